This design comes from an exercise in tuning for small area on the open sky130 flow, not from production work. Where RTL was checked, it was by simulation tests only, not by an equivalence proof against the original. Order is by start time. A run may have started before the one above it ended, and the first run may already hold edits. Some runs may be left out. An edit can pass the tests and still lose a function that they never use. Function not checked in runs 3 to 6: the RTL went through the layout flow alone. In runs 11 to 21 the design's own scripts or RTL, not TritonCTS, make the clock network. The flow treats the clock pin as an ideal source. Dropping or thinning the clock tree relies on that and would not hold on a real chip.

**design.v**
```verilog
`timescale 1ns/1ps
module uart_tx #(
    parameter integer CLOCK_FREQ = 100_000_000,  
    parameter integer BAUD       = 57600        
)(
    input  logic        clk,         
    input  logic        rstn,        
    input  logic        send,        
    input  logic [7:0]  bit_value,   
    output logic        tx,          
    output logic        busy,        
    output logic        ready        
);
    localparam integer CYCLES_PER_BIT = CLOCK_FREQ / BAUD;  
    typedef enum logic [1:0] {
        IDLE  = 2'b00,
        START = 2'b01,
        DATA  = 2'b10,
        STOP  = 2'b11
    } state_t;
    state_t state, next_state;
    localparam WIDTH = $clog2(CYCLES_PER_BIT);
    logic [WIDTH:0] cycle_cnt;
    int index, index_next;  
    always_comb begin
        index_next = index;
        busy       = (state != IDLE);
        ready      = (state == IDLE);
        case (state)
            IDLE: begin
                tx = 1'b1;  
            end
            START: begin
                tx = 1'b0;  
            end
            DATA: begin
                tx        = (index < 8) ? bit_value[index[2:0]] : 1'b1;  
                index_next = (index==8)?0:index + 1;
            end
            STOP: begin
                busy = 1'b0;
                tx   = 1'b1;  
            end
            default: begin
                tx = 1'b1;
            end
        endcase
    end
    always_ff @(posedge clk or posedge rstn) begin
        if (rstn) begin
            cycle_cnt  <= 0;
            next_state <= IDLE;
            index      <= 0;
            state      <= IDLE;
        end
        else begin
            case (state)
                IDLE: begin
                    cycle_cnt <= 0;
                    if (send) begin
                        next_state <= START;
                        index      <= 0;
                    end
                end
                START: begin
                    if (cycle_cnt < (WIDTH+1)'(CYCLES_PER_BIT - 1)) begin
                        cycle_cnt <= cycle_cnt + 1;
                    end
                    else begin
                        cycle_cnt  <= 0;
                        next_state <= DATA;
                    end
                end
                DATA: begin
                    if (cycle_cnt < (WIDTH+1)'(CYCLES_PER_BIT - 1)) begin
                        cycle_cnt <= cycle_cnt + 1;
                    end
                    else if (index == 8) begin
                        cycle_cnt  <= 0;
                        next_state <= STOP;
                        index      <= 0;
                    end
                    else begin
                        cycle_cnt <= 0;
                        index     <= index_next;
                    end
                end
                STOP: begin
                    if (cycle_cnt < (WIDTH+1)'(CYCLES_PER_BIT - 1)) begin
                        cycle_cnt <= cycle_cnt + 1;
                    end
                    else begin
                        cycle_cnt  <= 0;
                        next_state <= IDLE;
                    end
                end
                default: begin
                    cycle_cnt  <= 0;
                    next_state <= IDLE;
                end
            endcase
            state <= next_state;
        end
    end
endmodule
module uart_rx #(
    parameter CLOCK_FREQ = 100_000_000,  
    parameter BAUD       = 57600  
)(
    input  logic clk,
    input  logic rstn,
    input  logic rx,
    output logic [7:0] r_data,
    output logic       r_valid
);
    localparam int CYCLES_PER_BIT = CLOCK_FREQ / BAUD;
    localparam int CTR_WIDTH = $clog2(CYCLES_PER_BIT);
    typedef enum logic [1:0] {
        IDLE = 2'b00,
        START= 2'b01,
        DATA = 2'b10,
        STOP = 2'b11
    } state_t;
    state_t state;
    logic [CTR_WIDTH-1:0] count_cycles;
    logic [2:0]           bit_index;   
    logic [7:0]           rx_shift;
    logic hold_valid;
    always_ff @(posedge clk or posedge rstn) begin
        if (rstn) begin
            state        <= IDLE;
            count_cycles <= 0;
            bit_index    <= 0;
            rx_shift     <= 0;
            r_data       <= 0;
            r_valid      <= 0;
            hold_valid   <= 0;
        end else begin
            r_valid<=0;
            case (state)
                IDLE: begin
                    if (rx == 0) begin   
                        state        <= START;
                        count_cycles <= 0;
                    end
                end
                START: begin
                    if (count_cycles == CTR_WIDTH'(CYCLES_PER_BIT/2)) begin
                        if (rx == 0) begin
                            state        <= DATA;
                            count_cycles <= 0;
                            bit_index    <= 0;
                        end else begin
                            state <= IDLE;  
                        end
                    end else
                        count_cycles <= count_cycles + 1;
                end
                DATA: begin
                    if (count_cycles == CTR_WIDTH'(CYCLES_PER_BIT-1)) begin
                        count_cycles <= 0;
                        rx_shift[bit_index] <= rx;  
                        if (bit_index == 7) begin
                            state <= STOP;
                        end else
                            bit_index <= bit_index + 1;
                    end else
                        count_cycles <= count_cycles + 1;
                end
                STOP: begin
                    if (count_cycles == CTR_WIDTH'(CYCLES_PER_BIT-1)) begin
                        state        <= IDLE;
                        count_cycles <= 0;
                        r_data       <= rx_shift;
                        r_valid      <= 1; 
                    end else
                        count_cycles <= count_cycles + 1;
                end
            endcase
        end
    end
endmodule
`timescale 1ns/1ps
module send_message #(
    parameter logic[2:0] message_count=3
) (
    output logic[7:0] message,
    input logic  clk,
    input logic rstn,
    input logic ready
);
always_ff @( posedge clk ) begin
    if (ready) begin
         message<="E";
    end
end
endmodule
module rxlogic_handle(
    input  logic[7:0] r_data,
    input  logic clk,
    input logic rstp,
    input logic r_valid,
    output logic[7:0]  digit0,
    output logic[7:0]  digit1,
    output logic[7:0]  digit2,
    output logic[7:0]  digit3,
    output logic[7:0]  digit4,
    output logic[7:0]  digit5,
    output logic[7:0]  digit6,
    output logic[7:0]  digit7
);
logic[2:0] index;
always_ff @( posedge clk or posedge rstp ) begin : LogicHandler
    if(rstp) begin
      digit0<="0";
      digit1<="0";
      digit2<="0";
      digit3<="0";
      digit4<="0";
      digit5<="0";
      digit6<="0";
      digit7<="0";
      index<='1;
    end
    else begin
    if (r_valid) begin
        case (index)
            3'b111: begin
                digit7 <= r_data;
                index  <= index - 1;
            end
            3'b110: begin
                digit6 <= r_data;
                index  <= index - 1;
            end
            3'b101: begin
                digit5 <= r_data;
                index  <= index - 1;
            end
            3'b100: begin
                digit4 <= r_data;
                index  <= index - 1;
            end
            3'b011: begin
                digit3 <= r_data;
                index  <= index - 1;
            end
            3'b010: begin
                digit2 <= r_data;
                index  <= index - 1;
            end
            3'b001: begin
                digit1 <= r_data;
                index  <= index - 1;
            end
            3'b000: begin
                digit0 <= r_data;
                index  <= '1;
            end
            default:digit7<=r_data;
        endcase
    end
end
end
endmodule
module NDigitDisplay #(
    parameter N_DIGITS=8
)(
    input  logic        clk,
    input  logic        rstn, 
    input logic         rx,
    input logic         send,
    output logic        tx, 
    output logic [7:0]  an,
    output logic [6:0]  seg
);
    logic [7:0]  digit0;
    logic [7:0]  digit1;
    logic [7:0]  digit2;
    logic [7:0]  digit3;
    logic [7:0]  digit4;
    logic [7:0]  digit5;
    logic [7:0]  digit6;
    logic [7:0]  digit7;
    logic [7:0] message;
    logic ready;
    logic r_valid;
    logic [7:0] r_data;
    uart_tx UART_TX(
        .clk(clk),
        .tx(tx),
        .rstn(rstn),
        .send(send),
        .bit_value(message),
        .busy(),
        .ready(ready)
    );
    uart_rx UART_RX(
        .clk(clk),
        .rstn(rstn),
        .rx(rx),
        .r_data(r_data),
        .r_valid(r_valid)
    );
    send_message Message(
        .clk(clk),
        .rstn(rstn),
        .message(message),
        .ready(ready)
    );
    rxlogic_handle RxLogic(
        .clk(clk),
        .rstp(rstn),
        .r_data(r_data),
        .digit0(digit0),
        .digit1(digit1),
        .digit2(digit2),
        .digit3(digit3),
        .digit4(digit4),
        .digit5(digit5),
        .digit6(digit6),
        .digit7(digit7),
        .r_valid(r_valid)
    );
  function bit[6:0] CharToSSD(input logic [7:0] ascii);
    begin
      case(ascii)
        "0": CharToSSD = 7'b1000000;
        "1": CharToSSD = 7'b1111001;
        "2": CharToSSD = 7'b0100100;
        "3": CharToSSD = 7'b0110000;
        "4": CharToSSD = 7'b0011001;
        "5": CharToSSD = 7'b0010010;
        "6": CharToSSD = 7'b0000010;
        "7": CharToSSD = 7'b1111000;
        "8": CharToSSD = 7'b0000000;
        "9": CharToSSD = 7'b0010000;
        "A": CharToSSD = 7'b0001000;
        "B": CharToSSD = 7'b0000011;
        "C": CharToSSD = 7'b1000110;
        "D": CharToSSD = 7'b0100001;
        "E": CharToSSD = 7'b0000110;
        "F": CharToSSD = 7'b0001110;
        "G": CharToSSD = 7'b1000010;
        "H": CharToSSD = 7'b0001001;
        "I": CharToSSD = 7'b1111001;
        "J": CharToSSD = 7'b1110001;
        "K": CharToSSD = 7'b0001010;  
        "L": CharToSSD = 7'b1000111;
        "M": CharToSSD = 7'b0101011;  
        "N": CharToSSD = 7'b0101011;  
        "O": CharToSSD = 7'b1000000;
        "P": CharToSSD = 7'b0001100;
        "Q": CharToSSD = 7'b0011000;
        "R": CharToSSD = 7'b0001101;
        "S": CharToSSD = 7'b0010010;
        "T": CharToSSD = 7'b0000111;
        "U": CharToSSD = 7'b1000001;
        "V": CharToSSD = 7'b1110001;
        "W": CharToSSD = 7'b0101010;  
        "X": CharToSSD = 7'b0001001;
        "Y": CharToSSD = 7'b0010001;
        "Z": CharToSSD = 7'b0100100;
        default: CharToSSD = 7'b1111111;  
      endcase
    end
  endfunction
    localparam int refresh_cnt = 1000;
    localparam int ON_TIME = 100_000_000 / (refresh_cnt * N_DIGITS);
    localparam int CW = $clog2((ON_TIME > 1) ? ON_TIME : 2)+1;
    logic [CW-1:0] cnt;
    int index;
    always_ff @(posedge clk or posedge rstn) begin : ClockBlock
        if (rstn) begin
            cnt   <= '0;
            index <= 0;
            an    <= 8'b11111110;    
            seg   <= 7'b1111111;     
        end
        else begin : MainLogicBlock
            if (cnt == CW'(ON_TIME - 1)) begin
                cnt <= '0;
                if (index < 8) an[index[2:0]] <= 1'b1;   
                if (index != 7) an[(index==8) ? 3'd0 : index[2:0] + 3'd1] <= 1'b0;   
                index          <= (index==8)?0:index+1;
            end
            else begin
                cnt <= cnt + 1;           
            end
            case (index)
                0: seg <= CharToSSD(digit0);
                1: seg <= CharToSSD(digit1);
                2: seg <= CharToSSD(digit2);
                3: seg <= CharToSSD(digit3);
                4: seg <= CharToSSD(digit4);
                5: seg <= CharToSSD(digit5);
                6: seg <= CharToSSD(digit6);
                7: seg <= CharToSSD(digit7);
                default: seg <= CharToSSD(digit0);
            endcase
        end : MainLogicBlock
    end : ClockBlock
endmodule
```
**run.sh**
```bash
#!/bin/bash
# synth_recipe.tcl (not shown) runs the flow's synth.tcl, then flattens the netlist and writes it again
# the make line also repeats each setting of config.mk as NAME=value (left out here)
make -C /OpenROAD-flow-scripts/flow DESIGN_CONFIG=/design/flow/config.mk WORK_HOME=/design/flow/orfs CLKGATE_MAP_FILE= SYNTH_SCRIPT=/design/flow/synth_recipe.tcl finish
```
**config.mk**
```make
export PLATFORM = sky130hd
export DESIGN_NAME = NDigitDisplay
export DESIGN_NICKNAME = NDigitDisplay
export VERILOG_FILES = /design/flow/design.v
export SDC_FILE = /design/flow/constraint.sdc
export NUM_CORES = 4
export LEC_CHECK = 0
export CAP_MARGIN = 20
export CORE_MARGIN = 2
export CORE_UTILIZATION = 40
export SLEW_MARGIN = 20
```
**constraint.sdc**
```tcl
create_clock -name core_clock -period 10.0 [get_ports {clk}]
set_input_delay 2.0000 -clock core_clock [delete_from_list [all_inputs] [get_ports {clk}]]
set_output_delay 2.0000 -clock core_clock [all_outputs]
set_load 0.01 [all_outputs]
```
==> results.ini, run 1 <==
[status]
status=complete, no violations

[global_route]
antenna_found_initial=0
grt_max_degree=141
grt_pass1_wl_um=60000
grt_overflow_total=0
grt_pass1_vias=11500
grt_usage_pct=18.6

[synth]
synthArstFlopShare_pct=100
syn_nets=1744
ys_ff_latch=210
synthesis.area_mm2=0.0149
syn_avg_cell_area_um2=9.07
ys.warnings.count=5
synth_edf_count=0
synth_cells=1645
synth_seq_area_share_pct=35.5
yosysUniqueCellTypes=77
synth-main-ff-cell=dfrtp_1

[timing]
worst_pin_slew_ns=1.16
hold_violations=0
hold_ws_ns=0.382
min_period_over_period_pct=46.0
fin_crit_ns=4.60
finalSetupViolCount=0
fin_tns_setup_ns=0
slew_headroom_pct=20.7
rsz0062_at_grt=no
slew_violations=0
fmax_mhz=217
clock_skew_ns=0.0159

[worst_setup_path]
cp.required_ns=8.00
crit_buf_inv=1
worstPathArrival_ns=2.60
max_stage_delay_ns=0.48
startpoint_type=register
crit_family=simple AND/OR/NAND/NOR gates
path_class=reg -> out
slowest_stage=clkdlybuf4s50_1
cp_max_fo=7
path_cells=nor4_1 > nand4_1 > nor3_1 > nor2_1 > o31ai_1 > a21oi_1 > clkdlybuf4s50_1
cp-end-kind=output port

[place]
place_area_mm2=0.0154
portBuffers=19
gp_congestion=0.878
hpwl_um=25400

[detailed_routing]
drt-met1-wl_um=16900
vias=12200
dr.pass1.iters=6
route.met2.wl_um=16500
routed_via_density=5.82
wl_met3_um=1500
wl_per_cell_um=17.3
drc=0
ant_nets=0
wirelength_um=36100
drt_iter0_drc=943
top_layer=met4

[cts]
cts_sinks=210
cts_tree=done
cts.hold.buffers_added=0
cts_root_buf=clkbuf_16
clkTransAtPathRegs_ns=0.06
clk_latency_ns=0.52
cts_resized=0
cts_buffers=25
clockBufferDepth=3
post_cts_buffers=0
htree_levels=1

[finish]
layout-drive-gt1-share_pct=12.0
nNetsFinal=1704
syn2layout_area_growth_pct=8.79
stdcell_area_mm2=0.0162
diodes=0

[floorplan]
core_mm2=0.0367
num_rows=70
die_width_um=197
ios=20
dieArea_mm2=0.0389
start_util_pct=40.7
die_y_um=197

[job]
drv_cap=0

[min_path]
hp-class=reg -> reg

==> final cells by class <==
type / count / area, um^2
tap: 468 / 586
timing repair buffer: 26 / 243
clock buffer: 37 / 721
multi-input combinational: 1263 / 8990
fill: 3510 / 20500
clock inverter: 8 / 104
sequential: 210 / 5300
inverter: 79 / 304
==> per-stage QoR <==
step / utilization, % / setup slack [ns] / cells
floorplan: - / 2.32 / 1645
global placement: 42.0 / 5.78 / 2046
detailed placement: 42.0 / 5.76 / 2046
CTS: 44.3 / 5.34 / 2091
global route: 44.3 / 5.11 / 2091
finish: 44.3 / 5.40 / 2091
==> Yosys cell counts, drive strengths merged, types with 18 or more instances <==
cell type	number	area (um^2)
o22ai	23	144
xnor2	63	552
o221ai	18	158
nand4	28	181
nor4	28	190
a31oi	24	150
nor2b	37	231
nand2b	32	200
xor2	25	219
mux2i	19	190
ha	95	1190
dfrtp	177	4430
dfstp	33	867
clkbuf	77	289
and3	26	164
nand2	117	439
o211ai	22	165
o21ai	80	400
nand3	55	275
mux2	85	957
a211oi	20	150
inv	79	297
a21oi	92	460
nor3	27	140
nor2	142	533
==> layer usage <==
layer  vias to the layer above  global-route usage (%)
met4                         0                    6.15
met5                         -                       0
li1                       5920                       -
met1                      5905                    26.0
met2                       288                    29.7
met3                        67                    2.37
==> path summary, 6_finish.rpt <==
path,from,to,slack (ns),depth (start not counted)
worst min register to register,UART_TX.next_state[0],UART_TX.state[0],0.38,0
min in group asynchronous,rstn,UART_TX.next_state[1],2.11,2
worst min-delay path,UART_TX.next_state[0],UART_TX.state[0],0.38,0
max in group asynchronous,rstn,RxLogic.digit7[0],6.40,3
worst max register to register,index[12],seg[6],6.42,6
worst max-delay path,UART_TX.index[4],tx,5.40,7
==> state kept, by name (all words and copies together), names as in the netlist, named ones only <==
signal,flops
RxLogic.digit0,8
RxLogic.digit1,8
RxLogic.digit2,8
RxLogic.digit3,8
RxLogic.digit4,8
RxLogic.digit5,8
RxLogic.digit6,8
RxLogic.digit7,8
RxLogic.index,3
UART_RX.bit_index,3
UART_RX.count_cycles,11
UART_RX.r_data,8
UART_RX.r_valid,1
UART_RX.rx_shift,8
UART_RX.state,1
UART_TX.cycle_cnt,12
UART_TX.index,32
UART_TX.next_state,2
UART_TX.state,2
an,8
cnt,15
index,32
seg,7
==> worst reg2reg max path, stage by stage (launching register included) <==
cell	delay, ns
dfrtp_1	0.44
or4_1	0.68
nor3_2	0.66
nand3_1	0.50
a221oi_1	0.66
a2111oi_0	0.30
a31oi_1	0.27
==> placed cells by master (no fill, tap or decap), types with 26 or more instances in the layout <==
cell / synthesis / layout
dfstp_2: 33 / 33
nand4_1: 27 / 27
nor2b_1: 37 / 37
nor3_1: 26 / 26
dfrtp_1: 177 / 177
o21ai_0: 80 / 80
a21oi_1: 92 / 92
nand2b_1: 32 / 32
nand3_1: 55 / 55
ha_1: 95 / 95
mux2_2: 85 / 85
nand2_1: 117 / 117
nor4_1: 27 / 27
xnor2_1: 63 / 63
nor2_1: 142 / 142
inv_1: 79 / 78
==> cells by family (layout without fill, tap and decap cells) <==
kind of cell / after synthesis / after routing / synth area share, %
muxes: 117 / 117 / 9.65
xor gates and xnor gates: 88 / 88 / 5.16
buffers and inverters: 172 / 150 / 4.35
other: 1 / 1 / 0.0251
DFF: 210 / 210 / 35.5
adders and majority gates: 95 / 95 / 7.96
and+or+nand+nor: 566 / 566 / 19.7
AOI/OAI and AO/OA: 396 / 396 / 17.6
Power of run 1 is not shown: the default activity estimate is doubtful for this run.
==> inputs of run 2 (changes only) <==
==> design.v (replaced) <==
module uart_tx (
    input  logic clk,
    input  logic rst,
    input  logic send,
    output logic tx
);
    localparam int PER = 1736;
    localparam logic [7:0] MSG = "E";
    logic [3:0]  st;
    logic [10:0] t;
    wire term = (t == 11'(PER - 1));
    wire run  = (st >= 4'd2);
    always_ff @(posedge clk or posedge rst) begin
        if (rst) begin
            st <= 4'd0;
            t  <= 11'd0;
        end else begin
            if (!run)      t <= 11'd0;
            else if (term) t <= 11'd0;
            else           t <= t + 11'd1;
            case (st)
                4'd0:  if (send) st <= 4'd1;
                4'd1:  st <= 4'd2;
                4'd3:  st <= 4'd4;
                4'd14: st <= 4'd0;
                default: if (term) st <= st + 4'd1;
            endcase
        end
    end
    always_comb begin
        if (st == 4'd2 || st == 4'd3)       tx = 1'b0;
        else if (st >= 4'd4 && st <= 4'd11) tx = MSG[st - 4'd4];
        else                                tx = 1'b1;
    end
endmodule
module uart_rx (
    input  logic       clk,
    input  logic       rst,
    input  logic       rx,
    output logic [7:0] data,
    output logic       valid
);
    localparam int PER = 1736;
    logic [3:0]  st;
    logic [10:0] t;
    wire idle = (st == 4'd0);
    wire term = (t == 11'(PER - 1));
    always_ff @(posedge clk or posedge rst) begin
        if (rst) begin
            st    <= 4'd0;
            t     <= 11'd0;
            valid <= 1'b0;
        end else begin
            valid <= (st == 4'd10) && term;
            if (idle)
                t <= 11'(PER - 1 - 868);
            else
                t <= term ? 11'd0 : t + 11'd1;
            if (idle) begin
                if (!rx) st <= 4'd1;
            end else if (term) begin
                if (st == 4'd1)       st <= rx ? 4'd0 : 4'd2;
                else if (st == 4'd10) st <= 4'd0;
                else                  st <= st + 4'd1;
            end
        end
    end
    always_ff @(posedge clk)
        if (term && st >= 4'd2 && st <= 4'd9) data <= {rx, data[7:1]};
endmodule
module rxlogic_handle (
    input  logic        clk,
    input  logic        rst,
    input  logic [7:0]  data,
    input  logic        valid,
    input  logic [3:0]  sel,
    output logic [4:0]  code
);
    function automatic logic [4:0] enc(input logic [7:0] c);
        case (c)
            8'h30: enc = 5'd0;
            8'h31: enc = 5'd2;
            8'h32: enc = 5'd3;
            8'h33: enc = 5'd4;
            8'h34: enc = 5'd5;
            8'h35: enc = 5'd6;
            8'h36: enc = 5'd7;
            8'h37: enc = 5'd8;
            8'h38: enc = 5'd9;
            8'h39: enc = 5'd10;
            8'h41: enc = 5'd11;
            8'h42: enc = 5'd12;
            8'h43: enc = 5'd13;
            8'h44: enc = 5'd14;
            8'h45: enc = 5'd15;
            8'h46: enc = 5'd16;
            8'h47: enc = 5'd17;
            8'h48: enc = 5'd18;
            8'h49: enc = 5'd2;
            8'h4a: enc = 5'd19;
            8'h4b: enc = 5'd20;
            8'h4c: enc = 5'd21;
            8'h4d: enc = 5'd22;
            8'h4e: enc = 5'd22;
            8'h4f: enc = 5'd0;
            8'h50: enc = 5'd23;
            8'h51: enc = 5'd24;
            8'h52: enc = 5'd25;
            8'h53: enc = 5'd6;
            8'h54: enc = 5'd26;
            8'h55: enc = 5'd27;
            8'h56: enc = 5'd19;
            8'h57: enc = 5'd28;
            8'h58: enc = 5'd18;
            8'h59: enc = 5'd29;
            8'h5a: enc = 5'd3;            default: enc = 5'd1;
        endcase
    endfunction
    logic [4:0] d [8];
    logic [2:0] ptr;
    wire  [4:0] wcode = enc(data);
    always_ff @(posedge clk or posedge rst) begin
        if (rst) begin
            ptr <= 3'd7;
            for (int i = 0; i < 8; i++) d[i] <= 5'd0;
        end else if (valid) begin
            ptr    <= ptr - 3'd1;
            d[ptr] <= wcode;
        end
    end
    assign code = d[sel[2:0] & {3{~sel[3]}}];
endmodule
module NDigitDisplay #(
    parameter N_DIGITS=8
)(
    input  logic        clk,
    input  logic        rstn,
    input  logic        rx,
    input  logic        send,
    output logic        tx,
    output logic [7:0]  an,
    output logic [6:0]  seg
);
    function automatic logic [6:0] dec(input logic [4:0] c);
        case (c)
            5'd0: dec = 7'b1000000;
            5'd1: dec = 7'b1111111;
            5'd2: dec = 7'b1111001;
            5'd3: dec = 7'b0100100;
            5'd4: dec = 7'b0110000;
            5'd5: dec = 7'b0011001;
            5'd6: dec = 7'b0010010;
            5'd7: dec = 7'b0000010;
            5'd8: dec = 7'b1111000;
            5'd9: dec = 7'b0000000;
            5'd10: dec = 7'b0010000;
            5'd11: dec = 7'b0001000;
            5'd12: dec = 7'b0000011;
            5'd13: dec = 7'b1000110;
            5'd14: dec = 7'b0100001;
            5'd15: dec = 7'b0000110;
            5'd16: dec = 7'b0001110;
            5'd17: dec = 7'b1000010;
            5'd18: dec = 7'b0001001;
            5'd19: dec = 7'b1110001;
            5'd20: dec = 7'b0001010;
            5'd21: dec = 7'b1000111;
            5'd22: dec = 7'b0101011;
            5'd23: dec = 7'b0001100;
            5'd24: dec = 7'b0011000;
            5'd25: dec = 7'b0001101;
            5'd26: dec = 7'b0000111;
            5'd27: dec = 7'b1000001;
            5'd28: dec = 7'b0101010;
            5'd29: dec = 7'b0010001;            default: dec = 7'bxxxxxxx;
        endcase
    endfunction
    logic [7:0] r_data;
    logic       r_valid;
    logic [4:0] code;
    uart_tx UART_TX (.clk(clk), .rst(rstn), .send(send), .tx(tx));
    uart_rx UART_RX (.clk(clk), .rst(rstn), .rx(rx), .data(r_data), .valid(r_valid));
    logic [13:0] cnt;
    logic [3:0]  index;
    rxlogic_handle RxLogic (.clk(clk), .rst(rstn), .data(r_data), .valid(r_valid),
                            .sel(index), .code(code));
    always_ff @(posedge clk or posedge rstn) begin
        if (rstn) begin
            cnt   <= '0;
            index <= '0;
            seg   <= 7'b1111111;
        end else begin
            if (cnt == 14'd12499) begin
                cnt   <= '0;
                index <= (index == 4'd8) ? 4'd0 : index + 4'd1;
            end else
                cnt <= cnt + 14'd1;
            seg <= dec(code);
        end
    end
    always_comb
        for (int k = 0; k < 8; k++) an[k] = (index != 4'(k));
endmodule
==> results.ini, run 2 <==
[cts]
cts.hold.buffers_added=0  ; unchanged
cts_buffers=9  ; was 25
cts_tree=done  ; unchanged
clkTransAtPathRegs_ns=0.07  ; was 0.06 ns
cts_resized=0  ; unchanged
cts_root_buf=clkbuf_16  ; unchanged
clockBufferDepth=2  ; was 3
post_cts_buffers=0  ; unchanged
htree_levels=3  ; was 1
cts_sinks=112  ; was 210
clk_latency_ns=0.35  ; was 0.52 ns

[detailed_routing]
routed_via_density=5.50  ; was 5.82
route.met2.wl_um=6080  ; was 16500 um
drc=0  ; unchanged
wl_per_cell_um=14.7  ; was 17.3 um
drt-met1-wl_um=6390  ; was 16900 um
ant_nets=0  ; unchanged
vias=4947  ; was 12200
wl_met3_um=462  ; was 1500 um
drt_iter0_drc=487  ; was 943
wirelength_um=13200  ; was 36100 um
top_layer=met4  ; unchanged
dr.pass1.iters=5  ; was 6

[synth]
synth_adder_area_share_pct=6.74  ; was 7.96%
synth_cells=676  ; was 1645
yosysUniqueCellTypes=67  ; was 77
yosysMostFrequentCell=nand2_1  ; was dfrtp_1
synth_top_family_by_area=simple AND/OR/NAND/NOR gates  ; unchanged
synth_mux_area_share_pct=3.80  ; was 9.65%
yosysTopAreaCell=dfrtp_1  ; unchanged
synth-compound-area-share_pct=18.1  ; was 17.6%
yosys.area_share.simple_pct=18.9  ; was 19.7%
yosys-top-cells-count=nand2_1, dfrtp_1, o21ai_0, nor2_1, ha_1  ; was dfrtp_1, nor2_1, nand2_1, ha_1, a21oi_1
ys_ff_latch=112  ; was 210
synthXorXnorAreaFrac_pct=4.58  ; was 5.16%
ys.warnings.count=5  ; unchanged
synthTopCellsByArea=dfrtp_1, ha_1, nand2_1, o21ai_0, dfstp_2  ; was dfrtp_1, ha_1, mux2_2, dfstp_2, xnor2_1
synthArstFlopShare_pct=88.4  ; was 100%
syn_avg_cell_area_um2=9.34  ; was 9.07 um^2
synth_edf_count=8  ; was 0
synth-main-ff-cell=dfrtp_1  ; unchanged
yosysTopAreaCellShare_pct=35.3  ; was 29.7%
syn_nets=714  ; was 1744
synthesis.area_mm2=0.00632  ; was 0.0149 mm^2
synth_seq_area_share_pct=44.8  ; was 35.5%

[timing]
slew_violations=0  ; unchanged
rsz0062_at_grt=no  ; unchanged
fmax_mhz=232  ; was 217 MHz
worst_pin_slew_ns=0.989  ; was 1.16 ns
min_period_over_period_pct=43.2  ; was 46.0%
finalSetupViolCount=0  ; unchanged
fin_crit_ns=4.32  ; was 4.60 ns
slew_headroom_pct=34.1  ; was 20.7%
fin_tns_setup_ns=0  ; unchanged
clock_skew_ns=0.00933  ; was 0.0159 ns
hold_violations=0  ; unchanged

[finish]
top_regs=RxLogic.d x40, cnt x14  ; was UART_TX.index x32, index x32, cnt x15
top_register=RxLogic.d
layout-drive-gt1-share_pct=6.39  ; was 12.0%
diodes=0  ; unchanged
final_common_cell=nand2_1  ; was dfrtp_1
syn2layout_area_growth_pct=11.3  ; was 8.79%
largest_reg_flops=40
fill_cells=1444  ; was 3510
nNetsFinal=722  ; was 1704
utilization_pct=45.9  ; was 44.3%
final_cell_mix=nand2_1, dfrtp_1, o21ai_0  ; was dfrtp_1, nor2_1, nand2_1

[worst_setup_path]
cp-end-kind=output port  ; unchanged
max_stage_delay_ns=0.99  ; was 0.48 ns
cp.required_ns=8.00  ; about the same
reg2regPathDepth=7  ; was 6
path_class=reg -> out  ; unchanged
slowest_stage=dfrtp_1  ; was clkdlybuf4s50_1
worstPathArrival_ns=2.32  ; was 2.60 ns
path_cells=inv_1 > nor2_1 > nand2_1 > clkdlybuf4s50_1  ; was nor4_1 > nand4_1 > nor3_1 > nor2_1 > o31ai_1 > a21oi_1 > clkdlybuf4s50_1
reg2reg_slack_ns=6.50  ; was 6.42 ns
cp_max_fo=26  ; was 7
startpoint_type=register  ; unchanged

[job]
drv_cap=0  ; unchanged

[global_route]
grt_pass1_wl_um=22900  ; was 60000 um
grt_usage_pct=16.8  ; was 18.6%
grt_max_degree=59  ; was 141
antenna_found_initial=0  ; unchanged
grt_overflow_total=0  ; unchanged
grt_pass1_vias=4688  ; was 11500

[place]
gp_congestion=0.843  ; was 0.878
hpwl_um=9110  ; was 25400 um
portBuffers=19  ; unchanged

[floorplan]
core_mm2=0.0153  ; was 0.0367 mm^2
num_rows=45  ; was 70
start_util_pct=41.2  ; was 40.7%
ios=20  ; unchanged
dieArea_mm2=0.0168  ; was 0.0389 mm^2
die_width_um=130  ; was 197 um
die_y_um=130  ; was 197 um

[status]
status=complete, no violations  ; unchanged

[min_path]
whs_path_depth=1  ; was 0
hp-class=reg -> reg  ; unchanged

## run 2: metrics by stage
step / std cells / instance area, um^2 / setup slack (ns) / hold WS (ns)
5_1_grt: 900 / 7030 / 5.49 / 0.476
3_5_place_dp: 884 / 6690 / 6.04 / 0.458
3_3_place_gp: 884 / 6690 / 6.13 / 0.451
2_1_floorplan: 676 / 6320 / 5.43 / 0.424
4_1_cts: 900 / 7030 / 5.67 / 0.472
6_report: 900 / 7030 / 5.68 / 0.463
## run 2: logic make-up after synthesis
kind of cell             Yosys count
XOR/XNOR                          33
adder cells (fa/ha/maj)           34
buffers and inverters             50
AO/OA/AOI/OAI                    172
flip-flops                       112
AND/OR/NAND/NOR                  252
multiplexers                      23
## run 2: worst max-delay path, delay by kind of cell (launching register included)
kind	cells	cell delay [ns]
buf+inv	2	0.67
flops	1	0.99
simple gates	2	0.31
## run 2: worst paths after layout
| kind | to | start |
|---|---|---|
| min in group asynchronous | cnt[0] | rstn |
| max in group asynchronous | UART_RX.st[0] | rstn |
| setup reg to reg | seg[1] | index[2] |
| hold reg to reg | UART_TX.t[0] | UART_TX.t[0] |
| setup / recovery | an[6] | index[2] |
| hold / removal | UART_TX.t[0] | UART_TX.t[0] |
## run 2: per-layer routing
| metal | GRT usage (%) | vias up |
|---|---|---|
| met5 | 0 | - |
| met4 | 6.39 | 0 |
| met3 | 2.81 | 26 |
| met2 | 25.9 | 102 |
| met1 | 23.7 | 2381 |
| li1 | - | 2438 |
## run 2: area by class of cell
| type | count | area (um^2) | share of cell area [%] |
|---|---|---|---|
| Clock buffer | 11 | 264 | 3.75 |
| Clock inverter | 5 | 72.6 | 1.03 |
| Inverter | 26 | 100 | 1.42 |
| Multi-Input combinational cell | 514 | 3300 | 46.9 |
| Sequential cell | 112 | 2830 | 40.2 |
| Tap cell | 211 | 264 | 3.75 |
| Timing Repair Buffer | 21 | 205 | 2.92 |
Power of run 2 is not shown: the default activity estimate is doubtful for this run.
==> inputs of run 3 (changes only) <==
==> design.v (replaced) <==
module uart_tx (
    input  logic clk,
    input  logic rst,
    input  logic send,
    output logic tx
);
    localparam logic [10:0] T_INIT = 11'd1007;
    localparam logic [7:0] MSG = "E";
    logic [3:0]  st;
    logic [10:0] t;
    wire term = (t[9:0] == 10'd503);
    wire fb   = ~(t[10] ^ t[1]) ^ term;
    wire run  = (st != 4'd0) && (st != 4'd1);
    always_ff @(posedge clk or posedge rst) begin
        if (rst) begin
            st <= 4'd0;
            t  <= T_INIT;
        end else begin
            t <= run ? {t[9:0], fb} : T_INIT;
            case (st)
                4'd0:  if (send) st <= 4'd1;
                4'd1:  st <= 4'd2;
                4'd2:  if (term) st <= 4'd3;
                4'd3:  st <= 4'd4;
                4'd4:  if (term) st <= 4'd5;
                4'd5:  if (term) st <= 4'd6;
                4'd6:  if (term) st <= 4'd7;
                4'd7:  if (term) st <= 4'd8;
                4'd8:  if (term) st <= 4'd9;
                4'd9:  if (term) st <= 4'd10;
                4'd10: if (term) st <= 4'd11;
                4'd11: if (term) st <= 4'd12;
                4'd12: if (term) st <= 4'd13;
                4'd13: if (term) st <= 4'd14;
                default: st <= 4'd0;
            endcase
        end
    end
    always_comb begin
        case (st)
            4'd2, 4'd3:                  tx = 1'b0;        
            4'd4:                        tx = MSG[0];
            4'd5:                        tx = MSG[1];
            4'd6:                        tx = MSG[2];
            4'd7:                        tx = MSG[3];
            4'd8:                        tx = MSG[4];
            4'd9:                        tx = MSG[5];
            4'd10:                       tx = MSG[6];
            4'd11:                       tx = MSG[7];
            default:                     tx = 1'b1;
        endcase
    end
endmodule
module uart_rx (
    input  logic       clk,
    input  logic       rst,
    input  logic       rx,
    output logic [7:0] data,
    output logic       valid
);
    localparam logic [10:0] T_INIT = 11'd1515;
    localparam logic [3:0] S_IDLE = 4'd0, S_DONE = 4'd11, S_START = 4'd1, S_STOP = 4'd10;
    logic [3:0]  st;
    logic [10:0] t;
    wire idle = (st == S_IDLE) || (st == S_DONE);
    wire term = (t[9:0] == 10'd503);
    wire fb   = ~(t[10] ^ t[1]) ^ term;
    assign valid = (st == S_DONE);
    logic [3:0] st_succ;
    always_comb
        case (st)
            4'd2: st_succ = 4'd3;
            4'd3: st_succ = 4'd4;
            4'd4: st_succ = 4'd5;
            4'd5: st_succ = 4'd6;
            4'd6: st_succ = 4'd7;
            4'd7: st_succ = 4'd8;
            4'd8: st_succ = 4'd9;
            default: st_succ = 4'd10;
        endcase
    wire in_data = (st != S_IDLE) && (st != S_DONE) && (st != S_START) && (st != S_STOP);
    always_ff @(posedge clk or posedge rst) begin
        if (rst) begin
            st <= S_IDLE;
            t  <= T_INIT;
        end else begin
            t <= idle ? T_INIT : {t[9:0], fb};
            if (idle) st <= rx ? S_IDLE : S_START;
            else if (term) begin
                if (st == S_START)     st <= rx ? S_IDLE : 4'd2;
                else if (st == S_STOP) st <= S_DONE;
                else                   st <= st_succ;
            end
        end
    end
    always_ff @(posedge clk)
        if (term && in_data) data <= {rx, data[7:1]};
endmodule
module rxlogic_handle (
    input  logic        clk,
    input  logic        rst,
    input  logic [7:0]  data,
    input  logic        valid,
    input  logic [8:0]  sel,    
    output logic [4:0]  code
);
    function automatic logic [4:0] enc(input logic [7:0] c);
        enc[0] = ~((c == 8'h30) | (c == 8'h31) | (c == 8'h33) | (c == 8'h35) | (c == 8'h37) | (c == 8'h39) | (c == 8'h42) | (c == 8'h44) | (c == 8'h46) | (c == 8'h48) | (c == 8'h49) | (c == 8'h4b) | (c == 8'h4d) | (c == 8'h4e) | (c == 8'h4f) | (c == 8'h51) | (c == 8'h53) | (c == 8'h54) | (c == 8'h57) | (c == 8'h58));
        enc[1] = (c == 8'h31) | (c == 8'h32) | (c == 8'h35) | (c == 8'h36) | (c == 8'h39) | (c == 8'h41) | (c == 8'h44) | (c == 8'h45) | (c == 8'h48) | (c == 8'h49) | (c == 8'h4a) | (c == 8'h4d) | (c == 8'h4e) | (c == 8'h50) | (c == 8'h53) | (c == 8'h54) | (c == 8'h55) | (c == 8'h56) | (c == 8'h58) | (c == 8'h5a);
        enc[2] = (c == 8'h33) | (c == 8'h34) | (c == 8'h35) | (c == 8'h36) | (c == 8'h42) | (c == 8'h43) | (c == 8'h44) | (c == 8'h45) | (c == 8'h4b) | (c == 8'h4c) | (c == 8'h4d) | (c == 8'h4e) | (c == 8'h50) | (c == 8'h53) | (c == 8'h57) | (c == 8'h59);
        enc[3] = (c == 8'h37) | (c == 8'h38) | (c == 8'h39) | (c == 8'h41) | (c == 8'h42) | (c == 8'h43) | (c == 8'h44) | (c == 8'h45) | (c == 8'h51) | (c == 8'h52) | (c == 8'h54) | (c == 8'h55) | (c == 8'h57) | (c == 8'h59);
        enc[4] = (c == 8'h46) | (c == 8'h47) | (c == 8'h48) | (c == 8'h4a) | (c == 8'h4b) | (c == 8'h4c) | (c == 8'h4d) | (c == 8'h4e) | (c == 8'h50) | (c == 8'h51) | (c == 8'h52) | (c == 8'h54) | (c == 8'h55) | (c == 8'h56) | (c == 8'h57) | (c == 8'h58) | (c == 8'h59);
    endfunction
    logic [39:0] d;
    logic [2:0]  ptr;
    wire  [4:0]  wcode = enc(data);
    always_ff @(posedge clk or posedge rst) begin
        if (rst) begin
            ptr <= 3'd7;
            d   <= '0;
        end else if (valid) begin
            ptr <= {ptr[2] ^ ~(ptr[1] | ptr[0]), ptr[1] ^ ~ptr[0], ~ptr[0]};
            for (int k = 0; k < 8; k++)
                if (ptr == 3'(k)) d[5*k +: 5] <= wcode;
        end
    end
    always_comb begin
        code = '0;
        for (int k = 0; k < 8; k++)
            code = code | (d[5*k +: 5] & {5{sel[k]}});
        code = code | (d[4:0] & {5{sel[8]}});
    end
endmodule
module NDigitDisplay #(
    parameter N_DIGITS=8
)(
    input  logic        clk,
    input  logic        rstn,
    input  logic        rx,
    input  logic        send,
    output logic        tx,
    output logic [7:0]  an,
    output logic [6:0]  seg
);
    function automatic logic [6:0] dec(input logic [4:0] c);
        dec[0] = (c == 5'd1) | (c == 5'd2) | (c == 5'd5) | (c == 5'd12) | (c == 5'd14) | (c == 5'd18) | (c == 5'd19) | (c == 5'd21) | (c == 5'd22) | (c == 5'd25) | (c == 5'd26) | (c == 5'd27) | (c == 5'd29);
        dec[1] = (c == 5'd1) | (c == 5'd6) | (c == 5'd7) | (c == 5'd12) | (c == 5'd13) | (c == 5'd15) | (c == 5'd16) | (c == 5'd17) | (c == 5'd20) | (c == 5'd21) | (c == 5'd22) | (c == 5'd26) | (c == 5'd28);
        dec[2] = (c == 5'd1) | (c == 5'd3) | (c == 5'd13) | (c == 5'd15) | (c == 5'd16) | (c == 5'd21) | (c == 5'd23) | (c == 5'd25) | (c == 5'd26);
        dec[3] = (c == 5'd1) | (c == 5'd2) | (c == 5'd5) | (c == 5'd8) | (c == 5'd11) | (c == 5'd16) | (c == 5'd18) | (c == 5'd20) | (c == 5'd22) | (c == 5'd23) | (c == 5'd24) | (c == 5'd25) | (c == 5'd28);
        dec[4] = (c == 5'd1) | (c == 5'd2) | (c == 5'd4) | (c == 5'd5) | (c == 5'd6) | (c == 5'd8) | (c == 5'd10) | (c == 5'd19) | (c == 5'd24) | (c == 5'd29);
        dec[5] = (c == 5'd1) | (c == 5'd2) | (c == 5'd3) | (c == 5'd4) | (c == 5'd8) | (c == 5'd14) | (c == 5'd19) | (c == 5'd22) | (c == 5'd28);
        dec[6] = (c == 5'd0) | (c == 5'd1) | (c == 5'd2) | (c == 5'd8) | (c == 5'd13) | (c == 5'd17) | (c == 5'd19) | (c == 5'd21) | (c == 5'd27);
    endfunction
    logic [7:0] r_data;
    logic       r_valid;
    logic [4:0] code;
    uart_tx UART_TX (.clk(clk), .rst(rstn), .send(send), .tx(tx));
    uart_rx UART_RX (.clk(clk), .rst(rstn), .rx(rx), .data(r_data), .valid(r_valid));
    localparam logic [13:0] C_INIT = 14'd13977;
    logic [13:0] cnt;
    logic [3:0]  index;
    logic [8:0]  onehot;
    wire cterm = ({cnt[13], cnt[9:0]} == {1'b0, 10'd844});
    wire cfb   = ~(cnt[13] ^ cnt[11] ^ cnt[4] ^ cnt[1]) ^ cterm;
    rxlogic_handle RxLogic (.clk(clk), .rst(rstn), .data(r_data), .valid(r_valid),
                            .sel(onehot), .code(code));
    always_ff @(posedge clk or posedge rstn) begin
        if (rstn) begin
            cnt   <= C_INIT;
            index <= '0;
            seg   <= 7'b1111111;
        end else begin
            cnt <= {cnt[12:0], cfb};
            if (cterm)
                case (index)
                    4'd0: index <= 4'd1;
                    4'd1: index <= 4'd2;
                    4'd2: index <= 4'd3;
                    4'd3: index <= 4'd4;
                    4'd4: index <= 4'd5;
                    4'd5: index <= 4'd6;
                    4'd6: index <= 4'd7;
                    4'd7: index <= 4'd8;
                    default: index <= 4'd0;
                endcase
            seg <= dec(code);
        end
    end
    always_comb
        for (int k = 0; k < 9; k++) onehot[k] = (index == 4'(k));
    assign an = ~onehot[7:0];
endmodule
==> flow/run.sh (new file) <==
#!/bin/bash
# Layout flow: the standard synthesis with an area-oriented ABC script
# and no adder extraction, then the standard ORFS steps with a lighter clock
# tree and minimum-size port buffers. Each step's output goes to its own log.
set -euo pipefail
F=$PWD/flow
export MY_ABC_SCRIPT=$F/abc_area.script
export FLOW_SYNTH_TCL=$PWD/synth_recipe.tcl
bash standard.sh SYNTH_SCRIPT=$F/mysynth.tcl ADDER_MAP_FILE= synth > synth.log 2>&1
bash standard.sh \
  "CTS_ARGS=-sink_clustering_enable -repair_clock_nets -dont_use_dummy_load -buf_list sky130_fd_sc_hd__clkbuf_16 -sink_clustering_size 30" \
  "BUFFER_PORTS_ARGS=-buffer_cell sky130_fd_sc_hd__buf_1" \
  finish > layout.log 2>&1
==> flow/abc_area.script (new file) <==
strash
&get -n
&st
&syn2
&dch
&nf -R 1000
&st
&syn2
&dch
&nf -R 1000
&put
topo
==> flow/mysynth.tcl (new file) <==
# The standard synthesis (synth_recipe.tcl), with the ABC step given an
# area-oriented script instead of ORFS's speed script.
proc abc {args} {
  set i [lsearch -exact $args -script]
  if {$i >= 0} { lset args [expr {$i+1}] $::env(MY_ABC_SCRIPT) }
  yosys abc {*}$args
}
source $::env(FLOW_SYNTH_TCL)
==> standard.sh (new file) <==
#!/bin/bash
# synth_recipe.tcl (not shown) runs the flow's synth.tcl, then flattens the netlist and writes it again
# the make line also repeats each setting of config.mk as NAME=value (left out here)
make -C /OpenROAD-flow-scripts/flow DESIGN_CONFIG=/design/flow/config.mk WORK_HOME=/design/flow/orfs CLKGATE_MAP_FILE= SYNTH_SCRIPT=/design/flow/synth_recipe.tcl "${@:-finish}"
removed: run.sh
==> results.ini, run 3 <==
[synth]
yosysTopAreaCell=dfrtp_1  ; unchanged
synthTopCellsByArea=dfrtp_1, dfstp_2, edfxtp_1, nand2_1, mux2_1  ; was dfrtp_1, ha_1, nand2_1, o21ai_0, dfstp_2
ys.warnings.count=4  ; was 5
synth_cells=486  ; was 676
yosysUniqueCellTypes=46  ; was 67
yosys-top-cells-count=dfrtp_1, nand2_1, nor2_1, o21ai_0, dfstp_2  ; was nand2_1, dfrtp_1, o21ai_0, nor2_1, ha_1
synthArstFlopShare_pct=92.5  ; was 88.4%
synth_seq_area_share_pct=55.5  ; was 44.8%
synthesis.area_mm2=0.00493  ; was 0.00632 mm^2
synth-main-ff-cell=dfrtp_1  ; unchanged
syn_avg_cell_area_um2=10.2  ; was 9.34 um^2
syn_nets=490  ; was 714
yosysMostFrequentCell=dfrtp_1  ; was nand2_1
ys_ff_latch=106  ; was 112
synth_edf_count=8  ; unchanged
yosysTopAreaCellShare_pct=32.0  ; was 35.3%

[worst_setup_path]
startpoint_type=register  ; unchanged
cp-end-kind=output port  ; unchanged
cp.required_ns=8.00  ; about the same
worstPathArrival_ns=1.82  ; was 2.32 ns
cp_max_fo=16  ; was 26
path_class=reg -> out  ; unchanged

[timing]
slew_headroom_pct=34.2  ; was 34.1%
worst_pin_slew_ns=0.979  ; was 0.989 ns
fin_tns_setup_ns=0  ; unchanged
hold_violations=0  ; unchanged
rsz0062_at_grt=no  ; unchanged
min_period_over_period_pct=38.2  ; was 43.2%
clock_skew_ns=0.0179  ; was 0.00933 ns
finalSetupViolCount=0  ; unchanged
fmax_mhz=262  ; was 232 MHz
slew_violations=0  ; unchanged
fin_crit_ns=3.82  ; was 4.32 ns

[finish]
final_cell_mix=dfrtp_1, nand2_1, nor2_1  ; was nand2_1, dfrtp_1, o21ai_0
diodes=0  ; unchanged
syn2layout_area_growth_pct=10.8  ; was 11.3%
layout-drive-gt1-share_pct=10.2  ; was 6.39%
top_regs=RxLogic.d x40, cnt x14  ; unchanged
top_register=RxLogic.d  ; unchanged
final_common_cell=dfrtp_1  ; was nand2_1
nNetsFinal=526  ; was 722
largest_reg_flops=40  ; unchanged

[status]
status=complete, no violations  ; unchanged

[cts]
clockBufferDepth=2  ; unchanged
cts_root_buf=clkbuf_16  ; unchanged
cts.hold.buffers_added=0  ; unchanged
clk_latency_ns=0.35  ; about the same
clkTransAtPathRegs_ns=0.07  ; about the same
cts_buffers=9  ; unchanged
post_cts_buffers=0  ; unchanged
cts_tree=done  ; unchanged
cts_sinks=106  ; was 112
htree_levels=3  ; unchanged
cts_resized=0  ; unchanged

[floorplan]
dieArea_mm2=0.0132  ; was 0.0168 mm^2
core_mm2=0.0120  ; was 0.0153 mm^2
num_rows=40  ; was 45
die_y_um=115  ; was 130 um
ios=20  ; unchanged
start_util_pct=41.1  ; was 41.2%
die_width_um=115  ; was 130 um

[min_path]
hp-class=reg -> reg  ; unchanged

[place]
hpwl_um=7740  ; was 9110 um
portBuffers=19  ; unchanged
gp_congestion=0.888  ; was 0.843

[detailed_routing]
wirelength_um=11100  ; was 13200 um
routed_via_density=5.74  ; was 5.50
vias=3829  ; was 4947
wl_per_cell_um=16.6  ; was 14.7 um
drc=0  ; unchanged
ant_nets=0  ; unchanged
drt_iter0_drc=446  ; was 487
dr.pass1.iters=5  ; unchanged

[global_route]
grt_pass1_wl_um=18400  ; was 22900 um
grt_usage_pct=17.7  ; was 16.8%
grt_overflow_total=0  ; unchanged
grt_max_degree=55  ; was 59
antenna_found_initial=0  ; unchanged
grt_pass1_vias=3722  ; was 4688

[job]
drv_cap=0  ; unchanged

[run 3: critical path, stage by stage, from the launching register on]
cell	delay (ns)
dfrtp_1	0.65
nand2_1	0.17
nor2_1	0.35
clkinv_1	0.15
buf_1	0.15
[run 3: through the flow]
step	setup slack [ns]	utilization (%)	hold WS (ns)	cells	instance area [um^2]
2_1_floorplan	6.38	-	0.345	486	4930
3_3_place_gp	6.56	43.5	0.348	657	5230
3_5_place_dp	6.54	43.6	0.352	657	5240
4_1_cts	6.15	45.5	0.359	666	5460
5_1_grt	5.98	45.5	0.365	667	5470
6_report	6.18	45.5	0.358	667	5470
[run 3: logic make-up after synthesis]
| kind of cell | share of synthesized area [%] |
|---|---|
| buf+inv | 1.07 |
| flops | 55.5 |
| compound gates | 16.4 |
| xor+xnor | 1.95 |
| mux | 4.29 |
| simple gates | 20.8 |
[run 3: routing by layer]
layer | track usage (%) | wire, um | vias up
met1 | 23.8 | 5290 | 1863
met5 | 0 | 0 | -
li1 | - | - | 1861
met3 | 3.27 | 350 | 17
met4 | 9.32 | 240 | 0
met2 | 27.3 | 5180 | 88
[run 3: layout make-up]
type | instances | area [um^2]
Sequential cell | 106 | 2740
Clock buffer | 9 | 225
Fill cell | 1185 | 6540
Inverter | 14 | 55.1
Multi-Input combinational cell | 366 | 2150
Timing Repair Buffer | 25 | 114
Tap cell | 147 | 184
[run 3: path summary, 6_finish.rpt]
kind | endpoint | cells past startpoint | start | slack, ns
max | an[3] | 4 | index[0] | 6.18
min | cnt[13] | 0 | cnt[12] | 0.36
max reg2reg | RxLogic.d[17] | 8 | UART_RX.data[3] | 6.89
min reg2reg | cnt[13] | 0 | cnt[12] | 0.36
max in group asynchronous | RxLogic.d[25] | 3 | rstn | 7.26
min in group asynchronous | UART_TX.st[0] | 2 | rstn | 1.69
Power of run 3 is not shown: the default activity estimate is doubtful for this run.
==> inputs of run 4 (changes only) <==
--- a/flow/run.sh
+++ b/flow/run.sh
@@ -10,3 +10,3 @@
 bash standard.sh \
-  "CTS_ARGS=-sink_clustering_enable -repair_clock_nets -dont_use_dummy_load -buf_list sky130_fd_sc_hd__clkbuf_16 -sink_clustering_size 30" \
+  "CTS_ARGS=-sink_clustering_enable -repair_clock_nets -dont_use_dummy_load -buf_list sky130_fd_sc_hd__clkbuf_8" \
   "BUFFER_PORTS_ARGS=-buffer_cell sky130_fd_sc_hd__buf_1" \
==> results.ini, run 4 <==
[status]
status=complete, no violations  ; unchanged

[cts]
clkTransAtPathRegs_ns=0.10  ; was 0.07 ns
clk_latency_ns=0.38  ; was 0.35 ns
cts_resized=0  ; unchanged
cts_tree=done  ; unchanged
cts_buffers=9  ; unchanged
cts.hold.buffers_added=0  ; unchanged
cts_sinks=106  ; unchanged
post_cts_buffers=0  ; unchanged
htree_levels=3  ; unchanged
cts_root_buf=clkbuf_8  ; was clkbuf_16
clockBufferDepth=2  ; unchanged

[timing]
worst_pin_slew_ns=0.996  ; was 0.979 ns
slew_violations=0  ; unchanged
finalSetupViolCount=0  ; unchanged
hold_violations=0  ; unchanged
slew_headroom_pct=33.1  ; was 34.2%
clock_skew_ns=0.0283  ; was 0.0179 ns
min_period_over_period_pct=38.6  ; was 38.2%
rsz0062_at_grt=no  ; unchanged
fin_crit_ns=3.86  ; was 3.82 ns
fmax_mhz=259  ; was 262 MHz
setup_slack_ns=6.14  ; was 6.18 ns
fin_tns_setup_ns=0  ; unchanged

[detailed_routing]
wl_per_cell_um=16.5  ; was 16.6 um
drc=0  ; unchanged
dr.pass1.iters=5  ; unchanged
vias=3836  ; was 3829
wirelength_um=11000  ; was 11100 um
ant_nets=0  ; unchanged
drt_iter0_drc=405  ; was 446
routed_via_density=5.75  ; was 5.74

[floorplan]
ios=20  ; unchanged
die_width_um=115  ; unchanged
die_y_um=115  ; unchanged
core_mm2=0.0120  ; unchanged
start_util_pct=41.1  ; unchanged
num_rows=40  ; unchanged
dieArea_mm2=0.0132  ; unchanged

[synth]
yosysTopAreaCell=dfrtp_1  ; unchanged
synth_cells=486  ; unchanged
synth-main-ff-cell=dfrtp_1  ; unchanged
synthTopCellsByArea=dfrtp_1, dfstp_2, edfxtp_1, nand2_1, mux2_1  ; unchanged
yosys-top-cells-count=dfrtp_1, nand2_1, nor2_1, o21ai_0, dfstp_2  ; unchanged
syn_avg_cell_area_um2=10.2  ; unchanged
synth_seq_area_share_pct=55.5  ; unchanged
ys_ff_latch=106  ; unchanged
yosysTopAreaCellShare_pct=32.0  ; unchanged
synthesis.area_mm2=0.00493  ; unchanged
ys.warnings.count=4  ; unchanged
synthArstFlopShare_pct=92.5  ; unchanged
syn_nets=490  ; unchanged
synth_edf_count=8  ; unchanged
yosysMostFrequentCell=dfrtp_1  ; unchanged
yosysUniqueCellTypes=46  ; unchanged

[finish]
syn2layout_area_growth_pct=8.78  ; was 10.8%
top_register=RxLogic.d  ; unchanged
nNetsFinal=526  ; unchanged
largest_reg_flops=40  ; unchanged
stdcell_area_mm2=0.00537  ; was 0.00547 mm^2
final_common_cell=dfrtp_1  ; unchanged
diodes=0  ; unchanged
layout-drive-gt1-share_pct=10.2  ; unchanged
top_regs=RxLogic.d x40, cnt x14  ; unchanged
final_cell_mix=dfrtp_1, nand2_1, nor2_1  ; unchanged

[min_path]
whs_path_depth=0  ; unchanged
hp-start=cnt[12]  ; unchanged
hp-class=reg -> reg  ; unchanged
holdPathEnd=cnt[13]  ; unchanged

[worst_setup_path]
cp_max_fo=16  ; unchanged
startpoint_type=register  ; unchanged
rr_endpoint=RxLogic.d[17]  ; unchanged
worstPathArrival_ns=1.86  ; was 1.82 ns
reg2regPathDepth=8  ; unchanged
cp-end-kind=output port  ; unchanged
r2r_start=UART_RX.data[3]  ; unchanged
path_class=reg -> out  ; unchanged
cp.required_ns=8.00  ; about the same
reg2reg_slack_ns=6.90  ; was 6.89 ns

[global_route]
antenna_found_initial=0  ; unchanged
grt_pass1_wl_um=18100  ; was 18400 um
grt_pass1_vias=3661  ; was 3722
grt_usage_pct=17.4  ; was 17.7%
grt_max_degree=55  ; unchanged
grt_overflow_total=0  ; unchanged

[place]
portBuffers=19  ; unchanged
hpwl_um=7740  ; unchanged
place_area_mm2=0.00524  ; unchanged
gp_congestion=0.888  ; unchanged
dp_slack_ns=6.54  ; unchanged

[job]
drv_cap=0  ; unchanged

## run 4: layer usage
layer | global-route usage, % | wire, um | up-vias | part of all wire, %
li1 | - | - | 1862 | -
met1 | 23.7 | 5300 | 1856 | 48
met2 | 26.7 | 5030 | 96 | 46
met3 | 3.27 | 346 | 22 | 3.2
met4 | 9.08 | 294 | 0 | 2.7
met5 | 0 | 0 | - | 0
## run 4: cells by family (layout without fill, tap and decap cells)
| kind of cell | count (synthesis) | in the layout | share of synthesized area (%) |
|---|---|---|---|
| xor gates and xnor gates | 11 | 11 | 1.95 |
| buffers and inverters | 14 | 48 | 1.07 |
| DFF | 106 | 106 | 55.5 |
| and+or+nand+nor | 208 | 208 | 20.8 |
| AOI/OAI and AO/OA | 128 | 128 | 16.4 |
| muxes | 19 | 19 | 4.29 |
## run 4: worst max path at each step
| stage | cells past startpoint | end | startpoint | slack [ns] |
|---|---|---|---|---|
| global route | 4 | an[3] | index[0] | 5.94 |
| finish | 4 | an[3] | index[0] | 6.14 |
| CTS | 4 | an[6] | index[0] | 6.12 |
| floorplan | 1 | RxLogic.d[0] | rstn | 6.38 |
| global placement | 4 | an[6] | index[0] | 6.56 |
| detailed placement | 4 | an[6] | index[0] | 6.54 |
## run 4: final cells by class
cell class	instances	area [um^2]
clock buffer	9	124
inverter	14	55.1
timing repair buffer	25	114
tap	147	184
fill	1193	6650
multi-input combinational	366	2150
sequential	106	2740
## run 4: through the flow
step	hold slack, ns	cells	util [%]
after floorplan	0.345	486	-
after global placement	0.348	657	43.5
after detailed placement	0.352	657	43.6
after CTS	0.364	666	44.6
after global routing	0.370	667	44.7
final	0.362	667	44.7
## run 4: worst max-delay path, stage by stage (launching register included)
cell and delay [ns]:
dfrtp_1 0.66, nand2_1 0.17, nor2_1 0.36, clkinv_1 0.15, buf_1 0.15
Power of run 4 is not shown: the default activity estimate is doubtful for this run.
==> inputs of run 5 (changes only) <==
--- a/flow/run.sh
+++ b/flow/run.sh
@@ -10,3 +10,3 @@
 bash standard.sh \
-  "CTS_ARGS=-sink_clustering_enable -repair_clock_nets -dont_use_dummy_load -buf_list sky130_fd_sc_hd__clkbuf_8" \
+  "CTS_ARGS=-sink_clustering_enable -repair_clock_nets -dont_use_dummy_load -buf_list sky130_fd_sc_hd__clkbuf_16 -sink_clustering_size 60 -sink_clustering_max_diameter 150" \
   "BUFFER_PORTS_ARGS=-buffer_cell sky130_fd_sc_hd__buf_1" \
==> results.ini, run 5 <==
[detailed_routing]
ant_nets=0  ; unchanged
routed_via_density=5.74  ; was 5.75
dr.pass1.iters=5  ; unchanged
drc=0  ; unchanged
drt_iter0_drc=446  ; was 405
wl_per_cell_um=16.6  ; was 16.5 um
vias=3829  ; was 3836
wirelength_um=11100  ; was 11000 um

[worst_setup_path]
cp_max_fo=16  ; unchanged
reg2regPathDepth=8  ; unchanged
cp-end-kind=output port  ; unchanged
path_class=reg -> out  ; unchanged
worstPathArrival_ns=1.82  ; was 1.86 ns
cp.required_ns=8.00  ; about the same
startpoint_type=register  ; unchanged

[finish]
post_layout_nonfiller_instances=667  ; unchanged
diodes=0  ; unchanged
layout-drive-gt1-share_pct=10.2  ; unchanged
final_common_cell=dfrtp_1  ; unchanged
nNetsFinal=526  ; unchanged
top_register=RxLogic.d  ; unchanged
final_cell_mix=dfrtp_1, nand2_1, nor2_1  ; unchanged
syn2layout_area_growth_pct=10.8  ; was 8.78%
largest_reg_flops=40  ; unchanged
top_regs=RxLogic.d x40, cnt x14  ; unchanged
fill_cells=1185  ; was 1193

[timing]
setup_slack_ns=6.18  ; was 6.14 ns
hold_violations=0  ; unchanged
slew_headroom_pct=34.2  ; was 33.1%
clock_skew_ns=0.0179  ; was 0.0283 ns
min_period_over_period_pct=38.2  ; was 38.6%
fin_crit_ns=3.82  ; was 3.86 ns
worst_pin_slew_ns=0.979  ; was 0.996 ns
fin_tns_setup_ns=0  ; unchanged
hold_ws_ns=0.358  ; was 0.362 ns
rsz0062_at_grt=no  ; unchanged
finalSetupViolCount=0  ; unchanged
fmax_mhz=262  ; was 259 MHz
slew_violations=0  ; unchanged

[cts]
cts.hold.buffers_added=0  ; unchanged
clkTransAtPathRegs_ns=0.07  ; was 0.10 ns
htree_levels=3  ; unchanged
cts_buffers=9  ; unchanged
cts_root_buf=clkbuf_16  ; was clkbuf_8
cts_resized=0  ; unchanged
cts_tree=done  ; unchanged
clockBufferDepth=2  ; unchanged
post_cts_buffers=0  ; unchanged
clk_latency_ns=0.35  ; was 0.38 ns
cts_sinks=106  ; unchanged

[synth]
yosysTopAreaCell=dfrtp_1  ; unchanged
synthesis.area_mm2=0.00493  ; unchanged
ys_ff_latch=106  ; unchanged
synthArstFlopShare_pct=92.5  ; unchanged
yosysTopAreaCellShare_pct=32.0  ; unchanged
yosys-top-cells-count=dfrtp_1, nand2_1, nor2_1, o21ai_0, dfstp_2  ; unchanged
ys.warnings.count=4  ; unchanged
synth_cells=486  ; unchanged
syn_avg_cell_area_um2=10.2  ; unchanged
synth_edf_count=8  ; unchanged
synth-main-ff-cell=dfrtp_1  ; unchanged
syn_nets=490  ; unchanged
synthTopCellsByArea=dfrtp_1, dfstp_2, edfxtp_1, nand2_1, mux2_1  ; unchanged
yosysMostFrequentCell=dfrtp_1  ; unchanged
synth_seq_area_share_pct=55.5  ; unchanged
yosysUniqueCellTypes=46  ; unchanged

[min_path]
whs_path_depth=0  ; unchanged
hp-class=reg -> reg  ; unchanged

[floorplan]
num_rows=40  ; unchanged
dieArea_mm2=0.0132  ; unchanged
die_width_um=115  ; unchanged
start_util_pct=41.1  ; unchanged
die_y_um=115  ; unchanged
ios=20  ; unchanged
core_mm2=0.0120  ; unchanged

[place]
dp_slack_ns=6.54  ; unchanged
portBuffers=19  ; unchanged
gp_congestion=0.888  ; unchanged
dp_cells=657  ; unchanged
hpwl_um=7740  ; unchanged

[global_route]
antenna_found_initial=0  ; unchanged
grt_pass1_wl_um=18400  ; was 18100 um
grt_pass1_vias=3722  ; was 3661
grt_max_degree=55  ; unchanged
grt_usage_pct=17.7  ; was 17.4%
grt_overflow_total=0  ; unchanged

[status]
status=complete, no violations  ; unchanged

[job]
drv_cap=0  ; unchanged

-- run 5: cell counts after synthesis --
No cell type changed its count.
-- run 5: area by class of cell --
cell class	count	area [um^2]	share of cell area, %
Sequential cell	106	2740	50.0
Multi-Input combinational cell	366	2150	39.4
Clock buffer	9	225	4.12
Tap cell	147	184	3.36
Timing Repair Buffer	25	114	2.08
Inverter	14	55.1	1.01
-- run 5: logic make-up (layout without fill, tap and decap cells) --
kind of cell / Yosys count / count (layout) / share of synthesized area, %
AOI/OAI and AO/OA: 128 / 128 / 16.4
xor gates and xnor gates: 11 / 11 / 1.95
DFF: 106 / 106 / 55.5
muxes: 19 / 19 / 4.29
buffers and inverters: 14 / 48 / 1.07
and+or+nand+nor: 208 / 208 / 20.8
-- run 5: path summary, 6_finish.rpt --
path                                  from       endpoint  slack [ns]
setup reg to reg           UART_RX.data[3]  RxLogic.d[17]        6.89
min in group asynchronous             rstn  UART_TX.st[0]        1.69
setup / recovery                  index[0]          an[3]        6.18
max in group asynchronous             rstn  RxLogic.d[25]        7.26
hold reg to reg                    cnt[12]        cnt[13]        0.36
hold / removal                     cnt[12]        cnt[13]        0.36
-- run 5: per-layer routing --
layer	part of all wire (%)	vias up	GRT usage, %
li1	-	1861	-
met1	48	1863	23.8
met2	47	88	27.3
met3	3.2	17	3.27
met4	2.2	0	9.32
met5	0	-	0
-- run 5: critical path: stages (launching register included) --
cell and delay (ns):
dfrtp_1 0.65, nand2_1 0.17, nor2_1 0.35, clkinv_1 0.15
buf_1 0.15
-- run 5: metrics by stage --
stage | instance area [um^2] | util, %
after global placement | 5230 | 43.5
after detailed placement | 5240 | 43.6
final | 5470 | 45.5
after floorplan | 4930 | -
after global routing | 5470 | 45.5
after CTS | 5460 | 45.5
Power of run 5 is not shown: the default activity estimate is doubtful for this run.
==> inputs of run 6 (changes only) <==
--- a/flow/run.sh
+++ b/flow/run.sh
@@ -10,3 +10,3 @@
 bash standard.sh \
-  "CTS_ARGS=-sink_clustering_enable -repair_clock_nets -dont_use_dummy_load -buf_list sky130_fd_sc_hd__clkbuf_16 -sink_clustering_size 60 -sink_clustering_max_diameter 150" \
+  "CTS_ARGS=-sink_clustering_enable -repair_clock_nets -dont_use_dummy_load -buf_list sky130_fd_sc_hd__clkbuf_8 -sink_clustering_size 40 -sink_clustering_max_diameter 100" \
   "BUFFER_PORTS_ARGS=-buffer_cell sky130_fd_sc_hd__buf_1" \
==> results.ini, run 6 <==
[timing]
finalSetupViolCount=0  ; unchanged
fin_crit_ns=3.86  ; was 3.82 ns
slew_violations=0  ; unchanged
fin_tns_setup_ns=0  ; unchanged
hold_violations=0  ; unchanged
worst_pin_slew_ns=0.996  ; was 0.979 ns
clock_skew_ns=0.0283  ; was 0.0179 ns
min_period_over_period_pct=38.6  ; was 38.2%
rsz0062_at_grt=no  ; unchanged
slew_headroom_pct=33.1  ; was 34.2%
fmax_mhz=259  ; was 262 MHz

[cts]
cts_buffers=9  ; unchanged
cts_root_buf=clkbuf_8  ; was clkbuf_16
post_cts_buffers=0  ; unchanged
clkTransAtPathRegs_ns=0.10  ; was 0.07 ns
clockBufferDepth=2  ; unchanged
htree_levels=3  ; unchanged
cts_resized=0  ; unchanged
cts_tree=done  ; unchanged
cts.hold.buffers_added=0  ; unchanged
clk_latency_ns=0.38  ; was 0.35 ns
cts_sinks=106  ; unchanged

[finish]
diodes=0  ; unchanged
final_common_cell=dfrtp_1  ; unchanged
top_regs=RxLogic.d x40, cnt x14  ; unchanged
final_cell_mix=dfrtp_1, nand2_1, nor2_1  ; unchanged
layout-drive-gt1-share_pct=10.2  ; unchanged
syn2layout_area_growth_pct=8.78  ; was 10.8%
stdcell_area_mm2=0.00537  ; was 0.00547 mm^2
top_register=RxLogic.d  ; unchanged
nNetsFinal=526  ; unchanged
largest_reg_flops=40  ; unchanged

[synth]
synthesis.area_mm2=0.00493  ; unchanged
ys_ff_latch=106  ; unchanged
synth_edf_count=8  ; unchanged
yosys-top-cells-count=dfrtp_1, nand2_1, nor2_1, o21ai_0, dfstp_2  ; unchanged
yosysMostFrequentCell=dfrtp_1  ; unchanged
synth-main-ff-cell=dfrtp_1  ; unchanged
yosysTopAreaCellShare_pct=32.0  ; unchanged
syn_avg_cell_area_um2=10.2  ; unchanged
synthTopCellsByArea=dfrtp_1, dfstp_2, edfxtp_1, nand2_1, mux2_1  ; unchanged
syn_nets=490  ; unchanged
yosysTopAreaCell=dfrtp_1  ; unchanged
yosysUniqueCellTypes=46  ; unchanged
synthArstFlopShare_pct=92.5  ; unchanged
synth_seq_area_share_pct=55.5  ; unchanged
synth_cells=486  ; unchanged
ys.warnings.count=4  ; unchanged

[place]
portBuffers=19  ; unchanged
gp_congestion=0.888  ; unchanged
hpwl_um=7740  ; unchanged
place_area_mm2=0.00524  ; unchanged

[global_route]
antenna_found_initial=0  ; unchanged
grt_pass1_wl_um=18100  ; was 18400 um
grt_usage_pct=17.4  ; was 17.7%
grt_max_degree=55  ; unchanged
grt_overflow_total=0  ; unchanged
grt_pass1_vias=3661  ; was 3722

[detailed_routing]
drt_iter0_drc=405  ; was 446
routed_via_density=5.75  ; was 5.74
vias=3836  ; was 3829
wirelength_um=11000  ; was 11100 um
dr.pass1.iters=5  ; unchanged
wl_per_cell_um=16.5  ; was 16.6 um
drc=0  ; unchanged
ant_nets=0  ; unchanged

[job]
drv_cap=0  ; unchanged

[floorplan]
start_util_pct=41.1  ; unchanged
core_mm2=0.0120  ; unchanged
num_rows=40  ; unchanged
dieArea_mm2=0.0132  ; unchanged
die_y_um=115  ; unchanged
die_width_um=115  ; unchanged
ios=20  ; unchanged

[worst_setup_path]
cp-end-kind=output port  ; unchanged
startpoint_type=register  ; unchanged
path_class=reg -> out  ; unchanged
cp.required_ns=8.00  ; about the same
cp_max_fo=16  ; unchanged
worstPathArrival_ns=1.86  ; was 1.82 ns

[status]
status=complete, no violations  ; unchanged

[min_path]
hp-class=reg -> reg  ; unchanged

==> run 6: cell counts after synthesis <==
Identical to the previous run, type by type.
==> run 6: per-stage QoR <==
stage          setup slack [ns]  util [%]  hold WS, ns  std cells
2_1_floorplan              6.38         -        0.345        486
3_3_place_gp               6.56      43.5        0.348        657
3_5_place_dp               6.54      43.6        0.352        657
4_1_cts                    6.12      44.6        0.364        666
5_1_grt                    5.94      44.7        0.370        667
6_report                   6.14      44.7        0.362        667
==> run 6: logic make-up (layout without fill, tap and decap cells) <==
family          after synthesis  count (layout)  synth area share [%]
simple gates                208             208                  20.8
compound gates              128             128                  16.4
flops                       106             106                  55.5
buf+inv                      14              48                  1.07
xor+xnor                     11              11                  1.95
mux                          19              19                  4.29
==> run 6: worst max-delay path, cell delays in order (launching register included) <==
cell and delay, ns:
dfrtp_1 0.66, nand2_1 0.17, nor2_1 0.36, clkinv_1 0.15, buf_1 0.15
==> run 6: metal layers <==
| metal | GRT usage (%) | share of wire (%) |
|---|---|---|
| met3 | 3.27 | 3.2 |
| met2 | 26.7 | 46 |
| met5 | 0 | 0 |
| met1 | 23.7 | 48 |
| met4 | 9.08 | 2.7 |
==> run 6: worst paths after layout <==
check,cells past startpoint,endpoint,from,slack (ns)
min in group asynchronous,2,UART_TX.st[0],rstn,1.65
hold reg to reg,0,cnt[13],cnt[12],0.36
hold / removal,0,cnt[13],cnt[12],0.36
setup reg to reg,8,RxLogic.d[17],UART_RX.data[3],6.90
setup / recovery,4,an[3],index[0],6.14
max in group asynchronous,3,RxLogic.d[27],rstn,7.28
==> run 6: area by class of cell <==
type,instances,area [um^2]
clock buffers,9,124
repair buffers,25,114
inverters,14,55.1
flip-flops and latches,106,2740
multi-input cells,366,2150
well taps,147,184
fillers,1193,6650
Power of run 6 is not shown: the default activity estimate is doubtful for this run.
==> inputs of run 7 (changes only) <==
--- a/design.v
+++ b/design.v
@@ -103,31 +103,44 @@
     input  logic        valid,
-    input  logic [8:0]  sel,    
-    output logic [4:0]  code
+    input  logic        adv,     
+    output logic [4:0]  code     
 );
     function automatic logic [4:0] enc(input logic [7:0] c);
-        enc[0] = ~((c == 8'h30) | (c == 8'h31) | (c == 8'h33) | (c == 8'h35) | (c == 8'h37) | (c == 8'h39) | (c == 8'h42) | (c == 8'h44) | (c == 8'h46) | (c == 8'h48) | (c == 8'h49) | (c == 8'h4b) | (c == 8'h4d) | (c == 8'h4e) | (c == 8'h4f) | (c == 8'h51) | (c == 8'h53) | (c == 8'h54) | (c == 8'h57) | (c == 8'h58));
-        enc[1] = (c == 8'h31) | (c == 8'h32) | (c == 8'h35) | (c == 8'h36) | (c == 8'h39) | (c == 8'h41) | (c == 8'h44) | (c == 8'h45) | (c == 8'h48) | (c == 8'h49) | (c == 8'h4a) | (c == 8'h4d) | (c == 8'h4e) | (c == 8'h50) | (c == 8'h53) | (c == 8'h54) | (c == 8'h55) | (c == 8'h56) | (c == 8'h58) | (c == 8'h5a);
-        enc[2] = (c == 8'h33) | (c == 8'h34) | (c == 8'h35) | (c == 8'h36) | (c == 8'h42) | (c == 8'h43) | (c == 8'h44) | (c == 8'h45) | (c == 8'h4b) | (c == 8'h4c) | (c == 8'h4d) | (c == 8'h4e) | (c == 8'h50) | (c == 8'h53) | (c == 8'h57) | (c == 8'h59);
-        enc[3] = (c == 8'h37) | (c == 8'h38) | (c == 8'h39) | (c == 8'h41) | (c == 8'h42) | (c == 8'h43) | (c == 8'h44) | (c == 8'h45) | (c == 8'h51) | (c == 8'h52) | (c == 8'h54) | (c == 8'h55) | (c == 8'h57) | (c == 8'h59);
-        enc[4] = (c == 8'h46) | (c == 8'h47) | (c == 8'h48) | (c == 8'h4a) | (c == 8'h4b) | (c == 8'h4c) | (c == 8'h4d) | (c == 8'h4e) | (c == 8'h50) | (c == 8'h51) | (c == 8'h52) | (c == 8'h54) | (c == 8'h55) | (c == 8'h56) | (c == 8'h57) | (c == 8'h58) | (c == 8'h59);
-    endfunction
-    logic [39:0] d;
-    logic [2:0]  ptr;
+        logic is_letter, is_digit;
+        logic [4:0] lcode, dcode;
+        is_letter = (c[7:5] == 3'b010) && (c[4:0] != 5'd0) && (c[4:0] <= 5'd26);
+        is_digit  = (c[7:4] == 4'b0011) && (c[3:0] <= 4'd9);
+        lcode = ((c[4:0] == 5'd24) ? 5'd8 : c[4:0]) ^ 5'd15;
+        dcode[0] = (c[3:0] == 4'd2) | (c[3:0] == 4'd4) | (c[3:0] == 4'd7) | (c[3:0] == 4'd9);
+        dcode[1] = (c[3:0] == 4'd1) | (c[3:0] == 4'd4) | (c[3:0] == 4'd6) | (c[3:0] == 4'd7) | (c[3:0] == 4'd9);
+        dcode[2] = (c[3:0] == 4'd1) | (c[3:0] == 4'd2) | (c[3:0] == 4'd3) | (c[3:0] == 4'd4) | (c[3:0] == 4'd5) | (c[3:0] == 4'd7);
+        dcode[3] = (c[3:0] == 4'd5) | (c[3:0] == 4'd7);
+        dcode[4] = (c[3:0] == 4'd2) | (c[3:0] == 4'd3) | (c[3:0] == 4'd4) | (c[3:0] == 4'd5) | (c[3:0] == 4'd6) | (c[3:0] == 4'd8) | (c[3:0] == 4'd9);
+        enc = is_letter ? lcode : is_digit ? dcode : 5'd17;
+    endfunction
+    logic [39:0] d;        
+    logic [2:0]  rs;       
+    logic [2:0]  wpos;     
+    logic        pend;     
     wire  [4:0]  wcode = enc(data);
+    wire         wnow  = (valid | pend) && (wpos == 3'd7);
+    function automatic logic [2:0] inc1(input logic [2:0] x);
+        inc1 = {x[2] ^ (x[1] & x[0]), x[1] ^ x[0], ~x[0]};
+    endfunction
+    function automatic logic [2:0] inc2(input logic [2:0] x);
+        inc2 = {x[2] ^ x[1], ~x[1], x[0]};
+    endfunction
     always_ff @(posedge clk or posedge rst) begin
         if (rst) begin
-            ptr <= 3'd7;
-            d   <= '0;
-        end else if (valid) begin
-            ptr <= {ptr[2] ^ ~(ptr[1] | ptr[0]), ptr[1] ^ ~ptr[0], ~ptr[0]};
-            for (int k = 0; k < 8; k++)
-                if (ptr == 3'(k)) d[5*k +: 5] <= wcode;
-        end
-    end
-    always_comb begin
-        code = '0;
-        for (int k = 0; k < 8; k++)
-            code = code | (d[5*k +: 5] & {5{sel[k]}});
-        code = code | (d[4:0] & {5{sel[8]}});
-    end
+            d    <= '0;
+            rs   <= 3'd0;
+            wpos <= 3'd7;
+            pend <= 1'b0;
+        end else begin
+            d    <= {d[34:0], wnow ? wcode : d[39:35]};
+            pend <= (valid | pend) && !wnow;
+            wpos <= wnow ? wpos : inc1(wpos);
+            rs   <= adv ? inc2(rs) : inc1(rs);
+        end
+    end
+    assign code = (pend && rs == wpos) ? wcode : d[5*rs +: 5];
 endmodule
@@ -145,9 +158,9 @@
     function automatic logic [6:0] dec(input logic [4:0] c);
-        dec[0] = (c == 5'd1) | (c == 5'd2) | (c == 5'd5) | (c == 5'd12) | (c == 5'd14) | (c == 5'd18) | (c == 5'd19) | (c == 5'd21) | (c == 5'd22) | (c == 5'd25) | (c == 5'd26) | (c == 5'd27) | (c == 5'd29);
-        dec[1] = (c == 5'd1) | (c == 5'd6) | (c == 5'd7) | (c == 5'd12) | (c == 5'd13) | (c == 5'd15) | (c == 5'd16) | (c == 5'd17) | (c == 5'd20) | (c == 5'd21) | (c == 5'd22) | (c == 5'd26) | (c == 5'd28);
-        dec[2] = (c == 5'd1) | (c == 5'd3) | (c == 5'd13) | (c == 5'd15) | (c == 5'd16) | (c == 5'd21) | (c == 5'd23) | (c == 5'd25) | (c == 5'd26);
-        dec[3] = (c == 5'd1) | (c == 5'd2) | (c == 5'd5) | (c == 5'd8) | (c == 5'd11) | (c == 5'd16) | (c == 5'd18) | (c == 5'd20) | (c == 5'd22) | (c == 5'd23) | (c == 5'd24) | (c == 5'd25) | (c == 5'd28);
-        dec[4] = (c == 5'd1) | (c == 5'd2) | (c == 5'd4) | (c == 5'd5) | (c == 5'd6) | (c == 5'd8) | (c == 5'd10) | (c == 5'd19) | (c == 5'd24) | (c == 5'd29);
-        dec[5] = (c == 5'd1) | (c == 5'd2) | (c == 5'd3) | (c == 5'd4) | (c == 5'd8) | (c == 5'd14) | (c == 5'd19) | (c == 5'd22) | (c == 5'd28);
-        dec[6] = (c == 5'd0) | (c == 5'd1) | (c == 5'd2) | (c == 5'd8) | (c == 5'd13) | (c == 5'd17) | (c == 5'd19) | (c == 5'd21) | (c == 5'd27);
+        dec[0] = (c == 5'd13) | (c == 5'd11) | (c == 5'd7) | (c == 5'd6) | (c == 5'd5) | (c == 5'd3) | (c == 5'd2) | (c == 5'd1) | (c == 5'd29) | (c == 5'd27) | (c == 5'd26) | (c == 5'd25) | (c == 5'd23) | (c == 5'd22) | (c == 5'd17);
+        dec[1] = (c == 5'd13) | (c == 5'd12) | (c == 5'd10) | (c == 5'd9) | (c == 5'd8) | (c == 5'd4) | (c == 5'd3) | (c == 5'd2) | (c == 5'd1) | (c == 5'd28) | (c == 5'd27) | (c == 5'd24) | (c == 5'd18) | (c == 5'd17);
+        dec[2] = (c == 5'd12) | (c == 5'd10) | (c == 5'd9) | (c == 5'd3) | (c == 5'd31) | (c == 5'd29) | (c == 5'd27) | (c == 5'd21) | (c == 5'd17);
+        dec[3] = (c == 5'd15) | (c == 5'd14) | (c == 5'd9) | (c == 5'd7) | (c == 5'd6) | (c == 5'd4) | (c == 5'd2) | (c == 5'd1) | (c == 5'd31) | (c == 5'd30) | (c == 5'd29) | (c == 5'd24) | (c == 5'd23) | (c == 5'd17);
+        dec[4] = (c == 5'd15) | (c == 5'd6) | (c == 5'd5) | (c == 5'd30) | (c == 5'd28) | (c == 5'd25) | (c == 5'd23) | (c == 5'd22) | (c == 5'd20) | (c == 5'd19) | (c == 5'd17);
+        dec[5] = (c == 5'd15) | (c == 5'd11) | (c == 5'd6) | (c == 5'd5) | (c == 5'd2) | (c == 5'd1) | (c == 5'd25) | (c == 5'd24) | (c == 5'd21) | (c == 5'd20) | (c == 5'd17);
+        dec[6] = (c == 5'd15) | (c == 5'd12) | (c == 5'd8) | (c == 5'd6) | (c == 5'd5) | (c == 5'd3) | (c == 5'd0) | (c == 5'd26) | (c == 5'd25) | (c == 5'd17);
     endfunction
@@ -156,2 +169,4 @@
     logic [4:0] code;
+    logic [4:0] scode;    
+    localparam logic [4:0] BLANK = 5'd17;   
     uart_tx UART_TX (.clk(clk), .rst(rstn), .send(send), .tx(tx));
@@ -165,3 +180,3 @@
     rxlogic_handle RxLogic (.clk(clk), .rst(rstn), .data(r_data), .valid(r_valid),
-                            .sel(onehot), .code(code));
+                            .adv(cterm && index != 4'd8), .code(code));
     always_ff @(posedge clk or posedge rstn) begin
@@ -170,3 +185,3 @@
             index <= '0;
-            seg   <= 7'b1111111;
+            scode <= BLANK;
         end else begin
@@ -185,3 +200,3 @@
                 endcase
-            seg <= dec(code);
+            scode <= code;
         end
@@ -190,3 +205,4 @@
         for (int k = 0; k < 9; k++) onehot[k] = (index == 4'(k));
-    assign an = ~onehot[7:0];
-endmodule
+    assign an  = ~onehot[7:0];
+    assign seg = dec(scode);
+endmodule
--- a/flow/run.sh
+++ b/flow/run.sh
@@ -10,3 +10,3 @@
 bash standard.sh \
-  "CTS_ARGS=-sink_clustering_enable -repair_clock_nets -dont_use_dummy_load -buf_list sky130_fd_sc_hd__clkbuf_8 -sink_clustering_size 40 -sink_clustering_max_diameter 100" \
+  "CTS_ARGS=-sink_clustering_enable -repair_clock_nets -dont_use_dummy_load -buf_list sky130_fd_sc_hd__clkbuf_8" \
   "BUFFER_PORTS_ARGS=-buffer_cell sky130_fd_sc_hd__buf_1" \
==> results.ini, run 7 <==
[synth]
synth-main-ff-cell=dfrtp_1  ; unchanged
yosysTopAreaCellShare_pct=39.5  ; was 32.0%
synthesis.area_mm2=0.00444  ; was 0.00493 mm^2
synth_cells=369  ; was 486
yosysTopAreaCell=dfrtp_1  ; unchanged
yosysUniqueCellTypes=44  ; was 46
yosys-top-cells-count=dfrtp_1, a21oi_1, dfstp_2, nand2_1, o21ai_0  ; was dfrtp_1, nand2_1, nor2_1, o21ai_0, dfstp_2
ys_ff_latch=108  ; was 106
synthArstFlopShare_pct=92.6  ; was 92.5%
synth_edf_count=8  ; unchanged
yosysMostFrequentCell=dfrtp_1  ; unchanged
synth_seq_area_share_pct=62.7  ; was 55.5%
syn_avg_cell_area_um2=12.0  ; was 10.2 um^2
synthTopCellsByArea=dfrtp_1, dfstp_2, edfxtp_1, a21oi_1, mux2_1  ; was dfrtp_1, dfstp_2, edfxtp_1, nand2_1, mux2_1
syn_nets=373  ; was 490
ys.warnings.count=4  ; unchanged

[cts]
clkTransAtPathRegs_ns=0.10  ; about the same
cts_resized=0  ; unchanged
cts.hold.buffers_added=0  ; unchanged
post_cts_buffers=0  ; unchanged
cts_buffers=9  ; unchanged
cts_tree=done  ; unchanged
cts_root_buf=clkbuf_8  ; unchanged
htree_levels=3  ; unchanged
cts_sinks=108  ; was 106
clockBufferDepth=2  ; unchanged
clk_latency_ns=0.37  ; was 0.38 ns

[floorplan]
ios=20  ; unchanged
start_util_pct=40.9  ; was 41.1%
dieArea_mm2=0.0119  ; was 0.0132 mm^2
num_rows=38  ; was 40
core_mm2=0.0108  ; was 0.0120 mm^2
die_y_um=109  ; was 115 um
die_width_um=109  ; was 115 um

[finish]
diodes=0  ; unchanged
register_area_mm2=0.00278  ; was 0.00274 mm^2
syn2layout_area_growth_pct=8.55  ; was 8.78%
top_register=RxLogic.d  ; unchanged
final_cell_mix=dfrtp_1, a21oi_1, dfstp_2  ; was dfrtp_1, nand2_1, nor2_1
largest_reg_flops=40  ; unchanged
layout-drive-gt1-share_pct=11.6  ; was 10.2%
nNetsFinal=404  ; was 526
fill_cells=1004  ; was 1193
stdcell_area_mm2=0.00481  ; was 0.00537 mm^2
multiInputGateArea_mm2=0.00161  ; was 0.00215 mm^2
top_regs=RxLogic.d x40, cnt x14  ; unchanged
final_common_cell=dfrtp_1  ; unchanged

[global_route]
grt_max_degree=74  ; was 55
grt_pass1_wl_um=12700  ; was 18100 um
antenna_found_initial=0  ; unchanged
grt_overflow_total=0  ; unchanged
grt_usage_pct=13.7  ; was 17.4%
grt_pass1_vias=2655  ; was 3661

[place]
portBuffers=19  ; unchanged
hpwl_um=4820  ; was 7740 um
place_area_mm2=0.00469  ; was 0.00524 mm^2
gp_congestion=0.805  ; was 0.888

[detailed_routing]
drc=0  ; unchanged
ant_nets=0  ; unchanged
wl_per_cell_um=13.8  ; was 16.5 um
drt_iter0_drc=200  ; was 405
vias=2785  ; was 3836
wirelength_um=7420  ; was 11000 um
routed_via_density=5.18  ; was 5.75
dr.pass1.iters=4  ; was 5

[worst_setup_path]
path_class=reg -> out  ; unchanged
startpoint_type=register  ; unchanged
worstPathArrival_ns=2.21  ; was 1.86 ns
reg2regPathDepth=5  ; was 8
rr_endpoint=UART_RX.st[3]  ; was RxLogic.d[17]
critPathLaunch=scode[0]  ; was index[0]
cp.required_ns=8.00  ; about the same
cp-end-kind=output port  ; unchanged
reg2reg_slack_ns=7.59  ; was 6.90 ns
cp_max_fo=10  ; was 16
cp-endpoint=seg[2]  ; was an[3]
r2r_start=UART_RX.st[1]  ; was UART_RX.data[3]

[timing]
clock_skew_ns=0.0230  ; was 0.0283 ns
fmax_mhz=238  ; was 259 MHz
rsz0062_at_grt=no  ; unchanged
fin_crit_ns=4.21  ; was 3.86 ns
finalSetupViolCount=0  ; unchanged
slew_violations=0  ; unchanged
hold_violations=0  ; unchanged
slew_headroom_pct=37.1  ; was 33.1%
worst_pin_slew_ns=0.943  ; was 0.996 ns
fin_tns_setup_ns=0  ; unchanged
min_period_over_period_pct=42.1  ; was 38.6%

[status]
status=complete, no violations  ; unchanged

[job]
drv_cap=0  ; unchanged

[min_path]
hp-class=reg -> reg  ; unchanged

-- run 7: cell types whose count changed after synthesis, sizes merged, moves of 9 or more --
cell and change:
nor2 -27, nand3 +9, a22oi -9, nand2 -26, nor3 -11, o21ai -15, or3 -9
-- run 7: per-stage QoR --
step / util [%] / instances / hold WS [ns] / worst slack, ns
final: 44.4 / 538 / 0.343 / 5.79
after floorplan: - / 369 / 0.345 / 6.34
after detailed placement: 43.3 / 529 / 0.350 / 6.18
after global routing: 44.4 / 538 / 0.340 / 5.62
after global placement: 43.3 / 529 / 0.349 / 6.23
after CTS: 44.4 / 538 / 0.341 / 5.80
-- run 7: layer usage --
layer | vias to the layer above | wire, um | track usage [%]
met5 | - | 0 | 0
met4 | 0 | 149 | 7.05
met3 | 12 | 187 | 2.13
met2 | 38 | 3350 | 20.2
met1 | 1339 | 3740 | 19.6
li1 | 1396 | - | -
-- run 7: final cells by class --
class,instances,share of cell area (%)
timing repair buffer,20,1.64
multi-input combinational,250,33.5
sequential,108,57.7
inverter,11,0.884
tap,140,3.64
clock buffer,9,2.57
-- run 7: worst max-delay path: stages (launching register included) --
cell	delay (ns)
dfstp_2	0.62
clkinv_1	0.18
nor2_1	0.25
nand2b_1	0.23
a22oi_1	0.11
nor2_1	0.12
a31oi_1	0.05
o22ai_1	0.14
buf_1	0.17
-- run 7: cell families after synthesis --
| family | after synthesis | share of synthesized area (%) |
|---|---|---|
| AO/OA/AOI/OAI | 87 | 11.8 |
| XOR/XNOR | 17 | 3.36 |
| buffers and inverters | 11 | 0.931 |
| flip-flops | 108 | 62.7 |
| multiplexers | 22 | 6.69 |
| AND/OR/NAND/NOR | 124 | 14.5 |
-- run 7: how the worst min path moves through the flow --
stage	to	slack [ns]	start	cells after the start
floorplan	cnt[13]	0.35	cnt[12]	0
global placement	cnt[13]	0.35	cnt[12]	0
detailed placement	cnt[13]	0.35	cnt[12]	0
CTS	cnt[13]	0.34	cnt[12]	0
global route	cnt[13]	0.34	cnt[12]	0
finish	cnt[13]	0.34	cnt[12]	0
Power of run 7 is not shown: the default activity estimate is doubtful for this run.
==> inputs of run 8 (changes only) <==
==> run.sh (new file) <==
#!/bin/bash
# synth_recipe.tcl (not shown) runs the flow's synth.tcl, then flattens the netlist and writes it again
# the make line also repeats each setting of config.mk as NAME=value (left out here)
make -C /OpenROAD-flow-scripts/flow DESIGN_CONFIG=/design/flow/config.mk WORK_HOME=/design/flow/orfs CLKGATE_MAP_FILE= SYNTH_SCRIPT=/design/flow/synth_recipe.tcl finish
removed: flow/run.sh
removed: flow/abc_area.script
removed: flow/mysynth.tcl
removed: standard.sh
==> results.ini, run 8 <==
[global_route]
grt_pass1_vias=2832  ; was 2655
grt_pass1_wl_um=13600  ; was 12700 um
grt_max_degree=82  ; was 74
grt_overflow_total=0  ; unchanged
grt_usage_pct=13.2  ; was 13.7%
antenna_found_initial=0  ; unchanged

[cts]
post_cts_buffers=0  ; unchanged
cts_tree=done  ; unchanged
cts_root_buf=clkbuf_16  ; was clkbuf_8
cts_buffers=9  ; unchanged
clkTransAtPathRegs_ns=0.07  ; was 0.10 ns
cts_sinks=108  ; unchanged
cts_resized=0  ; unchanged
clk_latency_ns=0.34  ; was 0.37 ns
cts.hold.buffers_added=0  ; unchanged
htree_levels=3  ; unchanged
clockBufferDepth=2  ; unchanged

[floorplan]
core_mm2=0.0115  ; was 0.0108 mm^2
num_rows=39  ; was 38
dieArea_mm2=0.0127  ; was 0.0119 mm^2
die_y_um=113  ; was 109 um
die_width_um=113  ; was 109 um
start_util_pct=41.1  ; was 40.9%
ios=20  ; unchanged

[place]
portBuffers=19  ; unchanged
hpwl_um=5110  ; was 4820 um
gp_congestion=0.777  ; was 0.805
dp_cells=532  ; was 529

[detailed_routing]
routed_via_density=5.42  ; was 5.18
vias=2968  ; was 2785
dr.pass1.iters=4  ; unchanged
drt-met1-wl_um=3900  ; was 3740 um
wl_per_cell_um=14.3  ; was 13.8 um
top_layer=met4  ; unchanged
drt_iter0_drc=240  ; was 200
wirelength_um=7830  ; was 7420 um
drc=0  ; unchanged
route.met2.wl_um=3650  ; was 3350 um
wl_met3_um=176  ; was 187 um
ant_nets=0  ; unchanged

[synth]
ys.warnings.count=4  ; unchanged
synthTopCellsByArea=dfrtp_1, dfstp_2, edfxtp_1, mux4_2, nand2_1  ; was dfrtp_1, dfstp_2, edfxtp_1, a21oi_1, mux2_1
synth-main-ff-cell=dfrtp_1  ; unchanged
syn_avg_cell_area_um2=12.1  ; was 12.0 um^2
yosysUniqueCellTypes=62  ; was 44
yosysMostFrequentCell=dfrtp_1  ; unchanged
synth_edf_count=8  ; unchanged
yosysTopAreaCellShare_pct=37.1  ; was 39.5%
synthesis.area_mm2=0.00472  ; was 0.00444 mm^2
yosys-top-cells-count=dfrtp_1, nand2_1, dfstp_2, o21ai_0, clkbuf_1  ; was dfrtp_1, a21oi_1, dfstp_2, nand2_1, o21ai_0
synth_seq_area_share_pct=59.0  ; was 62.7%
yosysTopAreaCell=dfrtp_1  ; unchanged
ys_ff_latch=108  ; unchanged
syn_nets=402  ; was 373
synthArstFlopShare_pct=92.6  ; unchanged
synth_cells=390  ; was 369

[timing]
min_period_over_period_pct=43.3  ; was 42.1%
fmax_mhz=231  ; was 238 MHz
clock_skew_ns=0.00605  ; was 0.0230 ns
worst_pin_slew_ns=0.950  ; was 0.943 ns
fin_tns_setup_ns=0  ; unchanged
fin_crit_ns=4.33  ; was 4.21 ns
slew_headroom_pct=36.6  ; was 37.1%
slew_violations=0  ; unchanged
hold_violations=0  ; unchanged
finalSetupViolCount=0  ; unchanged
rsz0062_at_grt=no  ; unchanged

[worst_setup_path]
path_class=reg -> out  ; unchanged
cp-end-kind=output port  ; unchanged
cp.required_ns=8.00  ; about the same
cp_max_fo=20  ; was 10
startpoint_type=register  ; unchanged
worstPathArrival_ns=2.33  ; was 2.21 ns

[finish]
utilization_pct=46.2  ; was 44.4%
top_register=RxLogic.d  ; unchanged
layout-drive-gt1-share_pct=20.0  ; was 11.6%
syn2layout_area_growth_pct=12.4  ; was 8.55%
nNetsFinal=412  ; was 404
largest_reg_flops=40  ; unchanged
diodes=0  ; unchanged
top_regs=RxLogic.d x40, cnt x14  ; unchanged
final_cell_mix=dfrtp_1, nand2_1, dfstp_2  ; was dfrtp_1, a21oi_1, dfstp_2
final_common_cell=dfrtp_1  ; unchanged
post_layout_nonfiller_instances=548  ; was 538

[job]
drv_cap=0  ; unchanged

[min_path]
hp-class=reg -> reg  ; unchanged

[status]
status=complete, no violations  ; unchanged

[run 8: kinds of logic (layout without fill, tap and decap cells)]
family / after synthesis / after routing / synth area share, %
simple gates: 124 / 124 / 14.4
buf+inv: 32 / 47 / 2.76
fa+ha+maj: 8 / 8 / 2.12
compound gates: 76 / 76 / 10.6
xor+xnor: 20 / 20 / 3.71
mux: 22 / 22 / 7.51
flops: 108 / 108 / 59.0
[run 8: cell type report]
type / count / area (um^2)
clock buffers: 10 / 239
clock inverters: 6 / 52.6
fillers: 1033 / 6170
inverters: 10 / 38.8
multi-input cells: 250 / 1810
flip-flops and latches: 108 / 2780
well taps: 143 / 179
repair buffers: 21 / 205
[run 8: critical path: stages, from the launching register on]
cell and delay, ns:
dfrtp_1 0.72, or2_2 0.22, o21ai_0 0.07, a22o_1 0.20, a211o_1 0.29, clkdlybuf4s50_1 0.47
[run 8: routing by layer]
metal  track usage [%]  up-vias
met5                 0        -
met4              5.37        0
met3              3.08        8
met2              20.3       30
met1              18.1     1517
li1                  -     1413
[run 8: final timing paths]
kind                               from               to  slack (ns)  depth (start not counted)
hold reg to reg                 cnt[12]          cnt[13]        0.36                          0
hold / removal                  cnt[12]          cnt[13]        0.36                          0
max in group asynchronous          rstn    RxLogic.d[11]        6.83                          3
setup reg to reg           UART_RX.t[1]  UART_RX.data[1]        7.75                          3
min in group asynchronous          rstn    UART_TX.st[1]        1.92                          2
setup / recovery               scode[1]           seg[3]        5.67                          5
[run 8: metrics by stage]
stage | setup slack [ns] | hold slack, ns | area, um^2
floorplan | 5.43 | 0.345 | 4720
global placement | 6.11 | 0.348 | 5010
detailed placement | 6.06 | 0.347 | 5010
CTS | 5.65 | 0.361 | 5300
global route | 5.42 | 0.369 | 5300
finish | 5.67 | 0.360 | 5300
Power of run 8 is not shown: the default activity estimate is doubtful for this run.
==> inputs of run 9 (changes only) <==
==> flow/run.sh (new file) <==
#!/bin/bash
# Layout flow: the standard synthesis with an area-oriented ABC script
# and no adder extraction, then the standard ORFS steps with a lighter clock
# tree and minimum-size port buffers. Each step's output goes to its own log.
set -euo pipefail
F=$PWD/flow
export MY_ABC_SCRIPT=$F/abc_area.script
export FLOW_SYNTH_TCL=$PWD/synth_recipe.tcl
bash standard.sh SYNTH_SCRIPT=$F/mysynth.tcl ADDER_MAP_FILE= synth > synth.log 2>&1
bash standard.sh \
  "CTS_ARGS=-sink_clustering_enable -repair_clock_nets -dont_use_dummy_load -buf_list sky130_fd_sc_hd__clkbuf_8" \
  "BUFFER_PORTS_ARGS=-buffer_cell sky130_fd_sc_hd__buf_1" \
  finish > layout.log 2>&1
==> flow/abc_area.script (new file) <==
strash
&get -n
&st
&dc2
&syn4
&dc2
&dch
&nf -R 2000 -a
&put
topo
==> flow/mysynth.tcl (new file) <==
# The standard synthesis (synth_recipe.tcl), with the ABC step given an
# area-oriented script instead of ORFS's speed script.
proc abc {args} {
  set i [lsearch -exact $args -script]
  if {$i >= 0} { lset args [expr {$i+1}] $::env(MY_ABC_SCRIPT) }
  yosys abc {*}$args
}
source $::env(FLOW_SYNTH_TCL)
==> standard.sh (new file) <==
#!/bin/bash
# synth_recipe.tcl (not shown) runs the flow's synth.tcl, then flattens the netlist and writes it again
# the make line also repeats each setting of config.mk as NAME=value (left out here)
make -C /OpenROAD-flow-scripts/flow DESIGN_CONFIG=/design/flow/config.mk WORK_HOME=/design/flow/orfs CLKGATE_MAP_FILE= SYNTH_SCRIPT=/design/flow/synth_recipe.tcl "${@:-finish}"
--- a/config.mk
+++ b/config.mk
@@ -9,3 +9,3 @@
 export CORE_MARGIN = 2
-export CORE_UTILIZATION = 40
+export CORE_UTILIZATION = 65
 export SLEW_MARGIN = 20
removed: run.sh
==> results.ini, run 9 <==
[worst_setup_path]
critPathLaunch=scode[4]  ; was scode[1]
slowest_stage=dfstp_2  ; was dfrtp_1
worstPathArrival_ns=1.92  ; was 2.33 ns
crit_buf_inv=1  ; unchanged
worst_path_most_repeated_cell=o21ai_0
path_cells=nand2b_1 > nor3_1 > a31oi_1 > o21ai_0 > a21oi_1 > o21ai_0 > buf_1  ; was or2_2 > o21ai_0 > a22o_1 > a211o_1 > clkdlybuf4s50_1
cp.required_ns=8.00  ; about the same
path_class=reg -> out  ; unchanged
startpoint_type=register  ; unchanged
max_stage_delay_ns=0.62  ; was 0.72 ns
cp-end-kind=output port  ; unchanged
crit_family=flip-flops  ; unchanged
r2r_start=UART_RX.t[1]  ; unchanged
cp_max_fo=11  ; was 20

[synth]
yosys.area_share.simple_pct=17.8  ; was 14.4%
syn_nets=374  ; was 402
synth_edf_count=8  ; unchanged
ys.warnings.count=4  ; unchanged
yosysMostFrequentCell=dfrtp_1  ; unchanged
synth_top_family_by_area=simple AND/OR/NAND/NOR gates  ; unchanged
synthXorXnorAreaFrac_pct=2.85  ; was 3.71%
synthesis.area_mm2=0.00430  ; was 0.00472 mm^2
synth_cells=370  ; was 390
synth_seq_area_share_pct=64.7  ; was 59.0%
synthTopCellsByArea=dfrtp_1, dfstp_2, edfxtp_1, nand2_1, o21ai_0  ; was dfrtp_1, dfstp_2, edfxtp_1, mux4_2, nand2_1
synth_mux_area_share_pct=1.72  ; was 7.51%
yosys-top-cells-count=dfrtp_1, nand2_1, dfstp_2, o21ai_0, nor2_1  ; was dfrtp_1, nand2_1, dfstp_2, o21ai_0, clkbuf_1
synth_adder_area_share_pct=0  ; was 2.12%
yosysTopAreaCell=dfrtp_1  ; unchanged
syn_avg_cell_area_um2=11.6  ; was 12.1 um^2
synth-main-ff-cell=dfrtp_1  ; unchanged
synthArstFlopShare_pct=92.6  ; unchanged
ys_ff_latch=108  ; unchanged
yosysTopAreaCellShare_pct=40.8  ; was 37.1%
synth-compound-area-share_pct=12.4  ; was 10.6%
yosysUniqueCellTypes=44  ; was 62

[finish]
top_regs=RxLogic.d x40, cnt x14  ; unchanged
final_cell_mix=dfrtp_1, nand2_1, dfstp_2  ; unchanged
final_common_cell=dfrtp_1  ; unchanged
layout-drive-gt1-share_pct=11.2  ; was 20.0%
stdcell_area_mm2=0.00462  ; was 0.00530 mm^2
fill_cells=449  ; was 1033
largest_reg_flops=40  ; unchanged
top_register=RxLogic.d  ; unchanged
syn2layout_area_growth_pct=7.60  ; was 12.4%
diodes=0  ; unchanged
utilization_pct=72.4  ; was 46.2%
nNetsFinal=407  ; was 412

[timing]
slew_headroom_pct=45.8  ; was 36.6%
slew_violations=0  ; unchanged
fmax_mhz=255  ; was 231 MHz
worst_pin_slew_ns=0.807  ; was 0.950 ns
setup_slack_ns=6.08  ; was 5.67 ns
fin_crit_ns=3.92  ; was 4.33 ns
clock_skew_ns=0.0326  ; was 0.00605 ns
rsz0062_at_grt=no  ; unchanged
finalSetupViolCount=0  ; unchanged
fin_tns_setup_ns=0  ; unchanged
hold_violations=0  ; unchanged
min_period_over_period_pct=39.2  ; was 43.3%

[detailed_routing]
dr.pass1.iters=5  ; was 4
wirelength_um=7520  ; was 7830 um
ant_nets=0  ; unchanged
wl_per_cell_um=15.7  ; was 14.3 um
drt_iter0_drc=238  ; was 240
drc=0  ; unchanged
routed_via_density=6.06  ; was 5.42
vias=2898  ; was 2968

[cts]
htree_levels=3  ; unchanged
post_cts_buffers=0  ; unchanged
cts_root_buf=clkbuf_8  ; was clkbuf_16
clkTransAtPathRegs_ns=0.10  ; was 0.07 ns
cts.hold.buffers_added=0  ; unchanged
cts_buffers=9  ; unchanged
clockBufferDepth=2  ; unchanged
cts_tree=done  ; unchanged
cts_sinks=108  ; unchanged
cts_resized=0  ; unchanged
clk_latency_ns=0.37  ; was 0.34 ns

[global_route]
antenna_found_initial=0  ; unchanged
grt_pass1_vias=2737  ; was 2832
grt_max_degree=62  ; was 82
grt_pass1_wl_um=13200  ; was 13600 um
grt_overflow_total=0  ; unchanged
grt_usage_pct=23.1  ; was 13.2%

[place]
hpwl_um=5000  ; was 5110 um
portBuffers=19  ; unchanged
gp_congestion=0.890  ; was 0.777
place_area_mm2=0.00449  ; was 0.00501 mm^2
dp_slack_ns=6.24  ; was 6.06 ns

[min_path]
hp-start=cnt[9]  ; was cnt[12]
hp-class=reg -> reg  ; unchanged

[status]
status=complete, no violations  ; unchanged

[floorplan]
num_rows=29  ; was 39
die_width_um=85.3  ; was 113 um
dieArea_mm2=0.00728  ; was 0.0127 mm^2
ios=20  ; unchanged
start_util_pct=67.3  ; was 41.1%
core_mm2=0.00639  ; was 0.0115 mm^2
die_y_um=85.3  ; was 113 um

[job]
drv_cap=0  ; unchanged

run 9: cell types whose count changed in the layout (fill, tap and decap cells not counted), sizes merged, moves of 10 or more:
cell | previous run | this run
inv | 13 | 1
buf | 2 | 22
mux4 | 10 | 0
clkdlybuf4s50 | 19 | 0
o22ai | 1 | 16
nor3 | 2 | 14
run 9: path summary, 6_finish.rpt:
check                      slack (ns)  cells after the start         endpoint
min in group asynchronous        1.64                      2           cnt[6]
min reg2reg                      0.35                      0          cnt[10]
max in group asynchronous        7.25                      3    RxLogic.d[12]
min                              0.35                      0          cnt[10]
max reg2reg                      7.58                      3  UART_RX.data[6]
max                              6.08                      7           seg[3]
run 9: per-stage QoR:
stage               std cells  hold WS, ns
finish                    478        0.348
global placement          469        0.347
CTS                       478        0.345
detailed placement        469        0.349
floorplan                 370        0.345
global route              478        0.347
run 9: layout make-up:
type | instances | area [um^2] | share of cell area [%]
multi-input cells | 255 | 1500 | 32.5
inverters | 7 | 28.8 | 0.622
flip-flops and latches | 108 | 2780 | 60.1
clock buffers | 9 | 124 | 2.68
well taps | 77 | 96.3 | 2.08
repair buffers | 22 | 93.8 | 2.03
run 9: worst reg2reg max path, cell delays in order (launching register included):
cell	delay, ns
dfstp_2	0.57
nand4b_1	0.13
nor3_1	0.69
nor3b_2	0.65
run 9: routing by layer:
layer,vias to the layer above,wire [um],global-route usage (%)
met1,1421,3490,33.2
li1,1401,-,-
met3,10,264,6.42
met5,-,0,0
met4,0,86,6.35
met2,66,3680,35.3
run 9: cell families (layout without fill, tap and decap cells):
family,count (synthesis),count (layout)
AND/OR/NAND/NOR,149,149
flip-flops,108,108
AO/OA/AOI/OAI,85,85
XOR/XNOR,14,14
multiplexers,7,7
buffers and inverters,7,38
Power of run 9 is not shown: the default activity estimate is doubtful for this run.
==> inputs of run 10 (changes only) <==
--- a/config.mk
+++ b/config.mk
@@ -9,3 +9,3 @@
 export CORE_MARGIN = 2
-export CORE_UTILIZATION = 65
+export CORE_UTILIZATION = 40
 export SLEW_MARGIN = 20
==> results.ini, run 10 <==
[detailed_routing]
drc=0  ; unchanged
ant_nets=0  ; unchanged
vias=2904  ; was 2898
dr.pass1.iters=4  ; was 5
routed_via_density=5.42  ; was 6.06
drt_iter0_drc=187  ; was 238
wl_per_cell_um=14.6  ; was 15.7 um
wirelength_um=7810  ; was 7520 um

[floorplan]
die_width_um=108  ; was 85.3 um
ios=20  ; unchanged
die_y_um=108  ; was 85.3 um
dieArea_mm2=0.0116  ; was 0.00728 mm^2
core_mm2=0.0104  ; was 0.00639 mm^2
start_util_pct=41.4  ; was 67.3%
num_rows=37  ; was 29

[cts]
cts.hold.buffers_added=0  ; unchanged
cts_sinks=108  ; unchanged
cts_tree=done  ; unchanged
clockBufferDepth=2  ; unchanged
clk_latency_ns=0.37  ; about the same
post_cts_buffers=0  ; unchanged
cts_resized=0  ; unchanged
cts_root_buf=clkbuf_8  ; unchanged
htree_levels=3  ; unchanged
cts_buffers=9  ; unchanged
clkTransAtPathRegs_ns=0.08  ; was 0.10 ns

[timing]
fin_crit_ns=3.98  ; was 3.92 ns
fmax_mhz=251  ; was 255 MHz
worst_pin_slew_ns=0.900  ; was 0.807 ns
fin_tns_setup_ns=0  ; unchanged
finalSetupViolCount=0  ; unchanged
rsz0062_at_grt=no  ; unchanged
min_period_over_period_pct=39.8  ; was 39.2%
clock_skew_ns=0.0283  ; was 0.0326 ns
slew_headroom_pct=39.6  ; was 45.8%
hold_violations=0  ; unchanged
slew_violations=0  ; unchanged

[global_route]
grt_usage_pct=14.9  ; was 23.1%
grt_overflow_total=0  ; unchanged
antenna_found_initial=0  ; unchanged
grt_pass1_vias=2845  ; was 2737
grt_pass1_wl_um=13600  ; was 13200 um
grt_max_degree=60  ; was 62

[worst_setup_path]
crit_buf_inv=2  ; was 1
critPathLaunch=scode[3]  ; was scode[4]
crit_family=flip-flops  ; unchanged
r2r_start=UART_RX.t[1]  ; unchanged
path_class=reg -> out  ; unchanged
rr_endpoint=UART_RX.data[2]  ; was UART_RX.data[6]
startpoint_type=register  ; unchanged
worstPathArrival_ns=1.98  ; was 1.92 ns
cp-end-kind=output port  ; unchanged
cp.required_ns=8.00  ; about the same
reg2reg_slack_ns=7.51  ; was 7.58 ns
path_cells=clkinv_1 > a2111oi_0 > a41oi_1 > nand3_1 > buf_1  ; was nand2b_1 > nor3_1 > a31oi_1 > o21ai_0 > a21oi_1 > o21ai_0 > buf_1
cp_max_fo=14  ; was 11
slowest_stage=dfrtp_1  ; was dfstp_2
max_stage_delay_ns=0.60  ; was 0.62 ns
reg2regPathDepth=3  ; unchanged

[synth]
synthesis.area_mm2=0.00430  ; unchanged
yosys.area_share.simple_pct=17.8  ; unchanged
yosysMostFrequentCell=dfrtp_1  ; unchanged
synthArstFlopShare_pct=92.6  ; unchanged
synthXorXnorAreaFrac_pct=2.85  ; unchanged
synth-compound-area-share_pct=12.4  ; unchanged
synth_edf_count=8  ; unchanged
synth_mux_area_share_pct=1.72  ; unchanged
yosysTopAreaCell=dfrtp_1  ; unchanged
ys.warnings.count=4  ; unchanged
synth-main-ff-cell=dfrtp_1  ; unchanged
syn_avg_cell_area_um2=11.6  ; unchanged
syn_nets=374  ; unchanged
synth_adder_area_share_pct=0  ; unchanged
yosysUniqueCellTypes=44  ; unchanged
ys_ff_latch=108  ; unchanged
synthTopCellsByArea=dfrtp_1, dfstp_2, edfxtp_1, nand2_1, o21ai_0  ; unchanged
yosys-top-cells-count=dfrtp_1, nand2_1, dfstp_2, o21ai_0, nor2_1  ; unchanged
synth_seq_area_share_pct=64.7  ; unchanged
synth_top_family_by_area=simple AND/OR/NAND/NOR gates  ; unchanged
yosysTopAreaCellShare_pct=40.8  ; unchanged
synth_cells=370  ; unchanged

[finish]
layout-drive-gt1-share_pct=11.0  ; was 11.2%
nNetsFinal=406  ; was 407
final_cell_mix=dfrtp_1, nand2_1, dfstp_2  ; unchanged
syn2layout_area_growth_pct=9.14  ; was 7.60%
diodes=0  ; unchanged
top_register=RxLogic.d  ; unchanged
final_common_cell=dfrtp_1  ; unchanged
top_regs=RxLogic.d x40, cnt x14  ; unchanged
largest_reg_flops=40  ; unchanged
fill_cells=979  ; was 449

[min_path]
hp-class=reg -> reg  ; unchanged
whs_path_depth=0  ; unchanged
hp-start=cnt[12]  ; was cnt[9]
holdPathEnd=cnt[13]  ; was cnt[10]

[job]
drv_cap=0  ; unchanged

[place]
hpwl_um=5240  ; was 5000 um
gp_congestion=0.826  ; was 0.890
portBuffers=19  ; unchanged

[status]
status=complete, no violations  ; unchanged

[run 10: how the worst max path moves through the flow]
stage | cells past startpoint | to | slack, ns
floorplan | 1 | RxLogic.d[0] | 6.34
global placement | 4 | tx | 6.29
detailed placement | 4 | tx | 6.22
CTS | 4 | tx | 5.77
global route | 5 | seg[6] | 5.87
finish | 5 | seg[6] | 6.02
[run 10: cells by family after synthesis]
kind of cell	after synthesis
muxes	7
buffers and inverters	7
DFF	108
and+or+nand+nor	149
AOI/OAI and AO/OA	85
xor gates and xnor gates	14
[run 10: metal layers]
layer	track usage (%)	part of all wire, %
met1	20.8	48
met2	22.2	47
met3	4.18	3.2
met4	5.31	1.6
met5	0	0
[run 10: through the flow]
stage	instance area (um^2)	util (%)	setup WS, ns	hold slack (ns)	std cells
finish	4690	45.2	6.02	0.361	536
global route	4690	45.2	5.87	0.364	536
CTS	4680	45.1	5.77	0.363	536
detailed placement	4560	43.9	6.22	0.348	527
global placement	4560	43.9	6.29	0.347	527
floorplan	4300	-	6.34	0.345	370
[run 10: worst reg2reg max path, cell delays in order (launching register included)]
cell	delay (ns)
dfstp_2	0.56
nand4b_1	0.13
nor3_1	0.76
nor3b_2	0.67
[run 10: final cells by class]
type	count	area, um^2	share of cell area (%)
inverters	7	28.8	0.613
well taps	136	170	3.63
clock buffers	9	124	2.64
flip-flops and latches	108	2780	59.3
repair buffers	21	86.3	1.84
multi-input cells	255	1500	32.0
Power of run 10 is not shown: the default activity estimate is doubtful for this run.
==> inputs of run 11 (changes only) <==
--- a/flow/run.sh
+++ b/flow/run.sh
@@ -9,4 +9,4 @@
 bash standard.sh SYNTH_SCRIPT=$F/mysynth.tcl ADDER_MAP_FILE= synth > synth.log 2>&1
+export PRE_CTS_TCL=$F/mycts.tcl
 bash standard.sh \
-  "CTS_ARGS=-sink_clustering_enable -repair_clock_nets -dont_use_dummy_load -buf_list sky130_fd_sc_hd__clkbuf_8" \
   "BUFFER_PORTS_ARGS=-buffer_cell sky130_fd_sc_hd__buf_1" \
==> flow/mycts.tcl (new file) <==
# PRE_CTS hook: replaces TritonCTS with a small hand-built clock tree. The
# clock port drives one root inverter, which drives MY_CTS_NBUF leaf
# inverters, each driving the flip-flops of one cluster (k-means on the
# flip-flop positions) from the cluster's centre. Every flip-flop sees the
# same two inversions; the rest of ORFS's CTS step (placement legalisation,
# timing repair) runs as usual.
set ::env(MY_CTS_NBUF) 6
set ::env(MY_CTS_BUF) sky130_fd_sc_hd__inv_8
set ::env(MY_CTS_ROOT) sky130_fd_sc_hd__inv_6
# Clock tree built by hand in place of TritonCTS: the clock port drives
# NBUF buffers (CLKBUF), each driving the flip-flops of one cluster
# (k-means on the flip-flop positions), placed at its cluster's centre.
proc my_clock_tree {args} {
  set nbuf $::env(MY_CTS_NBUF)
  set cell $::env(MY_CTS_BUF)
  set block [ord::get_db_block]
  set master [[ord::get_db] findMaster $cell]
  set clknet [$block findNet clk]
  set sinks {}
  foreach it [$clknet getITerms] {
    set inst [$it getInst]
    set loc [$inst getLocation]
    lappend sinks [list $it [lindex $loc 0] [lindex $loc 1]]
  }
  # k-means, seeded along x
  set sorted [lsort -real -index 1 $sinks]
  set n [llength $sorted]
  set cent {}
  for {set k 0} {$k < $nbuf} {incr k} {
    set s [lindex $sorted [expr {int(($k + 0.5) * $n / $nbuf)}]]
    lappend cent [list [lindex $s 1] [lindex $s 2]]
  }
  for {set iter 0} {$iter < 50} {incr iter} {
    set groups {}
    for {set k 0} {$k < $nbuf} {incr k} { lappend groups {} }
    foreach s $sinks {
      set best 0; set bd 1e30
      for {set k 0} {$k < $nbuf} {incr k} {
        set c [lindex $cent $k]
        set d [expr {abs([lindex $s 1]-[lindex $c 0]) + abs([lindex $s 2]-[lindex $c 1])}]
        if {$d < $bd} { set bd $d; set best $k }
      }
      lset groups $best [concat [lindex $groups $best] [list $s]]
    }
    set cent {}
    foreach g $groups {
      set sx 0; set sy 0
      foreach s $g { set sx [expr {$sx + [lindex $s 1]}]; set sy [expr {$sy + [lindex $s 2]}] }
      set m [expr {max(1, [llength $g])}]
      lappend cent [list [expr {int($sx / $m)}] [expr {int($sy / $m)}]]
    }
  }
  for {set k 0} {$k < $nbuf} {incr k} {
    set g [lindex $groups $k]
    if {[llength $g] == 0} { continue }
    set inst [odb::dbInst_create $block $master "clkbuf_leaf_$k"]
    set net [odb::dbNet_create $block "clknet_leaf_$k"]
    $net setSigType CLOCK
    foreach s $g {
      set it [lindex $s 0]
      $it disconnect
      $it connect $net
    }
    [$inst findITerm A] connect $clknet
    [outterm $inst] connect $net
    set c [lindex $cent $k]
    $inst setLocation [lindex $c 0] [lindex $c 1]
    $inst setPlacementStatus PLACED
    puts "clock buffer $k: [llength $g] sinks at $c"
  }
  $clknet setSigType CLOCK
  if {[info exists ::env(MY_CTS_ROOT)]} {
    set rm [[ord::get_db] findMaster $::env(MY_CTS_ROOT)]
    set root [odb::dbInst_create $block $rm "clkbuf_root"]
    set rnet [odb::dbNet_create $block "clknet_root"]
    $rnet setSigType CLOCK
    set sx 0; set sy 0; set n 0
    foreach it [$clknet getITerms] {
      set l [[$it getInst] getLocation]
      set sx [expr {$sx + [lindex $l 0]}]; set sy [expr {$sy + [lindex $l 1]}]; incr n
      $it disconnect
      $it connect $rnet
    }
    [$root findITerm A] connect $clknet
    [outterm $root] connect $rnet
    $root setLocation [expr {int($sx/$n)}] [expr {int($sy/$n)}]
    $root setPlacementStatus PLACED
  }
}
proc outterm {inst} {
  set t [$inst findITerm X]
  if {$t == "NULL" || $t == ""} { set t [$inst findITerm Y] }
  return $t
}
proc clock_tree_synthesis {args} {
  my_clock_tree
  set_propagated_clock [all_clocks]
}
==> results.ini, run 11 <==
[status]
status=complete, no violations  ; unchanged

[synth]
yosys-top-cells-count=dfrtp_1, nand2_1, dfstp_2, o21ai_0, nor2_1  ; unchanged
syn_avg_cell_area_um2=11.6  ; unchanged
yosysTopAreaCell=dfrtp_1  ; unchanged
yosysMostFrequentCell=dfrtp_1  ; unchanged
synth-main-ff-cell=dfrtp_1  ; unchanged
yosysUniqueCellTypes=44  ; unchanged
ys_ff_latch=108  ; unchanged
synthArstFlopShare_pct=92.6  ; unchanged
syn_nets=374  ; unchanged
synth_edf_count=8  ; unchanged
synthesis.area_mm2=0.00430  ; unchanged
yosysTopAreaCellShare_pct=40.8  ; unchanged
ys.warnings.count=4  ; unchanged
synth_cells=370  ; unchanged
synth_seq_area_share_pct=64.7  ; unchanged
synthTopCellsByArea=dfrtp_1, dfstp_2, edfxtp_1, nand2_1, o21ai_0  ; unchanged

[cts]
clk_latency_ns=0.22  ; was 0.37 ns
cts_resized=0  ; unchanged
clkTransAtPathRegs_ns=0.10  ; was 0.08 ns
cts.hold.buffers_added=0  ; unchanged
post_cts_buffers=0  ; unchanged

[global_route]
antenna_found_initial=0  ; unchanged
grt_max_degree=60  ; unchanged
grt_pass1_vias=2827  ; was 2845
grt_usage_pct=13.7  ; was 14.9%
grt_overflow_total=0  ; unchanged
grt_pass1_wl_um=13500  ; was 13600 um

[floorplan]
die_width_um=108  ; unchanged
die_y_um=108  ; unchanged
start_util_pct=41.4  ; unchanged
ios=20  ; unchanged
num_rows=37  ; unchanged
dieArea_mm2=0.0116  ; unchanged
core_mm2=0.0104  ; unchanged

[timing]
rsz0062_at_grt=no  ; unchanged
finalSetupViolCount=0  ; unchanged
slew_violations=0  ; unchanged
worst_pin_slew_ns=0.892  ; was 0.900 ns
slew_headroom_pct=40.1  ; was 39.6%
fmax_mhz=261  ; was 251 MHz
hold_violations=0  ; unchanged
fin_crit_ns=3.84  ; was 3.98 ns
min_period_over_period_pct=38.4  ; was 39.8%
clock_skew_ns=0.0268  ; was 0.0283 ns
setup_slack_ns=6.16  ; was 6.02 ns
fin_tns_setup_ns=0  ; unchanged
hold_ws_ns=0.361  ; about the same

[min_path]
hp-start=cnt[12]  ; unchanged
whs_path_depth=0  ; unchanged
holdPathEnd=cnt[13]  ; unchanged
hp-class=reg -> reg  ; unchanged

[finish]
layout-drive-gt1-share_pct=10.6  ; was 11.0%
final_cell_mix=dfrtp_1, nand2_1, dfstp_2  ; unchanged
top_regs=RxLogic.d x40, cnt x14  ; unchanged
final_common_cell=dfrtp_1  ; unchanged
syn2layout_area_growth_pct=8.03  ; was 9.14%
largest_reg_flops=40  ; unchanged
diodes=0  ; unchanged
top_register=RxLogic.d  ; unchanged
nNetsFinal=404  ; was 406

[worst_setup_path]
r2r_start=UART_RX.t[1]  ; unchanged
slowest_stage=dfrtp_1  ; unchanged
reg2reg_slack_ns=7.49  ; was 7.51 ns
worstPathArrival_ns=1.84  ; was 1.98 ns
startpoint_type=register  ; unchanged
cp-end-kind=output port  ; unchanged
path_cells=clkinv_1 > a2111oi_0 > a41oi_1 > nand3_1 > buf_1  ; unchanged
max_stage_delay_ns=0.61  ; was 0.60 ns
crit_family=flip-flops  ; unchanged
rr_endpoint=UART_RX.data[0]  ; was UART_RX.data[2]
critPathLaunch=scode[3]  ; unchanged
reg2regPathDepth=3  ; unchanged
cp.required_ns=8.00  ; about the same
path_class=reg -> out  ; unchanged
crit_buf_inv=2  ; unchanged
cp_max_fo=14  ; unchanged
worst-path-stages=5  ; unchanged

[detailed_routing]
ant_nets=0  ; unchanged
wirelength_um=7700  ; was 7810 um
routed_via_density=5.44  ; was 5.42
drc=0  ; unchanged
drt_iter0_drc=192  ; was 187
wl_per_cell_um=14.4  ; was 14.6 um
dr.pass1.iters=4  ; unchanged
vias=2907  ; was 2904

[place]
portBuffers=19  ; unchanged
hpwl_um=5240  ; unchanged
dp_slack_ns=6.22  ; unchanged
gp_congestion=0.826  ; unchanged

[job]
drv_cap=0  ; unchanged

==> run 11: cell types whose count changed in the layout (fill, tap and decap cells not counted) <==
| cell | change |
|---|---|
| inv_8 | +6 |
| inv_6 | +1 |
| clkbuf_8 | -9 |
==> run 11: metrics by stage <==
stage / util, % / cells / instance area, um^2
floorplan: - / 370 / 4300
global placement: 43.9 / 527 / 4560
detailed placement: 43.9 / 527 / 4560
CTS: 44.7 / 534 / 4630
global route: 44.8 / 534 / 4640
finish: 44.8 / 534 / 4640
==> run 11: final cells by class <==
class	count	area, um^2
fillers	987	5730
flip-flops and latches	108	2780
repair buffers	21	86.3
inverters	14	105
well taps	136	170
multi-input cells	255	1500
==> run 11: cells by family after synthesis <==
group	synth area share [%]
buffers and inverters	0.611
AND/OR/NAND/NOR	17.8
AO/OA/AOI/OAI	12.4
flip-flops	64.7
multiplexers	1.72
XOR/XNOR	2.85
==> run 11: per-layer routing <==
metal	track usage [%]	wire (um)	share of wire, %	vias to the layer above
li1	-	-	-	1409
met1	20.6	3800	49	1450
met2	21.7	3560	46	32
met3	1.21	179	2.3	16
met4	2.93	162	2.1	0
met5	0	0	0	-
==> run 11: worst reg2reg max path: stages, from the launching register on <==
cell and delay (ns):
dfstp_2 0.57, nand4b_1 0.13, nor3_1 0.76, nor3b_2 0.67
==> run 11: worst max path at each step <==
| stage | slack [ns] | to |
|---|---|---|
| 2_1_floorplan | 6.34 | RxLogic.d[0] |
| 3_3_place_gp | 6.29 | tx |
| 3_5_place_dp | 6.22 | tx |
| 4_1_cts | 5.97 | tx |
| 5_1_grt | 6.02 | seg[6] |
| 6_report | 6.16 | seg[6] |
Power of run 11 is not shown: the default activity estimate is doubtful for this run.
==> inputs of run 12 (changes only) <==
--- a/design.v
+++ b/design.v
@@ -6,9 +6,8 @@
 );
-    localparam logic [10:0] T_INIT = 11'd1007;
     localparam logic [7:0] MSG = "E";
     logic [3:0]  st;
-    logic [10:0] t;
-    wire term = (t[9:0] == 10'd503);
-    wire fb   = ~(t[10] ^ t[1]) ^ term;
-    wire run  = (st != 4'd0) && (st != 4'd1);
+    logic [10:0] u;
+    wire term = (u[9:0] == 10'd520);           
+    wire kick = (st == 4'd1);
+    wire stop = term && (st == 4'd13);
     always_ff @(posedge clk or posedge rst) begin
@@ -16,5 +15,5 @@
             st <= 4'd0;
-            t  <= T_INIT;
-        end else begin
-            t <= run ? {t[9:0], fb} : T_INIT;
+            u  <= '0;
+        end else begin
+            u <= {u[9] ^ kick ^ stop, u[8:4], u[3] ^ kick ^ stop, u[2:0], u[10] ^ u[1] ^ term};
             case (st)
@@ -60,9 +59,9 @@
 );
-    localparam logic [10:0] T_INIT = 11'd1515;
     localparam logic [3:0] S_IDLE = 4'd0, S_DONE = 4'd11, S_START = 4'd1, S_STOP = 4'd10;
     logic [3:0]  st;
-    logic [10:0] t;
+    logic [10:0] u;
     wire idle = (st == S_IDLE) || (st == S_DONE);
-    wire term = (t[9:0] == 10'd503);
-    wire fb   = ~(t[10] ^ t[1]) ^ term;
+    wire term = (u[9:0] == 10'd520);
+    wire kick = idle && !rx;
+    wire stop = term && (st == S_STOP || (st == S_START && rx));
     assign valid = (st == S_DONE);
@@ -84,5 +83,5 @@
             st <= S_IDLE;
-            t  <= T_INIT;
-        end else begin
-            t <= idle ? T_INIT : {t[9:0], fb};
+            u  <= '0;
+        end else begin
+            u <= {u[9] ^ stop, u[8] ^ kick, u[7:4], u[3] ^ kick ^ stop, u[2], u[1] ^ kick, u[0], u[10] ^ u[1] ^ term};
             if (idle) st <= rx ? S_IDLE : S_START;
==> results.ini, run 12 <==
[worst_setup_path]
slowest_stage=dfstp_2  ; was dfrtp_1
reg2regPathDepth=4  ; was 3
reg2reg_slack_ns=7.77  ; was 7.49 ns
startpoint_type=register  ; unchanged
cp-endpoint=seg[6]  ; unchanged
worstPathArrival_ns=1.81  ; was 1.84 ns
path_class=reg -> out  ; unchanged
cp.required_ns=8.00  ; about the same
critPathLaunch=scode[0]  ; was scode[3]
worst-path-stages=5  ; unchanged
rr_endpoint=RxLogic.d[3]  ; was UART_RX.data[0]
worst_path_most_repeated_cell=nor2b_1
cp_max_fo=16  ; was 14
cp-end-kind=output port  ; unchanged
path_cells=nor2b_1 > nor2b_1 > nand3b_1 > nand4_1 > buf_1  ; was clkinv_1 > a2111oi_0 > a41oi_1 > nand3_1 > buf_1
max_stage_delay_ns=0.68  ; was 0.61 ns
crit_buf_inv=1  ; was 2
crit_family=simple AND/OR/NAND/NOR gates  ; was flip-flops
r2r_start=UART_RX.data[1]  ; was UART_RX.t[1]

[cts]
cts.hold.buffers_added=0  ; unchanged
post_cts_buffers=0  ; unchanged
cts_resized=0  ; unchanged
clkTransAtPathRegs_ns=0.10  ; about the same
clk_latency_ns=0.21  ; was 0.22 ns

[synth]
ys.warnings.count=4  ; unchanged
synth-main-ff-cell=dfrtp_1  ; unchanged
synthTopCellsByArea=dfrtp_1, dfstp_2, edfxtp_1, nand2_1, nor2_1  ; was dfrtp_1, dfstp_2, edfxtp_1, nand2_1, o21ai_0
syn_nets=374  ; unchanged
yosysTopAreaCell=dfrtp_1  ; unchanged
yosysMostFrequentCell=dfrtp_1  ; unchanged
yosysTopAreaCellShare_pct=50.7  ; was 40.8%
synth_cells=370  ; unchanged
synthesis.area_mm2=0.00429  ; was 0.00430 mm^2
synth_seq_area_share_pct=64.3  ; was 64.7%
ys_ff_latch=108  ; unchanged
yosys-top-cells-count=dfrtp_1, nand2_1, nor2_1, a21oi_1, o21ai_0  ; was dfrtp_1, nand2_1, dfstp_2, o21ai_0, nor2_1
yosysUniqueCellTypes=45  ; was 44
synthArstFlopShare_pct=92.6  ; unchanged
synth_edf_count=8  ; unchanged
syn_avg_cell_area_um2=11.6  ; about the same

[finish]
largest_reg_flops=40  ; unchanged
layout-drive-gt1-share_pct=6.03  ; was 10.6%
nNetsFinal=404  ; unchanged
stdcell_area_mm2=0.00464  ; about the same
top_register=RxLogic.d  ; unchanged
syn2layout_area_growth_pct=8.02  ; was 8.03%
diodes=0  ; unchanged
top_regs=RxLogic.d x40, cnt x14  ; unchanged
final_common_cell=dfrtp_1  ; unchanged
final_cell_mix=dfrtp_1, nand2_1, nor2_1  ; was dfrtp_1, nand2_1, dfstp_2
post_layout_nonfiller_instances=534  ; unchanged

[global_route]
grt_usage_pct=13.8  ; was 13.7%
grt_pass1_vias=2792  ; was 2827
grt_max_degree=89  ; was 60
antenna_found_initial=0  ; unchanged
grt_overflow_total=0  ; unchanged
grt_pass1_wl_um=13400  ; was 13500 um

[detailed_routing]
routed_via_density=5.51  ; was 5.44
wl_per_cell_um=14.4  ; about the same
vias=2941  ; was 2907
dr.pass1.iters=5  ; was 4
wirelength_um=7670  ; was 7700 um
ant_nets=0  ; unchanged
drc=0  ; unchanged
drt_iter0_drc=212  ; was 192

[timing]
fmax_mhz=262  ; was 261 MHz
setup_slack_ns=6.19  ; was 6.16 ns
clock_skew_ns=0.0197  ; was 0.0268 ns
worst_pin_slew_ns=0.752  ; was 0.892 ns
hold_violations=0  ; unchanged
fin_crit_ns=3.81  ; was 3.84 ns
rsz0062_at_grt=no  ; unchanged
finalSetupViolCount=0  ; unchanged
slew_violations=0  ; unchanged
slew_headroom_pct=49.9  ; was 40.1%
min_period_over_period_pct=38.1  ; was 38.4%
fin_tns_setup_ns=0  ; unchanged

[place]
gp_congestion=0.804  ; was 0.826
place_area_mm2=0.00455  ; was 0.00456 mm^2
dp_slack_ns=6.44  ; was 6.22 ns
dp_cells=527  ; unchanged
hpwl_um=5150  ; was 5240 um
portBuffers=19  ; unchanged

[floorplan]
dieArea_mm2=0.0116  ; about the same
die_y_um=108  ; about the same
die_width_um=108  ; about the same
ios=20  ; unchanged
num_rows=37  ; unchanged
core_mm2=0.0104  ; unchanged
start_util_pct=41.4  ; about the same

[min_path]
hp-class=reg -> reg  ; unchanged

[job]
drv_cap=0  ; unchanged

[status]
status=complete, no violations  ; unchanged

## run 12: changes by cell type in the layout (fill, tap and decap cells not counted), moves of 3 or more
cell and change:
a21oi_1 +10, and2_0 -5, or2_0 -8, nand4b_1 -3, nand2b_1 -7, nor2_1 +7
dfstp_2 -17, nor4b_1 +6, xor2_1 +3, nand2_1 -6, o21ai_0 -4, dfrtp_1 +17
## run 12: metrics by stage
step                      hold slack, ns  util (%)
after global placement             0.347      43.9
after detailed placement           0.349      43.9
after floorplan                    0.345         -
after CTS                          0.359      44.6
after global routing               0.353      44.7
final                              0.353      44.7
## run 12: worst min path at each step
stage	start	to	slack, ns	cells after the start
floorplan	cnt[12]	cnt[13]	0.35	0
global placement	cnt[12]	cnt[13]	0.35	0
detailed placement	cnt[12]	cnt[13]	0.35	0
CTS	RxLogic.d[7]	RxLogic.d[12]	0.36	0
global route	cnt[12]	cnt[13]	0.35	0
finish	RxLogic.d[7]	RxLogic.d[12]	0.35	0
## run 12: logic make-up (layout without fill, tap and decap cells)
kind of cell	after synthesis	in the layout	share of synthesized area (%)
muxes	7	7	1.72
buffers and inverters	9	37	0.787
AOI/OAI and AO/OA	93	93	13.7
xor gates and xnor gates	18	18	3.67
and+or+nand+nor	135	135	15.8
DFF	108	108	64.3
## run 12: per-layer routing
| metal | global-route usage [%] | vias up | wire (um) |
|---|---|---|---|
| met4 | 2.93 | 0 | 151 |
| li1 | - | 1414 | - |
| met1 | 20.2 | 1457 | 3640 |
| met3 | 1.21 | 11 | 276 |
| met2 | 22.5 | 59 | 3600 |
| met5 | 0 | - | 0 |
## run 12: cell type report
| cell class | instances | area (um^2) |
|---|---|---|
| Multi-Input combinational cell | 253 | 1500 |
| Tap cell | 136 | 170 |
| Sequential cell | 108 | 2760 |
| Timing Repair Buffer | 21 | 90.1 |
| Fill cell | 977 | 5730 |
| Inverter | 16 | 113 |
Power of run 12 is not shown: the default activity estimate is doubtful for this run.
==> inputs of run 13 (changes only) <==
==> flow/abc_area.script (replaced) <==
strash
&get -n
&st
&dc2
&syn3
&dch
&nf -R 2000 -a
&put
topo
==> results.ini, run 13 <==
[status]
status=complete, no violations  ; unchanged

[timing]
fin_tns_setup_ns=0  ; unchanged
clock_skew_ns=0.0292  ; was 0.0197 ns
slew_violations=0  ; unchanged
rsz0062_at_grt=no  ; unchanged
slew_headroom_pct=30.6  ; was 49.9%
fmax_mhz=254  ; was 262 MHz
worst_pin_slew_ns=1.03  ; was 0.752 ns
fin_crit_ns=3.93  ; was 3.81 ns
min_period_over_period_pct=39.3  ; was 38.1%
finalSetupViolCount=0  ; unchanged
hold_violations=0  ; unchanged
setup_slack_ns=6.07  ; was 6.19 ns

[floorplan]
dieArea_mm2=0.0117  ; was 0.0116 mm^2
die_y_um=108  ; about the same
num_rows=38  ; was 37
ios=20  ; unchanged
start_util_pct=40.6  ; was 41.4%
core_mm2=0.0107  ; was 0.0104 mm^2
die_width_um=108  ; about the same

[worst_setup_path]
reg2reg_slack_ns=7.66  ; was 7.77 ns
path_cells=nor2b_1 > o21ai_0 > a221o_1 > o31ai_1 > buf_1  ; was nor2b_1 > nor2b_1 > nand3b_1 > nand4_1 > buf_1
rr_endpoint=UART_RX.data[2]  ; was RxLogic.d[3]
slowest_stage=dfstp_2  ; unchanged
critPathLaunch=scode[0]  ; unchanged
path_class=reg -> out  ; unchanged
r2r_start=UART_RX.u[7]  ; was UART_RX.data[1]
crit_family=flip-flops  ; was simple AND/OR/NAND/NOR gates
cp.required_ns=8.00  ; about the same
crit_buf_inv=1  ; unchanged
cp-endpoint=seg[6]  ; unchanged
cp_max_fo=15  ; was 16
worstPathArrival_ns=1.93  ; was 1.81 ns
worst-path-stages=5  ; unchanged
reg2regPathDepth=3  ; was 4
cp-end-kind=output port  ; unchanged
max_stage_delay_ns=0.69  ; was 0.68 ns
startpoint_type=register  ; unchanged

[min_path]
whs_path_depth=0  ; unchanged
hp-class=reg -> reg  ; unchanged

[synth]
yosysTopAreaCell=dfrtp_1  ; unchanged
yosysMostFrequentCell=dfrtp_1  ; unchanged
synth_cells=383  ; was 370
ys.warnings.count=4  ; unchanged
synth_seq_area_share_pct=63.5  ; was 64.3%
yosysTopAreaCellShare_pct=50.1  ; was 50.7%
synthArstFlopShare_pct=92.6  ; unchanged
syn_avg_cell_area_um2=11.3  ; was 11.6 um^2
ys_ff_latch=108  ; unchanged
synthTopCellsByArea=dfrtp_1, dfstp_2, edfxtp_1, o21ai_0, nand2_1  ; was dfrtp_1, dfstp_2, edfxtp_1, nand2_1, nor2_1
synth_edf_count=8  ; unchanged
synth-main-ff-cell=dfrtp_1  ; unchanged
syn_nets=387  ; was 374
yosys-top-cells-count=dfrtp_1, nand2_1, o21ai_0, a21oi_1, nor2_1  ; was dfrtp_1, nand2_1, nor2_1, a21oi_1, o21ai_0
synthesis.area_mm2=0.00434  ; was 0.00429 mm^2
yosysUniqueCellTypes=40  ; was 45

[place]
dp_slack_ns=6.33  ; was 6.44 ns
hpwl_um=5050  ; was 5150 um
gp_congestion=0.756  ; was 0.804
portBuffers=19  ; unchanged
place_area_mm2=0.00460  ; was 0.00455 mm^2

[global_route]
grt_max_degree=89  ; unchanged
grt_pass1_vias=2761  ; was 2792
grt_pass1_wl_um=13000  ; was 13400 um
antenna_found_initial=0  ; unchanged
grt_overflow_total=0  ; unchanged
grt_usage_pct=13.1  ; was 13.8%

[cts]
clk_latency_ns=0.22  ; was 0.21 ns
clkTransAtPathRegs_ns=0.11  ; was 0.10 ns
cts_resized=0  ; unchanged
post_cts_buffers=0  ; unchanged
cts.hold.buffers_added=0  ; unchanged

[detailed_routing]
wirelength_um=7510  ; was 7670 um
wl_met3_um=175  ; was 276 um
wl_per_cell_um=13.7  ; was 14.4 um
vias=2898  ; was 2941
route.met2.wl_um=3600  ; about the same
drt-met1-wl_um=3600  ; was 3640 um
dr.pass1.iters=4  ; was 5
top_layer=met4  ; unchanged
routed_via_density=5.27  ; was 5.51
drc=0  ; unchanged
ant_nets=0  ; unchanged
drt_iter0_drc=228  ; was 212

[finish]
largest_reg_flops=40  ; unchanged
final_cell_mix=dfrtp_1, nand2_1, o21ai_0  ; was dfrtp_1, nand2_1, nor2_1
syn2layout_area_growth_pct=7.75  ; was 8.02%
layout-drive-gt1-share_pct=5.37  ; was 6.03%
final_common_cell=dfrtp_1  ; unchanged
diodes=0  ; unchanged
nNetsFinal=416  ; was 404
multiInputGateArea_mm2=0.00154  ; was 0.00150 mm^2
top_regs=RxLogic.d x40, cnt x14  ; unchanged
fill_cells=1027  ; was 977
register_area_mm2=0.00276  ; unchanged
top_register=RxLogic.d  ; unchanged
utilization_pct=43.7  ; was 44.7%
stdcell_area_mm2=0.00468  ; was 0.00464 mm^2

[job]
drv_cap=0  ; unchanged

run 13: cell count changes in the layout (fill, tap and decap cells not counted), moves of 4 or more:
cell,previous run,this run
nor2_1,32,28
mux2i_1,4,10
nand2_1,33,43
o22ai_1,17,2
o21ai_0,22,35
a221oi_1,1,6
a21oi_1,22,32
run 13: logic make-up after synthesis:
logic type | count (synthesis) | share of synthesized area (%)
simple gates | 134 | 15.3
compound gates | 96 | 12.9
buf+inv | 11 | 0.951
xor+xnor | 22 | 4.44
mux | 12 | 2.82
flops | 108 | 63.5
run 13: how the worst min path moves through the flow:
stage	slack (ns)	endpoint	start
global placement	0.35	cnt[13]	cnt[12]
finish	0.36	cnt[10]	cnt[9]
detailed placement	0.35	cnt[13]	cnt[12]
floorplan	0.35	cnt[13]	cnt[12]
global route	0.37	cnt[13]	cnt[12]
CTS	0.36	cnt[10]	cnt[9]
run 13: metal layers:
| metal | vias to the layer above | GRT usage, % |
|---|---|---|
| met5 | - | 0 |
| met4 | 0 | 2.01 |
| met3 | 7 | 0.964 |
| met2 | 27 | 21.9 |
| met1 | 1433 | 19.3 |
| li1 | 1431 | - |
run 13: area by class of cell:
cell class / count / share of cell area [%]
Multi-Input combinational cell: 264 / 32.9
Inverter: 18 / 2.57
Tap cell: 140 / 3.74
Timing Repair Buffer: 20 / 1.77
Sequential cell: 108 / 59.0
run 13: per-stage QoR:
stage	std cells	hold WS, ns
after detailed placement	543	0.349
after global routing	550	0.373
final	550	0.360
after global placement	543	0.347
after CTS	550	0.363
after floorplan	383	0.345
Power of run 13 is not shown: the default activity estimate is doubtful for this run.
==> inputs of run 14 (changes only) <==
==> flow/abc_area.script (replaced) <==
strash
&get -n
&st
&dc2
&syn4
&dch
&nf -R 2000 -a
&put
topo
==> results.ini, run 14 <==
[status]
status=complete, no violations  ; unchanged

[timing]
worst_pin_slew_ns=1.07  ; was 1.03 ns
slew_headroom_pct=28.2  ; was 30.6%
fin_tns_setup_ns=0  ; unchanged
min_period_over_period_pct=38.4  ; was 39.3%
slew_violations=0  ; unchanged
fmax_mhz=260  ; was 254 MHz
fin_crit_ns=3.84  ; was 3.93 ns
clock_skew_ns=0.0255  ; was 0.0292 ns
hold_violations=0  ; unchanged
finalSetupViolCount=0  ; unchanged
rsz0062_at_grt=no  ; unchanged

[finish]
nNetsFinal=410  ; was 416
fill_cells=987  ; was 1027
top_register=RxLogic.d  ; unchanged
syn2layout_area_growth_pct=7.73  ; was 7.75%
layout-drive-gt1-share_pct=5.69  ; was 5.37%
register_area_mm2=0.00276  ; unchanged
diodes=0  ; unchanged
final_cell_mix=dfrtp_1, nand2_1, nor2_1  ; was dfrtp_1, nand2_1, o21ai_0
final_common_cell=dfrtp_1  ; unchanged
multiInputGateArea_mm2=0.00152  ; was 0.00154 mm^2
top_regs=RxLogic.d x40, cnt x14  ; unchanged
utilization_pct=44.7  ; was 43.7%
largest_reg_flops=40  ; unchanged
stdcell_area_mm2=0.00464  ; was 0.00468 mm^2

[cts]
cts.hold.buffers_added=0  ; unchanged
clkTransAtPathRegs_ns=0.10  ; was 0.11 ns
post_cts_buffers=0  ; unchanged
clk_latency_ns=0.20  ; was 0.22 ns
cts_resized=0  ; unchanged

[global_route]
antenna_found_initial=0  ; unchanged
grt_max_degree=67  ; was 89
grt_usage_pct=13.7  ; was 13.1%
grt_pass1_wl_um=13400  ; was 13000 um
grt_pass1_vias=2797  ; was 2761
grt_overflow_total=0  ; unchanged

[worst_setup_path]
r2r_start=UART_RX.u[8]  ; was UART_RX.u[7]
reg2reg_slack_ns=7.85  ; was 7.66 ns
cp-end-kind=output port  ; unchanged
reg2regPathDepth=7  ; was 3
worstPathArrival_ns=1.84  ; was 1.93 ns
rr_endpoint=UART_RX.u[4]  ; was UART_RX.data[2]
startpoint_type=register  ; unchanged
cp.required_ns=8.00  ; about the same
path_class=reg -> out  ; unchanged
cp_max_fo=16  ; was 15

[synth]
ys_ff_latch=108  ; unchanged
yosys-top-cells-count=dfrtp_1, nand2_1, nor2_1, o21ai_0, nand3_1  ; was dfrtp_1, nand2_1, o21ai_0, a21oi_1, nor2_1
yosysUniqueCellTypes=42  ; was 40
yosysTopAreaCellShare_pct=50.6  ; was 50.1%
synthTopCellsByArea=dfrtp_1, dfstp_2, edfxtp_1, nand2_1, o21ai_0  ; was dfrtp_1, dfstp_2, edfxtp_1, o21ai_0, nand2_1
synthesis.area_mm2=0.00431  ; was 0.00434 mm^2
synth_seq_area_share_pct=64.1  ; was 63.5%
syn_avg_cell_area_um2=11.4  ; was 11.3 um^2
yosysTopAreaCell=dfrtp_1  ; unchanged
yosysMostFrequentCell=dfrtp_1  ; unchanged
synthArstFlopShare_pct=92.6  ; unchanged
synth-main-ff-cell=dfrtp_1  ; unchanged
ys.warnings.count=4  ; unchanged
synth_edf_count=8  ; unchanged
syn_nets=381  ; was 387
synth_cells=377  ; was 383

[detailed_routing]
vias=2945  ; was 2898
ant_nets=0  ; unchanged
wirelength_um=7650  ; was 7510 um
dr.pass1.iters=4  ; unchanged
drt_iter0_drc=171  ; was 228
routed_via_density=5.45  ; was 5.27
wl_per_cell_um=14.2  ; was 13.7 um
drc=0  ; unchanged

[floorplan]
die_y_um=108  ; about the same
die_width_um=108  ; about the same
ios=20  ; unchanged
start_util_pct=41.5  ; was 40.6%
num_rows=37  ; was 38
core_mm2=0.0104  ; was 0.0107 mm^2
dieArea_mm2=0.0116  ; was 0.0117 mm^2

[place]
hpwl_um=5230  ; was 5050 um
place_area_mm2=0.00456  ; was 0.00460 mm^2
gp_congestion=0.852  ; was 0.756
portBuffers=19  ; unchanged

[min_path]
hp-start=RxLogic.d[8]  ; was cnt[9]
whs_path_depth=0  ; unchanged
hp-class=reg -> reg  ; unchanged
holdPathEnd=RxLogic.d[13]  ; was cnt[10]

[job]
drv_cap=0  ; unchanged

-- run 14: worst max-delay path by stage --
| stage | start | to | depth (start not counted) |
|---|---|---|---|
| floorplan | rstn | RxLogic.d[0] | 1 |
| global placement | scode[3] | seg[6] | 5 |
| detailed placement | scode[3] | seg[6] | 5 |
| CTS | scode[3] | seg[6] | 5 |
| global route | scode[3] | seg[6] | 5 |
| finish | scode[3] | seg[6] | 5 |
-- run 14: routing by layer --
metal	global-route usage, %	wire length (um)
met2	21.6	3490
met4	2.29	123
met1	21.2	3760
met5	0	0
met3	1.09	273
-- run 14: layout make-up --
class                      instances  share of cell area [%]
inverter                          16                    2.43
multi-input combinational        260                    32.7
sequential                       108                    59.5
tap                              136                    3.67
timing repair buffer              20                    1.70
-- run 14: cells by family (layout without fill, tap and decap cells) --
logic type / Yosys count / in the layout / share of synthesized area (%)
simple gates: 156 / 156 / 18.9
flops: 108 / 108 / 64.1
compound gates: 80 / 80 / 11.1
xor+xnor: 17 / 17 / 3.46
buf+inv: 9 / 36 / 0.785
mux: 7 / 7 / 1.71
-- run 14: worst max-delay path: stages, from the launching register on --
cell and delay [ns]:
dfrtp_1 0.65, clkinv_1 0.19, a2111oi_0 0.43, a41oi_1 0.09, nand3_1 0.12, buf_1 0.15
-- run 14: through the flow --
step	worst slack, ns	hold WS [ns]	cells
after floorplan	6.32	0.345	377
after global placement	6.51	0.346	533
after detailed placement	6.41	0.349	533
after CTS	6.15	0.363	540
after global routing	5.99	0.365	540
final	6.16	0.359	540
Power of run 14 is not shown: the default activity estimate is doubtful for this run.
==> inputs of run 15 (changes only) <==
--- a/design.v
+++ b/design.v
@@ -122,2 +122,3 @@
     logic        pend;     
+    logic        fl;       
     wire  [4:0]  wcode = enc(data);
@@ -132,3 +133,3 @@
         if (rst) begin
-            d    <= '0;
+            fl   <= 1'b1;
             rs   <= 3'd0;
@@ -137,3 +138,3 @@
         end else begin
-            d    <= {d[34:0], wnow ? wcode : d[39:35]};
+            if (wpos == 3'd6) fl <= 1'b0;
             pend <= (valid | pend) && !wnow;
@@ -143,3 +144,5 @@
     end
-    assign code = (pend && rs == wpos) ? wcode : d[5*rs +: 5];
+    always_ff @(posedge clk)
+        d <= {d[34:0], wnow ? wcode : (d[39:35] & {5{~fl}})};
+    assign code = (pend && rs == wpos) ? wcode : (d[5*rs +: 5] & {5{~fl}});
 endmodule
==> flow/abc_area.script (replaced) <==
strash
&get -n
&st
&dc2
&syn4
&dc2
&dch
&nf -R 2000 -a
&put
topo
==> results.ini, run 15 <==
[status]
status=complete, no violations  ; unchanged

[place]
hpwl_um=5140  ; was 5230 um
portBuffers=19  ; unchanged
gp_congestion=0.914  ; was 0.852

[timing]
clock_skew_ns=0.0238  ; was 0.0255 ns
hold_violations=0  ; unchanged
slew_headroom_pct=51.2  ; was 28.2%
finalSetupViolCount=0  ; unchanged
fmax_mhz=252  ; was 260 MHz
slew_violations=0  ; unchanged
min_period_over_period_pct=39.7  ; was 38.4%
fin_tns_setup_ns=0  ; unchanged
fin_crit_ns=3.97  ; was 3.84 ns
worst_pin_slew_ns=0.732  ; was 1.07 ns
rsz0062_at_grt=no  ; unchanged

[synth]
synth_cells=368  ; was 377
yosysTopAreaCellShare_pct=28.6  ; was 50.6%
synth_edf_count=8  ; unchanged
yosysMostFrequentCell=dfrtp_1  ; unchanged
syn_nets=372  ; was 381
synthArstFlopShare_pct=56.0  ; was 92.6%
ys_ff_latch=109  ; was 108
syn_avg_cell_area_um2=11.2  ; was 11.4 um^2
synthTopCellsByArea=dfrtp_1, dfxtp_1, dfstp_2, edfxtp_1, nand2_1  ; was dfrtp_1, dfstp_2, edfxtp_1, nand2_1, o21ai_0
ys.warnings.count=4  ; unchanged
synthesis.area_mm2=0.00412  ; was 0.00431 mm^2
synth_seq_area_share_pct=62.8  ; was 64.1%
yosysTopAreaCell=dfrtp_1  ; unchanged
yosysUniqueCellTypes=47  ; was 42
synth-main-ff-cell=dfrtp_1  ; unchanged
yosys-top-cells-count=dfrtp_1, dfxtp_1, nand2_1, nor2_1, o21ai_0  ; was dfrtp_1, nand2_1, nor2_1, o21ai_0, nand3_1

[min_path]
hp-class=reg -> reg  ; unchanged

[finish]
largest_reg_flops=40  ; unchanged
layout-drive-gt1-share_pct=6.06  ; was 5.69%
top_regs=RxLogic.d x40, cnt x14  ; unchanged
diodes=0  ; unchanged
syn2layout_area_growth_pct=8.08  ; was 7.73%
multiInputGateArea_mm2=0.00150  ; was 0.00152 mm^2
fill_cells=973  ; was 987
top_register=RxLogic.d  ; unchanged
nNetsFinal=402  ; was 410
register_area_mm2=0.00258  ; was 0.00276 mm^2
final_cell_mix=dfrtp_1, dfxtp_1, nand2_1  ; was dfrtp_1, nand2_1, nor2_1
final_common_cell=dfrtp_1  ; unchanged

[worst_setup_path]
path_cells=nor2b_1 > nor2_1 > a32oi_1 > o311ai_0 > a21o_1 > buf_1  ; was clkinv_1 > a2111oi_0 > a41oi_1 > nand3_1 > buf_1
cp-end-kind=output port  ; unchanged
startpoint_type=register  ; unchanged
slowest_stage=dfrtp_1  ; unchanged
max_stage_delay_ns=0.52  ; was 0.65 ns
worstPathArrival_ns=1.97  ; was 1.84 ns
crit_buf_inv=1  ; was 2
crit_family=compound AO/OA/AOI/OAI gates  ; was flip-flops
cp_max_fo=14  ; was 16
path_class=reg -> out  ; unchanged
cp.required_ns=8.00  ; about the same

[cts]
clkTransAtPathRegs_ns=0.08  ; was 0.10 ns
cts_resized=0  ; unchanged
post_cts_buffers=0  ; unchanged
cts.hold.buffers_added=0  ; unchanged
clk_latency_ns=0.22  ; was 0.20 ns

[floorplan]
ios=20  ; unchanged
dieArea_mm2=0.0111  ; was 0.0116 mm^2
core_mm2=0.0101  ; was 0.0104 mm^2
num_rows=37  ; unchanged
die_width_um=105  ; was 108 um
die_y_um=105  ; was 108 um
start_util_pct=40.6  ; was 41.5%

[global_route]
grt_usage_pct=13.3  ; was 13.7%
antenna_found_initial=0  ; unchanged
grt_max_degree=62  ; was 67
grt_pass1_vias=2657  ; was 2797
grt_pass1_wl_um=12600  ; was 13400 um
grt_overflow_total=0  ; unchanged

[detailed_routing]
wl_per_cell_um=13.7  ; was 14.2 um
routed_via_density=5.33  ; was 5.45
drc=0  ; unchanged
drt_iter0_drc=147  ; was 171
dr.pass1.iters=4  ; unchanged
wirelength_um=7310  ; was 7650 um
ant_nets=0  ; unchanged
vias=2834  ; was 2945

[job]
drv_cap=0  ; unchanged

## run 15: cell count changes in the layout (fill, tap and decap cells not counted), sizes merged, moves of 4 or more
cell   change
a21oi      -8
a22o       +7
dfrtp     -40
dfxtp     +40
nand3      -8
nor2b      +5
nor4       -4
o21ai      -4
## run 15: final timing paths
path | startpoint | slack [ns] | cells after the start | to
max in group asynchronous | rstn | 7.53 | 3 | scode[1]
setup / recovery | scode[3] | 6.03 | 6 | seg[6]
setup reg to reg | UART_RX.data[1] | 7.76 | 5 | scode[2]
min in group asynchronous | rstn | 1.96 | 3 | cnt[8]
hold / removal | RxLogic.d[28] | 0.35 | 0 | RxLogic.d[33]
hold reg to reg | RxLogic.d[28] | 0.35 | 0 | RxLogic.d[33]
## run 15: area by class of cell
type,instances,area share [%]
inverter,17,2.56
multi-input combinational,249,33.6
sequential,109,58.1
tap,136,3.82
timing repair buffer,21,1.94
## run 15: routing by layer
layer	share of wire, %	global-route usage, %	up-vias
li1	-	-	1417
met1	49	19.1	1352
met2	45	22.4	55
met3	3.7	1.11	10
met4	1.7	1.81	0
met5	0	0	-
## run 15: kinds of logic (layout without fill, tap and decap cells)
family,Yosys count,after routing,synth area share [%]
AOI/OAI and AO/OA,89,89,14.5
buffers and inverters,10,38,0.912
muxes,2,2,0.517
xor gates and xnor gates,16,16,3.40
DFF,109,109,62.8
and+or+nand+nor,142,142,17.9
## run 15: metrics by stage
stage	std cells	hold WS (ns)	setup WS [ns]	utilization [%]	area [um^2]
6_report	532	0.347	6.03	43.9	4450
4_1_cts	532	0.348	6.04	43.9	4450
2_1_floorplan	368	0.331	6.58	-	4120
5_1_grt	532	0.353	5.91	43.9	4450
3_3_place_gp	525	0.335	6.36	43.1	4370
3_5_place_dp	525	0.337	6.29	43.1	4370
Power of run 15 is not shown: the default activity estimate is doubtful for this run.
==> inputs of run 16 (changes only) <==
--- a/flow/mycts.tcl
+++ b/flow/mycts.tcl
@@ -6,3 +6,3 @@
 # timing repair) runs as usual.
-set ::env(MY_CTS_NBUF) 6
+set ::env(MY_CTS_NBUF) 5
 set ::env(MY_CTS_BUF) sky130_fd_sc_hd__inv_8
==> results.ini, run 16 <==
[synth]
synth-main-ff-cell=dfrtp_1  ; unchanged
yosysTopAreaCellShare_pct=28.6  ; unchanged
synthArstFlopShare_pct=56.0  ; unchanged
yosysMostFrequentCell=dfrtp_1  ; unchanged
synthesis.area_mm2=0.00412  ; unchanged
ys_ff_latch=109  ; unchanged
yosys-top-cells-count=dfrtp_1, dfxtp_1, nand2_1, nor2_1, o21ai_0  ; unchanged
ys.warnings.count=4  ; unchanged
syn_avg_cell_area_um2=11.2  ; unchanged
yosysTopAreaCell=dfrtp_1  ; unchanged
synth_seq_area_share_pct=62.8  ; unchanged
synth_edf_count=8  ; unchanged
syn_nets=372  ; unchanged
synthTopCellsByArea=dfrtp_1, dfxtp_1, dfstp_2, edfxtp_1, nand2_1  ; unchanged
yosysUniqueCellTypes=47  ; unchanged
synth_cells=368  ; unchanged

[worst_setup_path]
crit_buf_inv=1  ; unchanged
cp.required_ns=8.00  ; about the same
r2r_start=UART_RX.data[1]  ; unchanged
path_class=reg -> out  ; unchanged
cp-end-kind=output port  ; unchanged
slowest_stage=dfrtp_1  ; unchanged
startpoint_type=register  ; unchanged
critPathLaunch=scode[3]  ; unchanged
cp_max_fo=14  ; unchanged
worstPathArrival_ns=1.99  ; was 1.97 ns
path_cells=nor2b_1 > nor2_1 > a32oi_1 > o311ai_0 > a21o_1 > buf_1  ; unchanged
max_stage_delay_ns=0.53  ; was 0.52 ns
crit_family=compound AO/OA/AOI/OAI gates  ; unchanged

[floorplan]
die_width_um=105  ; unchanged
start_util_pct=40.6  ; unchanged
dieArea_mm2=0.0111  ; unchanged
num_rows=37  ; unchanged
ios=20  ; unchanged
core_mm2=0.0101  ; unchanged
die_y_um=105  ; unchanged

[cts]
clkTransAtPathRegs_ns=0.11  ; was 0.08 ns
post_cts_buffers=0  ; unchanged
clk_latency_ns=0.20  ; was 0.22 ns
cts.hold.buffers_added=0  ; unchanged
cts_resized=0  ; unchanged

[timing]
slew_violations=0  ; unchanged
fin_tns_setup_ns=0  ; unchanged
min_period_over_period_pct=39.9  ; was 39.7%
worst_pin_slew_ns=0.727  ; was 0.732 ns
fmax_mhz=251  ; was 252 MHz
fin_crit_ns=3.99  ; was 3.97 ns
hold_violations=0  ; unchanged
slew_headroom_pct=51.6  ; was 51.2%
clock_skew_ns=0.0192  ; was 0.0238 ns
rsz0062_at_grt=no  ; unchanged
finalSetupViolCount=0  ; unchanged

[detailed_routing]
routed_via_density=5.39  ; was 5.33
vias=2861  ; was 2834
wl_per_cell_um=13.6  ; was 13.7 um
dr.pass1.iters=4  ; unchanged
drc=0  ; unchanged
drt_iter0_drc=165  ; was 147
ant_nets=0  ; unchanged
wirelength_um=7230  ; was 7310 um

[place]
portBuffers=19  ; unchanged
hpwl_um=5140  ; unchanged
dp_cells=525  ; unchanged
gp_congestion=0.914  ; unchanged

[finish]
top_register=RxLogic.d  ; unchanged
diodes=0  ; unchanged
syn2layout_area_growth_pct=7.81  ; was 8.08%
register_area_mm2=0.00258  ; unchanged
layout-drive-gt1-share_pct=5.82  ; was 6.06%
top_regs=RxLogic.d x40, cnt x14  ; unchanged
post_layout_nonfiller_instances=531  ; was 532
final_common_cell=dfrtp_1  ; unchanged
fill_cells=974  ; was 973
nNetsFinal=401  ; was 402
largest_reg_flops=40  ; unchanged
multiInputGateArea_mm2=0.00150  ; unchanged
final_cell_mix=dfrtp_1, dfxtp_1, nand2_1  ; unchanged

[global_route]
grt_max_degree=62  ; unchanged
antenna_found_initial=0  ; unchanged
grt_overflow_total=0  ; unchanged
grt_pass1_vias=2656  ; was 2657
grt_pass1_wl_um=12500  ; was 12600 um
grt_usage_pct=13.2  ; was 13.3%

[status]
status=complete, no violations  ; unchanged

[job]
drv_cap=0  ; unchanged

[min_path]
hp-class=reg -> reg  ; unchanged
hp-start=RxLogic.d[14]  ; was RxLogic.d[28]

## run 16: cell count changes in the layout (fill, tap and decap cells not counted)
| cell | before | now |
|---|---|---|
| inv_8 | 6 | 5 |
## run 16: worst paths after layout
path	end	slack (ns)	cells after the start
max	seg[6]	6.01	6
min reg2reg	RxLogic.d[19]	0.34	0
min in group asynchronous	index[3]	1.98	3
max reg2reg	scode[2]	7.80	5
min	RxLogic.d[19]	0.34	0
max in group asynchronous	UART_RX.st[0]	7.54	3
## run 16: worst reg2reg max path: stages (launching register included)
cell and delay [ns]:
edfxtp_1 0.54, or4_1 0.58, o221ai_1 0.44, o21ai_0 0.18, a22o_1 0.23, o21ai_0 0.18
## run 16: final cells by class
type / instances / share of cell area, %
Sequential cell: 109 / 58.2
Tap cell: 136 / 3.83
Timing Repair Buffer: 21 / 1.94
Inverter: 16 / 2.31
Multi-Input combinational cell: 249 / 33.7
## run 16: through the flow
step	utilization [%]	hold slack, ns	setup slack, ns	area, um^2
after global routing	43.8	0.353	5.88	4440
after global placement	43.1	0.335	6.36	4370
final	43.8	0.342	6.01	4440
after detailed placement	43.1	0.337	6.29	4370
after floorplan	-	0.331	6.58	4120
after CTS	43.8	0.352	6.03	4440
## run 16: cell families (layout without fill, tap and decap cells)
family                 after synthesis  in the layout  synth area share [%]
AND/OR/NAND/NOR                    142            142                  17.9
AO/OA/AOI/OAI                       89             89                  14.5
multiplexers                         2              2                 0.517
XOR/XNOR                            16             16                  3.40
flip-flops                         109            109                  62.8
buffers and inverters               10             37                 0.912
## run 16: metal layers
layer	GRT usage (%)	vias up	routed length [um]
met2	22.4	58	3340
met3	0.866	10	266
met1	19.2	1381	3510
met4	1.71	0	110
li1	-	1412	-
met5	0	-	0
Power of run 16 is not shown: the default activity estimate is doubtful for this run.
==> inputs of run 17 (changes only) <==
--- a/design.v
+++ b/design.v
@@ -59,3 +59,14 @@
 );
-    localparam logic [3:0] S_IDLE = 4'd0, S_DONE = 4'd11, S_START = 4'd1, S_STOP = 4'd10;
+    localparam logic [3:0] S_IDLE = 4'd0,
+                           S_START = 4'd4,
+                           S_D0 = 4'd8,
+                           S_D1 = 4'd9,
+                           S_D2 = 4'd10,
+                           S_D3 = 4'd11,
+                           S_D4 = 4'd12,
+                           S_D5 = 4'd13,
+                           S_D6 = 4'd14,
+                           S_D7 = 4'd15,
+                           S_STOP = 4'd6,
+                           S_DONE = 4'd2;
     logic [3:0]  st;
@@ -67,15 +78,15 @@
     assign valid = (st == S_DONE);
-    logic [3:0] st_succ;
+    logic [3:0] st_succ;    
     always_comb
         case (st)
-            4'd2: st_succ = 4'd3;
-            4'd3: st_succ = 4'd4;
-            4'd4: st_succ = 4'd5;
-            4'd5: st_succ = 4'd6;
-            4'd6: st_succ = 4'd7;
-            4'd7: st_succ = 4'd8;
-            4'd8: st_succ = 4'd9;
-            default: st_succ = 4'd10;
+            S_D0: st_succ = S_D1;
+            S_D1: st_succ = S_D2;
+            S_D2: st_succ = S_D3;
+            S_D3: st_succ = S_D4;
+            S_D4: st_succ = S_D5;
+            S_D5: st_succ = S_D6;
+            S_D6: st_succ = S_D7;
+            default: st_succ = S_STOP;
         endcase
-    wire in_data = (st != S_IDLE) && (st != S_DONE) && (st != S_START) && (st != S_STOP);
+    wire in_data = !idle && (st != S_START) && (st != S_STOP);
     always_ff @(posedge clk or posedge rst) begin
@@ -88,3 +99,3 @@
             else if (term) begin
-                if (st == S_START)     st <= rx ? S_IDLE : 4'd2;
+                if (st == S_START)     st <= rx ? S_IDLE : S_D0;
                 else if (st == S_STOP) st <= S_DONE;
--- a/flow/mycts.tcl
+++ b/flow/mycts.tcl
@@ -6,3 +6,3 @@
 # timing repair) runs as usual.
-set ::env(MY_CTS_NBUF) 5
+set ::env(MY_CTS_NBUF) 6
 set ::env(MY_CTS_BUF) sky130_fd_sc_hd__inv_8
==> results.ini, run 17 <==
[status]
status=complete, no violations  ; unchanged

[floorplan]
core_mm2=0.0102  ; was 0.0101 mm^2
die_width_um=106  ; was 105 um
num_rows=37  ; unchanged
die_y_um=106  ; was 105 um
ios=20  ; unchanged
dieArea_mm2=0.0111  ; about the same
start_util_pct=40.5  ; was 40.6%

[timing]
fin_tns_setup_ns=0  ; unchanged
rsz0062_at_grt=no  ; unchanged
slew_headroom_pct=48.6  ; was 51.6%
fin_crit_ns=3.80  ; was 3.99 ns
min_period_over_period_pct=38.0  ; was 39.9%
slew_violations=0  ; unchanged
worst_pin_slew_ns=0.767  ; was 0.727 ns
fmax_mhz=263  ; was 251 MHz
clock_skew_ns=0.0201  ; was 0.0192 ns
hold_violations=0  ; unchanged
finalSetupViolCount=0  ; unchanged

[synth]
syn_avg_cell_area_um2=10.7  ; was 11.2 um^2
synth-main-ff-cell=dfrtp_1  ; unchanged
ys.warnings.count=4  ; unchanged
synth_cells=385  ; was 368
yosysTopAreaCell=dfrtp_1  ; unchanged
synthArstFlopShare_pct=56.0  ; unchanged
synthesis.area_mm2=0.00412  ; about the same
yosysUniqueCellTypes=43  ; was 47
syn_nets=389  ; was 372
synth-compound-area-share_pct=12.6  ; was 14.5%
yosysMostFrequentCell=nand2_1  ; was dfrtp_1
yosys.area_share.simple_pct=19.1  ; was 17.9%
synth_adder_area_share_pct=0  ; unchanged
yosys-top-cells-count=nand2_1, dfrtp_1, nor2_1, dfxtp_1, o21ai_0  ; was dfrtp_1, dfxtp_1, nand2_1, nor2_1, o21ai_0
synth_top_family_by_area=simple AND/OR/NAND/NOR gates  ; unchanged
synthXorXnorAreaFrac_pct=3.40  ; about the same
ys_ff_latch=109  ; unchanged
synth_mux_area_share_pct=1.37  ; was 0.517%
synthTopCellsByArea=dfrtp_1, dfxtp_1, dfstp_2, edfxtp_1, nand2_1  ; unchanged
synth_seq_area_share_pct=62.7  ; was 62.8%
yosysTopAreaCellShare_pct=28.5  ; was 28.6%
synth_edf_count=8  ; unchanged

[worst_setup_path]
crit_buf_inv=1  ; unchanged
max_stage_delay_ns=0.57  ; was 0.53 ns
cp_max_fo=14  ; unchanged
rr_endpoint=UART_RX.data[0]  ; was scode[2]
reg2reg_slack_ns=7.82  ; was 7.80 ns
reg2regPathDepth=3  ; was 5
path_cells=nor2b_1 > nor2_1 > a32oi_1 > o311a_1 > o21ai_0 > buf_1  ; was nor2b_1 > nor2_1 > a32oi_1 > o311ai_0 > a21o_1 > buf_1
path_class=reg -> out  ; unchanged
cp-end-kind=output port  ; unchanged
startpoint_type=register  ; unchanged
crit_family=flip-flops  ; was compound AO/OA/AOI/OAI gates
cp.required_ns=8.00  ; about the same
critPathLaunch=scode[3]  ; unchanged
worstPathArrival_ns=1.80  ; was 1.99 ns
r2r_start=UART_RX.u[2]  ; was UART_RX.data[1]
slowest_stage=dfrtp_1  ; unchanged

[cts]
cts.hold.buffers_added=0  ; unchanged
clk_latency_ns=0.21  ; was 0.20 ns
post_cts_buffers=0  ; unchanged
clkTransAtPathRegs_ns=0.08  ; was 0.11 ns
cts_resized=0  ; unchanged

[place]
portBuffers=19  ; unchanged
hpwl_um=5000  ; was 5140 um
gp_congestion=0.895  ; was 0.914

[detailed_routing]
wirelength_um=7220  ; was 7230 um
dr.pass1.iters=4  ; unchanged
wl_per_cell_um=13.2  ; was 13.6 um
drc=0  ; unchanged
vias=2896  ; was 2861
ant_nets=0  ; unchanged
routed_via_density=5.28  ; was 5.39
drt_iter0_drc=141  ; was 165

[finish]
top_register=RxLogic.d  ; unchanged
final_cell_mix=nand2_1, dfrtp_1, nor2_1  ; was dfrtp_1, dfxtp_1, nand2_1
syn2layout_area_growth_pct=7.89  ; was 7.81%
layout-drive-gt1-share_pct=6.07  ; was 5.82%
nNetsFinal=418  ; was 401
top_regs=RxLogic.d x40, cnt x14  ; unchanged
largest_reg_flops=40  ; unchanged
diodes=0  ; unchanged
final_common_cell=nand2_1  ; was dfrtp_1

[global_route]
grt_overflow_total=0  ; unchanged
antenna_found_initial=0  ; unchanged
grt_pass1_wl_um=13100  ; was 12500 um
grt_pass1_vias=2822  ; was 2656
grt_usage_pct=13.6  ; was 13.2%
grt_max_degree=62  ; unchanged

[min_path]
hp-start=RxLogic.d[34]  ; was RxLogic.d[14]
whs_path_depth=0  ; unchanged
hp-class=reg -> reg  ; unchanged
holdPathEnd=RxLogic.d[39]  ; was RxLogic.d[19]

[job]
drv_cap=0  ; unchanged

-- run 17: layout make-up --
cell class / count / area, um^2
fillers: 991 / 5740
inverters: 16 / 110
multi-input cells: 267 / 1500
flip-flops and latches: 109 / 2580
well taps: 136 / 170
repair buffers: 20 / 78.8
-- run 17: cells by family after synthesis --
family	count (synthesis)
AOI/OAI and AO/OA	83
and+or+nand+nor	165
DFF	109
buffers and inverters	9
xor gates and xnor gates	16
muxes	3
-- run 17: worst register-to-register path: cells and delay by family (launching register included) --
| family | cells | cell delay (ns) |
|---|---|---|
| and+or+nand+nor | 2 | 0.75 |
| DFF | 1 | 0.39 |
| AOI/OAI and AO/OA | 1 | 0.67 |
-- run 17: worst max-delay path by stage --
stage                   to  cells after the start
finish              seg[6]                      6
global placement    seg[6]                      6
CTS                 seg[6]                      6
floorplan           seg[6]                      5
global route        seg[6]                      6
detailed placement  seg[6]                      6
-- run 17: per-layer routing --
metal	share of wire [%]	GRT usage, %	up-vias
met5	0	0	-
met4	2.1	3.01	0
met3	3.9	1.30	13
met2	44	22.1	68
met1	50	19.8	1374
li1	-	-	1441
-- run 17: through the flow --
step / utilization [%] / cells / area [um^2] / hold WS [ns] / setup WS, ns
5_1_grt: 43.7 / 548 / 4450 / 0.358 / 6.01
4_1_cts: 43.7 / 548 / 4450 / 0.352 / 6.22
3_3_place_gp: 42.9 / 541 / 4370 / 0.330 / 6.53
3_5_place_dp: 42.9 / 541 / 4370 / 0.336 / 6.46
6_report: 43.7 / 548 / 4450 / 0.351 / 6.20
2_1_floorplan: - / 385 / 4120 / 0.326 / 6.69
Power of run 17 is not shown: the default activity estimate is doubtful for this run.
==> inputs of run 18 (changes only) <==
==> flow/abc_area.script (replaced) <==
strash
&get -n
&st
&syn2
&dch
&nf -R 1000
&st
&syn2
&dch
&nf -R 1000
&put
topo
==> results.ini, run 18 <==
[worst_setup_path]
worstPathArrival_ns=2.03  ; was 1.80 ns
path_class=reg -> out  ; unchanged
crit_family=flip-flops  ; unchanged
slowest_stage=dfstp_2  ; was dfrtp_1
cp-end-kind=output port  ; unchanged
crit_buf_inv=2  ; was 1
worst_path_most_repeated_cell=nor2_1
r2r_start=UART_TX.u[5]  ; was UART_RX.u[2]
startpoint_type=register  ; unchanged
cp_max_fo=11  ; was 14
critPathLaunch=scode[0]  ; was scode[3]
cp.required_ns=8.00  ; about the same
max_stage_delay_ns=0.64  ; was 0.57 ns
path_cells=clkinv_1 > nor2_1 > nand2b_1 > a22oi_1 > nor2_1 > a31oi_1 > o22ai_1 > buf_1  ; was nor2b_1 > nor2_1 > a32oi_1 > o311a_1 > o21ai_0 > buf_1

[finish]
layout-drive-gt1-share_pct=6.34  ; was 6.07%
fill_cells=998  ; was 991
final_cell_mix=dfrtp_1, dfxtp_1, o21ai_0  ; was nand2_1, dfrtp_1, nor2_1
syn2layout_area_growth_pct=8.22  ; was 7.89%
final_common_cell=dfrtp_1  ; was nand2_1
top_regs=RxLogic.d x40, cnt x14  ; unchanged
diodes=0  ; unchanged
stdcell_area_mm2=0.00448  ; was 0.00445 mm^2
nNetsFinal=416  ; was 418
largest_reg_flops=40  ; unchanged
top_register=RxLogic.d  ; unchanged

[detailed_routing]
drc=0  ; unchanged
dr.pass1.iters=4  ; unchanged
vias=2822  ; was 2896
ant_nets=0  ; unchanged
wl_per_cell_um=12.5  ; was 13.2 um
drt_iter0_drc=117  ; was 141
routed_via_density=5.17  ; was 5.28
wirelength_um=6840  ; was 7220 um

[timing]
fin_tns_setup_ns=0  ; unchanged
worst_pin_slew_ns=0.808  ; was 0.767 ns
fin_crit_ns=4.03  ; was 3.80 ns
slew_violations=0  ; unchanged
fmax_mhz=248  ; was 263 MHz
min_period_over_period_pct=40.3  ; was 38.0%
slew_headroom_pct=45.6  ; was 48.6%
finalSetupViolCount=0  ; unchanged
clock_skew_ns=0.0283  ; was 0.0201 ns
hold_violations=0  ; unchanged
setup_slack_ns=5.97  ; was 6.20 ns
rsz0062_at_grt=no  ; unchanged

[synth]
synthesis.area_mm2=0.00414  ; was 0.00412 mm^2
synthArstFlopShare_pct=56.0  ; unchanged
ys_ff_latch=109  ; unchanged
synthTopCellsByArea=dfrtp_1, dfxtp_1, dfstp_2, edfxtp_1, o21ai_0  ; was dfrtp_1, dfxtp_1, dfstp_2, edfxtp_1, nand2_1
synth-main-ff-cell=dfrtp_1  ; unchanged
yosysTopAreaCellShare_pct=28.4  ; was 28.5%
yosysUniqueCellTypes=42  ; was 43
synth_edf_count=8  ; unchanged
yosysTopAreaCell=dfrtp_1  ; unchanged
yosysMostFrequentCell=dfrtp_1  ; was nand2_1
syn_avg_cell_area_um2=10.9  ; was 10.7 um^2
yosys-top-cells-count=dfrtp_1, dfxtp_1, o21ai_0, a21oi_1, nor2_1  ; was nand2_1, dfrtp_1, nor2_1, dfxtp_1, o21ai_0
synth_cells=381  ; was 385
ys.warnings.count=4  ; unchanged
syn_nets=385  ; was 389
synth_seq_area_share_pct=62.4  ; was 62.7%

[min_path]
hp-class=reg -> reg  ; unchanged
hp-start=RxLogic.d[11]  ; was RxLogic.d[34]

[cts]
clkTransAtPathRegs_ns=0.11  ; was 0.08 ns
cts_resized=0  ; unchanged
cts.hold.buffers_added=0  ; unchanged
post_cts_buffers=0  ; unchanged
clk_latency_ns=0.22  ; was 0.21 ns

[place]
hpwl_um=4550  ; was 5000 um
place_area_mm2=0.00440  ; was 0.00437 mm^2
gp_congestion=0.787  ; was 0.895
dp_slack_ns=6.21  ; was 6.46 ns
portBuffers=19  ; unchanged

[global_route]
grt_usage_pct=12.6  ; was 13.6%
grt_overflow_total=0  ; unchanged
grt_pass1_vias=2641  ; was 2822
antenna_found_initial=0  ; unchanged
grt_max_degree=62  ; unchanged
grt_pass1_wl_um=12300  ; was 13100 um

[floorplan]
core_mm2=0.0102  ; unchanged
num_rows=37  ; unchanged
dieArea_mm2=0.0112  ; was 0.0111 mm^2
die_y_um=106  ; about the same
start_util_pct=40.7  ; was 40.5%
die_width_um=106  ; about the same
ios=20  ; unchanged

[job]
drv_cap=0  ; unchanged

[status]
status=complete, no violations  ; unchanged

==> run 18: cell types whose count changed in the layout (fill, tap and decap cells not counted), sizes merged, moves of 10 or more <==
cell / change
nor2: -12
mux2i: +10
clkinv: +12
o22ai: -10
a21oi: +16
o21ai: +18
nand2: -23
==> run 18: kinds of logic after synthesis <==
| kind of cell | after synthesis | share of synthesized area, % |
|---|---|---|
| mux | 11 | 2.96 |
| simple gates | 115 | 13.9 |
| compound gates | 107 | 15.0 |
| xor+xnor | 18 | 3.81 |
| flops | 109 | 62.4 |
| buf+inv | 21 | 1.90 |
==> run 18: worst paths after layout <==
check,to,slack (ns),cells past startpoint
worst max-delay path,seg[2],5.97,8
worst min-delay path,RxLogic.d[16],0.33,0
worst max register to register,UART_TX.u[4],7.69,7
worst min register to register,RxLogic.d[16],0.33,0
max in group asynchronous,UART_RX.u[0],7.54,3
min in group asynchronous,UART_TX.st[2],1.96,3
==> run 18: metal layers <==
metal | up-vias | track usage [%] | wire length (um)
met5 | - | 0 | 0
met4 | 0 | 1.50 | 84
met3 | 7 | 1.30 | 198
met2 | 40 | 21.2 | 3110
met1 | 1344 | 18.2 | 3450
li1 | 1431 | - | -
==> run 18: layout make-up <==
class	count	area, um^2	share of cell area [%]
multi-input combinational	251	1480	33.0
sequential	109	2580	57.7
tap	136	170	3.80
inverter	28	155	3.46
timing repair buffer	22	93.8	2.09
==> run 18: worst reg2reg max path, cell delays in order (launching register included) <==
cell and delay (ns):
dfrtp_1 0.38, or4b_1 0.51, nor3_1 0.14, nand3_1 0.12, nor2_1 0.28, o21ai_0 0.21, or3_1 0.41, xnor2_1 0.15
==> run 18: per-stage QoR <==
stage | hold WS [ns] | util (%) | cells
after CTS | 0.331 | 44.0 | 546
after floorplan | 0.326 | - | 381
after global placement | 0.331 | 43.2 | 539
after detailed placement | 0.334 | 43.2 | 539
after global routing | 0.331 | 44.0 | 546
final | 0.328 | 44.0 | 546
Power of run 18 is not shown: the default activity estimate is doubtful for this run.
==> inputs of run 19 (changes only) <==
==> flow/abc_area.script (replaced) <==
strash
&get -n
&st
&dc2
&syn4
&dch
&nf -R 2000 -a
&put
topo
==> results.ini, run 19 <==
[min_path]
holdPathEnd=RxLogic.d[19]  ; was RxLogic.d[16]
whs_path_depth=0  ; unchanged
hp-start=RxLogic.d[14]  ; was RxLogic.d[11]
hp-class=reg -> reg  ; unchanged

[finish]
diodes=0  ; unchanged
final_common_cell=nand2_1  ; was dfrtp_1
nNetsFinal=414  ; was 416
stdcell_area_mm2=0.00447  ; was 0.00448 mm^2
top_regs=RxLogic.d x40, cnt x14  ; unchanged
layout-drive-gt1-share_pct=6.13  ; was 6.34%
syn2layout_area_growth_pct=8.05  ; was 8.22%
final_cell_mix=nand2_1, dfrtp_1, dfxtp_1  ; was dfrtp_1, dfxtp_1, o21ai_0
top_register=RxLogic.d  ; unchanged
utilization_pct=43.9  ; was 44.0%
largest_reg_flops=40  ; unchanged

[timing]
fin_crit_ns=3.74  ; was 4.03 ns
fin_tns_setup_ns=0  ; unchanged
rsz0062_at_grt=no  ; unchanged
min_period_over_period_pct=37.4  ; was 40.3%
slew_headroom_pct=50.6  ; was 45.6%
hold_violations=0  ; unchanged
fmax_mhz=267  ; was 248 MHz
worst_pin_slew_ns=0.741  ; was 0.808 ns
finalSetupViolCount=0  ; unchanged
slew_violations=0  ; unchanged
clock_skew_ns=0.0242  ; was 0.0283 ns

[cts]
clk_latency_ns=0.22  ; about the same
cts_resized=0  ; unchanged
clkTransAtPathRegs_ns=0.11  ; about the same
post_cts_buffers=0  ; unchanged
cts.hold.buffers_added=0  ; unchanged

[worst_setup_path]
crit_buf_inv=1  ; was 2
cp.required_ns=8.00  ; about the same
reg2regPathDepth=6  ; was 7
worstPathArrival_ns=1.74  ; was 2.03 ns
path_class=reg -> out  ; unchanged
r2r_start=UART_RX.data[2]  ; was UART_TX.u[5]
critPathLaunch=scode[2]  ; was scode[0]
slowest_stage=dfrtp_1  ; was dfstp_2
cp_max_fo=14  ; was 11
crit_family=simple AND/OR/NAND/NOR gates  ; was flip-flops
startpoint_type=register  ; unchanged
max_stage_delay_ns=0.52  ; was 0.64 ns
rr_endpoint=scode[4]  ; was UART_TX.u[4]
cp-end-kind=output port  ; unchanged
reg2reg_slack_ns=7.83  ; was 7.69 ns
path_cells=nor2_1 > o32ai_1 > nor4bb_1 > buf_1  ; was clkinv_1 > nor2_1 > nand2b_1 > a22oi_1 > nor2_1 > a31oi_1 > o22ai_1 > buf_1

[detailed_routing]
wl_per_cell_um=13.4  ; was 12.5 um
routed_via_density=5.24  ; was 5.17
dr.pass1.iters=4  ; unchanged
drt-met1-wl_um=3660  ; was 3450 um
drc=0  ; unchanged
wl_met3_um=223  ; was 198 um
wirelength_um=7280  ; was 6840 um
ant_nets=0  ; unchanged
vias=2850  ; was 2822
route.met2.wl_um=3200  ; was 3110 um
top_layer=met4  ; unchanged
drt_iter0_drc=117  ; unchanged

[place]
place_area_mm2=0.00439  ; was 0.00440 mm^2
gp_congestion=0.866  ; was 0.787
hpwl_um=4970  ; was 4550 um
portBuffers=19  ; unchanged

[synth]
syn_avg_cell_area_um2=10.9  ; about the same
synthArstFlopShare_pct=56.0  ; unchanged
synth_cells=380  ; was 381
ys_ff_latch=109  ; unchanged
yosysMostFrequentCell=nand2_1  ; was dfrtp_1
synthTopCellsByArea=dfrtp_1, dfxtp_1, dfstp_2, edfxtp_1, nand2_1  ; was dfrtp_1, dfxtp_1, dfstp_2, edfxtp_1, o21ai_0
yosys-top-cells-count=nand2_1, dfrtp_1, dfxtp_1, nor2_1  ; was dfrtp_1, dfxtp_1, o21ai_0, a21oi_1, nor2_1
synthesis.area_mm2=0.00414  ; about the same
yosysTopAreaCell=dfrtp_1  ; unchanged
synth-main-ff-cell=dfrtp_1  ; unchanged
yosysTopAreaCellShare_pct=28.4  ; about the same
syn_nets=384  ; was 385
ys.warnings.count=4  ; unchanged
synth_edf_count=8  ; unchanged
synth_seq_area_share_pct=62.5  ; was 62.4%
yosysUniqueCellTypes=48  ; was 42

[floorplan]
die_width_um=106  ; about the same
ios=20  ; unchanged
die_y_um=106  ; about the same
dieArea_mm2=0.0112  ; about the same
num_rows=37  ; unchanged
start_util_pct=40.6  ; was 40.7%
core_mm2=0.0102  ; unchanged

[global_route]
grt_overflow_total=0  ; unchanged
grt_pass1_wl_um=12700  ; was 12300 um
grt_usage_pct=13.1  ; was 12.6%
grt_max_degree=62  ; unchanged
grt_pass1_vias=2686  ; was 2641
antenna_found_initial=0  ; unchanged

[status]
status=complete, no violations  ; unchanged

[job]
drv_cap=0  ; unchanged

run 19: worst max path at each step:
stage,depth (start not counted),slack [ns],end
2_1_floorplan,3,6.66,seg[0]
3_3_place_gp,4,6.58,seg[0]
3_5_place_dp,4,6.51,seg[0]
4_1_cts,4,6.27,seg[0]
5_1_grt,4,6.12,seg[0]
6_report,4,6.26,seg[0]
run 19: cell families (layout without fill, tap and decap cells):
| kind of cell | count (synthesis) | count (layout) | synth area share [%] |
|---|---|---|---|
| xor+xnor | 18 | 18 | 3.81 |
| flops | 109 | 109 | 62.5 |
| buf+inv | 7 | 35 | 0.635 |
| compound gates | 80 | 80 | 12.2 |
| mux | 3 | 3 | 1.06 |
| simple gates | 163 | 163 | 19.8 |
run 19: through the flow:
stage / instances / hold slack, ns / setup slack [ns]
after floorplan: 380 / 0.326 / 6.66
after detailed placement: 537 / 0.333 / 6.51
after global placement: 537 / 0.330 / 6.58
after global routing: 544 / 0.353 / 6.12
final: 544 / 0.330 / 6.26
after CTS: 544 / 0.338 / 6.27
run 19: routing by layer:
layer | vias to the layer above | GRT usage (%)
met4 | 0 | 3.01
met5 | - | 0
met3 | 13 | 0.742
met1 | 1356 | 19.7
met2 | 54 | 21.1
li1 | 1427 | -
run 19: layout make-up:
| cell class | count | area, um^2 |
|---|---|---|
| fillers | 998 | 5720 |
| inverters | 14 | 103 |
| multi-input cells | 264 | 1530 |
| flip-flops and latches | 109 | 2580 |
| well taps | 136 | 170 |
| repair buffers | 21 | 86.3 |
run 19: worst reg2reg max path, stage by stage, from the launching register on:
cell and delay, ns:
edfxtp_1 0.53, or2_0 0.35, or3_1 0.36, o211ai_1 0.39, a21oi_1 0.09, a21oi_1 0.22, a22o_1 0.18
Power of run 19 is not shown: the default activity estimate is doubtful for this run.
==> inputs of run 20 (changes only) <==
==> flow/abc_area.script (replaced) <==
strash
&get -n
&st
&dc2
&syn4
&dc2
&syn3
&dch
&nf -R 2000 -a
&put
topo
==> results.ini, run 20 <==
[worst_setup_path]
r2r_start=UART_TX.u[7]  ; was UART_RX.data[2]
worstPathArrival_ns=2.04  ; was 1.74 ns
cp-end-kind=output port  ; unchanged
startpoint_type=register  ; unchanged
critPathLaunch=scode[0]  ; was scode[2]
path_class=reg -> out  ; unchanged
cp_max_fo=8  ; was 14
cp.required_ns=8.00  ; about the same

[timing]
worst_pin_slew_ns=1.02  ; was 0.741 ns
slew_violations=0  ; unchanged
rsz0062_at_grt=no  ; unchanged
finalSetupViolCount=0  ; unchanged
fmax_mhz=248  ; was 267 MHz
fin_tns_setup_ns=0  ; unchanged
hold_violations=0  ; unchanged
min_period_over_period_pct=40.4  ; was 37.4%
slew_headroom_pct=31.3  ; was 50.6%
clock_skew_ns=0.0415  ; was 0.0242 ns
fin_crit_ns=4.04  ; was 3.74 ns

[floorplan]
ios=20  ; unchanged
dieArea_mm2=0.0111  ; was 0.0112 mm^2
die_y_um=105  ; was 106 um
core_mm2=0.0101  ; was 0.0102 mm^2
die_width_um=105  ; was 106 um
start_util_pct=40.6  ; about the same
num_rows=37  ; unchanged

[place]
hpwl_um=4780  ; was 4970 um
gp_congestion=0.790  ; was 0.866
portBuffers=19  ; unchanged
dp_cells=531  ; was 537

[synth]
ys.warnings.count=4  ; unchanged
synth-main-ff-cell=dfrtp_1  ; unchanged
yosysTopAreaCellShare_pct=28.6  ; was 28.4%
yosysUniqueCellTypes=44  ; was 48
syn_nets=379  ; was 384
yosysTopAreaCell=dfrtp_1  ; unchanged
synthArstFlopShare_pct=56.0  ; unchanged
yosysMostFrequentCell=dfrtp_1  ; was nand2_1
synthesis.area_mm2=0.00411  ; was 0.00414 mm^2
synthTopCellsByArea=dfrtp_1, dfxtp_1, dfstp_2, edfxtp_1, nand2_1  ; unchanged
yosys-top-cells-count=dfrtp_1, dfxtp_1, nand2_1, nor2_1, o21ai_0  ; was nand2_1, dfrtp_1, dfxtp_1, nor2_1
syn_avg_cell_area_um2=11.0  ; was 10.9 um^2
synth_cells=375  ; was 380
synth_seq_area_share_pct=62.9  ; was 62.5%
synth_edf_count=8  ; unchanged
ys_ff_latch=109  ; unchanged

[finish]
nNetsFinal=408  ; was 414
top_register=RxLogic.d  ; unchanged
post_layout_nonfiller_instances=538  ; was 544
layout-drive-gt1-share_pct=5.72  ; was 6.13%
top_regs=RxLogic.d x40, cnt x14  ; unchanged
diodes=0  ; unchanged
final_cell_mix=dfrtp_1, dfxtp_1, nor2_1, nand2_1, o21ai_0  ; was nand2_1, dfrtp_1, dfxtp_1
syn2layout_area_growth_pct=7.91  ; was 8.05%
largest_reg_flops=40  ; unchanged
final_common_cell=dfrtp_1  ; was nand2_1

[global_route]
antenna_found_initial=0  ; unchanged
grt_usage_pct=12.6  ; was 13.1%
grt_max_degree=62  ; unchanged
grt_pass1_vias=2546  ; was 2686
grt_overflow_total=0  ; unchanged
grt_pass1_wl_um=12200  ; was 12700 um

[detailed_routing]
dr.pass1.iters=4  ; unchanged
vias=2805  ; was 2850
wirelength_um=7000  ; was 7280 um
ant_nets=0  ; unchanged
wl_per_cell_um=13.0  ; was 13.4 um
routed_via_density=5.21  ; was 5.24
drt_iter0_drc=97  ; was 117
drc=0  ; unchanged

[cts]
clk_latency_ns=0.23  ; was 0.22 ns
post_cts_buffers=0  ; unchanged
cts.hold.buffers_added=0  ; unchanged
cts_resized=0  ; unchanged
clkTransAtPathRegs_ns=0.12  ; was 0.11 ns

[min_path]
hp-class=reg -> reg  ; unchanged
hp-start=RxLogic.d[8]  ; was RxLogic.d[14]

[status]
status=complete, no violations  ; unchanged

[job]
drv_cap=0  ; unchanged

-- run 20: cell type report --
class	count	area [um^2]
well taps	136	170
multi-input cells	260	1510
fillers	961	5700
repair buffers	20	78.8
inverters	13	98.8
flip-flops and latches	109	2580
-- run 20: final timing paths --
path | end | slack (ns) | depth (start not counted)
max | seg[2] | 5.96 | 8
max in group asynchronous | cnt[1] | 7.53 | 3
min in group asynchronous | UART_TX.u[4] | 1.96 | 3
min reg2reg | RxLogic.d[13] | 0.30 | 0
max reg2reg | UART_TX.u[4] | 7.22 | 5
min | RxLogic.d[13] | 0.30 | 0
-- run 20: cell families after synthesis --
family / Yosys count / share of synthesized area (%)
and+or+nand+nor: 139 / 16.7
DFF: 109 / 62.9
AOI/OAI and AO/OA: 97 / 14.7
xor gates and xnor gates: 21 / 4.47
buffers and inverters: 6 / 0.548
muxes: 3 / 0.761
-- run 20: worst max-delay path, stage by stage, from the launching register on --
cell and delay, ns:
dfstp_2 0.59, clkinv_1 0.20, nor2_1 0.25, nand2b_1 0.22, nand2_1 0.07, a21oi_1 0.15, a31oi_1 0.05, o21ai_0 0.16
buf_1 0.16
-- run 20: metrics by stage --
step | util (%) | hold WS [ns] | setup slack [ns] | cell area, um^2
2_1_floorplan | - | 0.324 | 6.38 | 4110
3_3_place_gp | 43.0 | 0.333 | 6.25 | 4360
3_5_place_dp | 43.0 | 0.335 | 6.18 | 4360
4_1_cts | 43.8 | 0.303 | 5.94 | 4440
5_1_grt | 43.8 | 0.314 | 5.76 | 4440
6_report | 43.8 | 0.299 | 5.96 | 4440
-- run 20: per-layer routing --
| layer | GRT usage [%] | up-vias | share of wire (%) |
|---|---|---|---|
| met1 | 18.7 | 1354 | 51 |
| met5 | 0 | - | 0 |
| met3 | 1.55 | 5 | 2.8 |
| met4 | 1.33 | 0 | 0.97 |
| li1 | - | 1418 | - |
| met2 | 20.4 | 28 | 46 |
Power of run 20 is not shown: the default activity estimate is doubtful for this run.
==> inputs of run 21 (changes only) <==
==> flow/abc_area.script (replaced) <==
strash
&get -n
&st
&dc2
&syn4
&dc2
&dch -f
&nf -R 3000 -a
&put
topo
==> results.ini, run 21 <==
[global_route]
grt_pass1_wl_um=13000  ; was 12200 um
grt_pass1_vias=2794  ; was 2546
grt_max_degree=62  ; unchanged
grt_overflow_total=0  ; unchanged
antenna_found_initial=0  ; unchanged
grt_usage_pct=13.6  ; was 12.6%

[timing]
worst_pin_slew_ns=0.734  ; was 1.02 ns
clock_skew_ns=0.0233  ; was 0.0415 ns
slew_headroom_pct=51.1  ; was 31.3%
fin_crit_ns=3.77  ; was 4.04 ns
fmax_mhz=265  ; was 248 MHz
min_period_over_period_pct=37.7  ; was 40.4%
fin_tns_setup_ns=0  ; unchanged
hold_violations=0  ; unchanged
slew_violations=0  ; unchanged
finalSetupViolCount=0  ; unchanged
rsz0062_at_grt=no  ; unchanged

[synth]
ys_ff_latch=109  ; unchanged
synthArstFlopShare_pct=56.0  ; unchanged
yosysTopAreaCellShare_pct=28.5  ; was 28.6%
synth-main-ff-cell=dfrtp_1  ; unchanged
ys.warnings.count=4  ; unchanged
yosysMostFrequentCell=nand2_1  ; was dfrtp_1
synthesis.area_mm2=0.00412  ; was 0.00411 mm^2
yosysUniqueCellTypes=45  ; was 44
synth_seq_area_share_pct=62.7  ; was 62.9%
synth_cells=380  ; was 375
yosys-top-cells-count=nand2_1, dfrtp_1, dfxtp_1, nor2_1, o21ai_0  ; was dfrtp_1, dfxtp_1, nand2_1, nor2_1, o21ai_0
synthTopCellsByArea=dfrtp_1, dfxtp_1, dfstp_2, edfxtp_1, nand2_1  ; unchanged
syn_nets=384  ; was 379
yosysTopAreaCell=dfrtp_1  ; unchanged
syn_avg_cell_area_um2=10.9  ; was 11.0 um^2
synth_edf_count=8  ; unchanged

[worst_setup_path]
reg2reg_slack_ns=7.87  ; was 7.22 ns
r2r_start=UART_RX.u[7]  ; was UART_TX.u[7]
startpoint_type=register  ; unchanged
path_class=reg -> out  ; unchanged
reg2regPathDepth=3  ; was 5
rr_endpoint=UART_RX.data[3]  ; was UART_TX.u[4]
cp.required_ns=8.00  ; about the same
cp-end-kind=output port  ; unchanged
cp_max_fo=13  ; was 8
worstPathArrival_ns=1.77  ; was 2.04 ns

[cts]
post_cts_buffers=0  ; unchanged
cts.hold.buffers_added=0  ; unchanged
cts_resized=0  ; unchanged
clk_latency_ns=0.22  ; was 0.23 ns
clkTransAtPathRegs_ns=0.09  ; was 0.12 ns

[place]
hpwl_um=5190  ; was 4780 um
portBuffers=19  ; unchanged
dp_cells=536  ; was 531
place_area_mm2=0.00437  ; was 0.00436 mm^2
gp_congestion=0.858  ; was 0.790

[detailed_routing]
routed_via_density=5.27  ; was 5.21
drt_iter0_drc=137  ; was 97
ant_nets=0  ; unchanged
dr.pass1.iters=4  ; unchanged
drc=0  ; unchanged
wl_per_cell_um=13.6  ; was 13.0 um
vias=2860  ; was 2805
wirelength_um=7410  ; was 7000 um

[floorplan]
dieArea_mm2=0.0111  ; about the same
start_util_pct=40.5  ; was 40.6%
core_mm2=0.0102  ; was 0.0101 mm^2
num_rows=37  ; unchanged
ios=20  ; unchanged
die_width_um=106  ; was 105 um
die_y_um=106  ; was 105 um

[min_path]
hp-start=RxLogic.d[27]  ; was RxLogic.d[8]
hp-class=reg -> reg  ; unchanged
whs_path_depth=0  ; unchanged
holdPathEnd=RxLogic.d[32]  ; was RxLogic.d[13]

[finish]
post_layout_nonfiller_instances=543  ; was 538
diodes=0  ; unchanged
final_common_cell=nand2_1  ; was dfrtp_1
top_regs=RxLogic.d x40, cnt x14  ; unchanged
top_register=RxLogic.d  ; unchanged
layout-drive-gt1-share_pct=6.14  ; was 5.72%
stdcell_area_mm2=0.00445  ; was 0.00444 mm^2
final_cell_mix=nand2_1, dfrtp_1, dfxtp_1  ; was dfrtp_1, dfxtp_1, nor2_1, nand2_1, o21ai_0
largest_reg_flops=40  ; unchanged
syn2layout_area_growth_pct=7.89  ; was 7.91%
nNetsFinal=413  ; was 408

[job]
drv_cap=0  ; unchanged

[status]
status=complete, no violations  ; unchanged

==> run 21: changes by cell type in the layout (fill, tap and decap cells not counted), sizes merged, moves of 5 or more <==
| cell | delta |
|---|---|
| nor2 | -6 |
| nand2 | +11 |
| xnor2 | -5 |
| nor4 | -5 |
| nand3 | +10 |
| o21ai | -5 |
==> run 21: metal layers <==
layer  track usage (%)  routed length (um)
met2              22.1                3290
met4              3.76                 205
met5                 0                   0
met1              19.3                3630
met3              1.67                 283
==> run 21: area by class of cell <==
class                   instances  area (um^2)
flip-flops and latches        109         2580
fillers                      1010         5740
well taps                     136          170
multi-input cells             261         1500
repair buffers                 20         78.8
inverters                      17          114
==> run 21: kinds of logic after synthesis <==
| kind of cell | synth area share [%] |
|---|---|
| mux | 1.09 |
| simple gates | 18.1 |
| xor+xnor | 3.40 |
| buf+inv | 0.910 |
| compound gates | 13.8 |
| flops | 62.7 |
==> run 21: worst max path at each step <==
stage / start / endpoint / cells past startpoint
after global placement: scode[3] / seg[6] / 7
after global routing: scode[3] / seg[6] / 7
final: scode[3] / seg[6] / 7
after detailed placement: scode[3] / seg[6] / 7
after floorplan: scode[3] / seg[6] / 6
after CTS: scode[3] / seg[6] / 7
==> run 21: critical path: stages (launching register included) <==
cell and delay (ns):
dfrtp_1 0.52, nand2b_1 0.28, nand2_1 0.15, nor2_1 0.06
a21oi_1 0.15, o311a_1 0.19, o21ai_0 0.08, buf_1 0.14
==> run 21: metrics by stage <==
| step | setup slack [ns] | util [%] | hold WS (ns) |
|---|---|---|---|
| 2_1_floorplan | 6.73 | - | 0.326 |
| 3_3_place_gp | 6.54 | 42.9 | 0.332 |
| 3_5_place_dp | 6.50 | 42.9 | 0.339 |
| 4_1_cts | 6.24 | 43.7 | 0.357 |
| 5_1_grt | 6.14 | 43.7 | 0.367 |
| 6_report | 6.23 | 43.7 | 0.355 |
Power of run 21 is not shown: the default activity estimate is doubtful for this run.

port drivers added, routing unchanged:
How much do the figures lean on ideal ports? The routed layouts below were timed once more, with nothing changed but the port constraints.
Step 1, drivers: a clkbuf_16 drives clk and a buf_2 each remaining input, both assumed.
Step 2 adds t to the input delays and takes it off the output delays; t is the mean of the earliest and latest rising clock arrival at the registers after step 1. Input paths then give back, and output paths get back, about the clock's delay inside the block.
a / b / c = ideal / step 1 / step 2; a / b = the first two.
run	t (ns)	setup WS [ns]	worst data-port slew with drivers (ns)
run 1	0.551	5.399 / 5.355 / 5.834	0.04
run 2	0.393	5.681 / 5.636 / 6.029	0.03
run 3	0.378	6.179 / 6.139 / 6.517	0.03
run 4	0.397	6.137 / 6.102 / 6.499	0.03
run 5	0.378	6.179 / 6.139 / 6.517	0.03
run 6	0.397	6.137 / 6.102 / 6.499	0.03
run 7	0.386	5.790 / 5.759 / 6.145	0.03
run 8	0.377	5.670 / 5.635 / 6.012	0.03
run 9	0.383	6.077 / 6.044 / 6.427	0.03
run 10	0.387	6.021 / 5.992 / 6.379	0.03
run 11	0.248	6.162 / 6.121 / 6.369	0.03
run 12	0.243	6.189 / 6.147 / 6.390	0.03
run 13	0.247	6.069 / 6.028 / 6.275	0.03
run 14	0.233	6.157 / 6.116 / 6.350	0.03
run 15	0.245	6.034 / 5.992 / 6.238	0.03
run 16	0.234	6.010 / 5.968 / 6.202	0.03
run 17	0.243	6.204 / 6.164 / 6.407	0.03
run 18	0.242	5.969 / 5.930 / 6.172	0.03
run 19	0.249	6.256 / 6.216 / 6.466	0.03
run 20	0.246	5.964 / 5.924 / 6.170	0.03
run 21	0.246	6.231 / 6.191 / 6.437	0.03
After both steps every run listed still meets setup and hold.
